Background: an optimization exercise with open tools, aiming at small area. Do not read the settings as production practice. Function was checked by simulation only, so behaviour that the tests miss may differ from the original. The runs stand in the order in which they began. Some may have run side by side, so a run need not build on the results above it, and the first need not be the original design. The series may have gaps, and a smaller design here may also do less where the tests do not look. The clock port is modelled as an ideal driver; clocking choices that lean on that would not hold on a real chip.

==> design/flow/design.v <==
module mkmif_spi(
                 input wire           clk,
                 input wire           reset_n,
                 output wire          spi_sclk,
                 output wire          spi_cs_n,
                 input wire           spi_do,
                 output wire          spi_di,
                 input wire           set,
                 input wire           start,
                 input wire [2 : 0]   length,
                 input wire [15 : 0]  divisor,
                 output wire          ready,
                 input wire [55 : 0]  wr_data,
                 output wire [31 : 0] rd_data
                );
  localparam CTRL_IDLE  = 2'h0;
  localparam CTRL_START = 2'h1;
  localparam CTRL_WAIT  = 2'h2;
  localparam CTRL_DONE  = 2'h3;
  reg          do_sample0_reg;
  reg          do_sample1_reg;
  reg          cs_n_reg;
  reg          cs_n_new;
  reg          cs_n_we;
  reg          ready_reg;
  reg          ready_new;
  reg          ready_we;
  reg [55 : 0] data_reg;
  reg [55 : 0] data_new;
  reg          data_set;
  reg          data_nxt;
  reg          data_we;
  reg          sclk_reg;
  reg          sclk_new;
  reg          sclk_rst;
  reg          sclk_en;
  reg          sclk_we;
  reg [15 : 0] clk_ctr_reg;
  reg [15 : 0] clk_ctr_new;
  reg          clk_ctr_we;
  reg  [5 : 0] bit_ctr_reg;
  reg  [5 : 0] bit_ctr_new;
  reg          bit_ctr_rst;
  reg          bit_ctr_inc;
  reg          bit_ctr_done;
  reg          bit_ctr_we;
  reg [2 : 0]  length_reg;
  reg          length_we;
  reg [15 : 0] divisor_reg;
  reg          divisor_we;
  reg  [1 : 0] spi_ctrl_reg;
  reg  [1 : 0] spi_ctrl_new;
  reg          spi_ctrl_we;
  assign spi_sclk = sclk_reg;
  assign spi_cs_n = cs_n_reg;
  assign spi_di   = data_reg[55];
  assign rd_data  = data_reg[31 : 0];
  assign ready    = ready_reg;
  always @ (posedge clk or negedge reset_n)
    begin
      if (!reset_n)
        begin
          do_sample0_reg <= 1'h0;
          do_sample1_reg <= 1'h0;
          cs_n_reg       <= 1'h1;
          ready_reg      <= 1'h0;
          length_reg     <= 3'h0;
          divisor_reg    <= 16'h0;
          data_reg       <= 56'h0;
          sclk_reg       <= 1'h0;
          clk_ctr_reg    <= 16'h0;
          bit_ctr_reg    <= 6'h0;
          spi_ctrl_reg   <= CTRL_IDLE;
        end
      else
        begin
          do_sample0_reg <= spi_do;
          do_sample1_reg <= do_sample0_reg;
          if (cs_n_we)
            cs_n_reg <= cs_n_new;
          if (ready_we)
            ready_reg <= ready_new;
          if (data_we)
            data_reg <= data_new;
          if (length_we)
            length_reg <= length;
          if (divisor_we)
            divisor_reg <= divisor;
          if (sclk_we)
            sclk_reg <= sclk_new;
          if (clk_ctr_we)
            clk_ctr_reg <= clk_ctr_new;
          if (bit_ctr_we)
            bit_ctr_reg <= bit_ctr_new;
          if (spi_ctrl_we)
            spi_ctrl_reg <= spi_ctrl_new;
        end
    end  
  always @*
    begin : data_gen
      data_new = 56'h0;
      data_we  = 0;
      if (data_set)
        begin
          data_new = wr_data;
          data_we  = 1;
        end
      if (data_nxt)
        begin
          data_new = {data_reg[54 : 0], do_sample1_reg};
          data_we  = 1;
        end
    end  
  always @*
    begin : sclk_gen
      sclk_new     = 0;
      sclk_we      = 0;
      clk_ctr_new  = 0;
      clk_ctr_we   = 0;
      data_nxt     = 0;
      bit_ctr_rst  = 0;
      bit_ctr_inc  = 0;
      if (sclk_rst)
        begin
          clk_ctr_new = 0;
          clk_ctr_we  = 1;
          bit_ctr_rst = 1;
          sclk_new    = 0;
          sclk_we     = 1;
        end
      if (sclk_en)
        begin
          if (clk_ctr_reg == divisor_reg)
            begin
              clk_ctr_new = 0;
              clk_ctr_we  = 1'b1;
              sclk_new    = ~sclk_reg;
              sclk_we     = 1;
              if (sclk_reg)
                begin
                  bit_ctr_inc = 1;
                  data_nxt    = 1;
                end
            end
          else
            begin
              clk_ctr_new = clk_ctr_reg + 1'b1;
              clk_ctr_we  = 1'b1;
            end
        end
    end  
  always @*
    begin : bit_ctr
      bit_ctr_new  = 6'h0;
      bit_ctr_we   = 1'b0;
      bit_ctr_done = 1'b0;
      if (bit_ctr_reg == {length_reg, 3'h0})
        bit_ctr_done = 1'b1;
      if (bit_ctr_rst)
        begin
          bit_ctr_new = 6'h0;
          bit_ctr_we  = 1'b1;
        end
      if (bit_ctr_inc)
        begin
          bit_ctr_new = bit_ctr_reg + 1'b1;
          bit_ctr_we  = 1'b1;
        end
    end  
  always @*
    begin : spi_ctrl
      sclk_en      = 0;
      sclk_rst     = 0;
      cs_n_new     = 1;
      cs_n_we      = 0;
      data_set     = 0;
      length_we    = 0;
      divisor_we   = 0;
      ready_new    = 0;
      ready_we     = 0;
      spi_ctrl_new = CTRL_IDLE;
      spi_ctrl_we  = 0;
      case (spi_ctrl_reg)
        CTRL_IDLE:
          begin
            ready_new = 1;
            ready_we  = 1;
            if (set)
              begin
                data_set   = 1;
                length_we  = 1;
                divisor_we = 1;
              end
            if (start)
              begin
                ready_new    = 0;
                ready_we     = 1;
                sclk_rst     = 1;
                spi_ctrl_new = CTRL_START;
                spi_ctrl_we  = 1;
              end
          end
        CTRL_START:
          begin
            cs_n_new    = 0;
            cs_n_we     = 1;
            spi_ctrl_new = CTRL_WAIT;
            spi_ctrl_we  = 1;
          end
        CTRL_WAIT:
          begin
            sclk_en = 1;
            if (bit_ctr_done)
              begin
                spi_ctrl_new = CTRL_DONE;
                spi_ctrl_we  = 1;
              end
          end
        CTRL_DONE:
          begin
            ready_new    = 1;
            ready_we     = 1;
            cs_n_new     = 1;
            cs_n_we      = 1;
            spi_ctrl_new = CTRL_IDLE;
            spi_ctrl_we  = 1;
          end
        default:
          begin
          end
      endcase  
    end  
endmodule  
module mkmif_core(
                  input wire           clk,
                  input wire           reset_n,
                  output wire          spi_sclk,
                  output wire          spi_cs_n,
                  input wire           spi_do,
                  output wire          spi_di,
                  input wire           read_op,
                  input wire           write_op,
                  input wire           init_op,
                  output wire          ready,
                  output wire          valid,
                  input wire [15 : 0]  sclk_div,
                  input wire [15 : 0]  addr,
                  input wire [31 : 0]  write_data,
                  output wire [31 : 0] read_data
                 );
  localparam SPI_READ_DATA_CMD    = 8'h03;
  localparam SPI_WRITE_DATA_CMD   = 8'h02;
  localparam SPI_READ_STATUS_CMD  = 8'h05;
  localparam SPI_WRITE_STATUS_CMD = 8'h01;
  localparam SEQ_MODE_NO_HOLD = 8'b01000001;
  localparam CTRL_IDLE        = 0;
  localparam CTRL_READY       = 1;
  localparam CTRL_READ        = 2;
  localparam CTRL_WRITE       = 3;
  localparam CTRL_INIT        = 4;
  localparam CTRL_OP_START    = 5;
  localparam CTRL_OP_WAIT     = 6;
  reg          ready_reg;
  reg          ready_new;
  reg          ready_we;
  reg          valid_reg;
  reg          valid_new;
  reg          valid_we;
  reg [31 : 0] read_data_reg;
  reg          read_data_we;
  reg [3 : 0]  mkmif_ctrl_reg;
  reg [3 : 0]  mkmif_ctrl_new;
  reg          mkmif_ctrl_we;
  wire [31 : 0] spi_read_data;
  reg  [55 : 0] spi_write_data;
  reg           spi_set;
  reg           spi_start;
  wire          spi_ready;
  reg   [2 : 0] spi_length;
  assign ready     = ready_reg;
  assign valid     = valid_reg;
  assign read_data = read_data_reg;
  mkmif_spi spi(
                .clk(clk),
                .reset_n(reset_n),
                .spi_sclk(spi_sclk),
                .spi_cs_n(spi_cs_n),
                .spi_do(spi_do),
                .spi_di(spi_di),
                .set(spi_set),
                .start(spi_start),
                .length(spi_length),
                .divisor(sclk_div),
                .ready(spi_ready),
                .wr_data(spi_write_data),
                .rd_data(spi_read_data)
               );
  always @ (posedge clk or negedge reset_n)
    begin
      if (!reset_n)
        begin
          ready_reg      <= 0;
          valid_reg      <= 0;
          read_data_reg  <= 32'h0;
          mkmif_ctrl_reg <= CTRL_IDLE;
        end
      else
        begin
          if (ready_we)
            ready_reg <= ready_new;
          if (valid_we)
            valid_reg <= valid_new;
          if (read_data_we)
            read_data_reg <= spi_read_data;
          if (mkmif_ctrl_we)
            mkmif_ctrl_reg <= mkmif_ctrl_new;
        end
    end  
  always @*
    begin : mkmif_ctrl
      spi_set        = 0;
      spi_start      = 0;
      spi_length     = 3'h0;
      spi_write_data = 56'h0;
      read_data_we   = 0;
      ready_new      = 0;
      ready_we       = 0;
      valid_new      = 0;
      valid_we       = 0;
      mkmif_ctrl_new = CTRL_IDLE;
      mkmif_ctrl_we  = 0;
      case (mkmif_ctrl_reg)
        CTRL_IDLE:
          begin
            mkmif_ctrl_new = CTRL_INIT;
            mkmif_ctrl_we  = 1;
          end
        CTRL_READY:
          begin
            ready_new = 1;
            ready_we  = 1;
            if (read_op)
              begin
                ready_new      = 0;
                ready_we       = 1;
                valid_new      = 0;
                valid_we       = 1;
                mkmif_ctrl_new = CTRL_READ;
                mkmif_ctrl_we  = 1;
              end
            if (write_op)
              begin
                ready_new      = 0;
                ready_we       = 1;
                mkmif_ctrl_new = CTRL_WRITE;
                mkmif_ctrl_we  = 1;
              end
            if (init_op)
              begin
                ready_new      = 0;
                ready_we       = 1;
                mkmif_ctrl_new = CTRL_INIT;
                mkmif_ctrl_we  = 1;
              end
          end
        CTRL_READ:
          begin
            spi_set        = 1;
            spi_write_data = {SPI_READ_DATA_CMD, addr, 32'h0};
            spi_length     = 3'h7;
            mkmif_ctrl_new = CTRL_OP_START;
            mkmif_ctrl_we  = 1;
          end
        CTRL_WRITE:
          begin
            spi_set        = 1;
            spi_write_data = {SPI_WRITE_DATA_CMD, addr, write_data};
            spi_length     = 3'h7;
            mkmif_ctrl_new = CTRL_OP_START;
            mkmif_ctrl_we  = 1;
          end
        CTRL_INIT:
          begin
            if (spi_ready)
              begin
                spi_set        = 1;
                spi_write_data = {SPI_WRITE_STATUS_CMD, SEQ_MODE_NO_HOLD, 40'h0};
                spi_length     = 3'h2;
                mkmif_ctrl_new = CTRL_OP_START;
                mkmif_ctrl_we  = 1;
              end
          end
        CTRL_OP_START:
          begin
            spi_start      = 1;
            mkmif_ctrl_new = CTRL_OP_WAIT;
            mkmif_ctrl_we  = 1;
          end
        CTRL_OP_WAIT:
          begin
            if (spi_ready)
              begin
                read_data_we   = 1;
                valid_new      = 1;
                valid_we       = 1;
                mkmif_ctrl_new = CTRL_READY;
                mkmif_ctrl_we  = 1;
              end
          end
        default:
          begin
          end
      endcase  
    end  
endmodule  
module mkmif(
             input wire           clk,
             input wire           reset_n,
             output wire          spi_sclk,
             output wire          spi_cs_n,
             input wire           spi_do,
             output wire          spi_di,
             input wire           cs,
             input wire           we,
             input wire  [7 : 0]  address,
             input wire  [31 : 0] write_data,
             output wire [31 : 0] read_data
            );
  localparam ADDR_NAME0       = 8'h00;
  localparam ADDR_NAME1       = 8'h01;
  localparam ADDR_VERSION     = 8'h02;
  localparam ADDR_CTRL        = 8'h08;
  localparam CTRL_READ_BIT    = 0;
  localparam CTRL_WRITE_BIT   = 1;
  localparam CTRL_INIT_BIT    = 2;
  localparam ADDR_STATUS      = 8'h09;
  localparam STATUS_READY_BIT = 0;
  localparam STATUS_VALID_BIT = 1;
  localparam ADDR_SCLK_DIV    = 8'h0a;
  localparam ADDR_EMEM_ADDR   = 8'h10;
  localparam ADDR_EMEM_DATA   = 8'h20;
  localparam DEFAULT_SCLK_DIV = 16'h0020;
  localparam CORE_NAME0   = 32'h6d6b6d69;  
  localparam CORE_NAME1   = 32'h66202020;  
  localparam CORE_VERSION = 32'h302e3130;  
  reg          read_op_reg;
  reg          read_op_new;
  reg          write_op_reg;
  reg          write_op_new;
  reg          init_op_reg;
  reg          init_op_new;
  reg [15 : 0] addr_reg;
  reg          addr_we;
  reg [15 : 0] sclk_div_reg;
  reg          sclk_div_we;
  reg [31 : 0] write_data_reg;
  reg          write_data_we;
  wire          core_ready;
  wire          core_valid;
  wire [31 : 0] core_read_data;
  reg [31 : 0]  tmp_read_data;
  assign read_data = tmp_read_data;
  mkmif_core core(
                  .clk(clk),
                  .reset_n(reset_n),
                  .spi_sclk(spi_sclk),
                  .spi_cs_n(spi_cs_n),
                  .spi_do(spi_do),
                  .spi_di(spi_di),
                  .read_op(read_op_reg),
                  .write_op(write_op_reg),
                  .init_op(init_op_reg),
                  .ready(core_ready),
                  .valid(core_valid),
                  .sclk_div(sclk_div_reg),
                  .addr(addr_reg),
                  .write_data(write_data_reg),
                  .read_data(core_read_data)
                 );
  always @ (posedge clk or negedge reset_n)
    begin
      if (!reset_n)
        begin
          read_op_reg    <= 1'h0;
          write_op_reg   <= 1'h0;
          init_op_reg    <= 1'h0;
          addr_reg       <= 16'h0;
          sclk_div_reg   <= DEFAULT_SCLK_DIV;
          write_data_reg <= 32'h0;
        end
      else
        begin
          read_op_reg  <= read_op_new;
          write_op_reg <= write_op_new;
          init_op_reg  <= init_op_new;
          if (sclk_div_we)
            sclk_div_reg <= write_data[15 : 0];
          if (addr_we)
            addr_reg <= write_data[15 : 0];
          if (write_data_we)
            write_data_reg <= write_data;
        end
    end  
  always @*
    begin : api
      read_op_new   = 0;
      write_op_new  = 0;
      init_op_new   = 0;
      addr_we       = 0;
      sclk_div_we   = 0;
      write_data_we = 0;
      tmp_read_data = 32'h00000000;
      if (cs)
        begin
          if (we)
            begin
              case (address)
                ADDR_CTRL:
                  begin
                    read_op_new  = write_data[CTRL_READ_BIT];
                    write_op_new = write_data[CTRL_WRITE_BIT];
                    init_op_new  = write_data[CTRL_INIT_BIT];
                  end
                ADDR_SCLK_DIV:
                  sclk_div_we = 1;
                ADDR_EMEM_ADDR:
                  addr_we = 1;
                ADDR_EMEM_DATA:
                  write_data_we = 1;
                default:
                  begin
                  end
              endcase  
            end  
          else
            begin
              case (address)
                ADDR_NAME0:
                  tmp_read_data = CORE_NAME0;
                ADDR_NAME1:
                  tmp_read_data = CORE_NAME1;
                ADDR_VERSION:
                  tmp_read_data = CORE_VERSION;
                ADDR_STATUS:
                    tmp_read_data = {30'h0, {core_valid, core_ready}};
                ADDR_SCLK_DIV:
                  tmp_read_data = {16'h0, sclk_div_reg};
                ADDR_EMEM_ADDR:
                  tmp_read_data = {16'h0, addr_reg};
                ADDR_EMEM_DATA:
                  begin
                    tmp_read_data = core_read_data;
                  end
                default:
                  begin
                  end
              endcase  
            end
        end
    end  
endmodule  
==> design/flow/run.sh <==
#!/bin/bash
# synth_recipe.tcl (not shown) runs the flow's synth.tcl, then flattens the netlist and writes it again
# the make line also repeats each setting of config.mk as NAME=value (left out here)
make -C /OpenROAD-flow-scripts/flow DESIGN_CONFIG=/design/flow/config.mk WORK_HOME=/design/flow/orfs CLKGATE_MAP_FILE= SYNTH_SCRIPT=/design/flow/synth_recipe.tcl finish
==> design/flow/config.mk <==
export PLATFORM = sky130hd
export DESIGN_NAME = mkmif
export DESIGN_NICKNAME = mkmif
export VERILOG_FILES = /design/flow/design.v
export SDC_FILE = /design/flow/constraint.sdc
export NUM_CORES = 4
export LEC_CHECK = 0
export CAP_MARGIN = 20
export CORE_MARGIN = 2
export CORE_UTILIZATION = 40
export SLEW_MARGIN = 20
==> design/flow/constraint.sdc <==
create_clock -name core_clock -period 6.0 [get_ports {clk}]
set_input_delay 1.2000 -clock core_clock [delete_from_list [all_inputs] [get_ports {clk}]]
set_output_delay 1.2000 -clock core_clock [all_outputs]
set_load 0.01 [all_outputs]
==> results of run 1 <==
-- logic make-up (layout without fill, tap and decap cells) --
group | Yosys count | after routing | synth area share [%]
compound gates | 202 | 202 | 13.7
xor+xnor | 21 | 21 | 1.93
fa+ha+maj | 8 | 8 | 1.05
buf+inv | 79 | 157 | 3.43
flops | 207 | 207 | 54.5
mux | 125 | 125 | 14.7
simple gates | 194 | 194 | 10.8
-- layer usage --
metal / vias up / GRT usage (%)
met5: - / 0
met1: 3481 / 27.6
met2: 167 / 33.5
li1: 3177 / -
met4: 0 / 4.08
met3: 20 / 2.66
-- worst paths after layout --
path	startpoint	to	slack [ps]	cells after the start
setup / recovery	address[4]	read_data[13]	480	9
hold / removal	core.spi.do_sample0_reg$_DFF_PN0_	core.spi.do_sample1_reg$_DFF_PN0_	350	0
setup reg to reg	core.spi.clk_ctr_reg[9]$_DFFE_PN0P_	core.spi.data_reg[0]$_DFFE_PN0P_	3310	6
hold reg to reg	core.spi.do_sample0_reg$_DFF_PN0_	core.spi.do_sample1_reg$_DFF_PN0_	350	0
max in group asynchronous	reset_n	core.spi.data_reg[25]$_DFFE_PN0P_	4160	2
min in group asynchronous	reset_n	core.spi.spi_ctrl_reg[0]$_DFFE_PN0P_	630	1
-- cell usage after synthesis, types with 7 or more instances --
| cell type | n | area [um^2] |
|---|---|---|
| mux2i_1 | 9 | 90.1 |
| a22oi_1 | 58 | 435 |
| dfrtp_1 | 205 | 5130 |
| xor2_1 | 19 | 166 |
| nand2b_1 | 7 | 43.8 |
| nand2_1 | 56 | 210 |
| nor2_1 | 20 | 75.1 |
| a21oi_1 | 81 | 405 |
| o21ai_0 | 17 | 85.1 |
| nand3_1 | 15 | 75.1 |
| inv_1 | 22 | 82.6 |
| ha_1 | 8 | 100 |
| a31oi_1 | 15 | 93.8 |
| nor3_1 | 52 | 260 |
| mux2_2 | 113 | 1270 |
| and2_1 | 7 | 43.8 |
| buf_2 | 9 | 45.0 |
| clkbuf_1 | 42 | 158 |
-- layout make-up --
class	instances	area, um^2
clock inverter	9	78.8
sequential	207	5180
clock buffer	34	689
multi-input combinational	550	4030
tap	319	399
inverter	22	82.6
timing repair buffer	92	905
fill	2173	12000
-- metrics by stage --
stage | setup slack, ps | utilization [%] | std cells | area [um^2]
CTS | 479 | 48.6 | 1233 | 11400
global placement | 508 | 45.3 | 1190 | 10600
floorplan | 2070 | - | 836 | 9520
detailed placement | 468 | 45.3 | 1190 | 10600
global route | 342 | 48.6 | 1233 | 11400
finish | 476 | 48.6 | 1233 | 11400
-- placed cells by master, fill, tap and decap left out, drive strengths merged, types with 13 or more instances in the layout --
master,n
dfrtp,205
mux2,116
a21oi,81
clkdlybuf4s50,78
a22oi,58
nand2,56
nor3,53
clkbuf,35
inv,22
nor2,21
xor2,19
o21ai,17
nand3,16
a31oi,15
buf,13
==> run summary, run 1 <==
max cap viols=0; crit start category=input pin; setup bufs post-CTS=0; Met3 Wirelength=1080 um; Fin Setup TNS=0 ps; Slowest-stage cell, CP=clkdlybuf4s50_1; clk sinks=207; sequential share of the synthesized area=a little over half; Slew headroom=32.8%; Synth Register Bits=207; I/O pin cnt=80; final hold slack=between 300 and 400 ps; # DRC=0; share of cells above drive strength 1=20.4%; WP data required=4800 ps; CTS clk-pin slew, worst paths=60 ps; DPL Wire Length=15200 um; Syn. warnings=3; final setup vio count=0; Mapped Cells=836; crit path DAT=4320 ps; M1 WL=approximately 11000 um; Post-synth ARST share=100%; cts hold-fix bufs=0; Diodes inserted=0; CP cell instances=clkdlybuf4s50_1, nor4_4, buf_4, nand3b_1, nor3b_2, o41ai_4, buf_4, a31oi_1, clkdlybuf4s50_1; CP Max Fanout=16; total CTS buffers=24; vias in the first global route=between 6000 and 7000; FP Rows=56; worst min path class=register to register; Post-Syn Nets=889; drt initial violations=roughly 490; post-route ant nets=0; number of flops mapped to enable cells by yosys=0; fin. max-slew vios=0; Worst-Skew Late Latency=slightly above 500 ps; root buffer cell=clkbuf_16; CTS tree=built; Via Count=slightly below 7000; Post-Syn Area=0.00952 mm^2; status=finished clean; period utilization=92.1%; DR WL/cell=about 20 um; Worst Setup End Kind=output port; Overall Global Routing Usage=19.9%; area of the core=0.0234 mm^2; Routed WL=24100 um; number of port buffers=79; Slew @ Worst Pin=1010 ps; first-pass GRT wire length=38900 um; drt via density=5.55; Slowest Stage Delay on Critical Path=590 ps; Die Ht=158 um; Remaining Overflow, GRT=0; ys flop type=dfrtp_1; Starting Density=40.7%; First-pass DRT Iterations=6; P&R area growth vs syn=19.5%; Final Hold Fails=0; met2 routed WL=11800 um; H-Tree Depth=1; Buf/Inv on CP=4; initial antenna violation count=0; fin crit period=5520 ps; Max Clk Rate=181 MHz; clk_skew=around 12 ps; CP delay by family, top=buffers and inverters; DIE WIDTH=158 um; uppermost layer routed=met4; Final nets=950; syn avg cell area=11.4 um^2; unrepaired setup endpoints after global routing=no; CP Class=input pin to output port; die area=0.0250 mm^2; post-cts repair resize count=0; flip-flop count of the largest register after layout=56; post-synth cell types=54; largest net degree at the start of global routing=~160; gp weighted congestion=~0.76; Max Root-Sink Buffers=3
Power of run 1 is not shown: the default activity estimate is doubtful for this run.
==> run 2, diff against run 1 <==
==> design/flow/design.v (replaced) <==
module mkmif(
             input wire           clk,
             input wire           reset_n,
             output wire          spi_sclk,
             output wire          spi_cs_n,
             input wire           spi_do,
             output wire          spi_di,
             input wire           cs,
             input wire           we,
             input wire  [7 : 0]  address,
             input wire  [31 : 0] write_data,
             output wire [31 : 0] read_data
            );
  localparam ADDR_NAME0       = 8'h00;
  localparam ADDR_NAME1       = 8'h01;
  localparam ADDR_VERSION     = 8'h02;
  localparam ADDR_CTRL        = 8'h08;
  localparam ADDR_STATUS      = 8'h09;
  localparam ADDR_SCLK_DIV    = 8'h0a;
  localparam ADDR_EMEM_ADDR   = 8'h10;
  localparam ADDR_EMEM_DATA   = 8'h20;
  localparam DEFAULT_SCLK_DIV = 16'h0020;
  localparam CORE_NAME0   = 32'h6d6b6d69;  
  localparam CORE_NAME1   = 32'h66202020;  
  localparam CORE_VERSION = 32'h302e3130;  
  localparam CTRL_RDYA  = 3'h0;
  localparam CTRL_RDYB  = 3'h1;
  localparam CTRL_SET   = 3'h2;
  localparam CTRL_START = 3'h3;
  localparam CTRL_CSL   = 3'h4;
  localparam CTRL_CMPL  = 3'h5;
  localparam CTRL_WAIT  = 3'h6;
  localparam CTRL_DONE  = 3'h7;
  reg  [2 : 0]  ctrl_reg;
  reg  [2 : 0]  ctrl_new;
  reg  [2 : 0]  op_reg;          
  reg           valid_reg;
  reg           sclk_reg;
  reg  [15 : 0] sclk_div_reg;
  reg  [15 : 0] addr_reg;
  reg           addr_ok_reg;     
  reg  [31 : 0] wdata_reg;
  reg           wdata_ok_reg;    
  reg  [31 : 0] rdata_reg;
  reg           rdata_ok_reg;    
  reg  [47 : 0] shift_reg;
  reg           addr_ok_snap;
  reg           wdata_ok_snap;
  reg  [15 : 0] div_reg;
  reg  [15 : 0] clk_ctr_reg;
  reg  [5 : 0]  bit_ctr_reg;
  reg           do_sample0_reg;
  reg           do_sample1_reg;
  wire bus_wr    = cs & we;
  wire bus_rd    = cs & ~we;
  wire is_init   = op_reg[2];
  wire is_write  = op_reg[1] & ~op_reg[2];
  wire pending   = |op_reg;
  wire st_ready  = (ctrl_reg == CTRL_RDYA) | (ctrl_reg == CTRL_RDYB);
  wire st_set    = ctrl_reg == CTRL_SET;
  wire st_start  = ctrl_reg == CTRL_START;
  wire st_wait   = ctrl_reg == CTRL_WAIT;
  wire st_cmpl   = ctrl_reg == CTRL_CMPL;
  wire accept    = st_ready & pending;
  wire load_op   = (st_ready & ~pending) | st_cmpl;
  wire tick      = clk_ctr_reg == div_reg;
  wire fall      = st_wait & tick & sclk_reg;
  wire shift     = fall & (is_init | (bit_ctr_reg[5 : 3] != 3'h0));
  wire done      = is_init ? bit_ctr_reg[4] : (&bit_ctr_reg[5 : 3]);
  reg           di;
  assign spi_sclk = sclk_reg;
  assign spi_cs_n = ~(ctrl_reg[2] & ctrl_reg[1]);
  assign spi_di   = di;
  always @ (posedge clk or negedge reset_n)
    begin
      if (!reset_n)
        begin
          ctrl_reg     <= CTRL_RDYA;
          op_reg       <= 3'b100;
          valid_reg    <= 1'b0;
          sclk_reg     <= 1'b0;
          sclk_div_reg <= DEFAULT_SCLK_DIV;
          addr_ok_reg  <= 1'b0;
          wdata_ok_reg <= 1'b0;
          rdata_ok_reg <= 1'b0;
        end
      else
        begin
          ctrl_reg <= ctrl_new;
          if (load_op)
            op_reg <= (bus_wr && (address == ADDR_CTRL)) ? write_data[2 : 0] : 3'h0;
          if (accept & op_reg[0])
            valid_reg <= 1'b0;
          else if (st_cmpl)
            valid_reg <= 1'b1;
          if (st_start)
            sclk_reg <= 1'b0;
          else if (st_wait & tick)
            sclk_reg <= ~sclk_reg;
          if (bus_wr && (address == ADDR_SCLK_DIV))
            sclk_div_reg <= write_data[15 : 0];
          if (bus_wr && (address == ADDR_EMEM_ADDR))
            addr_ok_reg <= 1'b1;
          if (bus_wr && (address == ADDR_EMEM_DATA))
            wdata_ok_reg <= 1'b1;
          if (st_cmpl)
            rdata_ok_reg <= 1'b1;
        end
    end
  always @ (posedge clk)
    begin
      do_sample0_reg <= spi_do;
      do_sample1_reg <= do_sample0_reg;
      if (bus_wr && (address == ADDR_EMEM_ADDR))
        addr_reg <= write_data[15 : 0];
      if (bus_wr && (address == ADDR_EMEM_DATA))
        wdata_reg <= write_data;
      if (st_cmpl)
        rdata_reg <= {(is_init ? 16'h0 : shift_reg[31 : 16]), shift_reg[15 : 0]};
      if (st_set)
        begin
          shift_reg     <= {addr_reg, wdata_reg};
          div_reg       <= sclk_div_reg;
          addr_ok_snap  <= addr_ok_reg;
          wdata_ok_snap <= wdata_ok_reg;
        end
      else if (shift)
        shift_reg <= {shift_reg[46 : 0], do_sample1_reg};
      if (!st_wait || tick)
        clk_ctr_reg <= 16'h0;
      else
        clk_ctr_reg <= clk_ctr_reg + 1'b1;
      if (!st_wait)
        bit_ctr_reg <= 6'h0;
      else if (fall)
        bit_ctr_reg <= bit_ctr_reg + 1'b1;
    end
  always @*
    begin : ctrl
      case (ctrl_reg)
        CTRL_RDYA, CTRL_RDYB: ctrl_new = pending ? CTRL_SET : CTRL_RDYB;
        CTRL_SET:             ctrl_new = CTRL_START;
        CTRL_START:           ctrl_new = CTRL_CSL;
        CTRL_CSL:             ctrl_new = CTRL_WAIT;
        CTRL_WAIT:            ctrl_new = done ? CTRL_DONE : CTRL_WAIT;
        CTRL_DONE:            ctrl_new = CTRL_CMPL;
        default:              ctrl_new = CTRL_RDYA;
      endcase
    end
  always @*
    begin : di_gen
      if (is_init)
        di = (bit_ctr_reg == 6'd7) | (bit_ctr_reg == 6'd9) | (bit_ctr_reg == 6'd15);
      else if (bit_ctr_reg[5 : 3] == 3'h0)
        di = (bit_ctr_reg[2 : 0] == 3'd6) | ((bit_ctr_reg[2 : 0] == 3'd7) & ~op_reg[1]);
      else if (bit_ctr_reg < 6'd24)
        di = shift_reg[47] & addr_ok_snap;
      else
        di = shift_reg[47] & wdata_ok_snap & op_reg[1];
    end
  reg [31 : 0] tmp_read_data;
  always @*
    begin : api
      tmp_read_data = 32'h0;
      if (bus_rd)
        begin
          case (address)
            ADDR_NAME0:     tmp_read_data = CORE_NAME0;
            ADDR_NAME1:     tmp_read_data = CORE_NAME1;
            ADDR_VERSION:   tmp_read_data = CORE_VERSION;
            ADDR_STATUS:    tmp_read_data = {30'h0, valid_reg, (ctrl_reg == CTRL_RDYB)};
            ADDR_SCLK_DIV:  tmp_read_data = {16'h0, sclk_div_reg};
            ADDR_EMEM_ADDR: tmp_read_data = addr_ok_reg ? {16'h0, addr_reg} : 32'h0;
            ADDR_EMEM_DATA: tmp_read_data = rdata_ok_reg ? rdata_reg : 32'h0;
            default:        tmp_read_data = 32'h0;
          endcase
        end
    end
  assign read_data = tmp_read_data;
endmodule  
==> run 2 against run 1 <==
  * Wire length shrank 27%
  * Critical endpoint is now read_data[5]
  * Synthesized cell count down 31%
  * Largest cell class unchanged
  * Final area is 13% lower
  * Sequential share of layout area grew 11 points
  * Utilization increased by 0.38 points
  * Flip-flop and latch count decreased by 10
  * Clock-buffer cell count is 16 lower
  * Critical path depth down 2
  * Critical path type unchanged
  * Global-route usage fell by 3.0 points
  * Non-clock buffer count shrank 5
  * Worst setup slack better by 7.8 ps
  * Synthesized area down 14%
==> run summary, run 2 <==
status=finished clean; Max Clk Rate=181 MHz (+0.14%); WP data required=4800 ps (about the same); CTS tree=built; Slowest Stage Delay on Critical Path=650 ps (+60 ps); top post-synthesis cells by area=edfxtp_1 54%, dfrtp_1 7.7%, mux2_2 7.6%; Slew @ Worst Pin=987 ps (-19.2 ps); drt initial violations=418 (-15%); number of port buffers=79 (unchanged); Mapped Cells=575 (-31%); Final Cell Area=0.00988 mm^2 (-13%); Via Count=4906 (-28%); Post-Syn Area=0.00817 mm^2 (-14%); post-route ant nets=0 (unchanged); drt via density=5.23 (-5.8%); total CTS buffers=17 (-29%); Max Root-Sink Buffers=2 (-1); Worst Setup End Kind=output port; area of the core=0.0202 mm^2 (-14%); final setup vio count=0 (unchanged); syn avg cell area=14.2 um^2 (+25%); First-pass DRT Iterations=4 (-2); initial antenna violation count=0 (unchanged); area fraction of the dominant cell type after synthesis=53.6% (-0.27 points); max cap viols=0 (unchanged); Post-synth ARST share=13.7% (-86 points); most frequent cells in the layout=146 x edfxtp_1, 79 x clkdlybuf4s50_1, 55 x mux2_2, 38 x nor2_1, 33 x a21oi_1; commonest non-fill, non-tap cell in the layout=edfxtp_1; Syn. warnings=1 (-2); number of flops mapped to enable cells by yosys=146 (+146); cts hold-fix bufs=0 (unchanged); CP Max Fanout=28 (+12); Slowest-stage cell, CP=clkdlybuf4s50_1; unrepaired setup endpoints after global routing=no; Routed WL=17700 um (-27%); largest net degree at the start of global routing=68 (-58%); fin. max-slew vios=0 (unchanged); Diodes inserted=0 (unchanged); Remaining Overflow, GRT=0 (unchanged); CTS clk-pin slew, worst paths=80 ps (+20 ps); Final Hold Fails=0 (unchanged); FP Rows=52 (-7.1%); fin crit period=5520 ps (-7.78 ps); crit path DAT=4320 ps (about the same); ys flop type=edfxtp_1; # DRC=0 (unchanged); Starting Density=40.5% (-0.14 points); P&R area growth vs syn=20.8%; dominant cell type by area after synthesis=edfxtp_1; DR WL/cell=18.9 um (-3.4%); Synth top cells by count=146 x edfxtp_1, 55 x mux2_2, 38 x nor2_1; clk_skew=11.9 ps (+0.0321 ps); post-cts repair resize count=0 (unchanged); Overall Global Routing Usage=16.9% (-3.0 points); clk sinks=197 (-4.8%); gp weighted congestion=0.805 (+5.8%); CP cell instances=clkdlybuf4s50_1, nor2_1, and3_1, o21ai_0, a21o_1, a21oi_1, clkdlybuf4s50_1; share of cells above drive strength 1=17.5% (-2.8 points); Slew headroom=34.2% (+1.4 points); Final Non-Filler Cells=938 (-24%); die area=0.0216 mm^2 (-14%); Layout fillers=1782 (-18%); DIE WIDTH=147 um (-7.1%); first-pass GRT wire length=28000 um (-28%); worst min path class=register to register; Crit path top cell by count=clkdlybuf4s50_1; H-Tree Depth=4 (+3); setup bufs post-CTS=0 (unchanged); vias in the first global route=5004 (-28%); final hold slack=345 ps (-2.78 ps); sequential share of the synthesized area=67.8% (+13 points); dpl cells=906 (-24%); period utilization=91.9% (-0.13 points); flip-flop count of the largest register after layout=48 (-14%); I/O pin cnt=80 (unchanged); Synth Register Bits=197 (-4.8%); top-count cell post-synth=edfxtp_1; Post-Syn Nets=625 (-30%); crit start category=input pin; CP Class=input pin to output port; Worst-Skew Late Latency=430 ps (-80 ps); Die Ht=147 um (-7.1%); root buffer cell=clkbuf_16; post-synth cell types=47 (-13%); Post-DP Area=0.00925 mm^2 (-13%); DPL Wire Length=12300 um (-19%); Final nets=705 (-26%); Fin Setup TNS=0 ps (unchanged)
-- run 2: worst paths after layout --
kind	from	endpoint	slack [ps]	cells after the start
setup reg to reg	clk_ctr_reg[11]$_SDFF_PP0_	shift_reg[46]$_DFFE_PP_	2960	6
hold / removal	do_sample0_reg$_DFF_P_	do_sample1_reg$_DFF_P_	350	0
max in group asynchronous	reset_n	op_reg[2]$_DFFE_PN1P_	4500	2
hold reg to reg	do_sample0_reg$_DFF_P_	do_sample1_reg$_DFF_P_	350	0
setup / recovery	address[3]	read_data[5]	480	7
min in group asynchronous	reset_n	sclk_div_reg[9]$_DFFE_PN0P_	1160	2
-- run 2: per-layer routing --
metal,vias up,track usage (%),wire (um)
met1,2438,22.5,7920
met2,130,27.6,8710
met4,0,6.11,349
li1,2314,-,-
met3,24,3.63,750
met5,-,0,0
-- run 2: cell type report --
| class | count | area (um^2) | share of cell area [%] |
|---|---|---|---|
| clock buffer | 18 | 439 | 4.45 |
| clock inverter | 14 | 184 | 1.86 |
| multi-input combinational | 346 | 2500 | 25.3 |
| tap | 270 | 338 | 3.42 |
| timing repair buffer | 87 | 851 | 8.61 |
| sequential | 197 | 5540 | 56.1 |
| inverter | 6 | 22.5 | 0.228 |
-- run 2: cell families (layout without fill, tap and decap cells) --
kind of cell    count (synthesis)  after routing  synth area share (%)
fa+ha+maj                       5              5                 0.765
mux                            67             67                  9.66
xor+xnor                       30             30                  3.21
buf+inv                        32            125                  1.67
compound gates                 86             86                  6.54
flops                         197            197                  67.8
simple gates                  158            158                  10.3
-- run 2: critical path, delay by kind of cell --
| family | cells | cell delay (ps) |
|---|---|---|
| compound gates | 3 | 1250 |
| buf+inv | 2 | 1260 |
| simple gates | 2 | 600 |
-- run 2: stage by stage --
| stage | setup WS, ps | util [%] |
|---|---|---|
| 3_3_place_gp | 683 | 45.9 |
| 2_1_floorplan | 2060 | - |
| 4_1_cts | 542 | 49.0 |
| 3_5_place_dp | 543 | 45.9 |
| 6_report | 484 | 49.0 |
| 5_1_grt | 308 | 49.0 |
Power of run 2 is not shown: the default activity estimate is doubtful for this run.
==> run 3, diff against run 2 <==
--- a/design/flow/config.mk
+++ b/design/flow/config.mk
@@ -10,2 +10,3 @@
 export CORE_UTILIZATION = 40
+export CTS_BUF_LIST = sky130_fd_sc_hd__clkbuf_8
 export SLEW_MARGIN = 20
==> run 3 against run 2 <==
  * Still clean on timing, DRC and antenna
  * Synthesized area is the same
  * Die area is the same
  * Clock skew grew 6.5 ps
  * Final cell count is the same
  * Final area shrank 1.9%
  * Clock-buffer cell count is the same
  * Register-to-register slack is essentially flat
  * Flip-flop and latch count is the same
  * Via count grew 0.41%
  * Critical path depth is the same
  * Critical path type unchanged
==> run summary, run 3 <==
commonest non-fill, non-tap cell in the layout=edfxtp_1; DPL Wire Length=12300 um (unchanged); CTS tree=built; top post-synthesis cells by area=edfxtp_1 54%, dfrtp_1 7.7%, mux2_2 7.6%; setup bufs post-CTS=0 (unchanged); Fin Setup TNS=0 ps (unchanged); R2R cell count=6 (unchanged); worst min path class=register to register; most frequent cells in the layout=146 x edfxtp_1, 79 x clkdlybuf4s50_1, 55 x mux2_2, 38 x nor2_1, 33 x a21oi_1; ys flop type=edfxtp_1; CTS clk-pin slew, worst paths=110 ps (+30 ps); gp weighted congestion=0.805 (unchanged); I/O pin cnt=80 (unchanged); FP Rows=52 (unchanged); drt initial violations=423 (+1.2%); XOR/XNOR Fraction of Synth Area=3.21% (unchanged); Final Non-Filler Cells=938 (unchanged); Remaining Overflow, GRT=0 (unchanged); largest family of logic cells by synthesized area=simple AND/OR/NAND/NOR gates; Max Root-Sink Buffers=2 (unchanged); multi-input logic area=0.00250 mm^2 (unchanged); syn avg cell area=14.2 um^2 (unchanged); first-pass GRT wire length=27900 um (-0.35%); Compound-Gate Fraction of Synth Area=6.54% (unchanged); # DRC=0 (unchanged); crit path DAT=4290 ps (-30 ps); unrepaired setup endpoints after global routing=no; root buffer cell=clkbuf_8; Syn. warnings=1 (unchanged); CP Max Fanout=28 (unchanged); number of flops mapped to enable cells by yosys=146 (unchanged); share of cells above drive strength 1=17.5% (unchanged); top-count cell post-synth=edfxtp_1; WHS Path Cells=0 (unchanged); max cap viols=0 (unchanged); total CTS buffers=17 (unchanged); Via Count=4926 (+0.41%); number of port buffers=79 (unchanged); Synth top cells by count=146 x edfxtp_1, 55 x mux2_2, 38 x nor2_1; post-cts repair resize count=0 (unchanged); P&R area growth vs syn=18.5%; Max Clk Rate=182 MHz (+0.41%); Post-Synth Adder-Cell Area=0.765% (unchanged); crit start category=input pin; DR WL/cell=18.8 um (-0.34%); Starting Density=40.5% (unchanged); Post-Syn Area=0.00817 mm^2 (unchanged); Crit path top cell by count=clkdlybuf4s50_1; fin crit period=5490 ps (-22.5 ps); Diodes inserted=0 (unchanged); Synth Register Bits=197 (unchanged); Layout fillers=1806 (+1.3%); Worst Setup End Kind=output port; Final nets=705 (unchanged); Overall Global Routing Usage=16.9% (-0.055 points); post-route ant nets=0 (unchanged); Post-synth ARST share=13.7% (unchanged); die area=0.0216 mm^2 (unchanged); status=finished clean; Final Hold Fails=0 (unchanged); initial antenna violation count=0 (unchanged); clk_skew=18.4 ps (+6.52 ps); area fraction of the dominant cell type after synthesis=53.6% (unchanged); post-synthesis simple-gate area fraction=10.3% (unchanged); Routed WL=17700 um (-0.34%); Slowest Stage Delay on Critical Path=660 ps (about the same); Sequential Area=0.00554 mm^2 (unchanged); fin. max-slew vios=0 (unchanged); dominant cell type by area after synthesis=edfxtp_1; Slowest-stage cell, CP=clkdlybuf4s50_1; Worst-Skew Late Latency=470 ps (+40 ps); First-pass DRT Iterations=7 (+3); largest net degree at the start of global routing=68 (unchanged); period utilization=91.6% (-0.37 points); post-synth cell types=47 (unchanged); flip-flop count of the largest register after layout=48 (unchanged); sequential share of the synthesized area=67.8% (unchanged); cts hold-fix bufs=0 (unchanged); Post-Syn Nets=625 (unchanged); Slew headroom=33.7% (-0.49 points); DIE WIDTH=147 um (unchanged); Slew @ Worst Pin=995 ps (+7.31 ps); Die Ht=147 um (unchanged); CP cell instances=clkdlybuf4s50_1, nor2_1, and3_1, o21ai_0, a21o_1, a21oi_1, clkdlybuf4s50_1; vias in the first global route=5001 (-0.060%); clk sinks=197 (unchanged); mux share of post-synthesis cell area=9.66% (unchanged); drt via density=5.25 (+0.41%); final setup vio count=0 (unchanged); area of the core=0.0202 mm^2 (unchanged); Mapped Cells=575 (unchanged); dpl cells=906 (unchanged); H-Tree Depth=4 (unchanged); WP data required=4800 ps (about the same); CP Class=input pin to output port
run 3: changes by cell type in the layout (fill, tap and decap cells not counted):
cell,delta
clkbuf_16,-17
clkbuf_8,+17
run 3: worst max-delay path, delay by kind of cell:
| family | cells | cell delay (ps) |
|---|---|---|
| AOI/OAI and AO/OA | 3 | 1200 |
| and+or+nand+nor | 2 | 620 |
| buffers and inverters | 2 | 1270 |
run 3: area by class of cell:
class / instances / share of cell area (%)
Sequential cell: 197 / 57.2
Multi-Input combinational cell: 346 / 25.8
Timing Repair Buffer: 87 / 8.78
Inverter: 6 / 0.233
Clock inverter: 14 / 1.90
Tap cell: 270 / 3.49
Clock buffer: 18 / 2.56
run 3: cells by family (layout without fill, tap and decap cells):
group	Yosys count	count (layout)
DFF	197	197
and+or+nand+nor	158	158
AOI/OAI and AO/OA	86	86
muxes	67	67
buffers and inverters	32	125
xor gates and xnor gates	30	30
adders and majority gates	5	5
run 3: routing by layer:
| layer | GRT usage, % | part of all wire (%) | vias up |
|---|---|---|---|
| li1 | - | - | 2311 |
| met1 | 22.5 | 44 | 2445 |
| met2 | 27.4 | 49 | 139 |
| met3 | 3.48 | 4.4 | 31 |
| met4 | 6.30 | 2.3 | 0 |
| met5 | 0 | 0 | - |
run 3: metrics by stage:
| stage | hold slack [ps] | setup slack (ps) | utilization [%] | instance area (um^2) |
|---|---|---|---|---|
| finish | 352 | 506 | 48.0 | 9690 |
| global route | 367 | 309 | 48.0 | 9690 |
| CTS | 354 | 542 | 48.0 | 9690 |
| detailed placement | 314 | 543 | 45.9 | 9250 |
| global placement | 316 | 683 | 45.9 | 9250 |
| floorplan | 310 | 2060 | - | 8170 |
run 3: path summary, 6_finish.rpt:
check	to	slack [ps]	start
worst max-delay path	read_data[6]	510	address[3]
worst min-delay path	do_sample1_reg$_DFF_P_	350	do_sample0_reg$_DFF_P_
worst max register to register	shift_reg[46]$_DFFE_PP_	2950	clk_ctr_reg[11]$_SDFF_PP0_
worst min register to register	do_sample1_reg$_DFF_P_	350	do_sample0_reg$_DFF_P_
max in group asynchronous	op_reg[2]$_DFFE_PN1P_	4540	reset_n
min in group asynchronous	sclk_div_reg[9]$_DFFE_PN0P_	1120	reset_n
Power of run 3 is not shown: the default activity estimate is doubtful for this run.
==> run 4, diff against run 3 <==
==> design/flow/flow/run.sh (new file) <==
#!/bin/bash
set -euo pipefail
export BUFFER_PORTS_ARGS="-buffer_cell sky130_fd_sc_hd__buf_1"
bash standard.sh > standard.log 2>&1
==> design/flow/standard.sh (new file) <==
#!/bin/bash
# synth_recipe.tcl (not shown) runs the flow's synth.tcl, then flattens the netlist and writes it again
# the make line also repeats each setting of config.mk as NAME=value (left out here)
make -C /OpenROAD-flow-scripts/flow DESIGN_CONFIG=/design/flow/config.mk WORK_HOME=/design/flow/orfs CLKGATE_MAP_FILE= SYNTH_SCRIPT=/design/flow/synth_recipe.tcl "${@:-finish}"
removed: design/flow/run.sh
==> run 4 against run 3 <==
  * Critical endpoint is now read_data[3]
  * Register-to-register slack better by 160 ps
  * Global-route usage grew 0.50 points
  * Largest cell class unchanged
  * Worst setup slack gained 850 ps
==> run summary, run 4 <==
CP Class=input pin to output port; mux share of post-synthesis cell area=9.66% (unchanged); Slew @ Worst Pin=894 ps (-101 ps); Max Root-Sink Buffers=2 (unchanged); post-synthesis simple-gate area fraction=10.3% (unchanged); initial antenna violation count=0 (unchanged); Overall Global Routing Usage=17.4% (+0.50 points); Sequential Area=0.00554 mm^2 (unchanged); clk sinks=197 (unchanged); P&R area growth vs syn=11.9%; CTS tree=built; WP data required=4800 ps (about the same); crit path DAT=3450 ps (-840 ps); largest net degree at the start of global routing=68 (unchanged); Post-Syn Area=0.00817 mm^2 (unchanged); Slew headroom=40.4% (+6.7 points); fin. max-slew vios=0 (unchanged); syn avg cell area=14.2 um^2 (unchanged); Max Clk Rate=215 MHz (+18%); Post-Syn Nets=625 (unchanged); multi-input logic area=0.00250 mm^2 (unchanged); DPL Wire Length=12500 um (+1.9%); setup bufs post-CTS=0 (unchanged); CP Max Fanout=23 (-18%); Compound-Gate Fraction of Synth Area=6.54% (unchanged); clk_skew=15.0 ps (-3.44 ps); Post-Synth Adder-Cell Area=0.765% (unchanged); Mapped Cells=575 (unchanged); ys flop type=edfxtp_1; number of port buffers=79 (unchanged); drt via density=5.31 (+1.1%); largest family of logic cells by synthesized area=simple AND/OR/NAND/NOR gates; commonest non-fill, non-tap cell in the layout=edfxtp_1; Via Count=4972 (+0.93%); most frequent cells in the layout=146 x edfxtp_1, 79 x buf_1, 55 x mux2_2, 38 x nor2_1, 33 x a21oi_1; number of flops mapped to enable cells by yosys=146 (unchanged); fin crit period=4650 ps (-846 ps); die area=0.0216 mm^2 (unchanged); Fin Setup TNS=0 ps (unchanged); Final Hold Fails=0 (unchanged); worst min path class=register to register; Diodes inserted=0 (unchanged); sequential share of the synthesized area=67.8% (unchanged); # DRC=0 (unchanged); post-cts repair resize count=0 (unchanged); CTS clk-pin slew, worst paths=90 ps (-20 ps); FP Rows=52 (unchanged); Post-synth ARST share=13.7% (unchanged); Syn. warnings=1 (unchanged); XOR/XNOR Fraction of Synth Area=3.21% (unchanged); Routed WL=17900 um (+1.4%); Synth top cells by count=146 x edfxtp_1, 55 x mux2_2, 38 x nor2_1; top-count cell post-synth=edfxtp_1; crit start category=input pin; Synth Register Bits=197 (unchanged); total CTS buffers=17 (unchanged); gp weighted congestion=0.872 (+8.3%); Remaining Overflow, GRT=0 (unchanged); period utilization=77.5% (-14 points); Die Ht=147 um (unchanged); R2R cell count=6 (unchanged); DR WL/cell=19.1 um (+1.7%); status=finished clean; post-synth cell types=47 (unchanged); unrepaired setup endpoints after global routing=no; Starting Density=40.5% (unchanged); dominant cell type by area after synthesis=edfxtp_1; first-pass GRT wire length=28400 um (+1.9%); max cap viols=0 (unchanged); H-Tree Depth=4 (unchanged); post-route ant nets=0 (unchanged); WHS Path Cells=0 (unchanged); final setup vio count=0 (unchanged); root buffer cell=clkbuf_8; cts hold-fix bufs=0 (unchanged); share of cells above drive strength 1=16.8% (-0.70 points); First-pass DRT Iterations=5 (-2); I/O pin cnt=80 (unchanged); Layout fillers=1876 (+3.9%); vias in the first global route=4990 (-0.22%); flip-flop count of the largest register after layout=48 (unchanged); area fraction of the dominant cell type after synthesis=53.6% (unchanged); top post-synthesis cells by area=edfxtp_1 54%, dfrtp_1 7.7%, mux2_2 7.6%; DIE WIDTH=147 um (unchanged); area of the core=0.0202 mm^2 (unchanged); Worst-Skew Late Latency=470 ps (about the same); Final nets=704 (-0.14%); Worst Setup End Kind=output port; drt initial violations=419 (-0.95%)
-- run 4: routing by layer --
| metal | track usage, % | vias up | routed length (um) |
|---|---|---|---|
| met5 | 0 | - | 0 |
| met4 | 6.88 | 0 | 496 |
| met3 | 4.41 | 40 | 1010 |
| met2 | 27.1 | 195 | 8490 |
| met1 | 23.4 | 2432 | 7930 |
| li1 | - | 2305 | - |
-- run 4: worst paths after layout --
kind | startpoint | end | slack [ps]
setup / recovery | address[1] | read_data[3] | 1350
hold / removal | do_sample0_reg$_DFF_P_ | do_sample1_reg$_DFF_P_ | 330
setup reg to reg | clk_ctr_reg[6]$_SDFF_PP0_ | shift_reg[46]$_DFFE_PP_ | 3110
hold reg to reg | do_sample0_reg$_DFF_P_ | do_sample1_reg$_DFF_P_ | 330
max in group asynchronous | reset_n | sclk_div_reg[5]$_DFFE_PN1P_ | 4950
min in group asynchronous | reset_n | sclk_div_reg[14]$_DFFE_PN0P_ | 730
-- run 4: critical path, cell delays in order --
cell	delay, ps
buf_1	250
nor2_1	320
and3_1	430
and2_1	280
buf_4	310
a22oi_1	140
a21oi_1	300
buf_1	200
-- run 4: cells by family (layout without fill, tap and decap cells) --
family / after synthesis / count (layout)
AND/OR/NAND/NOR: 158 / 158
AO/OA/AOI/OAI: 86 / 86
adder cells (fa/ha/maj): 5 / 5
buffers and inverters: 32 / 123
multiplexers: 67 / 67
flip-flops: 197 / 197
XOR/XNOR: 30 / 30
-- run 4: final cells by class --
cell class	count	share of cell area [%]
clock buffers	17	2.56
clock inverters	14	1.74
inverters	6	0.246
multi-input cells	346	27.3
flip-flops and latches	197	60.6
well taps	270	3.69
repair buffers	86	3.82
-- run 4: metrics by stage --
stage	utilization [%]	cells	hold slack (ps)	instance area, um^2	setup slack [ps]
6_report	45.3	936	334	9150	1350
5_1_grt	45.3	936	355	9150	1180
4_1_cts	45.3	936	337	9150	1410
3_5_place_dp	43.4	905	315	8750	1420
3_3_place_gp	43.4	905	315	8750	1570
2_1_floorplan	-	575	310	8170	2060
Power of run 4 is not shown: the default activity estimate is doubtful for this run.
==> run 5, diff against run 4 <==
==> design/flow/flow/run.sh (replaced) <==
#!/bin/bash
# The standard layout (standard.sh, standard synthesis unchanged) with:
# - port buffers made from the smallest buffer cell (buf_1),
# - clock tree synthesis without dummy load cells,
# - after CTS, cells on paths with slack downsized (repair_timing -recover_power).
# Each make step's full log stays under orfs/logs/; standard.sh's own output goes to standard.log.
set -euo pipefail
HERE=$(pwd)
export BUFFER_PORTS_ARGS="-buffer_cell sky130_fd_sc_hd__buf_1"
export CTS_ARGS="-sink_clustering_enable -repair_clock_nets -dont_use_dummy_load -buf_list sky130_fd_sc_hd__clkbuf_8"
export POST_CTS_TCL="$HERE/flow/post_cts.tcl"
bash standard.sh > standard.log 2>&1
==> design/flow/flow/post_cts.tcl (new file) <==
# Downsize cells that have timing slack to spare, then legalize again.
log_cmd repair_timing -recover_power 100 -verbose
detailed_placement
check_placement -verbose
==> run 5 against run 4 <==
  * Via count decreased by 1.5%
  * Highest routed layer unchanged
  * Non-clock buffer count increased by 2
  * Wire length decreased by 0.80%
  * Critical path depth decreased by 1
  * Clock skew increased by 13 ps
  * Worst setup slack got worse by 320 ps
  * First-iteration DRC count decreased by 17%
  * Final area decreased by 2.2%
  * Flip-flop and latch count unchanged
  * Still clean on timing, DRC and antenna
  * Synthesized cell count unchanged
  * Sequential share of layout area increased by 1.4 points
==> run summary, run 5 <==
status=finished clean; CP Max Fanout=11 (-52%); R2R cell count=6 (unchanged); crit start category=input pin; Die Ht=147 um (unchanged); Fin Setup TNS=0 ps (unchanged); Syn. warnings=1 (unchanged); dominant cell type by area after synthesis=edfxtp_1; worst min path class=register to register; post-synth cell types=47 (unchanged); fin. max-slew vios=0 (unchanged); unrepaired setup endpoints after global routing=no; clk sinks=197 (unchanged); Overall Global Routing Usage=17.3% (-0.094 points); DR WL/cell=19.2 um (+0.48%); DPL Wire Length=12500 um (unchanged); period utilization=82.7% (+5.3 points); CTS clk-pin slew, worst paths=90 ps (about the same); Hold Startpoint=do_sample0_reg$_DFF_P_; Slowest-stage cell, CP=or4_1; Worst-Skew Late Latency=460 ps (about the same); max cap viols=0 (unchanged); First-pass DRT Iterations=5 (unchanged); share of cells above drive strength 1=13.1% (-3.7 points); ys flop type=edfxtp_1; # DRC=0 (unchanged); Post-Syn Nets=625 (unchanged); FP Rows=52 (unchanged); number of flops mapped to enable cells by yosys=146 (unchanged); Synth top cells by count=146 x edfxtp_1, 55 x mux2_2, 38 x nor2_1; Synth Register Bits=197 (unchanged); Post-synth ARST share=13.7% (unchanged); P&R area growth vs syn=9.43%; dpl cells=905 (unchanged); most frequent cells in the layout=146 x edfxtp_1, 73 x buf_1, 54 x mux2_2, 38 x nor2_1, 33 x a21oi_1; commonest non-fill, non-tap cell in the layout=edfxtp_1; Mapped Cells=575 (unchanged); largest net degree at the start of global routing=68 (unchanged); Slew @ Worst Pin=909 ps (+15.6 ps); WP data required=4800 ps (about the same); Max Clk Rate=201 MHz (-6.4%); Diodes inserted=0 (unchanged); Slew headroom=39.2% (-1.2 points); sequential share of the synthesized area=67.8% (unchanged); FF-to-FF Start=clk_ctr_reg[6]$_SDFF_PP0_; top-count cell post-synth=edfxtp_1; flip-flop count of the largest register after layout=48 (unchanged); I/O pin cnt=80 (unchanged); first-pass GRT wire length=28400 um (-0.24%); CTS tree=built; Worst Hold Path EP=do_sample1_reg$_DFF_P_; Via Count=4898 (-1.5%); drt via density=5.30 (-0.21%); FF-to-FF setup slack=3120 ps (about the same); Worst Setup End Kind=output port; Slowest Stage Delay on Critical Path=610 ps (+180 ps); Setup WS post-layout=1040 ps (-316 ps); CP delay by family, top=simple AND/OR/NAND/NOR gates; initial antenna violation count=0 (unchanged); WHS Path Cells=0 (unchanged); final setup vio count=0 (unchanged); fin crit period=4960 ps (+316 ps); Post-Syn Area=0.00817 mm^2 (unchanged); Final nets=706 (+0.28%); gp weighted congestion=0.872 (unchanged); CP cell instances=buf_1, or4_1, nor3_1, and3_1, a22oi_1, a21oi_1, buf_1; Starting Density=40.5% (unchanged); CP Class=input pin to output port; Routed WL=17800 um (-0.80%); Final Non-Filler Cells=924 (-1.3%); number of port buffers=79 (unchanged); post-placement setup slack=1420 ps (unchanged); die area=0.0216 mm^2 (unchanged); top post-synthesis cells by area=edfxtp_1 54%, dfrtp_1 7.7%, mux2_2 7.6%; FF-to-FF End=shift_reg[46]$_DFFE_PP_; clk_skew=27.8 ps (+12.9 ps); DIE WIDTH=147 um (unchanged); Crit path top cell by count=buf_1; syn avg cell area=14.2 um^2 (unchanged); post-route ant nets=0 (unchanged); Remaining Overflow, GRT=0 (unchanged); Buf/Inv on CP=2 (-1); area fraction of the dominant cell type after synthesis=53.6% (unchanged); crit path DAT=3760 ps (+310 ps); Final Hold Fails=0 (unchanged); area of the core=0.0202 mm^2 (unchanged); Core Util, Final=44.3% (-0.99 points); drt initial violations=347 (-17%); vias in the first global route=4981 (-0.18%)
## run 5: cell counts after synthesis
No cell type changed its count.
## run 5: worst max path at each step
stage / startpoint / to / cells after the start / slack, ps
final: address[4] / read_data[4] / 7 / 1040
after global routing: address[4] / read_data[5] / 7 / 930
after detailed placement: address[1] / read_data[3] / 8 / 1420
after global placement: address[1] / read_data[3] / 8 / 1570
after floorplan: address[4] / read_data[13] / 7 / 2060
## run 5: final cells by class
| cell class | count | area (um^2) |
|---|---|---|
| fillers | 1893 | 11200 |
| flip-flops and latches | 197 | 5540 |
| multi-input cells | 346 | 2430 |
| repair buffers | 88 | 379 |
| well taps | 270 | 338 |
| clock buffers | 17 | 234 |
| inverters | 6 | 22.5 |
## run 5: per-layer routing
layer	track usage (%)	vias up	routed length, um
met5	0	-	0
met4	8.41	0	639
met3	3.57	44	901
met2	26.6	170	8410
met1	23.5	2396	7830
li1	-	2288	-
## run 5: cell families after synthesis
| kind of cell | share of synthesized area [%] |
|---|---|
| flops | 67.8 |
| compound gates | 6.54 |
| simple gates | 10.3 |
| mux | 9.66 |
| xor+xnor | 3.21 |
| buf+inv | 1.67 |
| fa+ha+maj | 0.765 |
## run 5: per-stage QoR
| stage | hold slack [ps] | area (um^2) |
|---|---|---|
| floorplan | 310 | 8170 |
| global placement | 315 | 8750 |
| finish | 334 | 8940 |
| global route | 354 | 8940 |
| detailed placement | 315 | 8750 |
Power of run 5 is not shown: the default activity estimate is doubtful for this run.
==> run 6, diff against run 5 <==
--- a/design/flow/design.v
+++ b/design/flow/design.v
@@ -45,2 +45,3 @@
   reg           rdata_ok_reg;    
+  reg           rdata_hi_ok_reg;  
   reg  [47 : 0] shift_reg;
@@ -85,2 +86,3 @@
           rdata_ok_reg <= 1'b0;
+          rdata_hi_ok_reg <= 1'b0;
         end
@@ -106,3 +108,6 @@
           if (st_cmpl)
-            rdata_ok_reg <= 1'b1;
+            begin
+              rdata_ok_reg    <= 1'b1;
+              rdata_hi_ok_reg <= ~is_init;
+            end
         end
@@ -118,6 +123,5 @@
       if (st_cmpl)
-        rdata_reg <= {(is_init ? 16'h0 : shift_reg[31 : 16]), shift_reg[15 : 0]};
+        rdata_reg <= shift_reg[31 : 0];
       if (st_set)
         begin
-          shift_reg     <= {addr_reg, wdata_reg};
           div_reg       <= sclk_div_reg;
@@ -126,4 +130,5 @@
         end
-      else if (shift)
-        shift_reg <= {shift_reg[46 : 0], do_sample1_reg};
+      if (st_set | shift)
+        shift_reg <= ({48{st_set}} & {addr_reg, wdata_reg}) |
+                     ({48{shift}}  & {shift_reg[46 : 0], do_sample1_reg});
       if (!st_wait || tick)
@@ -173,3 +178,4 @@
             ADDR_EMEM_ADDR: tmp_read_data = addr_ok_reg ? {16'h0, addr_reg} : 32'h0;
-            ADDR_EMEM_DATA: tmp_read_data = rdata_ok_reg ? rdata_reg : 32'h0;
+            ADDR_EMEM_DATA: tmp_read_data = {(rdata_hi_ok_reg ? rdata_reg[31 : 16] : 16'h0),
+                                              (rdata_ok_reg ? rdata_reg[15 : 0] : 16'h0)};
             default:        tmp_read_data = 32'h0;
==> run 6 against run 5 <==
  * Still clean
  * Critical path depth unchanged
  * Synthesized cell count decreased by 0.87%
  * Flip-flop and latch count increased by 1
  * Global-route usage decreased by 0.064 points
  * Register-to-register slack got worse by 1200 ps
==> run summary, run 6 <==
CP Max Fanout=20 (+9); WP data required=4800 ps (about the same); Post-synth ARST share=14.1% (+0.44 points); post-synth cell types=48 (+2.1%); # DRC=0 (unchanged); ys flop type=edfxtp_1; Overall Global Routing Usage=17.2% (-0.064 points); number of flops mapped to enable cells by yosys=146 (unchanged); Starting Density=40.9% (+0.39 points); Post-Syn Area=0.00802 mm^2 (-1.9%); P&R area growth vs syn=10.6%; FF-to-FF setup slack=1940 ps (-1180 ps); crit start category=input pin; Worst Hold Path EP=do_sample1_reg$_DFF_P_; FP Rows=51 (-1.9%); commonest non-fill, non-tap cell in the layout=edfxtp_1; Synth Register Bits=198 (+0.51%); number of port buffers=79 (unchanged); met1 Use GR=24.3% (+0.81 points); Mapped Cells=570 (-0.87%); top post-synthesis cells by area=edfxtp_1 55%, dfrtp_1 8.1%, dfxtp_1 6.0%; area fraction of the dominant cell type after synthesis=54.7% (+1.1 points); WHS Path Cells=0 (unchanged); initial antenna violation count=0 (unchanged); period utilization=81.7% (-0.98 points); sequential share of the synthesized area=69.5% (+1.7 points); DPL Wire Length=12400 um (-0.44%); unrepaired setup endpoints after global routing=no; vias in the first global route=4904 (-1.5%); area of the core=0.0196 mm^2 (-2.9%); DR WL/cell=20.1 um (+4.5%); clk_skew=25.6 ps (-2.18 ps); Core Util, Final=45.2% (+0.88 points); top-count cell post-synth=edfxtp_1; Worst-Skew Late Latency=450 ps (about the same); status=finished clean; FF-to-FF End=shift_reg[0]$_DFFE_PP_; clk sinks=198 (+0.51%); fin. max-slew vios=0 (unchanged); Remaining Overflow, GRT=0 (unchanged); syn avg cell area=14.1 um^2 (-1.1%); Final Non-Filler Cells=910 (-1.5%); worst min path class=register to register; FF-to-FF Start=div_reg[7]$_DFFE_PN_; Worst Setup End Kind=output port; largest net degree at the start of global routing=68 (unchanged); Max Clk Rate=204 MHz (+1.2%); CTS clk-pin slew, worst paths=90 ps (about the same); crit path DAT=3700 ps (-60 ps); Post-Syn Nets=620 (-0.80%); die area=0.0212 mm^2 (-1.9%); CP Class=input pin to output port; Syn. warnings=1 (unchanged); GR Util met2=26.8% (+0.23 points); final setup vio count=0 (unchanged); Routed WL=18300 um (+2.9%); gr busiest metal=met2; share of cells above drive strength 1=8.68% (-4.5 points); Fin Setup TNS=0 ps (unchanged); Slew @ Worst Pin=1070 ps (+160 ps); max cap viols=0 (unchanged); First-pass DRT Iterations=6 (+1); DIE WIDTH=146 um (-0.95%); M3 GR Usage=2.98% (-0.59 points); flip-flop count of the largest register after layout=48 (unchanged); CTS tree=built; post-route ant nets=0 (unchanged); drt initial violations=391 (+13%); R2R cell count=7 (+1); Die Ht=146 um (-0.95%); Hold Startpoint=do_sample0_reg$_DFF_P_; I/O pin cnt=80 (unchanged); dpl cells=890 (-1.7%); Synth top cells by count=146 x edfxtp_1, 52 x a22o_1, 38 x nand2_1; most frequent cells in the layout=146 x edfxtp_1, 72 x buf_1, 52 x a22o_1, 38 x nand2_1, 35 x nor2_1; Via Count=4998 (+2.0%); gp weighted congestion=0.896 (+2.7%); first-pass GRT wire length=28200 um (-0.68%); fin crit period=4900 ps (-58.9 ps); Final nets=697 (-1.3%); Diodes inserted=0 (unchanged); dominant cell type by area after synthesis=edfxtp_1; drt via density=5.49 (+3.6%); Final Hold Fails=0 (unchanged); Slew headroom=28.6% (-11 points)
run 6: changes by cell type in the layout (fill, tap and decap cells not counted), sizes merged, moves of 5 or more:
cell / before / now
a22o: 8 / 52
mux2: 65 / 18
nand2: 31 / 38
and2: 4 / 9
nor2b: 20 / 7
run 6: per-layer routing:
| layer | routed length [um] | vias to the layer above |
|---|---|---|
| li1 | - | 2303 |
| met1 | 8360 | 2464 |
| met3 | 856 | 30 |
| met2 | 8660 | 201 |
| met5 | 0 | - |
| met4 | 412 | 0 |
run 6: worst max-delay path by stage:
stage / endpoint / cells past startpoint / slack (ps) / from
after floorplan: read_data[8] / 7 / 2020 / address[2]
after global placement: read_data[2] / 7 / 1210 / address[3]
after detailed placement: read_data[2] / 8 / 1300 / address[3]
after global routing: read_data[3] / 7 / 940 / address[3]
final: read_data[3] / 7 / 1100 / address[3]
run 6: cell families after synthesis:
family	share of synthesized area, %
simple gates	9.66
fa+ha+maj	0.905
compound gates	11.8
flops	69.5
xor+xnor	3.39
buf+inv	2.26
mux	2.53
run 6: cell type report:
| cell class | instances | area [um^2] |
|---|---|---|
| inverter | 9 | 33.8 |
| timing repair buffer | 89 | 420 |
| clock buffer | 17 | 234 |
| fill | 1787 | 10700 |
| sequential | 198 | 5570 |
| multi-input combinational | 332 | 2270 |
| tap | 265 | 332 |
run 6: metrics by stage:
stage                     hold slack (ps)  setup WS [ps]  cell area, um^2
final                                 356           1100             8860
after global routing                  368            935             8860
after detailed placement              315           1300             8560
after global placement                316           1210             8550
after floorplan                       310           2020             8020
run 6: critical path, stage by stage:
cell,delay [ps]
clkbuf_1,320
nor3_1,300
and4bb_2,280
and2_0,830
a22oi_1,340
a21oi_1,250
buf_1,170
Power of run 6 is not shown: the default activity estimate is doubtful for this run.
==> run 7, diff against run 6 <==
--- a/design/flow/flow/run.sh
+++ b/design/flow/flow/run.sh
@@ -9,3 +9,3 @@
 export BUFFER_PORTS_ARGS="-buffer_cell sky130_fd_sc_hd__buf_1"
-export CTS_ARGS="-sink_clustering_enable -repair_clock_nets -dont_use_dummy_load -buf_list sky130_fd_sc_hd__clkbuf_8"
+export CTS_ARGS="-sink_clustering_enable -repair_clock_nets -dont_use_dummy_load -buf_list sky130_fd_sc_hd__clkbuf_16 -sink_clustering_size 40 -sink_clustering_max_diameter 100"
 export POST_CTS_TCL="$HERE/flow/post_cts.tcl"
==> run 7 against run 6 <==
  * Non-clock buffer count is the same
  * Largest cell class unchanged
  * Clock-buffer cell count did not move
  * Hold slack worse by 14 ps
  * Via count rose by 0.24%
  * Fmax up 0.63%
  * Highest routed layer unchanged
  * Synthesized cell count unchanged
==> run summary, run 7 <==
syn avg cell area=14.1 um^2 (unchanged); Remaining Overflow, GRT=0 (unchanged); crit path DAT=3670 ps (-30 ps); most frequent cells in the layout=146 x edfxtp_1, 72 x buf_1, 52 x a22o_1, 38 x nand2_1, 35 x nor2_1; R2R cell count=7 (unchanged); vias in the first global route=4893 (-0.22%); Routed WL=18300 um (+0.18%); I/O pin cnt=80 (unchanged); top post-synthesis cells by area=edfxtp_1 55%, dfrtp_1 8.1%, dfxtp_1 6.0%; FF-to-FF Start=div_reg[7]$_DFFE_PN_; Fin Setup TNS=0 ps (unchanged); FF-to-FF End=shift_reg[0]$_DFFE_PP_; First-pass DRT Iterations=5 (-1); CP Class=input pin to output port; drt initial violations=455 (+16%); Slowest-stage cell, CP=and2_0; flip-flop count of the largest register after layout=48 (unchanged); number of flops mapped to enable cells by yosys=146 (unchanged); Die Ht=146 um (unchanged); top-count cell post-synth=edfxtp_1; Setup crit end=read_data[3]; Mapped Cells=570 (unchanged); DPL Wire Length=12400 um (unchanged); CP Max Fanout=20 (unchanged); DIE WIDTH=146 um (unchanged); fin crit period=4870 ps (-30.5 ps); Via Count=5010 (+0.24%); Starting Density=40.9% (unchanged); Max Clk Rate=205 MHz (+0.63%); fin. max-slew vios=0 (unchanged); final setup vio count=0 (unchanged); Synth Register Bits=198 (unchanged); Overall Global Routing Usage=17.2% (about the same); WP data required=4800 ps (about the same); drt via density=5.51 (+0.24%); dominant cell type by area after synthesis=edfxtp_1; # DRC=0 (unchanged); post-route ant nets=0 (unchanged); Synth top cells by count=146 x edfxtp_1, 52 x a22o_1, 38 x nand2_1; area of the core=0.0196 mm^2 (unchanged); sequential share of the synthesized area=69.5% (unchanged); Slew @ Worst Pin=1050 ps (-21.4 ps); FP Rows=51 (unchanged); max cap viols=0 (unchanged); Worst Setup SP=address[3]; unrepaired setup endpoints after global routing=no; status=finished clean; gp weighted congestion=0.896 (unchanged); Worst Setup End Kind=output port; post-synth cell types=48 (unchanged); Post-synth ARST share=14.1% (unchanged); largest net degree at the start of global routing=68 (unchanged); CTS tree=built; Syn. warnings=1 (unchanged); DR WL/cell=20.1 um (+0.18%); period utilization=81.2% (-0.51 points); first-pass GRT wire length=28300 um (+0.37%); Slowest Stage Delay on Critical Path=820 ps (about the same); CTS clk-pin slew, worst paths=70 ps (-20 ps); CP cell instances=clkbuf_1, nor3_1, and4bb_2, and2_0, a22oi_1, a21oi_1, buf_1; Layout fillers=1765 (-1.2%); area fraction of the dominant cell type after synthesis=54.7% (unchanged); Diodes inserted=0 (unchanged); Post-Syn Area=0.00802 mm^2 (unchanged); Final Hold Fails=0 (unchanged); ys flop type=edfxtp_1; Post-Syn Nets=620 (unchanged); FF-to-FF setup slack=1960 ps (+20 ps); worst min path class=register to register; crit start category=input pin; share of cells above drive strength 1=8.68% (unchanged); number of port buffers=79 (unchanged); P&R area growth vs syn=12.9%; initial antenna violation count=0 (unchanged); Slew headroom=30.1% (+1.4 points); clk_skew=20.3 ps (-5.38 ps); clk sinks=198 (unchanged); Worst-Skew Late Latency=430 ps (-20 ps); Final nets=697 (unchanged); commonest non-fill, non-tap cell in the layout=edfxtp_1; die area=0.0212 mm^2 (unchanged)
[run 7: worst max-delay path, delay by kind of cell]
family | cells | cell delay [ps]
simple gates | 3 | 1390
compound gates | 2 | 570
buf+inv | 2 | 490
[run 7: stage by stage]
step                cells  cell area (um^2)  setup WS, ps  utilization [%]  hold WS (ps)
floorplan             570              8020          2020                -           310
global placement      889              8550          1210             43.6           316
detailed placement    890              8560          1300             43.7           315
global route          910              9050           935             46.2           351
finish                910              9050          1130             46.2           342
[run 7: how the worst min path moves through the flow]
stage / startpoint / to / cells after the start
6_report: do_sample0_reg$_DFF_P_ / do_sample1_reg$_DFF_P_ / 0
5_1_grt: do_sample0_reg$_DFF_P_ / do_sample1_reg$_DFF_P_ / 0
3_5_place_dp: do_sample0_reg$_DFF_P_ / do_sample1_reg$_DFF_P_ / 0
3_3_place_gp: do_sample0_reg$_DFF_P_ / do_sample1_reg$_DFF_P_ / 0
2_1_floorplan: do_sample0_reg$_DFF_P_ / do_sample1_reg$_DFF_P_ / 0
[run 7: cells by family (layout without fill, tap and decap cells)]
family,after synthesis,after routing,share of synthesized area [%]
adder cells (fa/ha/maj),6,6,0.905
multiplexers,18,18,2.53
flip-flops,198,198,69.5
AND/OR/NAND/NOR,149,149,9.66
AO/OA/AOI/OAI,128,128,11.8
buffers and inverters,40,115,2.26
XOR/XNOR,31,31,3.39
[run 7: layout make-up]
type	count	area, um^2	share of cell area, %
Sequential cell	198	5570	61.5
Multi-Input combinational cell	332	2270	25.1
Clock buffer	17	425	4.70
Timing Repair Buffer	89	420	4.64
Tap cell	265	332	3.66
Inverter	9	33.8	0.373
[run 7: metal layers]
metal | up-vias | wire length [um] | global-route usage [%]
li1 | 2300 | - | -
met1 | 2483 | 8270 | 24.3
met2 | 200 | 8740 | 27.0
met3 | 27 | 956 | 2.88
met4 | 0 | 356 | 5.93
met5 | - | 0 | 0
Power of run 7 is not shown: the default activity estimate is doubtful for this run.
==> run 8, diff against run 7 <==
--- a/design/flow/flow/run.sh
+++ b/design/flow/flow/run.sh
@@ -9,3 +9,3 @@
 export BUFFER_PORTS_ARGS="-buffer_cell sky130_fd_sc_hd__buf_1"
-export CTS_ARGS="-sink_clustering_enable -repair_clock_nets -dont_use_dummy_load -buf_list sky130_fd_sc_hd__clkbuf_16 -sink_clustering_size 40 -sink_clustering_max_diameter 100"
+export CTS_ARGS="-sink_clustering_enable -repair_clock_nets -dont_use_dummy_load -buf_list sky130_fd_sc_hd__clkbuf_8"
 export POST_CTS_TCL="$HERE/flow/post_cts.tcl"
--- a/design/flow/config.mk
+++ b/design/flow/config.mk
@@ -9,3 +9,3 @@
 export CORE_MARGIN = 2
-export CORE_UTILIZATION = 40
+export CORE_UTILIZATION = 70
 export CTS_BUF_LIST = sky130_fd_sc_hd__clkbuf_8
==> run 8 against run 7 <==
  * Still clean on timing, DRC and antenna
  * Register-to-register slack better by 710 ps
  * Global-route usage up 11 points
  * Clock-buffer cell count unchanged
  * Final area is 3.7% lower
  * Wire length fell by 9.0%
  * Non-clock buffer count is 1 higher
  * Clock skew up 3.8 ps
  * Utilization grew 31 points
  * Die area is 42% lower
  * Sequential share of layout area is 2.3 points higher
  * Final cell count down 13%
  * Worst setup slack improved by 77 ps
  * Critical path type unchanged
  * Highest routed layer unchanged
==> run summary, run 8 <==
status=finished clean; most frequent cells in the layout=146 x edfxtp_1, 75 x buf_1, 52 x a22o_1, 38 x nand2_1, 35 x nor2_1; Routed WL=16700 um (-9.0%); Hold Startpoint=do_sample0_reg$_DFF_P_; die area=0.0123 mm^2 (-42%); clk_skew=24.1 ps (+3.82 ps); number of port buffers=79 (unchanged); Synth top cells by count=146 x edfxtp_1, 52 x a22o_1, 38 x nand2_1; top-count cell post-synth=edfxtp_1; sequential share of the synthesized area=69.5% (unchanged); # DRC=0 (unchanged); Overall Global Routing Usage=28.1% (+11 points); post-synthesis simple-gate area fraction=9.66% (unchanged); Post-Synth Adder-Cell Area=0.905% (unchanged); Starting Density=71.1% (+30 points); FF-to-FF Start=div_reg[11]$_DFFE_PN_; Remaining Overflow, GRT=0 (unchanged); FF-to-FF setup slack=2670 ps (+710 ps); final setup vio count=0 (unchanged); vias in the first global route=4901 (+0.16%); Worst Hold Path EP=do_sample1_reg$_DFF_P_; Layout fillers=690 (-61%); Syn. warnings=1 (unchanged); DPL Wire Length=11200 um (-10%); Worst-Skew Late Latency=470 ps (+40 ps); fin crit period=4800 ps (-76.7 ps); crit start category=input pin; worst min path class=register to register; CTS tree=built; multi-input logic area=0.00227 mm^2 (unchanged); Fin Setup TNS=0 ps (unchanged); share of cells above drive strength 1=8.82% (+0.14 points); drt via density=6.44 (+17%); First-pass DRT Iterations=7 (+2); largest net degree at the start of global routing=68 (unchanged); dominant cell type by area after synthesis=edfxtp_1; Max Clk Rate=208 MHz (+1.6%); FF-to-FF End=shift_reg[41]$_DFFE_PP_; WHS Path Cells=0 (unchanged); crit path DAT=3600 ps (-70 ps); DR WL/cell=21.1 um (+5.0%); Sequential Area=0.00557 mm^2 (unchanged); XOR/XNOR Fraction of Synth Area=3.39% (unchanged); period utilization=80.0% (-1.3 points); Diodes inserted=0 (unchanged); Post-synth ARST share=14.1% (unchanged); Worst Setup End Kind=output port; Post-Syn Area=0.00802 mm^2 (unchanged); WP data required=4800 ps (about the same); mux share of post-synthesis cell area=2.53% (unchanged); commonest non-fill, non-tap cell in the layout=edfxtp_1; I/O pin cnt=80 (unchanged); Slew headroom=27.4% (-2.7 points); Slew @ Worst Pin=1090 ps (+38.0 ps); clk sinks=198 (unchanged); post-route ant nets=0 (unchanged); Compound-Gate Fraction of Synth Area=11.8% (unchanged); drt initial violations=714 (+57%); syn avg cell area=14.1 um^2 (unchanged); flip-flop count of the largest register after layout=48 (unchanged); number of flops mapped to enable cells by yosys=146 (unchanged); R2R cell count=6 (-1); area of the core=0.0113 mm^2 (-42%); Final nets=698 (+0.14%); CP Class=input pin to output port; FP Rows=39 (-24%); fin. max-slew vios=0 (unchanged); largest family of logic cells by synthesized area=compound AO/OA/AOI/OAI gates; Synth Register Bits=198 (unchanged); P&R area growth vs syn=8.80%; DIE WIDTH=111 um (-24%); Die Ht=111 um (-24%); gp weighted congestion=1.03 (+15%); ys flop type=edfxtp_1; CTS clk-pin slew, worst paths=90 ps (+20 ps); post-synth cell types=48 (unchanged); unrepaired setup endpoints after global routing=no; CP Max Fanout=28 (+40%); initial antenna violation count=0 (unchanged); max cap viols=0 (unchanged); first-pass GRT wire length=26100 um (-7.6%); Post-Syn Nets=620 (unchanged); Final Hold Fails=0 (unchanged); Mapped Cells=570 (unchanged); top post-synthesis cells by area=edfxtp_1 55%, dfrtp_1 8.1%, dfxtp_1 6.0%; area fraction of the dominant cell type after synthesis=54.7% (unchanged); Via Count=5081 (+1.4%)
run 8: cell count changes in the layout (fill, tap and decap cells not counted), sizes merged:
cell	previous run	this run
clkbuf	29	26
buf	77	81
run 8: through the flow:
stage                     instance area, um^2  hold slack [ps]  setup WS (ps)  util (%)  std cells
final                                    8720              335           1200      77.4        789
after global placement                   8400              313           1530      74.5        768
after floorplan                          8020              310           2020         -        570
after global routing                     8720              340            962      77.4        789
after detailed placement                 8400              317           1320      74.5        768
run 8: logic make-up (layout without fill, tap and decap cells):
group,count (synthesis),in the layout
flip-flops,198,198
AO/OA/AOI/OAI,128,128
buffers and inverters,40,116
XOR/XNOR,31,31
AND/OR/NAND/NOR,149,149
adder cells (fa/ha/maj),6,6
multiplexers,18,18
run 8: worst max-delay path, stage by stage:
cell and delay (ps):
clkbuf_1 330, nor3_1 330, nor2b_1 260, a32o_1 160, nand3b_1 720, a21oi_1 400, buf_1 200
run 8: per-layer routing:
layer  wire [um]  global-route usage [%]
met5           0                       0
met2        7890                    42.8
met3        1270                    6.89
met1        7020                    39.7
met4         494                    11.2
run 8: final cells by class:
| type | count | area share, % |
|---|---|---|
| tap | 143 | 2.05 |
| clock buffer | 17 | 2.68 |
| sequential | 198 | 63.8 |
| inverter | 9 | 0.387 |
| multi-input combinational | 332 | 26.1 |
| timing repair buffer | 90 | 4.96 |
run 8: worst max-delay path by stage:
stage                     from  slack [ps]      endpoint
global placement    address[3]        1530  read_data[1]
detailed placement  address[3]        1320  read_data[6]
global route        address[3]         960  read_data[0]
finish              address[3]        1200  read_data[4]
floorplan           address[2]        2020  read_data[8]
Power of run 8 is not shown: the default activity estimate is doubtful for this run.
==> run 9, diff against run 8 <==
--- a/design/flow/flow/run.sh
+++ b/design/flow/flow/run.sh
@@ -4,3 +4,3 @@
 # - clock tree synthesis without dummy load cells,
-# - after CTS, cells on paths with slack downsized (repair_timing -recover_power).
+# - after CTS, cells downsized where slack, slew and capacitance margins allow (flow/area_recover.tcl).
 # Each make step's full log stays under orfs/logs/; standard.sh's own output goes to standard.log.
==> design/flow/flow/area_recover.tcl (new file) <==
# Area recovery: try each cell in a smaller drive strength of the same
# function (same name up to the drive suffix); keep the change only if
# setup and hold slack, max slew, max capacitance and the flip-flop clock-pin
# slews all stay within margins.
proc ar_clk_slew_max {} {
  set worst 0.0
  foreach p [get_pins -hierarchical */CLK] {
    set s [get_property $p slew_max]
    if {$s > $worst} { set worst $s }
  }
  return $worst
}

proc ar_ok { setup_min hold_min clk_slew_max } {
  if {[sta::max_slew_violation_count] > 0} { return 0 }
  if {[sta::max_capacitance_violation_count] > 0} { return 0 }
  if {[sta::max_slew_check_slack_limit] < 0.2} { return 0 }
  if {[sta::max_capacitance_check_slack_limit] < 0.2} { return 0 }
  if {[sta::worst_slack -max] < $setup_min} { return 0 }
  if {[sta::worst_slack -min] < $hold_min} { return 0 }
  if {[ar_clk_slew_max] > $clk_slew_max} { return 0 }
  return 1
}

proc area_recover { {setup_min 0.5} {hold_min 0.1} {clk_slew_max 0.110} } {
  set libname [get_name [get_libs *]]
  # family -> list of {area cellname}
  array set fam {}
  foreach lc [get_lib_cells */*] {
    set n [get_name $lc]
    if {![regexp {^(sky130_fd_sc_hd__[a-z0-9]+)_([0-9]+)$} $n -> f d]} continue
    if {[get_property $lc dont_use]} continue
    lappend fam($f) [list [get_property $lc area] $n]
  }
  set insts {}
  foreach inst [get_cells *] {
    set m [get_property $inst ref_name]
    if {![regexp {^(sky130_fd_sc_hd__[a-z0-9]+)_([0-9]+)$} $m -> f d]} continue
    if {[string match *tap* $f] || [string match *fill* $f] || [string match *decap* $f]} continue
    if {![info exists fam($f)]} continue
    set a [get_property [get_lib_cells */$m] area]
    lappend insts [list $a [get_name $inst] $f $m]
  }
  set saved 0.0
  set n 0
  foreach e [lsort -real -decreasing -index 0 $insts] {
    lassign $e a iname f m
    foreach c [lsort -real -increasing -index 0 $fam($f)] {
      lassign $c ca cn
      if {$ca >= $a} break
      replace_cell $iname $cn
      if {[ar_ok $setup_min $hold_min $clk_slew_max]} {
        set saved [expr {$saved + $a - $ca}]
        incr n
        break
      }
      replace_cell $iname $m
    }
  }
  puts "area_recover: $n cells downsized, [format %.1f $saved] um2 saved"
}
==> design/flow/flow/post_cts.tcl (replaced) <==
# Downsize cells with margin to spare (see area_recover.tcl), then legalize.
source [file join [file dirname [info script]] area_recover.tcl]
area_recover 0.4 0.1 0.115
detailed_placement
check_placement -verbose
--- a/design/flow/config.mk
+++ b/design/flow/config.mk
@@ -9,3 +9,3 @@
 export CORE_MARGIN = 2
-export CORE_UTILIZATION = 70
+export CORE_UTILIZATION = 40
 export CTS_BUF_LIST = sky130_fd_sc_hd__clkbuf_8
==> run 9 against run 8 <==
  * Still clean
  * Fmax fell by 3.4%
  * Non-clock buffer count decreased by 4
  * Wire length up 9.0%
  * Critical path depth grew 1
  * Final area decreased by 0.37%
  * Flip-flop and latch count unchanged
  * First-iteration DRC count is 51% lower
  * Die area grew 72%
  * Largest cell class unchanged
==> run summary, run 9 <==
Diodes inserted=0 (unchanged); unrepaired setup endpoints after global routing=no; syn avg cell area=14.1 um^2 (unchanged); worst min path class=register to register; Final Hold Fails=0 (unchanged); crit start category=input pin; Sequential Area=0.00557 mm^2 (unchanged); CP Max Fanout=20 (-29%); Post-synth ARST share=14.1% (unchanged); Slew headroom=28.9% (+1.6 points); Via Count=4939 (-2.8%); max cap viols=0 (unchanged); most frequent cells in the layout=146 x edfxtp_1, 81 x buf_1, 52 x a22o_1, 38 x nand2_1, 35 x nor2_1; first-pass GRT wire length=28200 um (+8.1%); Mapped Cells=570 (unchanged); Post-Syn Nets=620 (unchanged); # DRC=0 (unchanged); Slew @ Worst Pin=1070 ps (-20.5 ps); number of port buffers=79 (unchanged); sequential share of the synthesized area=69.5% (unchanged); fin. max-slew vios=0 (unchanged); P&R area growth vs syn=8.40%; die area=0.0212 mm^2 (+72%); FP Rows=51 (+31%); vias in the first global route=4882 (-0.39%); crit path DAT=3770 ps (+170 ps); Synth Register Bits=198 (unchanged); gp weighted congestion=0.896 (-13%); post-route ant nets=0 (unchanged); Starting Density=40.9% (-30 points); number of flops mapped to enable cells by yosys=146 (unchanged); area of the core=0.0196 mm^2 (+74%); Overall Global Routing Usage=17.2% (-11 points); CTS tree=built; top-count cell post-synth=edfxtp_1; Synth top cells by count=146 x edfxtp_1, 52 x a22o_1, 38 x nand2_1; DR WL/cell=20.0 um (-5.2%); drt initial violations=350 (-51%); area fraction of the dominant cell type after synthesis=54.7% (unchanged); Worst Setup End Kind=output port; period utilization=82.8% (+2.8 points); Remaining Overflow, GRT=0 (unchanged); Max Clk Rate=201 MHz (-3.4%); Routed WL=18200 um (+9.0%); post-synth cell types=48 (unchanged); ys flop type=edfxtp_1; I/O pin cnt=80 (unchanged); largest net degree at the start of global routing=68 (unchanged); Post-Syn Area=0.00802 mm^2 (unchanged); CTS clk-pin slew, worst paths=110 ps (+20 ps); flip-flop count of the largest register after layout=48 (unchanged); Fin Setup TNS=0 ps (unchanged); CP Class=input pin to output port; share of cells above drive strength 1=7.48% (-1.3 points); multi-input logic area=0.00223 mm^2 (-1.9%); clk_skew=39.0 ps (+15.0 ps); final setup vio count=0 (unchanged); dominant cell type by area after synthesis=edfxtp_1; top post-synthesis cells by area=edfxtp_1 55%, dfrtp_1 8.1%, dfxtp_1 6.0%; clk sinks=198 (unchanged); Die Ht=146 um (+31%); Syn. warnings=1 (unchanged); Layout fillers=1813 (+160%); Worst-Skew Late Latency=770 ps (+300 ps); DIE WIDTH=146 um (+31%); initial antenna violation count=0 (unchanged); Final nets=694 (-0.57%); fin crit period=4970 ps (+170 ps); commonest non-fill, non-tap cell in the layout=edfxtp_1; WP data required=4800 ps (about the same); drt via density=5.45 (-15%); status=finished clean; First-pass DRT Iterations=5 (-2); DPL Wire Length=12400 um (+11%)
[run 9: worst paths after layout]
| check | start | end | slack, ps | cells past startpoint |
|---|---|---|---|---|
| min in group asynchronous | reset_n | sclk_div_reg[1]$_DFFE_PN0P_ | 480 | 1 |
| setup / recovery | address[3] | read_data[2] | 1030 | 8 |
| hold / removal | do_sample0_reg$_DFF_P_ | do_sample1_reg$_DFF_P_ | 310 | 0 |
| setup reg to reg | clk_ctr_reg[5]$_SDFF_PP0_ | shift_reg[2]$_DFFE_PP_ | 1520 | 7 |
| max in group asynchronous | reset_n | sclk_div_reg[0]$_DFFE_PN0P_ | 5010 | 1 |
| hold reg to reg | do_sample0_reg$_DFF_P_ | do_sample1_reg$_DFF_P_ | 310 | 0 |
[run 9: area by class of cell]
class | instances | area share, %
sequential | 198 | 64.1
multi-input combinational | 332 | 25.7
timing repair buffer | 86 | 3.82
tap | 265 | 3.82
clock buffer | 17 | 2.23
inverter | 9 | 0.389
[run 9: metal layers]
| metal | up-vias | routed length [um] | GRT usage (%) | part of all wire [%] |
|---|---|---|---|---|
| met5 | - | 0 | 0 | 0 |
| met4 | 0 | 329 | 6.23 | 1.8 |
| met3 | 28 | 854 | 2.98 | 4.7 |
| met2 | 184 | 8580 | 26.5 | 47 |
| met1 | 2433 | 8420 | 24.6 | 46 |
| li1 | 2294 | - | - | - |
[run 9: logic make-up (layout without fill, tap and decap cells)]
family	after synthesis	count (layout)	share of synthesized area, %
fa+ha+maj	6	6	0.905
flops	198	198	69.5
mux	18	18	2.53
buf+inv	40	112	2.26
compound gates	128	128	11.8
xor+xnor	31	31	3.39
simple gates	149	149	9.66
[run 9: metrics by stage]
stage,instances,instance area (um^2),hold slack [ps],utilization [%],setup WS [ps]
floorplan,570,8020,310,-,2020
global placement,889,8550,316,43.6,1210
detailed placement,890,8560,315,43.7,1300
global route,907,8690,318,44.4,762
finish,907,8690,314,44.4,1030
[run 9: critical path: stages]
cell and delay [ps]:
buf_1 560, nor3_1 130, nor2b_1 190, a32o_1 210, nand3b_1 540, buf_1 570, nor2_1 190, buf_1 170
Power of run 9 is not shown: the default activity estimate is doubtful for this run.
==> run 10, diff against run 9 <==
--- a/design/flow/flow/area_recover.tcl
+++ b/design/flow/flow/area_recover.tcl
@@ -13,11 +13,25 @@
 
-proc ar_ok { setup_min hold_min clk_slew_max } {
+proc ar_ok { setup_min hold_min slew_min cap_min clk_slew_max is_clock } {
   if {[sta::max_slew_violation_count] > 0} { return 0 }
   if {[sta::max_capacitance_violation_count] > 0} { return 0 }
-  if {[sta::max_slew_check_slack_limit] < 0.2} { return 0 }
-  if {[sta::max_capacitance_check_slack_limit] < 0.2} { return 0 }
+  if {[sta::max_slew_check_slack_limit] < $slew_min} { return 0 }
+  if {[sta::max_capacitance_check_slack_limit] < $cap_min} { return 0 }
   if {[sta::worst_slack -max] < $setup_min} { return 0 }
   if {[sta::worst_slack -min] < $hold_min} { return 0 }
-  if {[ar_clk_slew_max] > $clk_slew_max} { return 0 }
+  if {$is_clock && [ar_clk_slew_max] > $clk_slew_max} { return 0 }
   return 1
+}
+
+# Is the instance part of the clock network (drives a clock net)?
+proc ar_is_clock { iname } {
+  set block [ord::get_db_block]
+  set inst [$block findInst $iname]
+  if {$inst == "NULL"} { return 0 }
+  foreach it [$inst getITerms] {
+    if {[$it isOutputSignal]} {
+      set net [$it getNet]
+      if {$net != "NULL" && [$net getSigType] == "CLOCK"} { return 1 }
+    }
+  }
+  return 0
 }
@@ -43,2 +57,8 @@
   }
+  # Margins: the given ones, or what the design already has where that is less.
+  set setup_min [expr {min($setup_min, [sta::worst_slack -max])}]
+  set hold_min [expr {min($hold_min, [sta::worst_slack -min])}]
+  set slew_min [expr {min(0.2, [sta::max_slew_check_slack_limit])}]
+  set cap_min [expr {min(0.2, [sta::max_capacitance_check_slack_limit])}]
+  set clk_slew_max [expr {max($clk_slew_max, [ar_clk_slew_max])}]
   set saved 0.0
@@ -47,2 +67,3 @@
     lassign $e a iname f m
+    set is_clock [ar_is_clock $iname]
     foreach c [lsort -real -increasing -index 0 $fam($f)] {
@@ -51,3 +72,3 @@
       replace_cell $iname $cn
-      if {[ar_ok $setup_min $hold_min $clk_slew_max]} {
+      if {[ar_ok $setup_min $hold_min $slew_min $cap_min $clk_slew_max $is_clock]} {
         set saved [expr {$saved + $a - $ca}]
--- a/design/flow/config.mk
+++ b/design/flow/config.mk
@@ -11,2 +11,3 @@
 export CTS_BUF_LIST = sky130_fd_sc_hd__clkbuf_8
+export PLACE_DENSITY = 0.9
 export SLEW_MARGIN = 20
==> run 10 against run 9 <==
  * Still clean
  * Synthesized area is the same
  * Hold slack improved by 20 ps
  * Final area fell by 0.12%
  * Wire length fell by 4.0%
  * Clock skew grew 4.1 ps
  * Highest routed layer unchanged
==> run summary, run 10 <==
Core Util, Final=44.3% (-0.051 points); FF-to-FF Start=clk_ctr_reg[5]$_SDFF_PP0_; Max Clk Rate=196 MHz (-2.4%); number of port buffers=79 (unchanged); FF-to-FF End=shift_reg[12]$_DFFE_PP_; syn avg cell area=14.1 um^2 (unchanged); Synth Register Bits=198 (unchanged); sequential share of the synthesized area=69.5% (unchanged); CP Class=input pin to output port; gr busiest metal=met2; Diodes inserted=0 (unchanged); First-pass DRT Iterations=5 (unchanged); clk sinks=198 (unchanged); largest net degree at the start of global routing=67 (-1.5%); Buf/Inv on CP=2 (-1); Routed WL=17500 um (-4.0%); top-count cell post-synth=edfxtp_1; R2R cell count=7 (unchanged); Crit path top cell by count=buf_1; Hold Startpoint=do_sample0_reg$_DFF_P_; area fraction of the dominant cell type after synthesis=54.7% (unchanged); FF-to-FF setup slack=1590 ps (+70 ps); Post-Syn Nets=620 (unchanged); CTS tree=built; Layout fillers=1725 (-4.9%); M3 GR Usage=3.73% (+0.75 points); WP data required=4800 ps (about the same); CP Max Fanout=28 (+40%); Mapped Cells=570 (unchanged); post-route ant nets=0 (unchanged); Slew headroom=24.6% (-4.4 points); crit path DAT=3890 ps (+120 ps); area of the core=0.0196 mm^2 (unchanged); GR Util met2=26.8% (+0.24 points); dpl cells=889 (-0.11%); Slowest Stage Delay on Critical Path=750 ps (+180 ps); number of flops mapped to enable cells by yosys=146 (unchanged); Post-synth ARST share=14.1% (unchanged); Die Ht=146 um (unchanged); I/O pin cnt=80 (unchanged); ys flop type=edfxtp_1; crit start category=input pin; Worst Setup End Kind=output port; P&R area growth vs syn=8.27%; WHS Path Cells=0 (unchanged); Via Count=5158 (+4.4%); Synth top cells by count=146 x edfxtp_1, 52 x a22o_1, 38 x nand2_1; CP delay by family, top=simple AND/OR/NAND/NOR gates; Final nets=693 (-0.14%); die area=0.0212 mm^2 (unchanged); gp weighted congestion=0.905 (+1.0%); first-pass GRT wire length=27500 um (-2.5%); clk_skew=43.1 ps (+4.08 ps); Remaining Overflow, GRT=0 (unchanged); max cap viols=0 (unchanged); unrepaired setup endpoints after global routing=no; flip-flop count of the largest register after layout=48 (unchanged); DR WL/cell=19.3 um (-3.9%); most frequent cells in the layout=146 x edfxtp_1, 80 x buf_1, 52 x a22o_1, 38 x nand2_1, 35 x nor2_1; Final Hold Fails=0 (unchanged); fin crit period=5090 ps (+124 ps); top post-synthesis cells by area=edfxtp_1 55%, dfrtp_1 8.1%, dfxtp_1 6.0%; final setup vio count=0 (unchanged); Worst-Skew Late Latency=600 ps (-170 ps); share of cells above drive strength 1=7.49% (+0.012 points); CP cell instances=buf_1, or3_1, nor3_1, a32o_1, nand3b_1, a21oi_1, buf_1; DPL Wire Length=12300 um (-1.4%); vias in the first global route=5101 (+4.5%); Overall Global Routing Usage=16.6% (-0.63 points); period utilization=84.9% (+2.1 points); Post-DP Area=0.00855 mm^2 (-0.18%); drt via density=5.69 (+4.5%); Starting Density=40.9% (unchanged); commonest non-fill, non-tap cell in the layout=edfxtp_1; drt initial violations=673 (+92%); initial antenna violation count=0 (unchanged); # DRC=0 (unchanged); Worst Hold Path EP=do_sample1_reg$_DFF_P_; post-synth cell types=48 (unchanged); CTS clk-pin slew, worst paths=80 ps (-30 ps); Slew @ Worst Pin=1130 ps (+62.4 ps); Final Cell Area=0.00868 mm^2 (-0.12%); Slowest-stage cell, CP=nand3b_1; Syn. warnings=1 (unchanged); FP Rows=51 (unchanged); Fin Setup TNS=0 ps (unchanged); met1 Use GR=21.1% (-3.6 points); dominant cell type by area after synthesis=edfxtp_1; Final Non-Filler Cells=906 (-0.11%); worst min path class=register to register; fin. max-slew vios=0 (unchanged); DIE WIDTH=146 um (unchanged); Post-Syn Area=0.00802 mm^2 (unchanged); status=finished clean
## run 10: worst max-delay path by stage
stage | startpoint | to | slack, ps | cells past startpoint
2_1_floorplan | address[2] | read_data[8] | 2020 | 7
3_3_place_gp | address[2] | read_data[3] | 1250 | 7
3_5_place_dp | address[3] | read_data[4] | 1120 | 7
5_1_grt | address[2] | read_data[4] | 850 | 7
6_report | address[2] | read_data[4] | 910 | 7
## run 10: layout make-up
type / count / area, um^2 / share of cell area (%)
inverters: 9 / 33.8 / 0.389
clock buffers: 17 / 188 / 2.16
flip-flops and latches: 198 / 5570 / 64.2
multi-input cells: 332 / 2230 / 25.7
well taps: 265 / 332 / 3.82
repair buffers: 85 / 328 / 3.78
## run 10: stage by stage
stage	worst slack, ps	hold WS, ps
floorplan	2020	310
detailed placement	1120	315
finish	908	333
global route	846	342
global placement	1250	312
## run 10: logic make-up after synthesis
kind of cell	count (synthesis)	share of synthesized area [%]
DFF	198	69.5
buffers and inverters	40	2.26
AOI/OAI and AO/OA	128	11.8
adders and majority gates	6	0.905
muxes	18	2.53
xor gates and xnor gates	31	3.39
and+or+nand+nor	149	9.66
## run 10: metal layers
metal	vias to the layer above	wire length (um)	share of wire, %
met1	2549	7050	40
met4	0	654	3.7
met3	49	1220	7.0
met5	-	0	0
li1	2288	-	-
met2	272	8540	49
Power of run 10 is not shown: the default activity estimate is doubtful for this run.
==> run 11, diff against run 10 <==
--- a/design/flow/design.v
+++ b/design/flow/design.v
@@ -69,2 +69,3 @@
   wire shift     = fall & (is_init | (bit_ctr_reg[5 : 3] != 3'h0));
+  wire sr_hold   = ~(st_set | shift);
   wire done      = is_init ? bit_ctr_reg[4] : (&bit_ctr_reg[5 : 3]);
@@ -130,5 +131,5 @@
         end
-      if (st_set | shift)
-        shift_reg <= ({48{st_set}} & {addr_reg, wdata_reg}) |
-                     ({48{shift}}  & {shift_reg[46 : 0], do_sample1_reg});
+      shift_reg <= ({48{st_set}}  & {addr_reg, wdata_reg}) |
+                   ({48{shift}}   & {shift_reg[46 : 0], do_sample1_reg}) |
+                   ({48{sr_hold}} & shift_reg);
       if (!st_wait || tick)
==> design/flow/flow/post_cts.tcl (replaced) <==
# Downsize cells with margin to spare (see area_recover.tcl), then legalize.
source [file join [file dirname [info script]] area_recover.tcl]
area_recover 0.4 0.1 0.110
detailed_placement
check_placement -verbose
--- a/design/flow/config.mk
+++ b/design/flow/config.mk
@@ -11,3 +11,2 @@
 export CTS_BUF_LIST = sky130_fd_sc_hd__clkbuf_8
-export PLACE_DENSITY = 0.9
 export SLEW_MARGIN = 20
==> run 11 against run 10 <==
  * First-iteration DRC count down 36%
  * Final cell count increased by 4.7%
  * Clock-buffer cell count unchanged
  * Highest routed layer unchanged
  * Wire length up 0.42%
  * Non-clock buffer count is 1 lower
  * Final area shrank 1.7%
  * Register-to-register slack improved by 1700 ps
  * Clock skew is 7.2 ps lower
  * Die area down 1.2%
  * Critical path type unchanged
  * Synthesized area down 1.2%
==> run summary, run 11 <==
fin. max-slew vios=0 (unchanged); Via Count=5135 (-0.45%); Remaining Overflow, GRT=0 (unchanged); CP cell instances=buf_1, or4_1, or3_1, nor3_2, a221oi_1, a21oi_1, buf_1; number of port buffers=79 (unchanged); CP Max Fanout=16 (-43%); Max Clk Rate=201 MHz (+2.5%); Syn. warnings=1 (unchanged); commonest non-fill, non-tap cell in the layout=edfxtp_1; top-count cell post-synth=edfxtp_1; flip-flop count of the largest register after layout=48 (unchanged); Slew @ Worst Pin=1050 ps (-74.5 ps); share of cells above drive strength 1=5.56% (-1.9 points); CTS clk-pin slew, worst paths=100 ps (+20 ps); initial antenna violation count=1 (+1); DIE WIDTH=145 um (-0.59%); FF-to-FF setup slack=3300 ps (+1710 ps); Slowest-stage cell, CP=nor3_2; Final Hold Fails=0 (unchanged); First-pass DRT Iterations=7 (+2); Setup crit end=read_data[4]; DPL Wire Length=11900 um (-3.3%); number of flops mapped to enable cells by yosys=98 (-33%); WP data required=4800 ps (about the same); Routed WL=17500 um (+0.42%); R2R cell count=5 (-2); worst min path class=register to register; final setup vio count=0 (unchanged); dominant cell type by area after synthesis=edfxtp_1; Starting Density=40.7% (-0.23 points); clk sinks=198 (unchanged); FP Rows=51 (unchanged); CP Class=input pin to output port; post-synth cell types=58 (+21%); largest net degree at the start of global routing=68 (+1.5%); ys flop type=edfxtp_1; Worst-Skew Late Latency=580 ps (-20 ps); post-route ant nets=0 (unchanged); vias in the first global route=5091 (-0.20%); FF-to-FF End=shift_reg[2]$_DFF_P_; Post-Syn Area=0.00792 mm^2 (-1.2%); Crit path top cell by count=buf_1; area of the core=0.0195 mm^2 (-0.65%); max cap viols=0 (unchanged); status=finished clean; unrepaired setup endpoints after global routing=no; Fin Setup TNS=0 ps (unchanged); clk_skew=35.9 ps (-7.18 ps); area fraction of the dominant cell type after synthesis=37.2% (-18 points); DR WL/cell=18.5 um (-4.1%); Synth Register Bits=198 (unchanged); drt via density=5.41 (-5.0%); drt initial violations=428 (-36%); Synth top cells by count=98 x edfxtp_1, 72 x dfxtp_1, 49 x and2_1; Worst Setup SP=address[3]; I/O pin cnt=80 (unchanged); crit start category=input pin; P&R area growth vs syn=7.71%; Post-synth ARST share=14.1% (unchanged); fin crit period=4970 ps (-125 ps); Layout fillers=1854 (+7.5%); # DRC=0 (unchanged); Post-Syn Nets=668 (+7.7%); top post-synthesis cells by area=edfxtp_1 37%, dfxtp_1 18%, dfrtp_1 8.2%; period utilization=82.8% (-2.1 points); Final nets=735 (+6.1%); crit path DAT=3770 ps (-120 ps); Overall Global Routing Usage=17.7% (+1.1 points); die area=0.0209 mm^2 (-1.2%); multi-input logic area=0.00254 mm^2 (+14%); syn avg cell area=12.8 um^2 (-8.9%); CTS tree=built; Sequential Area=0.00509 mm^2 (-8.6%); Die Ht=145 um (-0.59%); gp weighted congestion=0.861 (-4.9%); most frequent cells in the layout=98 x edfxtp_1, 79 x buf_1, 72 x dfxtp_1, 49 x and2_1, 48 x a221o_1; Slew headroom=29.7% (+5.2 points); Slowest Stage Delay on Critical Path=840 ps (+90 ps); Worst Setup End Kind=output port; sequential share of the synthesized area=64.2% (-5.2 points); Mapped Cells=618 (+8.4%); first-pass GRT wire length=28000 um (+1.6%); FF-to-FF Start=clk_ctr_reg[5]$_SDFF_PP0_
-- run 11: cell count changes in the layout (fill, tap and decap cells not counted), moves of 7 or more --
cell,delta
mux2_2,-12
dfxtp_1,+48
a22oi_1,-8
o21ai_0,-10
nor2_1,+10
and2_1,+41
edfxtp_1,-48
and3_1,-9
a221o_1,+48
mux2_1,+10
a221oi_1,+7
a22o_1,-49
-- run 11: worst min-delay path by stage --
stage,slack [ps],from,endpoint,cells after the start
floorplan,310,do_sample0_reg$_DFF_P_,do_sample1_reg$_DFF_P_,0
detailed placement,320,do_sample0_reg$_DFF_P_,do_sample1_reg$_DFF_P_,0
global route,350,do_sample0_reg$_DFF_P_,do_sample1_reg$_DFF_P_,0
finish,340,do_sample0_reg$_DFF_P_,do_sample1_reg$_DFF_P_,0
global placement,310,do_sample0_reg$_DFF_P_,do_sample1_reg$_DFF_P_,0
-- run 11: kinds of logic after synthesis --
family | Yosys count | share of synthesized area, %
AO/OA/AOI/OAI | 126 | 12.5
adder cells (fa/ha/maj) | 6 | 0.916
buffers and inverters | 47 | 2.88
multiplexers | 17 | 2.88
flip-flops | 198 | 64.2
XOR/XNOR | 30 | 3.32
AND/OR/NAND/NOR | 194 | 13.2
-- run 11: area by class of cell --
type / instances / area share (%)
antenna: 1 / 0.0293
sequential: 198 / 59.6
clock buffer: 17 / 2.38
tap: 265 / 3.89
timing repair buffer: 84 / 3.80
multi-input combinational: 373 / 29.8
inverter: 11 / 0.484
-- run 11: layer usage --
| layer | GRT usage [%] | wire length (um) | share of wire [%] | vias to the layer above |
|---|---|---|---|---|
| li1 | - | - | - | 2424 |
| met1 | 23.4 | 7910 | 45 | 2524 |
| met2 | 28.8 | 8520 | 49 | 171 |
| met3 | 4.01 | 878 | 5.0 | 16 |
| met4 | 5.83 | 229 | 1.3 | 0 |
| met5 | 0 | 0 | 0 | - |
-- run 11: through the flow --
stage	hold slack (ps)	utilization [%]	area [um^2]	worst slack [ps]	instances
after floorplan	310	-	7920	1900	618
final	339	43.8	8530	1030	949
after detailed placement	319	43.3	8440	1180	931
after global routing	353	43.8	8530	920	949
after global placement	314	43.3	8440	1210	931
-- run 11: worst max-delay path, delay by kind of cell --
| family | cells | cell delay [ps] |
|---|---|---|
| compound gates | 2 | 490 |
| buf+inv | 2 | 300 |
| simple gates | 3 | 1780 |
Power of run 11 is not shown: the default activity estimate is doubtful for this run.
==> run 12, diff against run 11 <==
--- a/design/flow/flow/run.sh
+++ b/design/flow/flow/run.sh
@@ -2,2 +2,3 @@
 # The standard layout (standard.sh, standard synthesis unchanged) with:
+# - the combinational logic remapped for area after floorplan (flow/post_floorplan.tcl),
 # - port buffers made from the smallest buffer cell (buf_1),
@@ -10,2 +11,7 @@
 export CTS_ARGS="-sink_clustering_enable -repair_clock_nets -dont_use_dummy_load -buf_list sky130_fd_sc_hd__clkbuf_8"
+# The library that restructure hands to ABC, without the platform's don't-use cells.
+python3 flow/filter_lib.py "$FLOW_HOME/platforms/sky130hd/lib/sky130_fd_sc_hd__tt_025C_1v80.lib" "$HERE/abc_lib.lib" \
+  'sky130_fd_sc_hd__probe*' 'sky130_fd_sc_hd__lpflow_*' > filter_lib.log 2>&1
+export RS_LIB="$HERE/abc_lib.lib"
+export POST_FLOORPLAN_TCL="$HERE/flow/post_floorplan.tcl"
 export POST_CTS_TCL="$HERE/flow/post_cts.tcl"
==> design/flow/flow/filter_lib.py (new file) <==
#!/usr/bin/env python3
"""Copy a Liberty file without the cells whose names match the given glob
patterns, so that ABC (OpenROAD restructure) cannot map to them."""
import fnmatch
import re
import sys

src, dst, *patterns = sys.argv[1:]
text = open(src).read()
out = []
pos = 0
cell_re = re.compile(r'\n\s*cell\s*\(\s*"?([\w]+)"?\s*\)\s*\{')
dropped = 0
while True:
    m = cell_re.search(text, pos)
    if not m:
        out.append(text[pos:])
        break
    name = m.group(1)
    # find the matching closing brace of this cell group
    depth = 0
    i = m.end() - 1
    while True:
        c = text[i]
        if c == '{':
            depth += 1
        elif c == '}':
            depth -= 1
            if depth == 0:
                break
        i += 1
    end = i + 1
    if any(fnmatch.fnmatch(name, p) for p in patterns):
        out.append(text[pos:m.start()])
        dropped += 1
    else:
        out.append(text[pos:end])
    pos = end
open(dst, 'w').write(''.join(out))
print(f"filter_lib: dropped {dropped} cells")
==> design/flow/flow/post_floorplan.tcl (new file) <==
# Remap the combinational logic for area with ABC (OpenROAD restructure).
# Registers are not touched; the placement stage's repair_design and the
# CTS stage's repair_timing then fix slew, capacitance and timing.
set rs_dir [file join $::env(OBJECTS_DIR) rs_work]
file mkdir $rs_dir
set_dont_use $::env(DONT_USE_CELLS)
log_cmd restructure -target area \
  -liberty_file $::env(RS_LIB) \
  -tielo_port sky130_fd_sc_hd__conb_1/LO -tiehi_port sky130_fd_sc_hd__conb_1/HI \
  -work_dir $rs_dir -abc_logfile [file join $rs_dir abc.log]
report_design_area
==> run 12 against run 11 <==
  * Flip-flop and latch count did not move
  * Still clean on timing, DRC and antenna
  * Synthesized cell count is the same
  * First-iteration DRC count increased by 64%
  * Final cell count is 2.1% higher
  * Utilization is 0.22 points lower
  * Hold slack got worse by 200 ps
  * Wire length is 0.10% higher
  * Non-clock buffer count rose by 36
==> run summary, run 12 <==
die area=0.0209 mm^2 (unchanged); DIE WIDTH=145 um (unchanged); dpl cells=922 (-0.97%); gp weighted congestion=0.843 (-2.1%); sequential share of the synthesized area=64.2% (unchanged); FF-to-FF Start=div_reg[11]$_DFFE_PN_; Syn. warnings=1 (unchanged); post-synth cell types=58 (unchanged); clk sinks=198 (unchanged); Final Non-Filler Cells=969 (+2.1%); ys flop type=edfxtp_1; CP Max Fanout=18 (+2); flip-flop count of the largest register after layout=48 (unchanged); Synth top cells by count=98 x edfxtp_1, 72 x dfxtp_1, 49 x and2_1; worst min path class=input pin to register; FF-to-FF End=shift_reg[11]$_DFF_P_; P&R area growth vs syn=7.17%; CTS tree=built; syn avg cell area=12.8 um^2 (unchanged); FF-to-FF setup slack=2170 ps (-1130 ps); post-route ant nets=0 (unchanged); WHS Path Cells=1 (+1); Slew @ Worst Pin=1340 ps (+290 ps); WP data required=4800 ps (about the same); Overall Global Routing Usage=17.6% (-0.071 points); drt initial violations=701 (+64%); Final nets=751 (+2.2%); largest net degree at the start of global routing=50 (-26%); most frequent cells in the layout=98 x edfxtp_1, 93 x clkinv_1, 84 x buf_1, 72 x dfxtp_1, 63 x a222oi_1; CP Class=input pin to output port; fin crit period=5130 ps (+160 ps); Slowest Stage Delay on Critical Path=540 ps (-300 ps); Post-Syn Nets=668 (unchanged); status=finished clean; Hold Startpoint=write_data[0]; crit start category=input pin; Max Clk Rate=195 MHz (-3.1%); Post-synth ARST share=14.1% (unchanged); Die Ht=145 um (unchanged); Setup WS post-layout=874 ps (-160 ps); First-pass DRT Iterations=6 (-1); max cap viols=0 (unchanged); R2R cell count=11 (+6); Via Count=5340 (+4.0%); area fraction of the dominant cell type after synthesis=37.2% (unchanged); Slew headroom=10.4% (-19 points); drt via density=5.51 (+1.8%); Fin Setup TNS=0 ps (unchanged); Final Hold Fails=0 (unchanged); vias in the first global route=5283 (+3.8%); CP cell instances=buf_1, nor4_1, nand2_1, o22a_1, nor3_1, buf_1, clkinv_1, buf_1, a21oi_1, buf_1; clk_skew=42.4 ps (+6.44 ps); Worst Hold Path EP=wdata_reg[0]$_DFFE_PP_; Layout fillers=1806 (-2.6%); FP Rows=51 (unchanged); top post-synthesis cells by area=edfxtp_1 37%, dfxtp_1 18%, dfrtp_1 8.2%; CTS clk-pin slew, worst paths=110 ps (about the same); first-pass GRT wire length=27700 um (-0.86%); initial antenna violation count=0 (-1); final setup vio count=0 (unchanged); unrepaired setup endpoints after global routing=no; DR WL/cell=18.1 um (-2.0%); Mapped Cells=618 (unchanged); Worst Setup End Kind=output port; Remaining Overflow, GRT=0 (unchanged); post-placement setup slack=1010 ps (-167 ps); multi-input logic area=0.00185 mm^2 (-27%); fin. max-slew vios=0 (unchanged); Worst-Skew Late Latency=1370 ps (+790 ps); period utilization=85.4% (+2.7 points); crit path DAT=3930 ps (+160 ps); # DRC=0 (unchanged); I/O pin cnt=80 (unchanged); Synth Register Bits=198 (unchanged); Diodes inserted=0 (-1); DPL Wire Length=11600 um (-2.3%); Crit path top cell by count=buf_1; Sequential Area=0.00509 mm^2 (unchanged); Starting Density=40.7% (unchanged); share of cells above drive strength 1=3.84% (-1.7 points); commonest non-fill, non-tap cell in the layout=edfxtp_1; number of port buffers=79 (unchanged); top-count cell post-synth=edfxtp_1; Post-Syn Area=0.00792 mm^2 (unchanged); Routed WL=17600 um (+0.10%); dominant cell type by area after synthesis=edfxtp_1; number of flops mapped to enable cells by yosys=98 (unchanged); area of the core=0.0195 mm^2 (unchanged); final hold slack=135 ps (-203 ps); Slowest-stage cell, CP=nor4_1
==> run 12: cells by family (layout without fill, tap and decap cells) <==
| group | count (synthesis) | after routing | share of synthesized area [%] |
|---|---|---|---|
| flops | 198 | 198 | 64.2 |
| fa+ha+maj | 6 | 0 | 0.916 |
| mux | 17 | 0 | 2.88 |
| simple gates | 194 | 107 | 13.2 |
| buf+inv | 47 | 230 | 2.88 |
| xor+xnor | 30 | 0 | 3.32 |
| compound gates | 126 | 169 | 12.5 |
==> run 12: final cells by class <==
| type | count | share of cell area [%] |
|---|---|---|
| repair buffers | 120 | 7.67 |
| flip-flops and latches | 198 | 59.9 |
| multi-input cells | 276 | 21.8 |
| inverters | 93 | 4.11 |
| clock buffers | 17 | 2.57 |
| well taps | 265 | 3.91 |
==> run 12: stage by stage <==
| step | util [%] | instance area [um^2] |
|---|---|---|
| 3_3_place_gp | 41.2 | 8020 |
| 3_5_place_dp | 41.2 | 8020 |
| 5_1_grt | 43.6 | 8490 |
| 2_1_floorplan | - | 7920 |
| 6_report | 43.6 | 8490 |
==> run 12: worst max path at each step <==
stage	endpoint	slack, ps	depth (start not counted)	from
3_5_place_dp	read_data[14]	1010	8	address[6]
6_report	read_data[14]	870	10	address[2]
2_1_floorplan	wdata_reg[0]$_DFFE_PP_	1900	3	address[3]
5_1_grt	read_data[14]	570	10	address[2]
3_3_place_gp	read_data[14]	1140	8	address[6]
==> run 12: critical path: cells and delay by family <==
kind            cells  cell delay (ps)
simple gates        3              800
buf+inv             5             1310
compound gates      2              610
==> run 12: routing by layer <==
metal	track usage (%)	wire length, um	share of wire (%)
met1	22.3	7430	42
met3	4.18	1140	6.5
met5	0	0	0
met4	7.56	402	2.3
met2	29.0	8580	49
Power of run 12 is not shown: the default activity estimate is doubtful for this run.
==> run 13, diff against run 12 <==
--- a/design/flow/flow/run.sh
+++ b/design/flow/flow/run.sh
@@ -18 +18,2 @@
 bash standard.sh > standard.log 2>&1
+rm -f abc_lib.lib
--- a/design/flow/flow/area_recover.tcl
+++ b/design/flow/flow/area_recover.tcl
@@ -38,2 +38,4 @@
 
+set ar_clock_cells 0
+
 proc area_recover { {setup_min 0.5} {hold_min 0.1} {clk_slew_max 0.110} } {
@@ -68,2 +70,4 @@
     set is_clock [ar_is_clock $iname]
+    # Clock buffers are left alone: resizing one leaf changes the skew.
+    if {$is_clock && !$::ar_clock_cells} continue
     foreach c [lsort -real -increasing -index 0 $fam($f)] {
==> run 13 against run 12 <==
  * The run now fails in clock tree synthesis (4_1_cts)
  * Synthesized cell count did not move
  * Synthesized area did not move
==> run summary, run 13 <==
top-count cell post-synth=edfxtp_1; largest family of logic cells by synthesized area=simple AND/OR/NAND/NOR gates; syn avg cell area=12.8 um^2 (unchanged); Error=Error: cts.tcl, 90 can't read "::ar_clock_cells": no such variable; DIE WIDTH=145 um (unchanged); Starting Density=40.7% (unchanged); area fraction of the dominant cell type after synthesis=37.2% (unchanged); Post-synth ARST share=14.1% (unchanged); Post-Syn Nets=668 (unchanged); post-synth cell types=58 (unchanged); dominant cell type by area after synthesis=edfxtp_1; DPL Wire Length=11600 um (unchanged); FP Rows=51 (unchanged); mux share of post-synthesis cell area=2.88% (unchanged); number of port buffers=79 (unchanged); Post-Syn Area=0.00792 mm^2 (unchanged); Die Ht=145 um (unchanged); Post-Synth Adder-Cell Area=0.916% (unchanged); ys flop type=edfxtp_1; Synth Register Bits=198 (unchanged); Mapped Cells=618 (unchanged); sequential share of the synthesized area=64.2% (unchanged); Compound-Gate Fraction of Synth Area=12.5% (unchanged); top post-synthesis cells by area=edfxtp_1 37%, dfxtp_1 18%, dfrtp_1 8.2%; I/O pin cnt=80 (unchanged); Halt Stage=clock tree synthesis (4_1_cts); Syn. warnings=1 (unchanged); gp weighted congestion=0.843 (unchanged); dpl cells=922 (unchanged); post-synthesis simple-gate area fraction=13.2% (unchanged); XOR/XNOR Fraction of Synth Area=3.32% (unchanged); clk sinks=198 (unchanged); Synth top cells by count=98 x edfxtp_1, 72 x dfxtp_1, 49 x and2_1; number of flops mapped to enable cells by yosys=98 (unchanged); status=stopped before the end
run 13: cell counts after synthesis:
No cell type changed its count.
run 13: worst max-delay path by stage:
stage                from                     end  cells after the start
3_5_place_dp   address[6]           read_data[14]                      8
3_3_place_gp   address[6]           read_data[14]                      8
2_1_floorplan  address[3]  wdata_reg[0]$_DFFE_PP_                      3
run 13: stage by stage:
step | area, um^2 | setup WS [ps]
floorplan | 7920 | 1900
global placement | 8020 | 1140
detailed placement | 8020 | 1010
run 13: logic make-up after synthesis:
| kind of cell | count (synthesis) |
|---|---|
| and+or+nand+nor | 194 |
| xor gates and xnor gates | 30 |
| muxes | 17 |
| adders and majority gates | 6 |
| buffers and inverters | 47 |
| DFF | 198 |
| AOI/OAI and AO/OA | 126 |
==> run 14, diff against run 13 <==
--- a/design/flow/flow/area_recover.tcl
+++ b/design/flow/flow/area_recover.tcl
@@ -38,3 +38,3 @@
 
-set ar_clock_cells 0
+set ::ar_clock_cells 0
 
==> run 14 against run 13 <==
  * The run now finishes clean
  * Synthesized area stayed put
  * Synthesized cell count stayed put
==> run summary, run 14 <==
status=finished clean; number of port buffers=79 (unchanged); Overall Global Routing Usage=17.6%; CP Max Fanout=18; Syn. warnings=1 (unchanged); gp weighted congestion=0.843 (unchanged); WP data required=4800 ps; drt initial violations=653; syn avg cell area=12.8 um^2 (unchanged); first-pass GRT wire length=approximately 28000 um; GR Util met2=28.8%; CTS tree=built; Die Ht=145 um (unchanged); most frequent cells in the layout=98 x edfxtp_1, 93 x clkinv_1, 84 x buf_1, 72 x dfxtp_1, 63 x a222oi_1; Slew headroom=31.0%; top-count cell post-synth=edfxtp_1; CTS clk-pin slew, worst paths=90 ps; FP Rows=51 (unchanged); die area=0.0209 mm^2; post-synth cell types=58 (unchanged); post-route ant nets=0; max cap viols=0; Setup WS post-layout=about 890 ps; Slowest Stage Delay on Critical Path=530 ps; Fin Setup TNS=0 ps; Crit path top cell by count=buf_1; period utilization=85.1%; commonest non-fill, non-tap cell in the layout=edfxtp_1; First-pass DRT Iterations=6; largest net degree at the start of global routing=50; CP Class=input pin to output port; gr busiest metal=met2; fin crit period=5110 ps; initial antenna violation count=0; Starting Density=40.7% (unchanged); area fraction of the dominant cell type after synthesis=37.2% (unchanged); Diodes inserted=0; Mapped Cells=618 (unchanged); drt via density=5.49; clk sinks=198 (unchanged); crit path DAT=slightly below 4000 ps; dominant cell type by area after synthesis=edfxtp_1; Final nets=722; DR WL/cell=18.5 um; number of flops mapped to enable cells by yosys=98 (unchanged); sequential share of the synthesized area=64.2% (unchanged); fin. max-slew vios=0; DPL Wire Length=11600 um (unchanged); Slew @ Worst Pin=between 1000 and 1500 ps; P&R area growth vs syn=3.71%; worst min path class=register to register; Via Count=5165; area of the core=0.0195 mm^2; # DRC=0; final setup vio count=0; Routed WL=17400 um; top post-synthesis cells by area=edfxtp_1 37%, dfxtp_1 18%, dfrtp_1 8.2%; met1 Use GR=22.3%; I/O pin cnt=80 (unchanged); unrepaired setup endpoints after global routing=no; Post-Syn Area=0.00792 mm^2 (unchanged); DIE WIDTH=145 um (unchanged); Synth top cells by count=98 x edfxtp_1, 72 x dfxtp_1, 49 x and2_1; CP cell instances=buf_1, nor4_1, nand2_1, o22a_1, nor3_1, buf_1, clkinv_1, buf_1, a21oi_1, buf_1; ys flop type=edfxtp_1; Final Hold Fails=0; post-placement setup slack=1010 ps (unchanged); clk_skew=28.0 ps; Post-Syn Nets=668 (unchanged); Synth Register Bits=198 (unchanged); Post-synth ARST share=14.1% (unchanged); Remaining Overflow, GRT=0; share of cells above drive strength 1=4.15%; Worst-Skew Late Latency=460 ps; crit start category=input pin; Max Clk Rate=196 MHz; M3 GR Usage=4.28%; Worst Setup End Kind=output port; Slowest-stage cell, CP=nor4_1; vias in the first global route=approximately 5300; flip-flop count of the largest register after layout=48
## run 14: final timing paths
path	start	to	slack, ps	cells after the start
max	address[2]	read_data[14]	890	10
min	do_sample0_reg$_DFF_P_	do_sample1_reg$_DFF_P_	320	0
max reg2reg	div_reg[11]$_DFFE_PN_	shift_reg[9]$_DFF_P_	2160	11
min reg2reg	do_sample0_reg$_DFF_P_	do_sample1_reg$_DFF_P_	320	0
max in group asynchronous	reset_n	sclk_div_reg[6]$_DFFE_PN0P_	4670	1
min in group asynchronous	reset_n	rdata_ok_reg$_DFFE_PN0P_	810	1
## run 14: layout make-up
cell class | count | area, um^2
inverters | 93 | 349
multi-input cells | 276 | 1850
well taps | 265 | 332
repair buffers | 91 | 360
fillers | 1835 | 11200
flip-flops and latches | 198 | 5090
clock buffers | 17 | 234
## run 14: kinds of logic (layout without fill, tap and decap cells)
| logic type | Yosys count | after routing | share of synthesized area (%) |
|---|---|---|---|
| compound gates | 126 | 169 | 12.5 |
| mux | 17 | 0 | 2.88 |
| flops | 198 | 198 | 64.2 |
| fa+ha+maj | 6 | 0 | 0.916 |
| simple gates | 194 | 107 | 13.2 |
| buf+inv | 47 | 201 | 2.88 |
| xor+xnor | 30 | 0 | 3.32 |
## run 14: worst max-delay path: cells and delay by family
kind	cells	cell delay [ps]
simple gates	3	770
compound gates	2	620
buf+inv	5	1320
## run 14: metrics by stage
stage          utilization, %  cells  cell area [um^2]  hold WS, ps
3_5_place_dp             41.2    922              8020          318
3_3_place_gp             41.2    922              8020          315
6_report                 42.2    940              8210          318
2_1_floorplan               -    618              7920          310
5_1_grt                  42.2    940              8210          332
## run 14: metal layers
layer  part of all wire, %  routed length, um
met5                     0                  0
met4                   2.8                488
met3                   6.8               1180
met2                    48               8320
met1                    43               7380
Power of run 14 is not shown: the default activity estimate is doubtful for this run.
==> run 15, diff against run 14 <==
--- a/design/flow/config.mk
+++ b/design/flow/config.mk
@@ -11,2 +11,4 @@
 export CTS_BUF_LIST = sky130_fd_sc_hd__clkbuf_8
+export GPL_ROUTABILITY_DRIVEN = 0
+export GPL_TIMING_DRIVEN = 0
 export SLEW_MARGIN = 20
==> run 15 against run 14 <==
  * Non-clock buffer count is 7 higher
  * Sequential share of layout area is 0.16 points lower
  * Fmax is 6.3% lower
  * Critical path depth is 2 lower
  * Synthesized cell count stayed put
  * Final area is 0.26% higher
  * Wire length is 0.54% higher
  * Worst setup slack worse by 340 ps
  * Final cell count is 0.74% higher
  * First-iteration DRC count is 4.1% lower
  * Flip-flop and latch count stayed put
  * Register-to-register slack better by 280 ps
==> run summary, run 15 <==
fin. max-slew vios=0 (unchanged); clk_skew=31.5 ps (+3.53 ps); dominant cell type by area after synthesis=edfxtp_1; CP Max Fanout=28 (+10); share of cells above drive strength 1=4.11% (-0.043 points); top post-synthesis cells by area=edfxtp_1 37%, dfxtp_1 18%, dfrtp_1 8.2%; I/O pin cnt=80 (unchanged); commonest non-fill, non-tap cell in the layout=edfxtp_1; Die Ht=145 um (unchanged); Final Hold Fails=0 (unchanged); Post-Syn Area=0.00792 mm^2 (unchanged); max cap viols=0 (unchanged); Synth Register Bits=198 (unchanged); Final nets=729 (+0.97%); Layout fillers=1822 (-0.71%); Overall Global Routing Usage=17.3% (-0.29 points); DIE WIDTH=145 um (unchanged); Post-synth ARST share=14.1% (unchanged); Slew headroom=32.3% (+1.3 points); period utilization=90.9% (+5.7 points); Post-DP Area=0.00814 mm^2 (+1.5%); unrepaired setup endpoints after global routing=no; met1 Use GR=20.9% (-1.3 points); Routed WL=17500 um (+0.54%); Syn. warnings=1 (unchanged); die area=0.0209 mm^2 (unchanged); WP data required=4800 ps (about the same); Worst-Skew Late Latency=470 ps (about the same); CTS tree=built; worst min path class=register to register; drt initial violations=626 (-4.1%); Max Clk Rate=183 MHz (-6.3%); # DRC=0 (unchanged); Starting Density=40.7% (unchanged); DR WL/cell=18.4 um (-0.20%); CTS clk-pin slew, worst paths=80 ps (about the same); Remaining Overflow, GRT=0 (unchanged); number of flops mapped to enable cells by yosys=98 (unchanged); Via Count=5217 (+1.0%); area of the core=0.0195 mm^2 (unchanged); number of port buffers=79 (unchanged); Slew @ Worst Pin=1010 ps (-27.0 ps); Synth top cells by count=98 x edfxtp_1, 72 x dfxtp_1, 49 x and2_1; Diodes inserted=0 (unchanged); largest net degree at the start of global routing=29 (-42%); post-route ant nets=0 (unchanged); drt via density=5.51 (+0.26%); CP Class=input pin to output port; Mapped Cells=618 (unchanged); GR Util met2=29.4% (+0.57 points); fin crit period=5450 ps (+344 ps); FP Rows=51 (unchanged); status=finished clean; most frequent cells in the layout=98 x edfxtp_1, 94 x buf_1, 93 x clkinv_1, 72 x dfxtp_1, 63 x a222oi_1; Post-Syn Nets=668 (unchanged); top-count cell post-synth=edfxtp_1; DPL Wire Length=12600 um (+8.3%); first-pass GRT wire length=27400 um (-1.3%); Final Cell Area=0.00823 mm^2 (+0.26%); syn avg cell area=12.8 um^2 (unchanged); post-synth cell types=58 (unchanged); clk sinks=198 (unchanged); gr busiest metal=met2; initial antenna violation count=0 (unchanged); P&R area growth vs syn=3.98%; Fin Setup TNS=0 ps (unchanged); M3 GR Usage=4.28% (unchanged); FF-to-FF setup slack=2440 ps (+280 ps); crit path DAT=4250 ps (+340 ps); final setup vio count=0 (unchanged); ys flop type=edfxtp_1; Core Util, Final=42.3% (+0.11 points); First-pass DRT Iterations=5 (-1); sequential share of the synthesized area=64.2% (unchanged); vias in the first global route=5295 (+0.095%); Worst Setup End Kind=output port; flip-flop count of the largest register after layout=48 (unchanged); area fraction of the dominant cell type after synthesis=37.2% (unchanged); crit start category=input pin
[run 15: path summary, 6_finish.rpt]
kind,from,end,cells after the start
setup / recovery,address[2],read_data[14],8
hold / removal,do_sample0_reg$_DFF_P_,do_sample1_reg$_DFF_P_,0
setup reg to reg,div_reg[6]$_DFFE_PN_,shift_reg[38]$_DFF_P_,10
hold reg to reg,do_sample0_reg$_DFF_P_,do_sample1_reg$_DFF_P_,0
max in group asynchronous,reset_n,sclk_div_reg[11]$_DFFE_PN0P_,1
min in group asynchronous,reset_n,sclk_div_reg[0]$_DFFE_PN0P_,1
[run 15: final cells by class]
cell class | instances | area, um^2 | area share [%]
clock buffer | 17 | 234 | 2.84
multi-input combinational | 276 | 1850 | 22.5
sequential | 198 | 5090 | 61.8
inverter | 93 | 349 | 4.24
timing repair buffer | 98 | 379 | 4.60
tap | 265 | 332 | 4.03
[run 15: through the flow]
| stage | std cells | setup slack (ps) | hold WS [ps] |
|---|---|---|---|
| floorplan | 618 | 1900 | 310 |
| global placement | 911 | -7470 | 313 |
| detailed placement | 929 | 594 | 319 |
| global route | 947 | 431 | 341 |
| finish | 947 | 547 | 338 |
[run 15: kinds of logic after synthesis]
logic type                 synth area share, %
DFF                                       64.2
and+or+nand+nor                           13.2
AOI/OAI and AO/OA                         12.5
buffers and inverters                     2.88
xor gates and xnor gates                  3.32
muxes                                     2.88
adders and majority gates                0.916
[run 15: critical path, cell delays in order]
cell      delay, ps
buf_1           130
nor4_1          500
nand2_1         100
o22a_1          220
nor3_1          440
clkinv_1        910
a21oi_1         550
buf_1           210
[run 15: per-layer routing]
layer,vias up,routed length (um)
li1,2454,-
met1,2538,7270
met2,185,8700
met3,40,1020
met4,0,472
met5,-,0
Power of run 15 is not shown: the default activity estimate is doubtful for this run.
==> run 16, diff against run 15 <==
--- a/design/flow/design.v
+++ b/design/flow/design.v
@@ -45,6 +45,3 @@
   reg           rdata_ok_reg;    
-  reg           rdata_hi_ok_reg;  
   reg  [47 : 0] shift_reg;
-  reg           addr_ok_snap;
-  reg           wdata_ok_snap;
   reg  [15 : 0] div_reg;
@@ -70,2 +67,4 @@
   wire sr_hold   = ~(st_set | shift);
+  wire set_addr  = st_set & addr_ok_reg;
+  wire set_data  = st_set & wdata_ok_reg & is_write;
   wire done      = is_init ? bit_ctr_reg[4] : (&bit_ctr_reg[5 : 3]);
@@ -87,3 +86,2 @@
           rdata_ok_reg <= 1'b0;
-          rdata_hi_ok_reg <= 1'b0;
         end
@@ -109,6 +107,3 @@
           if (st_cmpl)
-            begin
-              rdata_ok_reg    <= 1'b1;
-              rdata_hi_ok_reg <= ~is_init;
-            end
+            rdata_ok_reg <= 1'b1;
         end
@@ -128,6 +123,4 @@
           div_reg       <= sclk_div_reg;
-          addr_ok_snap  <= addr_ok_reg;
-          wdata_ok_snap <= wdata_ok_reg;
         end
-      shift_reg <= ({48{st_set}}  & {addr_reg, wdata_reg}) |
+      shift_reg <= {({16{set_addr}} & addr_reg), ({32{set_data}} & wdata_reg)} |
                    ({48{shift}}   & {shift_reg[46 : 0], do_sample1_reg}) |
@@ -161,6 +154,4 @@
         di = (bit_ctr_reg[2 : 0] == 3'd6) | ((bit_ctr_reg[2 : 0] == 3'd7) & ~op_reg[1]);
-      else if (bit_ctr_reg < 6'd24)
-        di = shift_reg[47] & addr_ok_snap;
       else
-        di = shift_reg[47] & wdata_ok_snap & op_reg[1];
+        di = shift_reg[47];
     end
@@ -179,4 +170,3 @@
             ADDR_EMEM_ADDR: tmp_read_data = addr_ok_reg ? {16'h0, addr_reg} : 32'h0;
-            ADDR_EMEM_DATA: tmp_read_data = {(rdata_hi_ok_reg ? rdata_reg[31 : 16] : 16'h0),
-                                              (rdata_ok_reg ? rdata_reg[15 : 0] : 16'h0)};
+            ADDR_EMEM_DATA: tmp_read_data = rdata_ok_reg ? rdata_reg : 32'h0;
             default:        tmp_read_data = 32'h0;
--- a/design/flow/config.mk
+++ b/design/flow/config.mk
@@ -11,4 +11,2 @@
 export CTS_BUF_LIST = sky130_fd_sc_hd__clkbuf_8
-export GPL_ROUTABILITY_DRIVEN = 0
-export GPL_TIMING_DRIVEN = 0
 export SLEW_MARGIN = 20
==> run 16 against run 15 <==
  * Highest routed layer unchanged
  * Wire length increased by 5.1%
  * Worst setup slack improved by 220 ps
  * Register-to-register slack improved by 140 ps
  * Final cell count increased by 0.95%
  * Flip-flop and latch count decreased by 3
==> run summary, run 16 <==
Post-Syn Nets=694 (+3.9%); max cap viols=0 (unchanged); Via Count=5269 (+1.0%); Final nets=738 (+1.2%); Final Hold Fails=0 (unchanged); I/O pin cnt=80 (unchanged); Worst-Skew Late Latency=460 ps (about the same); CP Max Fanout=17 (-39%); Routed WL=18300 um (+5.1%); share of cells above drive strength 1=4.34% (+0.24 points); XOR/XNOR Fraction of Synth Area=3.32% (about the same); Slew @ Worst Pin=1050 ps (+44.3 ps); Diodes inserted=0 (unchanged); CTS clk-pin slew, worst paths=90 ps (about the same); WHS Path Cells=0 (unchanged); Overall Global Routing Usage=18.4% (+1.1 points); P&R area growth vs syn=3.60%; worst min path class=register to register; number of port buffers=79 (unchanged); Post-synth ARST share=13.8% (-0.30 points); Starting Density=40.7% (about the same); Setup WS post-layout=766 ps (+218 ps); sequential share of the synthesized area=63.1% (-1.1 points); DPL Wire Length=12400 um (-0.95%); post-route ant nets=0 (unchanged); most frequent cells in the layout=96 x edfxtp_1, 89 x clkinv_1, 83 x buf_1, 72 x dfxtp_1, 43 x a222oi_1; CTS tree=built; FF-to-FF Start=clk_ctr_reg[1]$_SDFF_PP0_; crit start category=input pin; drt initial violations=540 (-14%); final setup vio count=0 (unchanged); FP Rows=51 (unchanged); Die Ht=145 um (about the same); Synth Register Bits=195 (-1.5%); CP Class=input pin to output port; status=finished clean; post-synth cell types=52 (-10%); Hold Startpoint=do_sample0_reg$_DFF_P_; Compound-Gate Fraction of Synth Area=13.1% (+0.60 points); Post-Syn Area=0.00792 mm^2 (about the same); commonest non-fill, non-tap cell in the layout=edfxtp_1; Post-DP Area=0.00803 mm^2 (-1.3%); FF-to-FF End=shift_reg[11]$_DFF_P_; Remaining Overflow, GRT=0 (unchanged); period utilization=87.2% (-3.6 points); First-pass DRT Iterations=6 (+1); clk_skew=31.9 ps (+0.429 ps); multi-input logic area=0.00194 mm^2 (+4.5%); Sequential Area=0.00500 mm^2 (-1.7%); Worst Setup End Kind=output port; Worst Hold Path EP=do_sample1_reg$_DFF_P_; dominant cell type by area after synthesis=edfxtp_1; syn avg cell area=12.3 um^2 (-4.0%); drt via density=5.51 (about the same); WP data required=4800 ps (about the same); ys flop type=edfxtp_1; post-placement setup slack=913 ps (+319 ps); fin crit period=5230 ps (-218 ps); Post-Synth Adder-Cell Area=0.790% (-0.13 points); clk sinks=195 (-1.5%); gp weighted congestion=0.806; number of flops mapped to enable cells by yosys=96 (-2.0%); DIE WIDTH=145 um (about the same); Mapped Cells=644 (+4.2%); Final Cell Area=0.00821 mm^2 (-0.33%); Fin Setup TNS=0 ps (unchanged); fin. max-slew vios=0 (unchanged); initial antenna violation count=0 (unchanged); vias in the first global route=5241 (-1.0%); area of the core=0.0195 mm^2 (unchanged); R2R cell count=12 (+2); mux share of post-synthesis cell area=6.44% (+3.6 points); unrepaired setup endpoints after global routing=no; top-count cell post-synth=edfxtp_1; flip-flop count of the largest register after layout=48 (unchanged); Synth top cells by count=96 x edfxtp_1, 72 x dfxtp_1, 57 x a21oi_1; area fraction of the dominant cell type after synthesis=36.4% (-0.77 points); Core Util, Final=42.2% (-0.14 points); top post-synthesis cells by area=edfxtp_1 36%, dfxtp_1 18%, dfrtp_1 7.9%; first-pass GRT wire length=28800 um (+5.0%); crit path DAT=4030 ps (-220 ps); # DRC=0 (unchanged); Layout fillers=1851 (+1.6%); Max Clk Rate=191 MHz (+4.2%); Syn. warnings=1 (unchanged); die area=0.0209 mm^2 (about the same); Slew headroom=29.8% (-2.4 points); largest family of logic cells by synthesized area=compound AO/OA/AOI/OAI gates; largest net degree at the start of global routing=38 (+31%); DR WL/cell=19.2 um (+4.1%); FF-to-FF setup slack=2580 ps (+140 ps); post-synthesis simple-gate area fraction=10.6% (-2.6 points)
-- run 16: changes by cell type after synthesis, moves of 22 or more --
cell	previous run	this run
a221o_1	48	16
mux2i_1	1	33
and2_1	49	0
a21oi_1	35	57
a22oi_1	2	44
-- run 16: worst max-delay path by stage --
stage / from / to / slack, ps / depth (start not counted)
global placement: address[4] / read_data[0] / 1010 / 7
finish: address[4] / read_data[0] / 770 / 8
floorplan: address[0] / wdata_reg[0]$_DFFE_PP_ / 1510 / 4
global route: address[4] / read_data[4] / 620 / 9
detailed placement: address[4] / read_data[4] / 910 / 9
-- run 16: area by class of cell --
class	count	area share (%)
clock buffers	17	2.85
inverters	89	4.07
multi-input cells	297	23.6
flip-flops and latches	195	61.0
well taps	265	4.04
repair buffers	93	4.48
-- run 16: worst max-delay path, cell delays in order --
cell      delay, ps
buf_1           130
nor4_1          730
nand3_1         210
nor3_1          180
buf_1           800
a221oi_1        230
a311oi_1        350
buf_1           190
-- run 16: per-layer routing --
metal / wire length, um / vias up / GRT usage [%]
met5: 0 / - / 0
met4: 431 / 0 / 7.72
met3: 1040 / 34 / 3.92
met2: 8800 / 202 / 29.1
met1: 8080 / 2555 / 24.7
li1: - / 2478 / -
-- run 16: cell families (layout without fill, tap and decap cells) --
family,after synthesis,count (layout)
flip-flops,195,195
AND/OR/NAND/NOR,163,131
AO/OA/AOI/OAI,154,166
multiplexers,49,0
buffers and inverters,48,199
XOR/XNOR,30,0
adder cells (fa/ha/maj),5,0
-- run 16: stage by stage --
step | hold WS (ps) | std cells
2_1_floorplan | 310 | 644
3_5_place_dp | 319 | 938
6_report | 338 | 956
3_3_place_gp | 315 | 937
5_1_grt | 354 | 956
Power of run 16 is not shown: the default activity estimate is doubtful for this run.
==> run 17, diff against run 16 <==
--- a/design/flow/config.mk
+++ b/design/flow/config.mk
@@ -9,3 +9,3 @@
 export CORE_MARGIN = 2
-export CORE_UTILIZATION = 40
+export CORE_UTILIZATION = 55
 export CTS_BUF_LIST = sky130_fd_sc_hd__clkbuf_8
==> run 17 against run 16 <==
  * Critical path depth rose by 2
  * Global-route usage rose by 5.5 points
  * Fmax fell by 2.0%
  * Final cell count fell by 9.0%
  * Via count fell by 0.49%
  * First-iteration DRC count rose by 19%
  * Final area fell by 1.2%
  * Worst setup slack got worse by 110 ps
  * Non-clock buffer count fell by 1
  * Largest cell class unchanged
==> run summary, run 17 <==
WHS Path Cells=0 (unchanged); CTS clk-pin slew, worst paths=80 ps (about the same); FF-to-FF setup slack=2520 ps (-60 ps); FP Rows=43 (-16%); Core Util, Final=58.0% (+16 points); status=finished clean; flip-flop count of the largest register after layout=48 (unchanged); R2R cell count=11 (-1); unrepaired setup endpoints after global routing=no; Max Clk Rate=187 MHz (-2.0%); Post-Syn Nets=694 (unchanged); number of flops mapped to enable cells by yosys=96 (unchanged); largest net degree at the start of global routing=38 (unchanged); Post-synth ARST share=13.8% (unchanged); CP Class=input pin to output port; Mapped Cells=644 (unchanged); Diodes inserted=0 (unchanged); post-synth cell types=52 (unchanged); period utilization=89.0% (+1.8 points); Slew @ Worst Pin=1040 ps (-9.61 ps); FF-to-FF Start=ctrl_reg[1]$_DFF_PN0_; final setup vio count=0 (unchanged); gp weighted congestion=0.866 (+7.5%); dominant cell type by area after synthesis=edfxtp_1; P&R area growth vs syn=2.35%; ys flop type=edfxtp_1; die area=0.0154 mm^2 (-27%); Worst Hold Path EP=do_sample1_reg$_DFF_P_; area of the core=0.0140 mm^2 (-28%); Slew headroom=30.5% (+0.64 points); CTS tree=built; Final Hold Fails=0 (unchanged); initial antenna violation count=0 (unchanged); DIE WIDTH=124 um (-14%); drt initial violations=644 (+19%); max cap viols=0 (unchanged); DR WL/cell=19.8 um (+3.2%); Synth top cells by count=96 x edfxtp_1, 72 x dfxtp_1, 57 x a21oi_1; fin. max-slew vios=0 (unchanged); Final nets=737 (-0.14%); Hold Startpoint=do_sample0_reg$_DFF_P_; Via Count=5243 (-0.49%); worst min path class=register to register; CP Max Fanout=18 (+1); number of port buffers=79 (unchanged); clk_skew=35.8 ps (+3.88 ps); sequential share of the synthesized area=63.1% (unchanged); Overall Global Routing Usage=23.9% (+5.5 points); WP data required=4800 ps (about the same); First-pass DRT Iterations=6 (unchanged); Post-Syn Area=0.00792 mm^2 (unchanged); Worst Setup End Kind=output port; top post-synthesis cells by area=edfxtp_1 36%, dfxtp_1 18%, dfrtp_1 7.9%; DPL Wire Length=11600 um (-7.1%); post-route ant nets=0 (unchanged); Worst-Skew Late Latency=470 ps (about the same); Die Ht=124 um (-14%); most frequent cells in the layout=96 x edfxtp_1, 89 x clkinv_1, 84 x buf_1, 72 x dfxtp_1, 43 x a222oi_1; commonest non-fill, non-tap cell in the layout=edfxtp_1; drt via density=6.03 (+9.3%); Syn. warnings=1 (unchanged); Layout fillers=1224 (-34%); clk sinks=195 (unchanged); # DRC=0 (unchanged); Remaining Overflow, GRT=0 (unchanged); fin crit period=5340 ps (+106 ps); Starting Density=56.6% (+16 points); vias in the first global route=5062 (-3.4%); crit start category=input pin; Routed WL=17200 um (-6.1%); first-pass GRT wire length=26800 um (-6.7%); area fraction of the dominant cell type after synthesis=36.4% (unchanged); top-count cell post-synth=edfxtp_1; Synth Register Bits=195 (unchanged); Fin Setup TNS=0 ps (unchanged); crit path DAT=4140 ps (+110 ps); share of cells above drive strength 1=4.20% (-0.14 points); syn avg cell area=12.3 um^2 (unchanged); I/O pin cnt=80 (unchanged); FF-to-FF End=shift_reg[17]$_DFF_P_
## run 17: cell type report
type / count / area (um^2) / area share (%)
sequential: 195 / 5000 / 61.7
multi-input combinational: 297 / 1960 / 24.1
timing repair buffer: 92 / 355 / 4.38
inverter: 89 / 334 / 4.12
clock buffer: 17 / 234 / 2.89
tap: 180 / 225 / 2.78
## run 17: cells by family after synthesis
logic type / count (synthesis) / synth area share, %
adders and majority gates: 5 / 0.790
muxes: 49 / 6.44
DFF: 195 / 63.1
AOI/OAI and AO/OA: 154 / 13.1
and+or+nand+nor: 163 / 10.6
buffers and inverters: 48 / 2.56
xor gates and xnor gates: 30 / 3.32
## run 17: metrics by stage
step / setup WS, ps / hold WS (ps) / std cells / instance area, um^2
2_1_floorplan: 1510 / 310 / 644 / 7920
3_5_place_dp: 1230 / 318 / 853 / 7930
3_3_place_gp: 1300 / 312 / 853 / 7930
6_report: 660 / 329 / 870 / 8110
5_1_grt: 354 / 331 / 870 / 8110
## run 17: how the worst max path moves through the flow
stage	depth (start not counted)	slack [ps]	start	to
6_report	10	660	address[4]	read_data[6]
3_3_place_gp	10	1300	address[5]	read_data[6]
5_1_grt	10	350	address[4]	read_data[6]
2_1_floorplan	4	1510	address[0]	wdata_reg[0]$_DFFE_PP_
3_5_place_dp	10	1230	address[4]	read_data[6]
## run 17: metal layers
layer,global-route usage [%],vias up,part of all wire (%)
li1,-,2474,-
met1,31.8,2530,42
met4,8.22,0,1.2
met3,6.04,19,7.9
met5,0,-,0
met2,38.4,220,49
## run 17: worst max-delay path: stages
cell	delay, ps
buf_1	150
nor4_1	700
o2111ai_1	210
o21a_1	150
nor3_1	140
buf_1	260
clkinv_1	270
buf_1	500
a21oi_1	370
buf_1	190
Power of run 17 is not shown: the default activity estimate is doubtful for this run.
==> run 18, diff against run 17 <==
--- a/design/flow/config.mk
+++ b/design/flow/config.mk
@@ -7,6 +7,6 @@
 export LEC_CHECK = 0
-export CAP_MARGIN = 20
+export CAP_MARGIN = 0
 export CORE_MARGIN = 2
-export CORE_UTILIZATION = 55
+export CORE_UTILIZATION = 40
 export CTS_BUF_LIST = sky130_fd_sc_hd__clkbuf_8
-export SLEW_MARGIN = 20
+export SLEW_MARGIN = 0
==> run 18 against run 17 <==
  * Final area up 1.5%
  * Fmax up 3.0%
  * Highest routed layer unchanged
  * Clock skew down 2.2 ps
==> run summary, run 18 <==
status=finished clean; dominant cell type by area after synthesis=edfxtp_1; P&R area growth vs syn=3.93%; syn avg cell area=12.3 um^2 (unchanged); FP Rows=51 (+19%); post-route ant nets=0 (unchanged); Final Hold Fails=0 (unchanged); Synth top cells by count=96 x edfxtp_1, 72 x dfxtp_1, 57 x a21oi_1; Syn. warnings=1 (unchanged); Post-Synth Adder-Cell Area=0.790% (unchanged); Sequential Area=0.00500 mm^2 (unchanged); Fin Setup TNS=0 ps (unchanged); unrepaired setup endpoints after global routing=no; Compound-Gate Fraction of Synth Area=13.1% (unchanged); fin crit period=5180 ps (-156 ps); post-synth cell types=52 (unchanged); Slew headroom=18.5% (-12 points); Slew @ Worst Pin=1220 ps (+173 ps); CTS tree=built; Layout fillers=1829 (+49%); Post-synth ARST share=13.8% (unchanged); drt initial violations=506 (-21%); Post-Syn Area=0.00792 mm^2 (unchanged); XOR/XNOR Fraction of Synth Area=3.32% (unchanged); vias in the first global route=5263 (+4.0%); DR WL/cell=19.1 um (-3.5%); WP data required=4800 ps (about the same); Overall Global Routing Usage=18.4% (-5.5 points); Max Clk Rate=193 MHz (+3.0%); sequential share of the synthesized area=63.1% (unchanged); mux share of post-synthesis cell area=6.44% (unchanged); First-pass DRT Iterations=7 (+1); top-count cell post-synth=edfxtp_1; die area=0.0209 mm^2 (+36%); period utilization=86.4% (-2.6 points); DPL Wire Length=12500 um (+7.8%); fin. max-slew vios=0 (unchanged); crit start category=input pin; WHS Path Cells=0 (unchanged); clk sinks=195 (unchanged); multi-input logic area=0.00195 mm^2 (-0.26%); drt via density=5.54 (-8.1%); largest net degree at the start of global routing=38 (unchanged); top post-synthesis cells by area=edfxtp_1 36%, dfxtp_1 18%, dfrtp_1 7.9%; flip-flop count of the largest register after layout=48 (unchanged); number of flops mapped to enable cells by yosys=96 (unchanged); Via Count=5282 (+0.74%); Worst Setup End Kind=output port; R2R cell count=11 (unchanged); most frequent cells in the layout=96 x edfxtp_1, 89 x clkinv_1, 79 x buf_1, 72 x dfxtp_1, 43 x a222oi_1; I/O pin cnt=80 (unchanged); Final nets=736 (-0.14%); gp weighted congestion=0.806 (-7.0%); Synth Register Bits=195 (unchanged); largest family of logic cells by synthesized area=compound AO/OA/AOI/OAI gates; initial antenna violation count=0 (unchanged); worst min path class=register to register; commonest non-fill, non-tap cell in the layout=edfxtp_1; area of the core=0.0195 mm^2 (+39%); CP Class=input pin to output port; Starting Density=40.7% (-16 points); crit path DAT=3980 ps (-160 ps); number of port buffers=79 (unchanged); max cap viols=0 (unchanged); ys flop type=edfxtp_1; Die Ht=145 um (+17%); Mapped Cells=644 (unchanged); # DRC=0 (unchanged); Diodes inserted=0 (unchanged); first-pass GRT wire length=28900 um (+7.8%); final setup vio count=0 (unchanged); area fraction of the dominant cell type after synthesis=36.4% (unchanged); Worst-Skew Late Latency=460 ps (about the same); clk_skew=33.6 ps (-2.21 ps); post-synthesis simple-gate area fraction=10.6% (unchanged); Post-Syn Nets=694 (unchanged); CP Max Fanout=22 (+4); CTS clk-pin slew, worst paths=80 ps (about the same); DIE WIDTH=145 um (+17%); Routed WL=18200 um (+5.8%); Remaining Overflow, GRT=0 (unchanged); share of cells above drive strength 1=5.08% (+0.88 points)
## run 18: cell counts after synthesis
Identical to the previous run, type by type.
## run 18: worst max-delay path, cell delays in order
cell and delay, ps:
buf_1 130, nor4_1 710, o2111ai_1 220, o21a_1 150
nor3_1 480, clkinv_1 310, buf_2 370, a31oi_1 230
buf_1 180
## run 18: through the flow
stage	hold slack (ps)	util [%]	setup slack, ps	std cells	cell area, um^2
after detailed placement	316	41.2	906	937	8020
after floorplan	310	-	1510	644	7920
after global routing	350	42.3	422	954	8230
after global placement	315	41.2	1010	937	8020
final	344	42.3	816	954	8230
## run 18: final timing paths
| check | startpoint | to | slack, ps |
|---|---|---|---|
| worst min register to register | do_sample0_reg$_DFF_P_ | do_sample1_reg$_DFF_P_ | 340 |
| worst min-delay path | do_sample0_reg$_DFF_P_ | do_sample1_reg$_DFF_P_ | 340 |
| min in group asynchronous | reset_n | sclk_div_reg[3]$_DFFE_PN0P_ | 800 |
| max in group asynchronous | reset_n | ctrl_reg[2]$_DFF_PN0_ | 4680 |
| worst max-delay path | address[4] | read_data[4] | 820 |
| worst max register to register | ctrl_reg[1]$_DFF_PN0_ | shift_reg[8]$_DFF_P_ | 3030 |
## run 18: final cells by class
class / count / area share [%]
clock buffer: 17 / 2.84
timing repair buffer: 91 / 4.60
multi-input combinational: 297 / 23.7
sequential: 195 / 60.8
inverter: 89 / 4.06
tap: 265 / 4.03
## run 18: kinds of logic (layout without fill, tap and decap cells)
| group | Yosys count | after routing |
|---|---|---|
| XOR/XNOR | 30 | 0 |
| adder cells (fa/ha/maj) | 5 | 0 |
| AO/OA/AOI/OAI | 154 | 166 |
| AND/OR/NAND/NOR | 163 | 131 |
| flip-flops | 195 | 195 |
| multiplexers | 49 | 0 |
| buffers and inverters | 48 | 197 |
## run 18: routing by layer
metal | vias up | part of all wire, % | global-route usage [%]
met1 | 2563 | 43 | 24.2
li1 | 2471 | - | -
met4 | 0 | 2.3 | 6.29
met5 | - | 0 | 0
met2 | 215 | 48 | 29.9
met3 | 33 | 6.9 | 4.61
Power of run 18 is not shown: the default activity estimate is doubtful for this run.

-- afterwards: timing with drivers on the ports --
In the flow no input, the clock included, has a driving cell. The finished layouts below were timed again as built, in two steps.
Step 1 assumes that a clkbuf_16 drives the clock port and a buf_2 every other input.
Step 2 times the ports against the registers' clock, not the clock port: input delays grow and output delays shrink by t, the midpoint of the rising clock arrivals with the driver on.
a / b / c = ideal ports / drivers / drivers and shift; a / b = the first two.
run | t (ns) | setup WS [ns] | worst data-port slew with drivers (ns)
run 1 | 0.550 | 0.476 / 0.454 / 0.454 | 0.07
run 2 | 0.471 | 0.484 / 0.458 / 0.458 | 0.05
run 3 | 0.499 | 0.506 / 0.479 / 0.479 | 0.05
run 4 | 0.504 | 1.352 / 1.318 / 1.318 | 0.04
run 5 | 0.491 | 1.037 / 1.014 / 1.014 | 0.04
run 6 | 0.477 | 1.095 / 1.063 / 1.063 | 0.07
run 7 | 0.455 | 1.126 / 1.096 / 1.096 | 0.07
run 8 | 0.493 | 1.203 / 1.181 / 1.181 | 0.05
run 9 | 0.789 | 1.032 / 0.992 / 0.992 | 0.07
run 10 | 0.611 | 0.908 / 0.887 / 0.887 | 0.08
run 11 | 0.607 | 1.034 / 1.011 / 1.011 | 0.04
run 12 | 1.392 | 0.874 / 0.850 / 0.850 | 0.06
run 14 | 0.479 | 0.891 / 0.868 / 0.868 | 0.06
run 15 | 0.485 | 0.547 / 0.526 / 0.526 | 0.07
run 16 | 0.485 | 0.766 / 0.741 / 0.741 | 0.05
run 17 | 0.490 | 0.660 / 0.639 / 0.639 | 0.04
run 18 | 0.482 | 0.816 / 0.794 / 0.794 | 0.05
After both steps every run listed still meets setup and hold. For run 9, which loses most, drivers alone change the setup slack by -0.040 ns; drivers and shift together by -0.040 ns.
